This is an optimization exercise on Yosys and OpenROAD, whose aim is small area, a short achievable clock period and few clock cycles per item, not a production implementation.
RTL that was checked went through simulation tests only; none was proved equivalent to the original.
Runs are listed by start time; runs that overlapped did not see each other's results, and the first one shown may already differ from the original design.
The series may have gaps, and a smaller design here may also do less where the tests do not look.
No functional check of the RTL was part of run 3.
Power figures rest on the tool's default switching activity, not on a simulated workload.

===== design/flow/config.mk =====
export PLATFORM = sky130hd
export DESIGN_NAME = Fibonacci
export DESIGN_NICKNAME = Fibonacci
export VERILOG_FILES = /design/flow/design.v
export SDC_FILE = /design/flow/constraint.sdc
export NUM_CORES = 4
export LEC_CHECK = 0
export CAP_MARGIN = 20
export CORE_MARGIN = 2
export CORE_UTILIZATION = 40
export SLEW_MARGIN = 20

===== design/flow/constraint.sdc =====
create_clock -name core_clock -period 4.0 [get_ports {CLK}]
set_input_delay 0.8000 -clock core_clock [delete_from_list [all_inputs] [get_ports {CLK}]]
set_output_delay 0.8000 -clock core_clock [all_outputs]
set_load 0.01 [all_outputs]

===== design/flow/design.v =====
module Adder#(BITS=32, CLKS=3'd0)(
    input CLK,
    input RST,
    input [BITS-1:0]A, B,
    input IEA, IEB,
    output reg [BITS-1:0]Y,
    output reg OE);
    reg [BITS-1:0]a, b;
    reg [2:0]cnt;		 
    localparam [2:0] StINIT=3'd0, StA=3'd1, StB=3'd2, StAB=3'd3, StOE=3'd4;
    reg [2:0]state;
    always @ (posedge CLK) begin
      if (RST) begin
        state<=StINIT;
        OE<=0;
        cnt<=0;
      end else
        case (state)
            StINIT: begin
                cnt<=CLKS;
                OE<=0;
                if (IEA && !IEB) begin
                    a<=A; state<=StA;
                end
                if (!IEA && IEB) begin
                    b<=B; state<=StB;
                end
                if (IEA && IEB) begin
                    a<=A; b<=B; state<=StAB;
                end
            end
            StA: begin
                if (IEB) begin
                    b<=B; state<=StAB;
                end
            end
            StB: begin
                if (IEA) begin
                    a<=A; state<=StAB;
                end
            end
            StAB: begin
                Y<=a+b;
                if (cnt)
                    cnt<=(cnt-3'b1);
                else
                    state<=StOE;
            end
            StOE: begin
                OE<=1;
                if (OE && !IEA && !IEB)
                    state<=StINIT;
            end
            default: state<=StINIT;
        endcase
    end
endmodule
module Counter#(BITS=32, CLKS=3'd1)(
    input CLK,
    input RST,
    input [BITS-1:0]INP,         
    input IE,
    output reg [BITS-1:0]OUT,    
    output reg OE,
    input DECR,		 
    input [BITS-1:0]STOP,	 
    input CE,		 
    output reg INIT, DONE);
   localparam one=BITS'(1);	 
   reg [2:0]cnt;		 
   localparam StTEST=1'b0, StWAIT=1'b1;
   reg state;
   always @ (posedge CLK) begin
      if (RST) begin
	 cnt<=0;
	 INIT<=0;
	 DONE<=1;
	 OE<=0;
	 state<=StTEST;
      end else if (IE) begin
	 cnt<=CLKS;
	 INIT<=1;
	 DONE<=0;
	 OUT<=INP;
	 OE<=0;
	 state<=StTEST;
      end else if (!DONE)
	case (state)
	  StTEST: begin
	     if (DECR ? (OUT<STOP || &OUT) : (OUT>STOP)) begin
		DONE<=1;
		OE<=0;
	     end else begin
		OE<=1;
		if (CE) begin
		   INIT<=0;
		   state<=StWAIT;
		end
	     end
	  end
	  StWAIT: begin
	     if (cnt && CE)
	       cnt<=(cnt-3'b1);
	     else
	       OE<=0;
	     if (!CE) begin
		OUT<=(DECR ? OUT-one : OUT+one);
		state<=StTEST;
	     end
	  end
	endcase
   end
endmodule
module Store#(BITS=32, FIRST=0)(
    input CLK,
    input RST,
    input [BITS-1:0]INP,
    output reg [BITS-1:0]OUT,
    input IE,
    output reg OE,
    input INIT);
   reg ie;
   always @ (posedge CLK) begin
      if (RST) begin
	 OE<=0;
	 ie<=0;
      end else begin
      if (IE && !ie) begin
	 OUT<=(INIT ? FIRST : INP);
	 OE<=1;
	 ie<=1;
      end
      if (!IE && ie) begin
	 OE<=0;
	 ie<=0;
      end
      end
   end
endmodule
module Fibonacci#(BITS=32)(
    input CLK,
    input RST,
    input      [BITS-1:0]INP, input      IE,
    output [BITS-1:0]OUT, output OE);
    wire [BITS-1:0]add_out, sto1_out;
    wire ctr_init, ctr_oe, sto1_oe, sto2_oe, add_oe;
    localparam false=1'b0;
    localparam true=1'b1;
    localparam zero=BITS'(0);
    localparam one=BITS'(1);
    Counter#(.BITS(BITS)) ctr(
        .CLK(CLK),
        .RST(RST),
        .INP(INP),
        .IE(IE),
        .OUT(),          
        .OE(ctr_oe),
        .DECR(true),     
        .STOP(zero),     
        .CE(add_oe),
        .INIT(ctr_init),
        .DONE(OE)
    );
    Adder#(.BITS(BITS)) add(
        .CLK(CLK),
        .RST(RST),
        .A(OUT),
        .IEA(sto2_oe),
        .B(sto1_out),
        .IEB(sto1_oe),
        .Y(add_out),
        .OE(add_oe)
    );
    Store#(.BITS(BITS), .FIRST(one)) sto1(
        .CLK(CLK),
        .RST(RST),
        .INP(add_out),
        .IE(ctr_oe),
        .OUT(sto1_out),
        .OE(sto1_oe),
        .INIT(ctr_init)
    );
    Store#(.BITS(BITS), .FIRST(zero)) sto2(
        .CLK(CLK),
        .RST(RST),
        .INP(sto1_out),
        .IE(ctr_oe),
        .OUT(OUT),
        .OE(sto2_oe),
        .INIT(ctr_init)
    );
endmodule

===== design/flow/run.sh =====
#!/bin/bash
# synth_recipe.tcl (not shown) runs the flow's synth.tcl, then flattens the netlist and writes it again
# the make line also repeats each setting of config.mk as NAME=value (left out here)
make -C /OpenROAD-flow-scripts/flow DESIGN_CONFIG=/design/flow/config.mk WORK_HOME=/design/flow/orfs CLKGATE_MAP_FILE= SYNTH_SCRIPT=/design/flow/synth_recipe.tcl finish

==> reports/metrics.csv, run 1 <==
metric,value,unit
status,timing/DRC/antenna clean,
cell area after layout,11500,sq um
"Distinct cells, synth",53,
PostCTS Resize Cnt,0,
Synth area leader,edfxtp_1,
critical path's slowest cell,fa_1,
WL/cell,15.6,um
Total Routing Usage GR,0.145,
Die Y-Extent,159,um
Fillers,2103,
R2R Setup Slk,1.04,ns
Root Driver,clkbuf_16,
port buffer count,67,
Worst Setup SP,add.b[0],
Post-route DRC,0,
Diodes inserted,0,
post-synthesis sequential area ratio,0.634,
DIE WIDTH,159,um
Final Cycle Share,0.740,
Clock Sinks,208,
CTS tree,yes,
Final Skew,0.00894,ns
ratio of cells with drive above 1 in the final layout,0.0800,
synth warn,4,
setup bufs post-CTS,0,
hpwl dp,12100,um
min cycle time layout,2.96,ns
worst endpoint data arrival time,3.21,ns
Avg Vias per Cell,5.03,
Max Freq,338,MHz
Synth top area share,0.600,
DR pass1 iterations,4,
Syn Nets,835,
setup_tns,0,ns
Mapped Area,9600,sq um
clk buf depth,3,
Relative slew margins,0.530,
cts hold-fix bufs,0,
worst-path cell chain,ha_1 > fa_1 > a21oi_1 > o221ai_1 > a31oi_1 > o21ai_0 > a21boi_0 > o21ai_0 > xor2_1,
total CTS buffers,24,
min-delay worst type,flop to flop,
Max VDD drop,0.268,mV
"top cells by area, synth","edfxtp_1 60%, ha_1 5.2%, nor2b_1 4.2%",
Post-synth ARST share,0,
"Clk Latency, worst-skew pair",0.50,ns
grt total ovfl,0,
first-pass GRT wire length,29900,um
Most common cell on crit path,o21ai_0,
Yosys reg bits,208,
area grow syn2layout,19.6,%
Max Fanout on Critical Path,3,
kind of critical path,flop to flop,
fin nets,908,
worst-margin pin slew,0.706,ns
top-level I/O count,68,
Leak,3.94,nW
starting density of the core,0.408,
post-synthesis cell count,759,
Detailed Route Iter0 Violations,344,
"Slew Viols, Final",0,
Post-DP Area,10600,sq um
routed vias,5881,
synth cell count leaders,"192 x edfxtp_1, 65 x nor2b_1, 64 x nand2_1",
nature of the critical path endpoint,flop,
largest net degree at the start of global routing,64,
RSZ-0062 raised after global routing,false,
r2r startpoint,add.b[0],
GP Congestion,0.807,
CP required,4.25,ns
die area,25300,sq um
Worst-path clk slew,0.06,ns
H-tree depth,1,
Detail Route Antenna Nets,0,
Total Wirelength,18300,um
Rows,56,
Final Util,0.488,
worst min-delay path startpoint,sto1.OUT[20],
core area,23500,sq um
initial antenna violation count,0,
most frequent cell after synthesis,edfxtp_1,
Synth Area per Inst,12.7,sq um
PwrDens,440,nW/um^2
Post-synth EDFFs,192,
startpoint types,flop,
final hold vios,0,
Main synth FF type,edfxtp_1,
"slowest stage delay, CP",0.47,ns
vias in the first global route,5824,
max capacitance violation total,0,
final setup fails,0,
metal layers:
metal  track usage  part of all wire
met5             0                 0
met1         0.209              0.49
met3        0.0234             0.032
met4        0.0335             0.020
met2         0.234              0.46
worst max-delay path: cells and delay by family (launching register included):
kind | cells | cell delay [ns]
fa+ha+maj | 2 | 0.71
compound gates | 6 | 1.49
xor+xnor | 1 | 0.16
flops | 1 | 0.36
sequential cells by signal (all words and copies together), names as in the netlist, 3 cells and up:
register	flops
add.Y	32
add.a	32
add.b	32
ctr.OUT	32
sto1.OUT	32
sto2.OUT	32
add.cnt	3
add.state	3
ctr.cnt	3
cells in the final DEF, fill, tap and decap left out, types with 23 or more instances in the layout:
cell,n
edfxtp_1,192
clkdlybuf4s50_1,66
nor2b_1,65
nand2_1,64
o21ai_0,49
xnor2_1,40
ha_1,40
a21oi_1,37
nor2_1,35
clkbuf_16,25
inv_1,23
xor2_1,23
final cells by class:
class / count / area, sq um / share of cell area
inverter: 23 / 86.3 / 0.00752
sequential: 208 / 6090 / 0.530
clock buffer: 29 / 641 / 0.0558
multi-input combinational: 498 / 3330 / 0.290
timing repair buffer: 77 / 741 / 0.0645
clock inverter: 15 / 201 / 0.0175
tap: 319 / 399 / 0.0347
cell families (layout without fill, tap and decap cells):
group | Yosys count | after routing | synth area share
DFF | 208 | 208 | 0.634
AOI/OAI and AO/OA | 146 | 146 | 0.0927
xor gates and xnor gates | 63 | 63 | 0.0575
buffers and inverters | 53 | 144 | 0.0246
muxes | 3 | 3 | 0.00326
adders and majority gates | 41 | 41 | 0.0542
and+or+nand+nor | 245 | 245 | 0.134
metrics by stage:
step	total power, W	hold slack, ns	cells	worst slack, ns
floorplan	0.00270	0.418	759	0.0617
global placement	0.00281	0.423	1125	1.12
detailed placement	0.00281	0.426	1125	1.05
CTS	0.00512	0.440	1169	1.04
global route	0.00525	0.452	1169	0.820
finish	0.00506	0.438	1169	1.04
path summary, 6_finish.rpt:
| kind | endpoint | cells past startpoint |
|---|---|---|
| worst max-delay path | add.Y[18] | 9 |
| worst min register to register | add.b[20] | 0 |
| worst max register to register | add.Y[18] | 9 |
| worst min-delay path | add.b[20] | 0 |
report_power, final:
| group | leakage (nW) | switching, W | internal, W |
|---|---|---|---|
| sequential | 1.89 | 0.0000384 | 0.00243 |
| combinational | 1.64 | 0.000166 | 0.000130 |
| clock | 0.410 | 0.000832 | 0.00146 |
Testbench counts, summed over its fixed seeds: cycles 1,044,579, items 384.
==> run 2: changes to the inputs <==
==> design/flow/design.v (replaced) <==
module FA(input a, input b, input c, output s, output co);
    assign s = a ^ b ^ c;
    assign co = (a & b) | (c & (a ^ b));
endmodule
module Fibonacci(
    input CLK,
    input RST,
    input [31:0] INP, input IE,
    output [31:0] OUT, output OE);
    reg [31:0] u, v;
    reg [27:0] cnt;    
    reg [0:0] act;    
    reg oe;           
    wire idle = ~act[0];
    assign OUT = v;
    assign OE = oe;
    wire go = IE & idle;
    wire [3:0] r = INP[3:0];
    wire [27:0] nit = INP[31:4];
    reg [31:0] pu, pv;
    always @* begin
        case (r)
        4'd0: begin pu = 32'hfffffc25; pv = 32'h00000000; end
        4'd1: begin pu = 32'h00000262; pv = 32'h00000001; end
        4'd2: begin pu = 32'hfffffe87; pv = 32'h00000001; end
        4'd3: begin pu = 32'h000000e9; pv = 32'h00000002; end
        4'd4: begin pu = 32'hffffff70; pv = 32'h00000003; end
        4'd5: begin pu = 32'h00000059; pv = 32'h00000005; end
        4'd6: begin pu = 32'hffffffc9; pv = 32'h00000008; end
        4'd7: begin pu = 32'h00000022; pv = 32'h0000000d; end
        4'd8: begin pu = 32'hffffffeb; pv = 32'h00000015; end
        4'd9: begin pu = 32'h0000000d; pv = 32'h00000022; end
        4'd10: begin pu = 32'hfffffff8; pv = 32'h00000037; end
        4'd11: begin pu = 32'h00000005; pv = 32'h00000059; end
        4'd12: begin pu = 32'hfffffffd; pv = 32'h00000090; end
        4'd13: begin pu = 32'h00000002; pv = 32'h000000e9; end
        4'd14: begin pu = 32'hffffffff; pv = 32'h00000179; end
        4'd15: begin pu = 32'h00000001; pv = 32'h00000262; end
        endcase
    end
    wire s1 = ~v[11] ^ v[6];
    wire c1 = ~v[11] & v[6];
    wire s2, c2;
    FA f2(.a(~v[12]), .b(v[7]), .c(v[5]), .s(s2), .co(c2));
    wire s3, c3;
    FA f3(.a(~v[13]), .b(v[8]), .c(v[6]), .s(s3), .co(c3));
    wire s4, c4;
    FA f4(.a(~v[14]), .b(v[9]), .c(v[7]), .s(s4), .co(c4));
    wire s5, c5;
    FA f5(.a(~v[15]), .b(v[10]), .c(v[8]), .s(s5), .co(c5));
    wire s6, c6;
    FA f6(.a(~v[16]), .b(v[11]), .c(v[9]), .s(s6), .co(c6));
    wire s7, c7;
    FA f7(.a(~v[17]), .b(v[12]), .c(v[10]), .s(s7), .co(c7));
    wire s8, c8;
    FA f8(.a(~v[18]), .b(v[13]), .c(v[11]), .s(s8), .co(c8));
    wire s9, c9;
    FA f9(.a(~v[19]), .b(v[14]), .c(v[12]), .s(s9), .co(c9));
    wire s10, c10;
    FA f10(.a(~v[20]), .b(v[15]), .c(v[13]), .s(s10), .co(c10));
    wire s11, c11;
    FA f11(.a(~v[21]), .b(v[16]), .c(v[14]), .s(s11), .co(c11));
    wire s12, c12;
    FA f12(.a(~v[22]), .b(v[17]), .c(v[15]), .s(s12), .co(c12));
    wire s13, c13;
    FA f13(.a(~v[23]), .b(v[18]), .c(v[16]), .s(s13), .co(c13));
    wire s14, c14;
    FA f14(.a(~v[24]), .b(v[19]), .c(v[17]), .s(s14), .co(c14));
    wire s15, c15;
    FA f15(.a(~v[25]), .b(v[20]), .c(v[18]), .s(s15), .co(c15));
    wire s16, c16;
    FA f16(.a(~v[26]), .b(v[21]), .c(v[19]), .s(s16), .co(c16));
    wire s17, c17;
    FA f17(.a(~v[27]), .b(v[22]), .c(v[20]), .s(s17), .co(c17));
    wire s18, c18;
    FA f18(.a(~v[28]), .b(v[23]), .c(v[21]), .s(s18), .co(c18));
    wire s19, c19;
    FA f19(.a(~v[29]), .b(v[24]), .c(v[22]), .s(s19), .co(c19));
    wire s20, c20;
    FA f20(.a(~v[30]), .b(v[25]), .c(v[23]), .s(s20), .co(c20));
    wire s21, c21;
    FA f21(.a(~v[31]), .b(v[26]), .c(v[24]), .s(s21), .co(c21));
    wire s22 = ~v[7] ^ v[2];
    wire c22 = ~v[7] & v[2];
    wire s23, c23;
    FA f23(.a(~v[8]), .b(v[3]), .c(v[1]), .s(s23), .co(c23));
    wire s24, c24;
    FA f24(.a(~v[9]), .b(v[4]), .c(v[2]), .s(s24), .co(c24));
    wire s25, c25;
    FA f25(.a(~v[10]), .b(v[5]), .c(v[3]), .s(s25), .co(c25));
    wire s26, c26;
    FA f26(.a(v[4]), .b(v[0]), .c(~u[11]), .s(s26), .co(c26));
    wire s27, c27;
    FA f27(.a(v[1]), .b(~u[12]), .c(c1), .s(s27), .co(c27));
    wire s28, c28;
    FA f28(.a(v[2]), .b(~u[13]), .c(c2), .s(s28), .co(c28));
    wire s29, c29;
    FA f29(.a(v[3]), .b(~u[14]), .c(c3), .s(s29), .co(c29));
    wire s30, c30;
    FA f30(.a(v[4]), .b(~u[15]), .c(c4), .s(s30), .co(c30));
    wire s31, c31;
    FA f31(.a(v[5]), .b(~u[16]), .c(c5), .s(s31), .co(c31));
    wire s32, c32;
    FA f32(.a(v[6]), .b(~u[17]), .c(c6), .s(s32), .co(c32));
    wire s33, c33;
    FA f33(.a(v[7]), .b(~u[18]), .c(c7), .s(s33), .co(c33));
    wire s34, c34;
    FA f34(.a(v[8]), .b(~u[19]), .c(c8), .s(s34), .co(c34));
    wire s35, c35;
    FA f35(.a(v[9]), .b(~u[20]), .c(c9), .s(s35), .co(c35));
    wire s36, c36;
    FA f36(.a(v[10]), .b(~u[21]), .c(c10), .s(s36), .co(c36));
    wire s37, c37;
    FA f37(.a(v[11]), .b(~u[22]), .c(c11), .s(s37), .co(c37));
    wire s38, c38;
    FA f38(.a(v[12]), .b(~u[23]), .c(c12), .s(s38), .co(c38));
    wire s39, c39;
    FA f39(.a(v[13]), .b(~u[24]), .c(c13), .s(s39), .co(c39));
    wire s40, c40;
    FA f40(.a(v[14]), .b(~u[25]), .c(c14), .s(s40), .co(c40));
    wire s41, c41;
    FA f41(.a(v[15]), .b(~u[26]), .c(c15), .s(s41), .co(c41));
    wire s42, c42;
    FA f42(.a(v[16]), .b(~u[27]), .c(c16), .s(s42), .co(c42));
    wire s43, c43;
    FA f43(.a(v[17]), .b(~u[28]), .c(c17), .s(s43), .co(c43));
    wire s44, c44;
    FA f44(.a(v[18]), .b(~u[29]), .c(c18), .s(s44), .co(c44));
    wire s45, c45;
    FA f45(.a(v[19]), .b(~u[30]), .c(c19), .s(s45), .co(c45));
    wire s46, c46;
    FA f46(.a(v[20]), .b(~u[31]), .c(c20), .s(s46), .co(c46));
    wire s47 = ~~v[1];
    wire c47 = ~v[1];
    wire s48 = ~v[2] ^ ~u[2];
    wire c48 = ~v[2] & ~u[2];
    wire s49 = ~v[3] ^ ~u[3];
    wire c49 = ~v[3] & ~u[3];
    wire s50 = ~v[4] ^ ~u[4];
    wire c50 = ~v[4] & ~u[4];
    wire s51, c51;
    FA f51(.a(~v[5]), .b(v[0]), .c(~u[5]), .s(s51), .co(c51));
    wire s52, c52;
    FA f52(.a(~v[6]), .b(v[1]), .c(~u[6]), .s(s52), .co(c52));
    wire s53, c53;
    FA f53(.a(v[0]), .b(~u[7]), .c(s22), .s(s53), .co(c53));
    wire s54, c54;
    FA f54(.a(~u[8]), .b(c22), .c(s23), .s(s54), .co(c54));
    wire s55, c55;
    FA f55(.a(~u[9]), .b(c23), .c(s24), .s(s55), .co(c55));
    wire s56, c56;
    FA f56(.a(~u[10]), .b(c24), .c(s25), .s(s56), .co(c56));
    wire s57, c57;
    FA f57(.a(s1), .b(c25), .c(s26), .s(s57), .co(c57));
    wire s58, c58;
    FA f58(.a(c26), .b(s2), .c(s27), .s(s58), .co(c58));
    wire s59, c59;
    FA f59(.a(s3), .b(c27), .c(s28), .s(s59), .co(c59));
    wire s60, c60;
    FA f60(.a(s4), .b(c28), .c(s29), .s(s60), .co(c60));
    wire s61, c61;
    FA f61(.a(s5), .b(c29), .c(s30), .s(s61), .co(c61));
    wire s62, c62;
    FA f62(.a(s6), .b(c30), .c(s31), .s(s62), .co(c62));
    wire s63, c63;
    FA f63(.a(s7), .b(c31), .c(s32), .s(s63), .co(c63));
    wire s64, c64;
    FA f64(.a(s8), .b(c32), .c(s33), .s(s64), .co(c64));
    wire s65, c65;
    FA f65(.a(s9), .b(c33), .c(s34), .s(s65), .co(c65));
    wire s66, c66;
    FA f66(.a(s10), .b(c34), .c(s35), .s(s66), .co(c66));
    wire s67, c67;
    FA f67(.a(s11), .b(c35), .c(s36), .s(s67), .co(c67));
    wire s68, c68;
    FA f68(.a(s12), .b(c36), .c(s37), .s(s68), .co(c68));
    wire s69, c69;
    FA f69(.a(s13), .b(c37), .c(s38), .s(s69), .co(c69));
    wire s70, c70;
    FA f70(.a(s14), .b(c38), .c(s39), .s(s70), .co(c70));
    wire s71, c71;
    FA f71(.a(s15), .b(c39), .c(s40), .s(s71), .co(c71));
    wire s72, c72;
    FA f72(.a(s16), .b(c40), .c(s41), .s(s72), .co(c72));
    wire s73, c73;
    FA f73(.a(s17), .b(c41), .c(s42), .s(s73), .co(c73));
    wire s74, c74;
    FA f74(.a(s18), .b(c42), .c(s43), .s(s74), .co(c74));
    wire s75, c75;
    FA f75(.a(s19), .b(c43), .c(s44), .s(s75), .co(c75));
    wire s76, c76;
    FA f76(.a(s20), .b(c44), .c(s45), .s(s76), .co(c76));
    wire s77, c77;
    FA f77(.a(s21), .b(c45), .c(s46), .s(s77), .co(c77));
    wire [31:0] ra_0 = {c76, c75, c74, c73, c72, c71, c70, c69, c68, c67, c66, c65, c64, c63, c62, c61, c60, c59, c58, c57, c56, c55, c54, c53, c52, c51, c50, c49, c48, c47, s47, ~v[0]};
    wire [31:0] rb_0 = {s77, s76, s75, s74, s73, s72, s71, s70, s69, s68, s67, s66, s65, s64, s63, s62, s61, s60, s59, s58, s57, s56, s55, s54, s53, s52, s51, s50, s49, s48, ~u[1], ~u[0]};
    wire [32:0] sum_0 = ra_0 + rb_0;
    always @(posedge CLK) begin
        if (go) v[31:0] <= pv[31:0];
        else if (act[0]) v[31:0] <= sum_0[31:0];
        u[31:0] <= idle ? pu[31:0] : v[31:0];
        cnt <= idle ? nit : cnt - 1'b1;
        if (RST) begin
            act <= 0;
            oe <= 1'b1;
        end else if (go) begin
            act <= |nit;
            oe <= ~|nit;
        end else begin
            act <= act[0] & (cnt != 28'd1);
            oe <= ~(act[0] & (cnt != 28'd1));
        end
    end
endmodule
==> design/flow/flow/run.sh (new file) <==
#!/bin/bash
# The standard layout (standard.sh: ORFS synthesis to finish), with
# the port buffers made of sky130_fd_sc_hd__buf_2 cells instead of the cell buffer_ports picks
# by default (a slow delay buffer). Make's output goes to flow.log here.
set -euo pipefail
bash standard.sh "BUFFER_PORTS_ARGS=-buffer_cell sky130_fd_sc_hd__buf_2" finish > flow.log 2>&1
==> design/flow/standard.sh (new file) <==
#!/bin/bash
# synth_recipe.tcl (not shown) runs the flow's synth.tcl, then flattens the netlist and writes it again
# the make line also repeats each setting of config.mk as NAME=value (left out here)
make -C /OpenROAD-flow-scripts/flow DESIGN_CONFIG=/design/flow/config.mk WORK_HOME=/design/flow/orfs CLKGATE_MAP_FILE= SYNTH_SCRIPT=/design/flow/synth_recipe.tcl "${@:-finish}"
--- a/design/flow/config.mk
+++ b/design/flow/config.mk
@@ -5,7 +5,11 @@
 export SDC_FILE = /design/flow/constraint.sdc
 export NUM_CORES = 4
 export LEC_CHECK = 0
+export ABC_CLOCK_PERIOD_IN_PS = 2000
 export CAP_MARGIN = 20
 export CORE_MARGIN = 2
 export CORE_UTILIZATION = 40
+export CTS_BUF_LIST = sky130_fd_sc_hd__clkbuf_8 sky130_fd_sc_hd__clkbuf_4
+export SETUP_SLACK_MARGIN = 0.6
 export SLEW_MARGIN = 20
+export SYNTH_HIERARCHICAL = 1
removed: design/flow/run.sh
==> run 2 against run 1 <==
Net effect:
- still clean on timing, DRC and antenna
- area after synthesis shrank 23%
- register-to-register slack lost 0.98 ns
- non-clock buffer count is 73 higher
- worst hold slack improved by 0.088 ns
- fmax is 25% lower
- wire length increased by 6.8%
- global-route usage up 5.9 points
- cell area is 19% lower
- largest cell class is now multi-input gates
==> reports/metrics.csv, run 2 <==
metric,value,unit
startpoint types,flop,
"Clk Latency, worst-skew pair",0.40,ns
RSZ-0062 raised after global routing,true,
area of the multi-input gates,5300,sq um
setup_tns,0,ns
Reg2Reg Depth,13,
synth warn,7,
min-delay worst type,flop to flop,
"most common cell after layout, fill and taps aside",a21oi_1,
Syn Nets,935,
"slowest stage delay, CP",0.53,ns
Yosys reg bits,94,
Synth Area per Inst,9.48,sq um
routed vias,6048,
Post-synth EDFFs,32,
Worst Setup SP,v[7],
Relative slew margins,0.410,
DR pass1 iterations,13,
Top Family by Delay on Critical Path,adder cells,
most frequent cell after synthesis,a21oi_1,
area grow syn2layout,25.4,%
Main synth FF type,dfxtp_1,
hpwl dp,14700,um
Total Routing Usage GR,0.205,
Synth area leader,fa_1,
synth cell count leaders,"103 x a21oi_1, 80 x nor2_1, 77 x inv_1",
Mapped Area,7400,sq um
clk buf depth,2,
min cycle time layout,3.94,ns
Post-route DRC,0,
ratio of cells with drive above 1 in the final layout,0.304,
Clock Sinks,94,
largest registers,"u (32), v (32), cnt (28)",
initial antenna violation count,0,
Max Freq,254,MHz
post-synthesis cell count,781,
critical path's slowest cell,fa_1,
first-pass GRT wire length,31400,um
cell area after layout,9290,sq um
CTS tree,yes,
Hold Slack,0.527,ns
H-tree depth,3,
most frequent cells in the layout,"87 x a21oi_1, 77 x nor2_1, 74 x buf_4",
Post-DP Area,8320,sq um
Fillers,1638,
Final Cycle Share,0.985,
worst endpoint data arrival time,4.21,ns
Final Util,0.513,
DIE WIDTH,140,um
Min-Delay Endpoint,cnt[6],
worst-path cell chain,buf_6 > fa_2 > fa_1 > fa_1 > ha_4 > nand2_4 > o32ai_1 > a211oi_2 > o211ai_2 > nand2_2 > or4b_4 > a21o_1 > a21oi_2,
core area,18100,sq um
Avg Vias per Cell,5.28,
Final Skew,0.0187,ns
"Slew Viols, Final",0,
Sequential cell area,2210,sq um
status,timing/DRC/antenna clean,
Diodes inserted,0,
CP bufs+invs,1,
nature of the critical path endpoint,flop,
grt total ovfl,0,
Total Wirelength,19500,um
Worst-path clk slew,0.12,ns
worst min-delay path startpoint,cnt[6],
"Distinct cells, synth",62,
Detailed Route Iter0 Violations,346,
Root Driver,clkbuf_8,
fin nets,1066,
R2R Setup Slk,0.06,ns
Detail Route Antenna Nets,0,
port buffer count,67,
"top cells by area, synth","fa_1 19%, dfxtp_1 17%, edfxtp_1 13%",
post-synthesis sequential area ratio,0.297,
WL/cell,17.0,um
Max Fanout on Critical Path,4,
vias in the first global route,6030,
top-level I/O count,68,
CP required,4.26,ns
Most common cell on crit path,fa_1,
worst-margin pin slew,0.885,ns
die area,19600,sq um
Rows,49,
Post-synth ARST share,0,
starting density of the core,0.409,
total CTS buffers,9,
WHS Path Cells,2,
largest net degree at the start of global routing,59,
final hold vios,0,
kind of critical path,flop to flop,
reg2reg end,v[29],
r2r startpoint,v[7],
GP Congestion,0.887,
final setup fails,0,
Die Y-Extent,140,um
Synth top area share,0.195,
max capacitance violation total,0,
run 2: area by class of cell:
cell class / count / share of cell area
multi-input cells: 580 / 0.571
well taps: 229 / 0.0309
inverters: 77 / 0.0314
flip-flops and latches: 94 / 0.238
clock inverters: 6 / 0.00795
clock buffers: 10 / 0.0148
repair buffers: 150 / 0.107
run 2: worst min-delay path, stage by stage (launching register included):
cell,delay [ns]
dfxtp_1,0.33
o21ai_0,0.08
a31oi_1,0.08
run 2: routing by layer:
| layer | wire [um] | track usage | part of all wire | vias to the layer above |
|---|---|---|---|---|
| li1 | - | - | - | 2939 |
| met2 | 9130 | 0.330 | 0.47 | 138 |
| met1 | 9280 | 0.289 | 0.48 | 2954 |
| met5 | 0 | 0 | 0 | - |
| met3 | 827 | 0.0335 | 0.042 | 17 |
| met4 | 285 | 0.0505 | 0.015 | 0 |
run 2: how the worst max path moves through the flow:
stage,to,cells past startpoint
finish,v[29],13
global route,v[26],12
CTS,v[29],11
detailed placement,v[26],12
global placement,v[26],12
floorplan,v[29],11
run 2: cells by family (layout without fill, tap and decap cells):
family / count (synthesis) / count (layout) / synth area share
compound gates: 191 / 191 / 0.153
flops: 94 / 94 / 0.297
simple gates: 207 / 207 / 0.144
fa+ha+maj: 119 / 119 / 0.274
xor+xnor: 51 / 51 / 0.0603
buf+inv: 107 / 243 / 0.0547
mux: 12 / 12 / 0.0169
run 2: repair_timing:
action | 4_1_cts | 5_1_grt
buffers inserted | 24 | 21
resized for setup | 43 | 42
hold buffers | 0 | 0
pin swaps | 18 | 19
setup endpoints to repair | 19 | 20
run 2: through the flow:
step,cells,setup WS (ns)
finish,1146,0.0584
detailed placement,1085,0.0189
floorplan,781,0.158
global placement,1085,0.104
global route,1146,-0.0104
CTS,1125,0.161
run 2: modules after synthesis (local to each module, per instance):
module / flops+latches / times used / cells inside
FA: 0 / 71 / 1
Fibonacci: 94 / 1 / 710
Testbench counts for the RTL of run 2, summed over its fixed seeds: cycles 6,114, items 384.
Power of run 2 is left out: the tool's default activity adds up to more than one toggle a clock period on the data nets, which glitch-free logic cannot reach.
==> run 3: changes to the inputs <==
--- a/design/flow/design.v
+++ b/design/flow/design.v
@@ -7,7 +7,7 @@
     input RST,
     input [31:0] INP, input IE,
     output [31:0] OUT, output OE);
-    reg [31:0] u, v;
+    reg [31:0] nu, v;    
     reg [27:0] cnt;    
     reg [0:0] act;    
     reg oe;           
@@ -89,67 +89,67 @@
     wire s25, c25;
     FA f25(.a(~v[10]), .b(v[5]), .c(v[3]), .s(s25), .co(c25));
     wire s26, c26;
-    FA f26(.a(v[4]), .b(v[0]), .c(~u[11]), .s(s26), .co(c26));
+    FA f26(.a(v[4]), .b(v[0]), .c(nu[11]), .s(s26), .co(c26));
     wire s27, c27;
-    FA f27(.a(v[1]), .b(~u[12]), .c(c1), .s(s27), .co(c27));
+    FA f27(.a(v[1]), .b(nu[12]), .c(c1), .s(s27), .co(c27));
     wire s28, c28;
-    FA f28(.a(v[2]), .b(~u[13]), .c(c2), .s(s28), .co(c28));
+    FA f28(.a(v[2]), .b(nu[13]), .c(c2), .s(s28), .co(c28));
     wire s29, c29;
-    FA f29(.a(v[3]), .b(~u[14]), .c(c3), .s(s29), .co(c29));
+    FA f29(.a(v[3]), .b(nu[14]), .c(c3), .s(s29), .co(c29));
     wire s30, c30;
-    FA f30(.a(v[4]), .b(~u[15]), .c(c4), .s(s30), .co(c30));
+    FA f30(.a(v[4]), .b(nu[15]), .c(c4), .s(s30), .co(c30));
     wire s31, c31;
-    FA f31(.a(v[5]), .b(~u[16]), .c(c5), .s(s31), .co(c31));
+    FA f31(.a(v[5]), .b(nu[16]), .c(c5), .s(s31), .co(c31));
     wire s32, c32;
-    FA f32(.a(v[6]), .b(~u[17]), .c(c6), .s(s32), .co(c32));
+    FA f32(.a(v[6]), .b(nu[17]), .c(c6), .s(s32), .co(c32));
     wire s33, c33;
-    FA f33(.a(v[7]), .b(~u[18]), .c(c7), .s(s33), .co(c33));
+    FA f33(.a(v[7]), .b(nu[18]), .c(c7), .s(s33), .co(c33));
     wire s34, c34;
-    FA f34(.a(v[8]), .b(~u[19]), .c(c8), .s(s34), .co(c34));
+    FA f34(.a(v[8]), .b(nu[19]), .c(c8), .s(s34), .co(c34));
     wire s35, c35;
-    FA f35(.a(v[9]), .b(~u[20]), .c(c9), .s(s35), .co(c35));
+    FA f35(.a(v[9]), .b(nu[20]), .c(c9), .s(s35), .co(c35));
     wire s36, c36;
-    FA f36(.a(v[10]), .b(~u[21]), .c(c10), .s(s36), .co(c36));
+    FA f36(.a(v[10]), .b(nu[21]), .c(c10), .s(s36), .co(c36));
     wire s37, c37;
-    FA f37(.a(v[11]), .b(~u[22]), .c(c11), .s(s37), .co(c37));
+    FA f37(.a(v[11]), .b(nu[22]), .c(c11), .s(s37), .co(c37));
     wire s38, c38;
-    FA f38(.a(v[12]), .b(~u[23]), .c(c12), .s(s38), .co(c38));
+    FA f38(.a(v[12]), .b(nu[23]), .c(c12), .s(s38), .co(c38));
     wire s39, c39;
-    FA f39(.a(v[13]), .b(~u[24]), .c(c13), .s(s39), .co(c39));
+    FA f39(.a(v[13]), .b(nu[24]), .c(c13), .s(s39), .co(c39));
     wire s40, c40;
-    FA f40(.a(v[14]), .b(~u[25]), .c(c14), .s(s40), .co(c40));
+    FA f40(.a(v[14]), .b(nu[25]), .c(c14), .s(s40), .co(c40));
     wire s41, c41;
-    FA f41(.a(v[15]), .b(~u[26]), .c(c15), .s(s41), .co(c41));
+    FA f41(.a(v[15]), .b(nu[26]), .c(c15), .s(s41), .co(c41));
     wire s42, c42;
-    FA f42(.a(v[16]), .b(~u[27]), .c(c16), .s(s42), .co(c42));
+    FA f42(.a(v[16]), .b(nu[27]), .c(c16), .s(s42), .co(c42));
     wire s43, c43;
-    FA f43(.a(v[17]), .b(~u[28]), .c(c17), .s(s43), .co(c43));
+    FA f43(.a(v[17]), .b(nu[28]), .c(c17), .s(s43), .co(c43));
     wire s44, c44;
-    FA f44(.a(v[18]), .b(~u[29]), .c(c18), .s(s44), .co(c44));
+    FA f44(.a(v[18]), .b(nu[29]), .c(c18), .s(s44), .co(c44));
     wire s45, c45;
-    FA f45(.a(v[19]), .b(~u[30]), .c(c19), .s(s45), .co(c45));
+    FA f45(.a(v[19]), .b(nu[30]), .c(c19), .s(s45), .co(c45));
     wire s46, c46;
-    FA f46(.a(v[20]), .b(~u[31]), .c(c20), .s(s46), .co(c46));
+    FA f46(.a(v[20]), .b(nu[31]), .c(c20), .s(s46), .co(c46));
     wire s47 = ~~v[1];
     wire c47 = ~v[1];
-    wire s48 = ~v[2] ^ ~u[2];
-    wire c48 = ~v[2] & ~u[2];
-    wire s49 = ~v[3] ^ ~u[3];
-    wire c49 = ~v[3] & ~u[3];
-    wire s50 = ~v[4] ^ ~u[4];
-    wire c50 = ~v[4] & ~u[4];
+    wire s48 = ~v[2] ^ nu[2];
+    wire c48 = ~v[2] & nu[2];
+    wire s49 = ~v[3] ^ nu[3];
+    wire c49 = ~v[3] & nu[3];
+    wire s50 = ~v[4] ^ nu[4];
+    wire c50 = ~v[4] & nu[4];
     wire s51, c51;
-    FA f51(.a(~v[5]), .b(v[0]), .c(~u[5]), .s(s51), .co(c51));
+    FA f51(.a(~v[5]), .b(v[0]), .c(nu[5]), .s(s51), .co(c51));
     wire s52, c52;
-    FA f52(.a(~v[6]), .b(v[1]), .c(~u[6]), .s(s52), .co(c52));
+    FA f52(.a(~v[6]), .b(v[1]), .c(nu[6]), .s(s52), .co(c52));
     wire s53, c53;
-    FA f53(.a(v[0]), .b(~u[7]), .c(s22), .s(s53), .co(c53));
+    FA f53(.a(v[0]), .b(nu[7]), .c(s22), .s(s53), .co(c53));
     wire s54, c54;
-    FA f54(.a(~u[8]), .b(c22), .c(s23), .s(s54), .co(c54));
+    FA f54(.a(nu[8]), .b(c22), .c(s23), .s(s54), .co(c54));
     wire s55, c55;
-    FA f55(.a(~u[9]), .b(c23), .c(s24), .s(s55), .co(c55));
+    FA f55(.a(nu[9]), .b(c23), .c(s24), .s(s55), .co(c55));
     wire s56, c56;
-    FA f56(.a(~u[10]), .b(c24), .c(s25), .s(s56), .co(c56));
+    FA f56(.a(nu[10]), .b(c24), .c(s25), .s(s56), .co(c56));
     wire s57, c57;
     FA f57(.a(s1), .b(c25), .c(s26), .s(s57), .co(c57));
     wire s58, c58;
@@ -193,12 +193,12 @@
     wire s77, c77;
     FA f77(.a(s21), .b(c45), .c(s46), .s(s77), .co(c77));
     wire [31:0] ra_0 = {c76, c75, c74, c73, c72, c71, c70, c69, c68, c67, c66, c65, c64, c63, c62, c61, c60, c59, c58, c57, c56, c55, c54, c53, c52, c51, c50, c49, c48, c47, s47, ~v[0]};
-    wire [31:0] rb_0 = {s77, s76, s75, s74, s73, s72, s71, s70, s69, s68, s67, s66, s65, s64, s63, s62, s61, s60, s59, s58, s57, s56, s55, s54, s53, s52, s51, s50, s49, s48, ~u[1], ~u[0]};
+    wire [31:0] rb_0 = {s77, s76, s75, s74, s73, s72, s71, s70, s69, s68, s67, s66, s65, s64, s63, s62, s61, s60, s59, s58, s57, s56, s55, s54, s53, s52, s51, s50, s49, s48, nu[1], nu[0]};
     wire [32:0] sum_0 = ra_0 + rb_0;
     always @(posedge CLK) begin
         if (go) v[31:0] <= pv[31:0];
         else if (act[0]) v[31:0] <= sum_0[31:0];
-        u[31:0] <= idle ? pu[31:0] : v[31:0];
+        nu[31:0] <= idle ? ~pu[31:0] : ~v[31:0];
         cnt <= idle ? nit : cnt - 1'b1;
         if (RST) begin
             act <= 0;
==> design/flow/config.mk (replaced) <==
export PLATFORM = sky130hd
export DESIGN_NAME = Fibonacci
export DESIGN_NICKNAME = Fibonacci
export VERILOG_FILES = /design/flow/design.v
export SDC_FILE = /design/flow/constraint.sdc
export NUM_CORES = 4
export LEC_CHECK = 0
export CAP_MARGIN = 20
export CORE_MARGIN = 2
export CORE_UTILIZATION = 40
export CTS_BUF_LIST = sky130_fd_sc_hd__clkbuf_8 sky130_fd_sc_hd__clkbuf_4
export SETUP_SLACK_MARGIN = 0.1
export SLEW_MARGIN = 20
export SYNTH_HIERARCHICAL = 1
==> run 3 against run 2 <==
Net effect:
- critical path depth is 3 lower
- register-to-register slack hardly changed
- core utilization is 3.0 points lower
- still clean
- worst hold slack worse by 0.043 ns
- fmax hardly changed
- cell area is 3.7% lower
- global-route usage is 0.38 points higher
==> reports/metrics.csv, run 3 <==
metric,value,unit
Max Freq,254,MHz
startpoint types,flop,
DIE WIDTH,141,um
die area,19800,sq um
most frequent cells in the layout,"72 x a21oi_1, 70 x nor2_1, 69 x buf_4",
Diodes inserted,0,
routed vias,6262,
clk buf depth,2,
Relative slew margins,0.330,
post-synthesis cell count,796,
H-tree depth,3,
Post-synth ARST share,0,
Min-Delay Endpoint,cnt[6],
Final Cycle Share,0.985,
largest registers,"nu (32), v (32), cnt (28)",
cts hold-fix bufs,0,
worst endpoint data arrival time,4.09,ns
kind of critical path,flop to flop,
"top cells by area, synth","fa_1 19%, dfxtp_1 17%, edfxtp_1 13%",
min-delay worst type,flop to flop,
nature of the critical path endpoint,flop,
R2R Setup Slk,0.06,ns
Hold Slack,0.484,ns
Rows,50,
synth cell count leaders,"78 x a21oi_1, 72 x fa_1, 71 x nor2_1",
total CTS buffers,9,
Layout Cells excl Fill,1140,
Total Routing Usage GR,0.208,
"Slew Viols, Final",0,
Mapped Area,7490,sq um
worst min-delay path startpoint,cnt[6],
Post-route DRC,0,
CP required,4.15,ns
first-pass GRT wire length,32500,um
GP Congestion,0.904,
DR pass1 iterations,5,
starting density of the core,0.405,
WHS Path Cells,2,
initial antenna violation count,1,
r2r startpoint,v[8],
Max Fanout on Critical Path,3,
Syn Nets,951,
Main synth FF type,dfxtp_1,
Synth Area per Inst,9.41,sq um
Yosys reg bits,94,
Fillers,1791,
worst-margin pin slew,1.00,ns
top-level I/O count,68,
Post-synth EDFFs,32,
WL/cell,17.9,um
Total Wirelength,20400,um
largest net degree at the start of global routing,56,
Reg2Reg Depth,10,
most frequent cell after synthesis,a21oi_1,
Die Y-Extent,141,um
core area,18500,sq um
ratio of cells with drive above 1 in the final layout,0.241,
"Clk Latency, worst-skew pair",0.39,ns
Clock Sinks,94,
post-synthesis sequential area ratio,0.294,
setup ws final,0.0591,ns
pre-CTS setup slack,0.0818,ns
Detailed Route Iter0 Violations,421,
Synth area leader,fa_1,
CTS tree,yes,
reg2reg end,v[28],
final setup fails,0,
fin nets,1056,
Worst-path clk slew,0.12,ns
Root Driver,clkbuf_8,
port buffer count,67,
grt total ovfl,0,
max capacitance violation total,0,
Final Skew,0.0109,ns
hpwl dp,15600,um
min cycle time layout,3.94,ns
area grow syn2layout,19.4,%
status,timing/DRC/antenna clean,
"Distinct cells, synth",60,
final hold vios,0,
vias in the first global route,6028,
Avg Vias per Cell,5.49,
"most common cell after layout, fill and taps aside",a21oi_1,
dpl cells,1104,
Detail Route Antenna Nets,0,
synth warn,7,
Synth top area share,0.192,
RSZ-0062 raised after global routing,true,
[run 3: cell types whose count changed in the layout (fill, tap and decap cells not counted), moves of 8 or more]
cell and delta:
inv_1 -20, xor2_1 -10, o21a_1 +8, buf_6 -9, a21oi_1 -15, nand2_1 +9, o21ai_0 +22, nor3_1 +14
[run 3: worst max path at each step]
stage	from	to	slack, ns	cells past startpoint
after floorplan	v[14]	v[28]	0.07	12
after global placement	v[18]	v[23]	0.09	12
after detailed placement	v[9]	v[28]	0.08	11
after CTS	v[17]	v[28]	0.08	11
after global routing	v[16]	v[28]	-0.02	12
final	v[8]	v[28]	0.06	10
[run 3: what timing repair did]
item | 4_1_cts | 5_1_grt
buffers inserted | 4 | 16
endpoints found under the setup margin | 6 | 15
gates resized for setup | 1 | 55
pin swaps | 0 | 25
[run 3: cells by family after synthesis]
logic type / share of synthesized area
mux: 0.0177
compound gates: 0.177
buf+inv: 0.0473
fa+ha+maj: 0.272
flops: 0.294
simple gates: 0.144
xor+xnor: 0.0479
[run 3: final cells by class]
type,count,area (sq um),area share
sequential,94,2200,0.246
clock buffer,9,124,0.0138
multi-input combinational,611,5230,0.584
inverter,49,184,0.0206
tap,234,293,0.0327
timing repair buffer,136,853,0.0954
clock inverter,7,61.3,0.00685
[run 3: Yosys stat by module (local to each module, per instance)]
module	flip-flops and latches	area, sq um	copies in the design	cells inside
Fibonacci	94	6070	1	725
FA	0	20.0	71	1
[run 3: per-stage QoR]
step	setup TNS, ns	utilization	area [sq um]
finish	0	0.483	8950
global placement	0	0.451	8350
CTS	0	0.463	8570
floorplan	0	-	7520
global route	-0.0245	0.483	8950
detailed placement	0	0.451	8350
[run 3: worst max-delay path: stages, from the launching register on]
cell and delay, ns:
edfxtp_1 0.54, fa_1 0.45, fa_1 0.53, fa_1 0.47, ha_4 0.31, and4_4 0.22, nand4_1 0.12, or3_4 0.44
a2111oi_4 0.39, o21a_1 0.17, nor3_1 0.05
[run 3: layer usage]
| metal | global-route usage | up-vias | part of all wire |
|---|---|---|---|
| met4 | 0.0495 | 2 | 0.018 |
| met1 | 0.291 | 3078 | 0.47 |
| met5 | 0 | - | 0.00064 |
| met2 | 0.337 | 141 | 0.47 |
| met3 | 0.0387 | 27 | 0.040 |
| li1 | - | 3014 | - |
Power of run 3 is left out for the same reason.
==> run 4: changes to the inputs <==
==> design/flow/design.v: back to that of run 2 <==
--- a/design/flow/config.mk
+++ b/design/flow/config.mk
@@ -5,10 +5,11 @@
 export SDC_FILE = /design/flow/constraint.sdc
 export NUM_CORES = 4
 export LEC_CHECK = 0
+export ABC_CLOCK_PERIOD_IN_PS = 3000
 export CAP_MARGIN = 20
 export CORE_MARGIN = 2
 export CORE_UTILIZATION = 40
 export CTS_BUF_LIST = sky130_fd_sc_hd__clkbuf_8 sky130_fd_sc_hd__clkbuf_4
-export SETUP_SLACK_MARGIN = 0.1
+export SETUP_SLACK_MARGIN = 0.3
 export SLEW_MARGIN = 20
 export SYNTH_HIERARCHICAL = 1
==> run 4 against run 3 <==
Net effect:
- still clean on timing, DRC and antenna
- global-route usage is 0.49 points lower
- via count is 6.5% lower
- first-iteration DRC count is 31% lower
- wire length is 5.3% lower
- core utilization is 1.5 points higher
- largest cell class unchanged
- highest routed layer is now met4
==> reports/metrics.csv, run 4 <==
metric,value,unit
max capacitance violation total,0,
Rows,49,
vias in the first global route,5928,
top-level I/O count,68,
critical path's slowest cell,fa_1,
"top cells by area, synth","fa_1 19%, dfxtp_1 17%, edfxtp_1 13%",
Avg Vias per Cell,5.21,
CTS tree,yes,
"Slew Viols, Final",0,
post-synthesis sequential area ratio,0.297,
Synth top area share,0.195,
Total Wirelength,19300,um
Die Y-Extent,140,um
fin nets,1045,
clk buf depth,2,
Detail Route Antenna Nets,0,
routed vias,5858,
first-pass GRT wire length,31300,um
Fillers,1651,
most frequent cell after synthesis,a21oi_1,
Root Driver,clkbuf_8,
"slowest stage delay, CP",0.57,ns
Hold Slack,0.524,ns
largest registers,"u (32), v (32), cnt (28)",
Simple-Gate Fraction of Synth Area,0.144,
starting density of the core,0.409,
grt total ovfl,0,
Mapped Area,7400,sq um
GP Congestion,0.882,
Most common cell on crit path,fa_1,
startpoint types,flop,
"Distinct cells, synth",62,
kind of critical path,flop to flop,
WL/cell,17.2,um
Synth area leader,fa_1,
synth cell count leaders,"103 x a21oi_1, 80 x nor2_1, 77 x inv_1",
Post-synth ARST share,0,
status,timing/DRC/antenna clean,
Post-DP Area,8310,sq um
core area,18100,sq um
die area,19600,sq um
post-synthesis cell count,781,
H-tree depth,3,
final hold vios,0,
worst-margin pin slew,0.867,ns
min-delay worst type,flop to flop,
worst endpoint data arrival time,4.07,ns
total CTS buffers,9,
Adder-Cell Fraction of Synth Area,0.274,
Post-route DRC,0,
synth warn,7,
"most common cell after layout, fill and taps aside",a21oi_1,
initial antenna violation count,0,
DIE WIDTH,140,um
final setup fails,0,
Main synth FF type,dfxtp_1,
Final Cycle Share,0.989,
nature of the critical path endpoint,flop,
Synth Area in Compound Gates,0.153,
Clock Sinks,94,
Diodes inserted,0,
area grow syn2layout,21.6,%
RSZ-0062 raised after global routing,true,
port buffer count,67,
Max Fanout on Critical Path,4,
Total Routing Usage GR,0.203,
DR pass1 iterations,23,
main combinational cell family by area after synthesis,adder cells,
CP required,4.11,ns
Synth Area per Inst,9.48,sq um
mux cell area share after synthesis,0.0169,
xor/xnor share of the synthesized area,0.0603,
most frequent cells in the layout,"87 x a21oi_1, 78 x nor2_1, 69 x inv_1",
cell area after layout,9000,sq um
worst-path cell chain,fa_2 > fa_1 > fa_1 > ha_4 > a21oi_2 > o21ai_2 > or4b_4 > o31ai_4 > a21oi_4 > a211oi_2 > xor2_1 > nor2_1,
Detailed Route Iter0 Violations,290,
Post-synth EDFFs,32,
Worst-path clk slew,0.11,ns
largest net degree at the start of global routing,53,
min cycle time layout,3.96,ns
Yosys reg bits,94,
Final Skew,0.0122,ns
"Clk Latency, worst-skew pair",0.39,ns
Max Freq,253,MHz
hpwl dp,14700,um
Syn Nets,935,
ratio of cells with drive above 1 in the final layout,0.278,
Relative slew margins,0.420,
[run 4: Yosys stat by module, one instance, submodules excluded]
| module | cell area, sq um | times used |
|---|---|---|
| Fibonacci | 5980 | 1 |
| FA | 20.0 | 71 |
[run 4: cells by family (layout without fill, tap and decap cells)]
group           count (synthesis)  after routing
compound gates                191            191
xor+xnor                       51             51
fa+ha+maj                     119            119
buf+inv                       107            222
flops                          94             94
mux                            12             12
simple gates                  207            207
[run 4: cell type report]
cell class                      instances  area (sq um)  share of cell area
Sequential cell                        94          2210               0.245
Clock inverter                          7          61.3             0.00681
Clock buffer                            9           124              0.0138
Tap cell                              229           287              0.0318
Inverter                               77           289              0.0321
Multi-Input combinational cell        580          5220               0.580
Timing Repair Buffer                  129           812              0.0902
[run 4: worst paths after layout]
| check | from | slack (ns) | to | cells after the start |
|---|---|---|---|---|
| worst max-delay path | v[7] | 0.04 | v[26] | 12 |
| worst min-delay path | cnt[6] | 0.52 | cnt[6] | 2 |
| worst max register to register | v[7] | 0.04 | v[26] | 12 |
| worst min register to register | cnt[6] | 0.52 | cnt[6] | 2 |
[run 4: what timing repair did]
item                       CTS  global route
hold buffers                 0             0
setup endpoints to repair   11            16
cloned                       0             0
resized for setup           30            41
hold endpoints to repair     0             0
setup buffers               16             8
pin swaps                   23            27
[run 4: per-stage QoR]
step	worst slack, ns	instances	setup TNS (ns)	utilization
finish	0.0440	1125	0	0.498
global route	-0.107	1125	-0.209	0.498
CTS	0.135	1117	0	0.484
detailed placement	0.0233	1085	0	0.460
global placement	0.0376	1085	0	0.460
floorplan	0.158	781	0	-
[run 4: critical path: cells and delay by family (launching register included)]
kind	cells	cell delay, ns
adder cells (fa/ha/maj)	4	1.65
AO/OA/AOI/OAI	5	0.72
AND/OR/NAND/NOR	2	0.63
flip-flops	1	0.51
XOR/XNOR	1	0.16
[run 4: metal layers]
layer  global-route usage  part of all wire
met1                0.286              0.48
met2                0.329              0.46
met3               0.0338             0.044
met4               0.0532             0.017
met5                    0                 0
Testbench counts for the RTL of run 4, summed over its fixed seeds: cycles 6,114, items 384.
Power of run 4 is left out for the same reason.
==> run 5: changes to the inputs <==
==> design/flow/design.v (replaced) <==
module FA(input a, input b, input c, output s, output co);
    assign s = a ^ b ^ c;
    assign co = (a & b) | (c & (a ^ b));
endmodule
module Fibonacci(
    input CLK,
    input RST,
    input [31:0] INP, input IE,
    output [31:0] OUT, output OE);
    reg [31:0] v;
    reg [15:0] nu;       
    reg [15:0] pre;      
    reg [0:0] cb;        
    reg [26:0] cnt;      
    reg [1:0] act;       
    reg oe;              
    wire idle = ~act[1];
    assign OUT = v;
    assign OE = oe;
    wire go = IE & idle;
    wire [4:0] r = INP[4:0];
    wire [26:0] nit = INP[31:5];
    reg [31:0] p_v;
    reg [15:0] p_nu;
    reg [0:0] p_cb;
    reg [15:0] p_pre;
    always @* begin
        case (r)
        5'd0: begin p_v = 32'hffde0000; p_nu = 16'h3d04; p_cb = 1'h0; p_pre = 16'hfe9f; end
        5'd1: begin p_v = 32'h00140001; p_nu = 16'h7522; p_cb = 1'h0; p_pre = 16'h8a55; end
        5'd2: begin p_v = 32'hfff30001; p_nu = 16'hb227; p_cb = 1'h0; p_pre = 16'h34f4; end
        5'd3: begin p_v = 32'h00070002; p_nu = 16'h274a; p_cb = 1'h0; p_pre = 16'hbe08; end
        5'd4: begin p_v = 32'hfffb0003; p_nu = 16'hd972; p_cb = 1'h0; p_pre = 16'h9efc; end
        5'd5: begin p_v = 32'h00020005; p_nu = 16'hbd; p_cb = 1'h0; p_pre = 16'h5bc3; end
        5'd6: begin p_v = 32'hfffe0008; p_nu = 16'hda30; p_cb = 1'h0; p_pre = 16'ha6bf; end
        5'd7: begin p_v = 32'h0001000d; p_nu = 16'hdaee; p_cb = 1'h0; p_pre = 16'hae82; end
        5'd8: begin p_v = 32'hffff0015; p_nu = 16'hb51f; p_cb = 1'h0; p_pre = 16'h5400; end
        5'd9: begin p_v = 32'h00000022; p_nu = 16'h900e; p_cb = 1'h0; p_pre = 16'h141; end
        5'd10: begin p_v = 32'hffff0037; p_nu = 16'h452e; p_cb = 1'h0; p_pre = 16'h5400; end
        5'd11: begin p_v = 32'h00000059; p_nu = 16'hd53d; p_cb = 1'h0; p_pre = 16'h141; end
        5'd12: begin p_v = 32'hffff0090; p_nu = 16'h1a6c; p_cb = 1'h0; p_pre = 16'h5400; end
        5'd13: begin p_v = 32'h000000e9; p_nu = 16'hefaa; p_cb = 1'h0; p_pre = 16'h141; end
        5'd14: begin p_v = 32'hffff0179; p_nu = 16'ha17; p_cb = 1'h0; p_pre = 16'h5400; end
        5'd15: begin p_v = 32'h00000262; p_nu = 16'hf9c2; p_cb = 1'h0; p_pre = 16'h141; end
        5'd16: begin p_v = 32'hffff03db; p_nu = 16'h3da; p_cb = 1'h0; p_pre = 16'h5400; end
        5'd17: begin p_v = 32'h0000063d; p_nu = 16'hfd9d; p_cb = 1'h0; p_pre = 16'h141; end
        5'd18: begin p_v = 32'hffff0a18; p_nu = 16'h178; p_cb = 1'h0; p_pre = 16'h5400; end
        5'd19: begin p_v = 32'h00001055; p_nu = 16'hff16; p_cb = 1'h0; p_pre = 16'h141; end
        5'd20: begin p_v = 32'hffff1a6d; p_nu = 16'h8f; p_cb = 1'h0; p_pre = 16'h5400; end
        5'd21: begin p_v = 32'h00002ac2; p_nu = 16'hffa6; p_cb = 1'h0; p_pre = 16'h141; end
        5'd22: begin p_v = 32'hffff452f; p_nu = 16'h36; p_cb = 1'h0; p_pre = 16'h5400; end
        5'd23: begin p_v = 32'h00006ff1; p_nu = 16'hffdd; p_cb = 1'h0; p_pre = 16'h141; end
        5'd24: begin p_v = 32'hffffb520; p_nu = 16'h14; p_cb = 1'h0; p_pre = 16'h5400; end
        5'd25: begin p_v = 32'h00002511; p_nu = 16'hfff2; p_cb = 1'h0; p_pre = 16'h142; end
        5'd26: begin p_v = 32'hffffda31; p_nu = 16'h7; p_cb = 1'h0; p_pre = 16'h5401; end
        5'd27: begin p_v = 32'h0000ff42; p_nu = 16'hfffa; p_cb = 1'h0; p_pre = 16'h143; end
        5'd28: begin p_v = 32'hffffd973; p_nu = 16'h2; p_cb = 1'h0; p_pre = 16'h5404; end
        5'd29: begin p_v = 32'h0000d8b5; p_nu = 16'hfffd; p_cb = 1'h0; p_pre = 16'h148; end
        5'd30: begin p_v = 32'hffffb228; p_nu = 16'h0; p_cb = 1'h0; p_pre = 16'h540c; end
        5'd31: begin p_v = 32'h00008add; p_nu = 16'hfffe; p_cb = 1'h0; p_pre = 16'h155; end
        endcase
    end
    wire sl1 = ~v[14] ^ ~v[8];
    wire cl1 = ~v[14] & ~v[8];
    wire sl2, cl2;
    FA fl2(.a(~v[15]), .b(~v[9]), .c(~v[7]), .s(sl2), .co(cl2));
    wire sl3 = ~~v[8];
    wire cl3 = ~v[8];
    wire sl4 = ~v[9] ^ ~v[3];
    wire cl4 = ~v[9] & ~v[3];
    wire sl5, cl5;
    FA fl5(.a(~v[10]), .b(~v[4]), .c(~v[2]), .s(sl5), .co(cl5));
    wire sl6, cl6;
    FA fl6(.a(~v[11]), .b(~v[5]), .c(~v[3]), .s(sl6), .co(cl6));
    wire sl7, cl7;
    FA fl7(.a(~v[12]), .b(~v[6]), .c(~v[4]), .s(sl7), .co(cl7));
    wire sl8 = v[2] ^ v[0];
    wire cl8 = v[2] & v[0];
    wire sl9, cl9;
    FA fl9(.a(~v[13]), .b(~v[7]), .c(~v[5]), .s(sl9), .co(cl9));
    wire sl10, cl10;
    FA fl10(.a(v[3]), .b(v[1]), .c(nu[13]), .s(sl10), .co(cl10));
    wire sl11, cl11;
    FA fl11(.a(~v[6]), .b(v[4]), .c(v[2]), .s(sl11), .co(cl11));
    wire sl12, cl12;
    FA fl12(.a(v[0]), .b(nu[14]), .c(sl1), .s(sl12), .co(cl12));
    wire sl13, cl13;
    FA fl13(.a(v[5]), .b(v[3]), .c(v[1]), .s(sl13), .co(cl13));
    wire sl14, cl14;
    FA fl14(.a(nu[15]), .b(cl1), .c(sl2), .s(sl14), .co(cl14));
    wire sl15 = ~~v[6];
    wire cl15 = ~v[6];
    wire sl16 = ~v[7] ^ ~v[1];
    wire cl16 = ~v[7] & ~v[1];
    wire sl17, cl17;
    FA fl17(.a(~v[2]), .b(~v[0]), .c(nu[8]), .s(sl17), .co(cl17));
    wire sl18, cl18;
    FA fl18(.a(~v[1]), .b(nu[9]), .c(cl3), .s(sl18), .co(cl18));
    wire sl19, cl19;
    FA fl19(.a(v[0]), .b(nu[10]), .c(cl4), .s(sl19), .co(cl19));
    wire sl20, cl20;
    FA fl20(.a(v[1]), .b(nu[11]), .c(cl5), .s(sl20), .co(cl20));
    wire sl21, cl21;
    FA fl21(.a(nu[12]), .b(sl8), .c(cl6), .s(sl21), .co(cl21));
    wire sl22, cl22;
    FA fl22(.a(cl8), .b(cl7), .c(sl9), .s(sl22), .co(cl22));
    wire sl23, cl23;
    FA fl23(.a(cl9), .b(cl10), .c(sl11), .s(sl23), .co(cl23));
    wire sl24, cl24;
    FA fl24(.a(cl11), .b(sl13), .c(cl12), .s(sl24), .co(cl24));
    wire sl25 = ~~v[1];
    wire cl25 = ~v[1];
    wire sl26 = ~v[2] ^ nu[2];
    wire cl26 = ~v[2] & nu[2];
    wire sl27 = ~v[3] ^ nu[3];
    wire cl27 = ~v[3] & nu[3];
    wire sl28 = ~v[4] ^ nu[4];
    wire cl28 = ~v[4] & nu[4];
    wire sl29 = ~v[5] ^ nu[5];
    wire cl29 = ~v[5] & nu[5];
    wire sl30, cl30;
    FA fl30(.a(~v[0]), .b(nu[6]), .c(sl15), .s(sl30), .co(cl30));
    wire sl31, cl31;
    FA fl31(.a(nu[7]), .b(cl15), .c(sl16), .s(sl31), .co(cl31));
    wire sl32, cl32;
    FA fl32(.a(cl16), .b(sl3), .c(sl17), .s(sl32), .co(cl32));
    wire sl33, cl33;
    FA fl33(.a(sl4), .b(cl17), .c(sl18), .s(sl33), .co(cl33));
    wire sl34, cl34;
    FA fl34(.a(sl5), .b(cl18), .c(sl19), .s(sl34), .co(cl34));
    wire sl35, cl35;
    FA fl35(.a(sl6), .b(cl19), .c(sl20), .s(sl35), .co(cl35));
    wire sl36, cl36;
    FA fl36(.a(sl7), .b(cl20), .c(sl21), .s(sl36), .co(cl36));
    wire sl37, cl37;
    FA fl37(.a(sl10), .b(cl21), .c(sl22), .s(sl37), .co(cl37));
    wire sl38, cl38;
    FA fl38(.a(sl12), .b(cl22), .c(sl23), .s(sl38), .co(cl38));
    wire sl39, cl39;
    FA fl39(.a(cl23), .b(sl14), .c(sl24), .s(sl39), .co(cl39));
    wire [15:0] ra_l = {cl38, cl37, cl36, cl35, cl34, cl33, cl32, cl31, cl30, cl29, cl28, cl27, cl26, cl25, sl25, ~v[0]};
    wire [15:0] rb_l = {sl39, sl38, sl37, sl36, sl35, sl34, sl33, sl32, sl31, sl30, sl29, sl28, sl27, sl26, nu[1], nu[0]};
    wire [16:0] sum_l = ra_l + rb_l;
    wire sh1 = ~v[30] ^ ~v[24];
    wire ch1 = ~v[30] & ~v[24];
    wire sh2, ch2;
    FA fh2(.a(~v[31]), .b(~v[25]), .c(~v[23]), .s(sh2), .co(ch2));
    wire sh3 = ~v[26] ^ ~v[20];
    wire ch3 = ~v[26] & ~v[20];
    wire sh4, ch4;
    FA fh4(.a(~v[27]), .b(~v[21]), .c(~v[19]), .s(sh4), .co(ch4));
    wire sh5, ch5;
    FA fh5(.a(~v[28]), .b(~v[22]), .c(~v[20]), .s(sh5), .co(ch5));
    wire sh6 = v[18] ^ v[16];
    wire ch6 = v[18] & v[16];
    wire sh7, ch7;
    FA fh7(.a(~v[29]), .b(~v[23]), .c(~v[21]), .s(sh7), .co(ch7));
    wire sh8, ch8;
    FA fh8(.a(v[19]), .b(v[17]), .c(pre[13]), .s(sh8), .co(ch8));
    wire sh9, ch9;
    FA fh9(.a(~v[22]), .b(v[20]), .c(v[18]), .s(sh9), .co(ch9));
    wire sh10, ch10;
    FA fh10(.a(v[16]), .b(pre[14]), .c(sh1), .s(sh10), .co(ch10));
    wire sh11, ch11;
    FA fh11(.a(v[21]), .b(v[19]), .c(v[17]), .s(sh11), .co(ch11));
    wire sh12, ch12;
    FA fh12(.a(pre[15]), .b(ch1), .c(sh2), .s(sh12), .co(ch12));
    wire sh13 = ~v[24] ^ ~v[18];
    wire ch13 = ~v[24] & ~v[18];
    wire sh14, ch14;
    FA fh14(.a(~v[25]), .b(~v[19]), .c(~v[17]), .s(sh14), .co(ch14));
    wire sh15, ch15;
    FA fh15(.a(~v[18]), .b(v[16]), .c(pre[10]), .s(sh15), .co(ch15));
    wire sh16, ch16;
    FA fh16(.a(v[17]), .b(pre[11]), .c(ch3), .s(sh16), .co(ch16));
    wire sh17, ch17;
    FA fh17(.a(pre[12]), .b(sh6), .c(ch4), .s(sh17), .co(ch17));
    wire sh18, ch18;
    FA fh18(.a(ch6), .b(ch5), .c(sh7), .s(sh18), .co(ch18));
    wire sh19, ch19;
    FA fh19(.a(ch7), .b(ch8), .c(sh9), .s(sh19), .co(ch19));
    wire sh20, ch20;
    FA fh20(.a(ch9), .b(sh11), .c(ch10), .s(sh20), .co(ch20));
    wire sh21 = ~v[16] ^ pre[0];
    wire ch21 = ~v[16] & pre[0];
    wire sh22 = ~v[17] ^ pre[1];
    wire ch22 = ~v[17] & pre[1];
    wire sh23 = ~v[18] ^ pre[2];
    wire ch23 = ~v[18] & pre[2];
    wire sh24 = ~v[19] ^ pre[3];
    wire ch24 = ~v[19] & pre[3];
    wire sh25 = ~v[20] ^ pre[4];
    wire ch25 = ~v[20] & pre[4];
    wire sh26 = ~v[21] ^ pre[5];
    wire ch26 = ~v[21] & pre[5];
    wire sh27, ch27;
    FA fh27(.a(~v[22]), .b(~v[16]), .c(pre[6]), .s(sh27), .co(ch27));
    wire sh28, ch28;
    FA fh28(.a(~v[23]), .b(~v[17]), .c(pre[7]), .s(sh28), .co(ch28));
    wire sh29, ch29;
    FA fh29(.a(~v[16]), .b(pre[8]), .c(sh13), .s(sh29), .co(ch29));
    wire sh30, ch30;
    FA fh30(.a(pre[9]), .b(ch13), .c(sh14), .s(sh30), .co(ch30));
    wire sh31, ch31;
    FA fh31(.a(sh3), .b(ch14), .c(sh15), .s(sh31), .co(ch31));
    wire sh32, ch32;
    FA fh32(.a(ch15), .b(sh4), .c(sh16), .s(sh32), .co(ch32));
    wire sh33, ch33;
    FA fh33(.a(sh5), .b(ch16), .c(sh17), .s(sh33), .co(ch33));
    wire sh34, ch34;
    FA fh34(.a(sh8), .b(ch17), .c(sh18), .s(sh34), .co(ch34));
    wire sh35, ch35;
    FA fh35(.a(sh10), .b(ch18), .c(sh19), .s(sh35), .co(ch35));
    wire sh36, ch36;
    FA fh36(.a(ch19), .b(sh12), .c(sh20), .s(sh36), .co(ch36));
    wire [15:0] ra_h = {ch35, ch34, ch33, ch32, ch31, ch30, ch29, ch28, ch27, ch26, ch25, ch24, ch23, ch22, ch21, sh21};
    wire [15:0] rb_h = {sh36, sh35, sh34, sh33, sh32, sh31, sh30, sh29, sh28, sh27, sh26, sh25, sh24, sh23, sh22, cb[0]};
    wire [15:0] sum_h = ra_h + rb_h;
    wire sp1, cp1;
    FA fp1(.a(~v[10]), .b(~v[8]), .c(v[6]), .s(sp1), .co(cp1));
    wire sp2, cp2;
    FA fp2(.a(v[4]), .b(v[2]), .c(~v[16]), .s(sp2), .co(cp2));
    wire sp3 = cl13 ^ cl2;
    wire cp3 = cl13 & cl2;
    wire sp4, cp4;
    FA fp4(.a(~v[11]), .b(~v[9]), .c(v[7]), .s(sp4), .co(cp4));
    wire sp5, cp5;
    FA fp5(.a(v[5]), .b(v[3]), .c(v[0]), .s(sp5), .co(cp5));
    wire sp6, cp6;
    FA fp6(.a(~v[12]), .b(~v[10]), .c(v[8]), .s(sp6), .co(cp6));
    wire sp7 = v[6] ^ v[4];
    wire cp7 = v[6] & v[4];
    wire sp8, cp8;
    FA fp8(.a(~v[13]), .b(~v[11]), .c(v[9]), .s(sp8), .co(cp8));
    wire sp9, cp9;
    FA fp9(.a(v[7]), .b(v[5]), .c(v[2]), .s(sp9), .co(cp9));
    wire sp10, cp10;
    FA fp10(.a(~v[14]), .b(~v[12]), .c(v[10]), .s(sp10), .co(cp10));
    wire sp11, cp11;
    FA fp11(.a(v[8]), .b(v[6]), .c(v[3]), .s(sp11), .co(cp11));
    wire sp12, cp12;
    FA fp12(.a(~v[15]), .b(~v[13]), .c(v[11]), .s(sp12), .co(cp12));
    wire sp13, cp13;
    FA fp13(.a(v[9]), .b(v[7]), .c(v[4]), .s(sp13), .co(cp13));
    wire sp14, cp14;
    FA fp14(.a(~v[14]), .b(v[12]), .c(v[10]), .s(sp14), .co(cp14));
    wire sp15, cp15;
    FA fp15(.a(v[8]), .b(v[5]), .c(v[3]), .s(sp15), .co(cp15));
    wire sp16, cp16;
    FA fp16(.a(~v[15]), .b(v[13]), .c(v[11]), .s(sp16), .co(cp16));
    wire sp17, cp17;
    FA fp17(.a(v[9]), .b(v[6]), .c(v[4]), .s(sp17), .co(cp17));
    wire sp18, cp18;
    FA fp18(.a(v[14]), .b(v[12]), .c(v[10]), .s(sp18), .co(cp18));
    wire sp19 = v[7] ^ v[5];
    wire cp19 = v[7] & v[5];
    wire sp20, cp20;
    FA fp20(.a(v[15]), .b(v[13]), .c(v[11]), .s(sp20), .co(cp20));
    wire sp21 = v[8] ^ v[6];
    wire cp21 = v[8] & v[6];
    wire sp22, cp22;
    FA fp22(.a(v[14]), .b(v[12]), .c(v[9]), .s(sp22), .co(cp22));
    wire sp23 = v[15] ^ v[13];
    wire cp23 = v[15] & v[13];
    wire sp24, cp24;
    FA fp24(.a(sp2), .b(sp1), .c(sp3), .s(sp24), .co(cp24));
    wire sp25, cp25;
    FA fp25(.a(~v[17]), .b(cp2), .c(cp1), .s(sp25), .co(cp25));
    wire sp26 = sp4 ^ sp5;
    wire cp26 = sp4 & sp5;
    wire sp27, cp27;
    FA fp27(.a(v[1]), .b(~v[18]), .c(sp7), .s(sp27), .co(cp27));
    wire sp28, cp28;
    FA fp28(.a(cp4), .b(cp5), .c(sp6), .s(sp28), .co(cp28));
    wire sp29, cp29;
    FA fp29(.a(v[0]), .b(~v[19]), .c(cp7), .s(sp29), .co(cp29));
    wire sp30, cp30;
    FA fp30(.a(cp6), .b(sp8), .c(sp9), .s(sp30), .co(cp30));
    wire sp31, cp31;
    FA fp31(.a(v[1]), .b(~v[20]), .c(cp8), .s(sp31), .co(cp31));
    wire sp32, cp32;
    FA fp32(.a(cp9), .b(sp10), .c(sp11), .s(sp32), .co(cp32));
    wire sp33, cp33;
    FA fp33(.a(v[2]), .b(~v[21]), .c(cp10), .s(sp33), .co(cp33));
    wire sp34, cp34;
    FA fp34(.a(cp11), .b(sp12), .c(sp13), .s(sp34), .co(cp34));
    wire sp35, cp35;
    FA fp35(.a(v[0]), .b(~v[22]), .c(cp12), .s(sp35), .co(cp35));
    wire sp36, cp36;
    FA fp36(.a(cp13), .b(sp14), .c(sp15), .s(sp36), .co(cp36));
    wire sp37, cp37;
    FA fp37(.a(v[1]), .b(~v[23]), .c(cp14), .s(sp37), .co(cp37));
    wire sp38, cp38;
    FA fp38(.a(cp15), .b(sp16), .c(sp17), .s(sp38), .co(cp38));
    wire sp39, cp39;
    FA fp39(.a(v[2]), .b(~v[24]), .c(sp19), .s(sp39), .co(cp39));
    wire sp40, cp40;
    FA fp40(.a(cp16), .b(cp17), .c(sp18), .s(sp40), .co(cp40));
    wire sp41, cp41;
    FA fp41(.a(v[3]), .b(~v[25]), .c(cp19), .s(sp41), .co(cp41));
    wire sp42, cp42;
    FA fp42(.a(sp21), .b(cp18), .c(sp20), .s(sp42), .co(cp42));
    wire sp43, cp43;
    FA fp43(.a(v[7]), .b(v[4]), .c(~v[26]), .s(sp43), .co(cp43));
    wire sp44, cp44;
    FA fp44(.a(cp21), .b(cp20), .c(sp22), .s(sp44), .co(cp44));
    wire sp45, cp45;
    FA fp45(.a(v[10]), .b(v[8]), .c(v[5]), .s(sp45), .co(cp45));
    wire sp46, cp46;
    FA fp46(.a(~v[27]), .b(sp23), .c(cp22), .s(sp46), .co(cp46));
    wire sp47, cp47;
    FA fp47(.a(v[14]), .b(v[11]), .c(v[9]), .s(sp47), .co(cp47));
    wire sp48, cp48;
    FA fp48(.a(v[6]), .b(~v[28]), .c(cp23), .s(sp48), .co(cp48));
    wire sp49, cp49;
    FA fp49(.a(v[15]), .b(v[12]), .c(v[10]), .s(sp49), .co(cp49));
    wire sp50 = v[7] ^ ~v[29];
    wire cp50 = v[7] & ~v[29];
    wire sp51, cp51;
    FA fp51(.a(v[13]), .b(v[11]), .c(v[8]), .s(sp51), .co(cp51));
    wire sp52 = v[14] ^ v[12];
    wire cp52 = v[14] & v[12];
    wire sp53 = cl14 ^ cl24;
    wire cp53 = cl14 & cl24;
    wire sp54, cp54;
    FA fp54(.a(cp3), .b(sp26), .c(sp25), .s(sp54), .co(cp54));
    wire sp55, cp55;
    FA fp55(.a(cp26), .b(sp27), .c(cp25), .s(sp55), .co(cp55));
    wire sp56, cp56;
    FA fp56(.a(cp27), .b(sp29), .c(cp28), .s(sp56), .co(cp56));
    wire sp57, cp57;
    FA fp57(.a(cp29), .b(cp30), .c(sp31), .s(sp57), .co(cp57));
    wire sp58, cp58;
    FA fp58(.a(cp31), .b(cp32), .c(sp33), .s(sp58), .co(cp58));
    wire sp59, cp59;
    FA fp59(.a(cp33), .b(cp34), .c(sp35), .s(sp59), .co(cp59));
    wire sp60, cp60;
    FA fp60(.a(cp35), .b(cp36), .c(sp37), .s(sp60), .co(cp60));
    wire sp61, cp61;
    FA fp61(.a(sp39), .b(cp37), .c(cp38), .s(sp61), .co(cp61));
    wire sp62, cp62;
    FA fp62(.a(cp39), .b(sp41), .c(cp40), .s(sp62), .co(cp62));
    wire sp63, cp63;
    FA fp63(.a(sp43), .b(cp41), .c(cp42), .s(sp63), .co(cp63));
    wire sp64, cp64;
    FA fp64(.a(cp43), .b(sp45), .c(cp44), .s(sp64), .co(cp64));
    wire sp65, cp65;
    FA fp65(.a(cp45), .b(sp47), .c(sp48), .s(sp65), .co(cp65));
    wire sp66, cp66;
    FA fp66(.a(sp50), .b(cp47), .c(sp49), .s(sp66), .co(cp66));
    wire sp67, cp67;
    FA fp67(.a(~v[30]), .b(cp50), .c(cp49), .s(sp67), .co(cp67));
    wire sp68, cp68;
    FA fp68(.a(v[9]), .b(~v[31]), .c(sp52), .s(sp68), .co(cp68));
    wire sp69 = sp24 ^ sp53;
    wire cp69 = sp24 & sp53;
    wire sp70, cp70;
    FA fp70(.a(cp24), .b(cp53), .c(sp54), .s(sp70), .co(cp70));
    wire sp71, cp71;
    FA fp71(.a(sp28), .b(cp54), .c(sp55), .s(sp71), .co(cp71));
    wire sp72, cp72;
    FA fp72(.a(sp30), .b(cp55), .c(sp56), .s(sp72), .co(cp72));
    wire sp73, cp73;
    FA fp73(.a(sp32), .b(cp56), .c(sp57), .s(sp73), .co(cp73));
    wire sp74, cp74;
    FA fp74(.a(sp34), .b(cp57), .c(sp58), .s(sp74), .co(cp74));
    wire sp75, cp75;
    FA fp75(.a(sp36), .b(cp58), .c(sp59), .s(sp75), .co(cp75));
    wire sp76, cp76;
    FA fp76(.a(sp38), .b(cp59), .c(sp60), .s(sp76), .co(cp76));
    wire sp77, cp77;
    FA fp77(.a(sp40), .b(cp60), .c(sp61), .s(sp77), .co(cp77));
    wire sp78, cp78;
    FA fp78(.a(sp42), .b(cp61), .c(sp62), .s(sp78), .co(cp78));
    wire sp79, cp79;
    FA fp79(.a(sp44), .b(cp62), .c(sp63), .s(sp79), .co(cp79));
    wire sp80, cp80;
    FA fp80(.a(sp46), .b(cp63), .c(sp64), .s(sp80), .co(cp80));
    wire sp81, cp81;
    FA fp81(.a(cp46), .b(sp65), .c(cp64), .s(sp81), .co(cp81));
    wire sp82, cp82;
    FA fp82(.a(cp48), .b(sp66), .c(cp65), .s(sp82), .co(cp82));
    wire sp83, cp83;
    FA fp83(.a(sp51), .b(cp66), .c(sp67), .s(sp83), .co(cp83));
    wire sp84, cp84;
    FA fp84(.a(cp51), .b(sp68), .c(cp67), .s(sp84), .co(cp84));
    wire [15:0] ra_p = {cp83, cp82, cp81, cp80, cp79, cp78, cp77, cp76, cp75, cp74, cp73, cp72, cp71, cp70, cp69, sp69};
    wire [15:0] rb_p = {sp84, sp83, sp82, sp81, sp80, sp79, sp78, sp77, sp76, sp75, sp74, sp73, sp72, sp71, sp70, cl39};
    wire [15:0] sum_p = ra_p + rb_p;
    always @(posedge CLK) begin
        if (go) v[15:0] <= p_v[15:0];
        else if (act[0]) v[15:0] <= sum_l[15:0];
        if (go) v[31:16] <= p_v[31:16];
        else if (act[1]) v[31:16] <= sum_h;
        nu <= idle ? p_nu : ~v[15:0];
        cb <= idle ? p_cb : sum_l[16];
        pre <= idle ? p_pre : sum_p;
        cnt <= idle ? nit : cnt - 1'b1;
        if (RST) begin
            act <= 0;
            oe <= 1'b1;
        end else if (go) begin
            act <= {1'b1, |nit};
            oe <= 1'b0;
        end else begin
            act <= {act[0], act[0] & (cnt != 27'd1)};
            oe <= ~act[0];
        end
    end
endmodule
==> run 5 against run 4 <==
Net effect:
- wire length rose by 61%
- worst hold slack got worse by 0.011 ns
- clock-buffer cell count rose by 2
- die area rose by 39%
- setup slack improved by 0.0085 ns
- critical endpoint is now pre[10]
- clock skew rose by 0.0037 ns
- global-route usage rose by 3.3 points
- core utilization fell by 0.54 points
- first-iteration DRC count rose by 120%
- area after synthesis rose by 40%
- final cell count rose by 38%
- flip-flop and latch count rose by 1
==> reports/metrics.csv, run 5 <==
metric,value,unit
max capacitance violation total,0,
fin nets,1482,
Syn Nets,1349,
most frequent cells in the layout,"105 x fa_1, 100 x a21oi_1, 87 x buf_4",
CTS tree,yes,
Worst Setup SP,v[8],
Max Fanout on Critical Path,3,
Root Driver,clkbuf_8,
min cycle time layout,3.95,ns
worst-margin pin slew,0.969,ns
max FFs per register,32,
Diodes inserted,0,
GP Congestion,0.979,
Synth area leader,fa_1,
Post-route DRC,0,
DR pass1 iterations,5,
Rows,58,
final setup fails,0,
cell area after layout,12500,sq um
Detail Route Antenna Nets,0,
most frequent cell after synthesis,fa_1,
Detailed Route Iter0 Violations,648,
RSZ-0062 raised after global routing,true,
cts hold-fix bufs,0,
r2r startpoint,v[8],
first-pass GRT wire length,48900,um
Total Routing Usage GR,0.237,
Synth Area per Inst,9.61,sq um
die area,27300,sq um
vias in the first global route,8434,
Synth top area share,0.252,
Fillers,2360,
most flop-heavy register,v,
synth warn,7,
Final Util,0.492,
ratio of cells with drive above 1 in the final layout,0.241,
Most common cell on crit path,fa_2,
clk buf depth,2,
top-level I/O count,68,
Worst-path clk slew,0.11,ns
Main synth FF type,dfxtp_1,
Post-synth EDFFs,32,
Final Cycle Share,0.987,
min-delay worst type,flop to flop,
Mapped Area,10400,sq um
largest net degree at the start of global routing,84,
"Slew Viols, Final",0,
Die Y-Extent,165,um
Yosys reg bits,95,
largest registers,"v (32), cnt (27)",
final hold vios,0,
synth cell count leaders,"131 x fa_1, 106 x a21oi_1, 102 x ha_1",
status,timing/DRC/antenna clean,
worst endpoint data arrival time,4.24,ns
total CTS buffers,9,
"most common cell after layout, fill and taps aside",fa_1,
Total Wirelength,31100,um
post-synthesis sequential area ratio,0.214,
CP bufs+invs,2,
WL/cell,20.1,um
worst-path cell chain,inv_2 > buf_12 > fa_2 > fa_1 > fa_1 > fa_2 > fa_2 > a211oi_4 > o21ai_2 > a21boi_2 > o31ai_2 > xor2_1 > a22o_1,
routed vias,8714,
core area,25300,sq um
CP required,4.29,ns
post-synthesis cell count,1081,
"top cells by area, synth","fa_1 25%, ha_1 12%, dfxtp_1 12%",
grt total ovfl,0,
startpoint types,flop,
"slowest stage delay, CP",0.51,ns
hpwl dp,24800,um
Post-synth ARST share,0,
DIE WIDTH,165,um
Clock Sinks,95,
nature of the critical path endpoint,flop,
Post-DP Area,11600,sq um
"Clk Latency, worst-skew pair",0.39,ns
initial antenna violation count,0,
Top Family by Delay on Critical Path,adder cells,
Hold Slack,0.514,ns
"Distinct cells, synth",69,
kind of critical path,flop to flop,
Relative slew margins,0.352,
area grow syn2layout,20.0,%
Avg Vias per Cell,5.63,
critical path's slowest cell,fa_1,
Final Skew,0.0159,ns
port buffer count,67,
H-tree depth,3,
Max Freq,253,MHz
worst min-delay path startpoint,cnt[6],
starting density of the core,0.410,
==> run 5: worst paths after layout <==
kind / slack, ns / endpoint / cells after the start
max: 0.05 / pre[10] / 13
min: 0.51 / cnt[6] / 2
max reg2reg: 0.05 / pre[10] / 13
min reg2reg: 0.51 / cnt[6] / 2
==> run 5: worst reg2reg max path: cells and delay by family, from the launching register on <==
kind	cells	cell delay (ns)
adder cells (fa/ha/maj)	5	2.20
AO/OA/AOI/OAI	5	0.87
XOR/XNOR	1	0.14
flip-flops	1	0.42
buffers and inverters	2	0.21
==> run 5: what timing repair did <==
action	4_1_cts	5_1_grt
resized for setup	44	45
setup buffers	21	15
endpoints found under the setup margin	14	19
pin swaps	32	39
endpoints found under the hold margin	0	0
==> run 5: area by class of cell <==
cell class | count | area, sq um | share of cell area
repair buffers | 169 | 1210 | 0.0970
inverters | 54 | 206 | 0.0166
clock inverters | 5 | 63.8 | 0.00512
multi-input cells | 885 | 8210 | 0.658
clock buffers | 11 | 145 | 0.0116
flip-flops and latches | 95 | 2230 | 0.179
well taps | 330 | 413 | 0.0331
==> run 5: Yosys stat by module (local to each module, per instance) <==
module / cells / flip-flops and latches / area (sq um) / copies in the design
FA: 1 / 0 / 20.0 / 128
Fibonacci: 953 / 95 / 7830 / 1
==> run 5: kinds of logic (layout without fill, tap and decap cells) <==
group | Yosys count | after routing | share of synthesized area
AND/OR/NAND/NOR | 274 | 274 | 0.128
XOR/XNOR | 59 | 59 | 0.0497
flip-flops | 95 | 95 | 0.214
adder cells (fa/ha/maj) | 233 | 233 | 0.375
buffers and inverters | 101 | 239 | 0.0383
multiplexers | 18 | 18 | 0.0176
AO/OA/AOI/OAI | 301 | 301 | 0.177
==> run 5: routing by layer <==
layer,vias to the layer above,routed length [um],part of all wire,global-route usage
li1,4102,-,-,-
met1,4280,14600,0.47,0.354
met2,307,14100,0.45,0.366
met3,25,2140,0.069,0.0380
met4,0,327,0.010,0.0387
met5,-,0,0,0
==> run 5: stage by stage <==
step / cells / worst slack, ns / TNS [ns]
floorplan: 1081 / 0.0476 / 0
global placement: 1497 / 0.0636 / 0
detailed placement: 1497 / 0.00812 / 0
CTS: 1534 / 0.0788 / 0
global route: 1549 / -0.0785 / -0.259
finish: 1549 / 0.0524 / 0
Testbench counts for the RTL of run 5, summed over its fixed seeds: cycles 3,534, items 384.
Power of run 5 is left out for the same reason.
==> run 6: changes to the inputs <==
==> design/flow/design.v (replaced) <==
module FA(input a, input b, input c, output s, output co);
    assign s = a ^ b ^ c;
    assign co = (a & b) | (c & (a ^ b));
endmodule
module Fibonacci(
    input CLK,
    input RST,
    input [31:0] INP, input IE,
    output [31:0] OUT, output OE);
    reg [31:0] v;
    reg [14:0] nu;       
    reg [16:0] pre;      
    reg [0:0] cb;        
    reg [1:0] pc;        
    reg [25:0] cnt;      
    reg [1:0] act;       
    reg oe;              
    wire idle = ~act[1];
    assign OUT = v;
    assign OE = oe;
    wire go = IE & idle;
    wire [5:0] r = INP[5:0];
    wire [25:0] nit = INP[31:6];
    reg [31:0] p_v;
    reg [14:0] p_nu;
    reg [0:0] p_cb;
    reg [16:0] p_pre;
    always @* begin
        case (r)
        6'd0: begin p_v = 32'h9e358000; p_nu = 15'h20ba; p_cb = 1'h0; p_pre = 17'h58ec; end
        6'd1: begin p_v = 32'hc7b00001; p_nu = 15'h1b1d; p_cb = 1'h0; p_pre = 17'h13f61; end
        6'd2: begin p_v = 32'h65e60001; p_nu = 15'h3bd8; p_cb = 1'h0; p_pre = 17'h18dcd; end
        6'd3: begin p_v = 32'h2d968002; p_nu = 15'h56f6; p_cb = 1'h0; p_pre = 17'hc2ae; end
        6'd4: begin p_v = 32'h937c8003; p_nu = 15'h12cf; p_cb = 1'h0; p_pre = 17'h1307a; end
        6'd5: begin p_v = 32'hc1138005; p_nu = 15'h69c6; p_cb = 1'h0; p_pre = 17'h1e8a8; end
        6'd6: begin p_v = 32'h54908008; p_nu = 15'h7c96; p_cb = 1'h0; p_pre = 17'h10ea2; end
        6'd7: begin p_v = 32'h15a4000d; p_nu = 15'h665d; p_cb = 1'h0; p_pre = 17'h1d749; end
        6'd8: begin p_v = 32'h6a348015; p_nu = 15'h62f4; p_cb = 1'h0; p_pre = 17'h1c5ea; end
        6'd9: begin p_v = 32'h7fd88022; p_nu = 15'h4952; p_cb = 1'h0; p_pre = 17'h7d32; end
        6'd10: begin p_v = 32'hea0d0037; p_nu = 15'h2c47; p_cb = 1'h0; p_pre = 17'h1231b; end
        6'd11: begin p_v = 32'h69e60059; p_nu = 15'h759a; p_cb = 1'h0; p_pre = 17'h195cd; end
        6'd12: begin p_v = 32'h53f30090; p_nu = 15'h21e2; p_cb = 1'h0; p_pre = 17'h198e7; end
        6'd13: begin p_v = 32'hbdd900e9; p_nu = 15'h177d; p_cb = 1'h0; p_pre = 17'heb3; end
        6'd14: begin p_v = 32'h11cc8179; p_nu = 15'h3960; p_cb = 1'h0; p_pre = 17'h19d1a; end
        6'd15: begin p_v = 32'hcfa60262; p_nu = 15'h50de; p_cb = 1'h0; p_pre = 17'h1a14d; end
        6'd16: begin p_v = 32'he17283db; p_nu = 15'ha3f; p_cb = 1'h0; p_pre = 17'h1e66; end
        6'd17: begin p_v = 32'hb119063d; p_nu = 15'h5b1e; p_cb = 1'h0; p_pre = 17'h1b533; end
        6'd18: begin p_v = 32'h928c0a18; p_nu = 15'h655e; p_cb = 1'h0; p_pre = 17'h1c919; end
        6'd19: begin p_v = 32'h43a51055; p_nu = 15'h407d; p_cb = 1'h0; p_pre = 17'h5e4b; end
        6'd20: begin p_v = 32'hd6311a6d; p_nu = 15'h25dc; p_cb = 1'h0; p_pre = 17'h10763; end
        6'd21: begin p_v = 32'h19d6aac2; p_nu = 15'h665a; p_cb = 1'h0; p_pre = 17'h15b2e; end
        6'd22: begin p_v = 32'hf007c52f; p_nu = 15'hc37; p_cb = 1'h0; p_pre = 17'h14290; end
        6'd23: begin p_v = 32'h09deeff1; p_nu = 15'h7292; p_cb = 1'h0; p_pre = 17'h933e; end
        6'd24: begin p_v = 32'hf9e6b520; p_nu = 15'h7eca; p_cb = 1'h0; p_pre = 17'h1cb4f; end
        6'd25: begin p_v = 32'h03c52511; p_nu = 15'h715d; p_cb = 1'h0; p_pre = 17'h13e8d; end
        6'd26: begin p_v = 32'hfdabda31; p_nu = 15'h7028; p_cb = 1'h0; p_pre = 17'h1e9db; end
        6'd27: begin p_v = 32'h0170ff42; p_nu = 15'h6186; p_cb = 1'h0; p_pre = 17'h867; end
        6'd28: begin p_v = 32'hff1c5973; p_nu = 15'h51af; p_cb = 1'h0; p_pre = 17'hd242; end
        6'd29: begin p_v = 32'h008cd8b5; p_nu = 15'h3336; p_cb = 1'h0; p_pre = 17'h1baa9; end
        6'd30: begin p_v = 32'hffa8b228; p_nu = 15'h4e6; p_cb = 1'h0; p_pre = 17'h16ceb; end
        6'd31: begin p_v = 32'h00358add; p_nu = 15'h381d; p_cb = 1'h0; p_pre = 17'h11d15; end
        6'd32: begin p_v = 32'hffdebd05; p_nu = 15'h3d04; p_cb = 1'h0; p_pre = 17'h7f80; end
        6'd33: begin p_v = 32'h0014c7e2; p_nu = 15'h7522; p_cb = 1'h0; p_pre = 17'h19215; end
        6'd34: begin p_v = 32'hfff304e7; p_nu = 15'h3227; p_cb = 1'h0; p_pre = 17'hf195; end
        6'd35: begin p_v = 32'h0007ccc9; p_nu = 15'h274a; p_cb = 1'h0; p_pre = 17'h163a9; end
        6'd36: begin p_v = 32'hfffb51b0; p_nu = 15'h5972; p_cb = 1'h0; p_pre = 17'h4abe; end
        6'd37: begin p_v = 32'h00029e79; p_nu = 15'hbd; p_cb = 1'h0; p_pre = 17'h8e67; end
        6'd38: begin p_v = 32'hfffe7029; p_nu = 15'h5a30; p_cb = 1'h0; p_pre = 17'hcea5; end
        6'd39: begin p_v = 32'h00010ea2; p_nu = 15'h5aee; p_cb = 1'h0; p_pre = 17'h1528d; end
        6'd40: begin p_v = 32'hffff7ecb; p_nu = 15'h351f; p_cb = 1'h0; p_pre = 17'h10131; end
        6'd41: begin p_v = 32'h00000d6d; p_nu = 15'h100e; p_cb = 1'h0; p_pre = 17'h133be; end
        6'd42: begin p_v = 32'hffff8c38; p_nu = 15'h452e; p_cb = 1'h0; p_pre = 17'h2a70; end
        6'd43: begin p_v = 32'h000019a5; p_nu = 15'h553d; p_cb = 1'h0; p_pre = 17'h153ae; end
        6'd44: begin p_v = 32'hffffa5dd; p_nu = 15'h1a6c; p_cb = 1'h0; p_pre = 17'h5e1d; end
        6'd45: begin p_v = 32'h00003f82; p_nu = 15'h6faa; p_cb = 1'h0; p_pre = 17'h1a74b; end
        6'd46: begin p_v = 32'hffffe55f; p_nu = 15'ha17; p_cb = 1'h0; p_pre = 17'he567; end
        6'd47: begin p_v = 32'h000024e1; p_nu = 15'h79c2; p_cb = 1'h0; p_pre = 17'h8233; end
        6'd48: begin p_v = 32'hffff8a40; p_nu = 15'h3da; p_cb = 1'h0; p_pre = 17'h479a; end
        6'd49: begin p_v = 32'h00002f21; p_nu = 15'h7d9d; p_cb = 1'h0; p_pre = 17'hbf4d; end
        6'd50: begin p_v = 32'hffffb961; p_nu = 15'h178; p_cb = 1'h0; p_pre = 17'h1e6e6; end
        6'd51: begin p_v = 32'h00006882; p_nu = 15'h7f16; p_cb = 1'h0; p_pre = 17'h9bb3; end
        6'd52: begin p_v = 32'hffffa1e3; p_nu = 15'h8f; p_cb = 1'h0; p_pre = 17'h16299; end
        6'd53: begin p_v = 32'h00000a65; p_nu = 15'h7fa6; p_cb = 1'h0; p_pre = 17'h1f3cd; end
        6'd54: begin p_v = 32'hffffac48; p_nu = 15'h36; p_cb = 1'h0; p_pre = 17'h3665; end
        6'd55: begin p_v = 32'h000036ad; p_nu = 15'h7fdd; p_cb = 1'h0; p_pre = 17'h1fb2; end
        6'd56: begin p_v = 32'hffffe2f5; p_nu = 15'h14; p_cb = 1'h0; p_pre = 17'h13616; end
        6'd57: begin p_v = 32'h000019a2; p_nu = 15'h7ff2; p_cb = 1'h0; p_pre = 17'h14b49; end
        6'd58: begin p_v = 32'hfffffc97; p_nu = 15'h7; p_cb = 1'h0; p_pre = 17'h1615e; end
        6'd59: begin p_v = 32'h00001639; p_nu = 15'h7ffa; p_cb = 1'h0; p_pre = 17'ha228; end
        6'd60: begin p_v = 32'hffff92d0; p_nu = 15'h2; p_cb = 1'h0; p_pre = 17'he386; end
        6'd61: begin p_v = 32'h00002909; p_nu = 15'h7ffd; p_cb = 1'h0; p_pre = 17'h17b2e; end
        6'd62: begin p_v = 32'hffffbbd9; p_nu = 15'h0; p_cb = 1'h0; p_pre = 17'h13eb3; end
        6'd63: begin p_v = 32'h000064e2; p_nu = 15'h7ffe; p_cb = 1'h0; p_pre = 17'haf61; end
        endcase
    end
    wire sl1 = ~(v[6]);
    wire cl1 = v[6];
    wire sl2 = v[7] ^ v[5];
    wire cl2 = v[7] & v[5];
    wire sl3 = v[4] ^ v[2];
    wire cl3 = v[4] & v[2];
    wire sl4, cl4;
    FA fl4(.a(v[5]), .b(v[3]), .c(v[1]), .s(sl4), .co(cl4));
    wire sl5, cl5;
    FA fl5(.a(v[4]), .b(v[2]), .c(nu[13]), .s(sl5), .co(cl5));
    wire sl6 = ~v[13] ^ ~v[0];
    wire cl6 = ~v[13] & ~v[0];
    wire sl7, cl7;
    FA fl7(.a(v[3]), .b(nu[14]), .c(~v[14]), .s(sl7), .co(cl7));
    wire sl8, cl8;
    FA fl8(.a(~v[1]), .b(cl1), .c(sl2), .s(sl8), .co(cl8));
    wire sl9 = v[2] ^ v[0];
    wire cl9 = v[2] & v[0];
    wire sl10, cl10;
    FA fl10(.a(v[3]), .b(v[1]), .c(nu[10]), .s(sl10), .co(cl10));
    wire sl11, cl11;
    FA fl11(.a(v[0]), .b(nu[11]), .c(~v[11]), .s(sl11), .co(cl11));
    wire sl12, cl12;
    FA fl12(.a(nu[12]), .b(~v[12]), .c(cl3), .s(sl12), .co(cl12));
    wire sl13, cl13;
    FA fl13(.a(sl6), .b(sl1), .c(cl4), .s(sl13), .co(cl13));
    wire sl14, cl14;
    FA fl14(.a(cl6), .b(cl5), .c(sl7), .s(sl14), .co(cl14));
    wire sl15 = ~(nu[1]);
    wire cl15 = nu[1];
    wire sl16 = nu[2] ^ ~v[2];
    wire cl16 = nu[2] & ~v[2];
    wire sl17 = nu[3] ^ ~v[3];
    wire cl17 = nu[3] & ~v[3];
    wire sl18 = nu[4] ^ ~v[4];
    wire cl18 = nu[4] & ~v[4];
    wire sl19 = nu[5] ^ ~v[5];
    wire cl19 = nu[5] & ~v[5];
    wire sl20 = nu[6] ^ ~v[6];
    wire cl20 = nu[6] & ~v[6];
    wire sl21, cl21;
    FA fl21(.a(v[0]), .b(nu[7]), .c(~v[7]), .s(sl21), .co(cl21));
    wire sl22, cl22;
    FA fl22(.a(v[1]), .b(nu[8]), .c(~v[8]), .s(sl22), .co(cl22));
    wire sl23, cl23;
    FA fl23(.a(nu[9]), .b(~v[9]), .c(sl9), .s(sl23), .co(cl23));
    wire sl24, cl24;
    FA fl24(.a(~v[10]), .b(cl9), .c(sl10), .s(sl24), .co(cl24));
    wire sl25, cl25;
    FA fl25(.a(sl3), .b(cl10), .c(sl11), .s(sl25), .co(cl25));
    wire sl26, cl26;
    FA fl26(.a(cl11), .b(sl4), .c(sl12), .s(sl26), .co(cl26));
    wire sl27, cl27;
    FA fl27(.a(sl5), .b(cl12), .c(sl13), .s(sl27), .co(cl27));
    wire sl28, cl28;
    FA fl28(.a(sl8), .b(cl13), .c(sl14), .s(sl28), .co(cl28));
    wire [14:0] ra_l = {cl27, cl26, cl25, cl24, cl23, cl22, cl21, cl20, cl19, cl18, cl17, cl16, cl15, sl15, nu[0]};
    wire [14:0] rb_l = {sl28, sl27, sl26, sl25, sl24, sl23, sl22, sl21, sl20, sl19, sl18, sl17, sl16, ~v[1], ~v[0]};
    wire [15:0] sum_l = ra_l + rb_l;
    wire sh1 = v[24] ^ v[22];
    wire ch1 = v[24] & v[22];
    wire sh2 = v[19] ^ v[17];
    wire ch2 = v[19] & v[17];
    wire sh3, ch3;
    FA fh3(.a(v[20]), .b(v[18]), .c(v[16]), .s(sh3), .co(ch3));
    wire sh4 = pre[12] ^ pc[1];
    wire ch4 = pre[12] & pc[1];
    wire sh5, ch5;
    FA fh5(.a(v[21]), .b(v[19]), .c(v[17]), .s(sh5), .co(ch5));
    wire sh6, ch6;
    FA fh6(.a(~pre[13]), .b(v[28]), .c(v[15]), .s(sh6), .co(ch6));
    wire sh7, ch7;
    FA fh7(.a(v[22]), .b(v[20]), .c(v[18]), .s(sh7), .co(ch7));
    wire sh8, ch8;
    FA fh8(.a(~pre[14]), .b(v[29]), .c(v[16]), .s(sh8), .co(ch8));
    wire sh9, ch9;
    FA fh9(.a(v[23]), .b(v[21]), .c(v[19]), .s(sh9), .co(ch9));
    wire sh10, ch10;
    FA fh10(.a(~pre[15]), .b(v[30]), .c(v[17]), .s(sh10), .co(ch10));
    wire sh11, ch11;
    FA fh11(.a(v[20]), .b(pre[16]), .c(~v[31]), .s(sh11), .co(ch11));
    wire sh12, ch12;
    FA fh12(.a(v[18]), .b(v[15]), .c(~sh1), .s(sh12), .co(ch12));
    wire sh13 = v[17] ^ v[15];
    wire ch13 = v[17] & v[15];
    wire sh14, ch14;
    FA fh14(.a(v[18]), .b(v[16]), .c(pre[10]), .s(sh14), .co(ch14));
    wire sh15, ch15;
    FA fh15(.a(v[15]), .b(pre[11]), .c(~v[26]), .s(sh15), .co(ch15));
    wire sh16, ch16;
    FA fh16(.a(~v[27]), .b(ch2), .c(sh4), .s(sh16), .co(ch16));
    wire sh17, ch17;
    FA fh17(.a(ch4), .b(ch3), .c(sh5), .s(sh17), .co(ch17));
    wire sh18, ch18;
    FA fh18(.a(ch5), .b(~ch6), .c(sh7), .s(sh18), .co(ch18));
    wire sh19, ch19;
    FA fh19(.a(ch7), .b(~ch8), .c(sh9), .s(sh19), .co(ch19));
    wire sh20, ch20;
    FA fh20(.a(ch9), .b(~ch10), .c(sh11), .s(sh20), .co(ch20));
    wire sh21 = pre[0] ^ cb[0];
    wire ch21 = pre[0] & cb[0];
    wire sh22 = pre[1] ^ ~v[16];
    wire ch22 = pre[1] & ~v[16];
    wire sh23 = pre[2] ^ ~v[17];
    wire ch23 = pre[2] & ~v[17];
    wire sh24 = pre[3] ^ ~v[18];
    wire ch24 = pre[3] & ~v[18];
    wire sh25 = pre[4] ^ ~v[19];
    wire ch25 = pre[4] & ~v[19];
    wire sh26 = pre[5] ^ ~v[20];
    wire ch26 = pre[5] & ~v[20];
    wire sh27, ch27;
    FA fh27(.a(pre[6]), .b(pc[0]), .c(~v[21]), .s(sh27), .co(ch27));
    wire sh28, ch28;
    FA fh28(.a(v[15]), .b(pre[7]), .c(~v[22]), .s(sh28), .co(ch28));
    wire sh29, ch29;
    FA fh29(.a(v[16]), .b(pre[8]), .c(~v[23]), .s(sh29), .co(ch29));
    wire sh30, ch30;
    FA fh30(.a(pre[9]), .b(~v[24]), .c(sh13), .s(sh30), .co(ch30));
    wire sh31, ch31;
    FA fh31(.a(~v[25]), .b(ch13), .c(sh14), .s(sh31), .co(ch31));
    wire sh32, ch32;
    FA fh32(.a(sh2), .b(ch14), .c(sh15), .s(sh32), .co(ch32));
    wire sh33, ch33;
    FA fh33(.a(ch15), .b(sh3), .c(sh16), .s(sh33), .co(ch33));
    wire sh34, ch34;
    FA fh34(.a(~sh6), .b(ch16), .c(sh17), .s(sh34), .co(ch34));
    wire sh35, ch35;
    FA fh35(.a(~sh8), .b(ch17), .c(sh18), .s(sh35), .co(ch35));
    wire sh36, ch36;
    FA fh36(.a(~sh10), .b(ch18), .c(sh19), .s(sh36), .co(ch36));
    wire sh37, ch37;
    FA fh37(.a(~sh12), .b(ch19), .c(sh20), .s(sh37), .co(ch37));
    wire [16:0] ra_h = {ch36, ch35, ch34, ch33, ch32, ch31, ch30, ch29, ch28, ch27, ch26, ch25, ch24, ch23, ch22, ch21, sh21};
    wire [16:0] rb_h = {sh37, sh36, sh35, sh34, sh33, sh32, sh31, sh30, sh29, sh28, sh27, sh26, sh25, sh24, sh23, sh22, ~v[15]};
    wire [16:0] sum_h = ra_h + rb_h;
    wire sp1 = v[8] ^ v[6];
    wire cp1 = v[8] & v[6];
    wire sp2, cp2;
    FA fp2(.a(~v[4]), .b(v[2]), .c(v[15]), .s(sp2), .co(cp2));
    wire sp3 = cl2 ^ sp1;
    wire cp3 = cl2 & sp1;
    wire sp4 = ~(v[9] ^ v[7]);
    wire cp4 = v[9] | v[7];
    wire sp5, cp5;
    FA fp5(.a(~v[5]), .b(v[3]), .c(v[0]), .s(sp5), .co(cp5));
    wire sp6, cp6;
    FA fp6(.a(v[10]), .b(v[8]), .c(v[6]), .s(sp6), .co(cp6));
    wire sp7 = ~(v[11] ^ v[9]);
    wire cp7 = v[11] | v[9];
    wire sp8 = v[7] ^ ~v[5];
    wire cp8 = v[7] & ~v[5];
    wire sp9, cp9;
    FA fp9(.a(v[12]), .b(v[10]), .c(v[8]), .s(sp9), .co(cp9));
    wire sp10 = ~v[6] ^ ~v[3];
    wire cp10 = ~v[6] & ~v[3];
    wire sp11 = ~(v[13] ^ v[11]);
    wire cp11 = v[13] | v[11];
    wire sp12, cp12;
    FA fp12(.a(~v[9]), .b(v[7]), .c(v[4]), .s(sp12), .co(cp12));
    wire sp13 = ~v[2] ^ ~v[0];
    wire cp13 = ~v[2] & ~v[0];
    wire sp14, cp14;
    FA fp14(.a(v[14]), .b(v[12]), .c(v[10]), .s(sp14), .co(cp14));
    wire sp15, cp15;
    FA fp15(.a(v[8]), .b(v[5]), .c(v[3]), .s(sp15), .co(cp15));
    wire sp16 = ~v[1] ^ ~v[21];
    wire cp16 = ~v[1] & ~v[21];
    wire sp17, cp17;
    FA fp17(.a(v[13]), .b(v[11]), .c(v[0]), .s(sp17), .co(cp17));
    wire sp18, cp18;
    FA fp18(.a(v[9]), .b(v[6]), .c(v[4]), .s(sp18), .co(cp18));
    wire sp19 = ~v[2] ^ ~v[22];
    wire cp19 = ~v[2] & ~v[22];
    wire sp20, cp20;
    FA fp20(.a(v[14]), .b(v[12]), .c(v[1]), .s(sp20), .co(cp20));
    wire sp21, cp21;
    FA fp21(.a(v[10]), .b(v[7]), .c(v[5]), .s(sp21), .co(cp21));
    wire sp22 = ~v[3] ^ ~v[23];
    wire cp22 = ~v[3] & ~v[23];
    wire sp23, cp23;
    FA fp23(.a(v[13]), .b(v[2]), .c(v[0]), .s(sp23), .co(cp23));
    wire sp24, cp24;
    FA fp24(.a(v[11]), .b(v[8]), .c(v[6]), .s(sp24), .co(cp24));
    wire sp25 = ~v[4] ^ ~v[24];
    wire cp25 = ~v[4] & ~v[24];
    wire sp26, cp26;
    FA fp26(.a(v[14]), .b(v[3]), .c(v[1]), .s(sp26), .co(cp26));
    wire sp27, cp27;
    FA fp27(.a(v[12]), .b(v[9]), .c(v[7]), .s(sp27), .co(cp27));
    wire sp28 = ~v[5] ^ ~v[25];
    wire cp28 = ~v[5] & ~v[25];
    wire sp29, cp29;
    FA fp29(.a(v[4]), .b(v[2]), .c(~v[13]), .s(sp29), .co(cp29));
    wire sp30, cp30;
    FA fp30(.a(v[10]), .b(v[8]), .c(v[6]), .s(sp30), .co(cp30));
    wire sp31, cp31;
    FA fp31(.a(v[5]), .b(v[3]), .c(~v[14]), .s(sp31), .co(cp31));
    wire sp32 = ~v[11] ^ ~v[9];
    wire cp32 = ~v[11] & ~v[9];
    wire sp33 = ~(v[6] ^ v[4]);
    wire cp33 = v[6] | v[4];
    wire sp34, cp34;
    FA fp34(.a(v[12]), .b(v[10]), .c(v[8]), .s(sp34), .co(cp34));
    wire sp35, cp35;
    FA fp35(.a(v[7]), .b(v[5]), .c(~v[13]), .s(sp35), .co(cp35));
    wire sp36 = ~v[11] ^ ~v[9];
    wire cp36 = ~v[11] & ~v[9];
    wire sp37, cp37;
    FA fp37(.a(v[8]), .b(v[6]), .c(~v[14]), .s(sp37), .co(cp37));
    wire sp38 = ~v[12] ^ ~v[10];
    wire cp38 = ~v[12] & ~v[10];
    wire sp39, cp39;
    FA fp39(.a(v[9]), .b(v[7]), .c(~v[13]), .s(sp39), .co(cp39));
    wire sp40, cp40;
    FA fp40(.a(cl7), .b(sp3), .c(~sp2), .s(sp40), .co(cp40));
    wire sp41, cp41;
    FA fp41(.a(~v[16]), .b(cp1), .c(sp4), .s(sp41), .co(cp41));
    wire sp42 = ~cp2 ^ cp3;
    wire cp42 = ~cp2 & cp3;
    wire sp43, cp43;
    FA fp43(.a(v[4]), .b(v[1]), .c(v[17]), .s(sp43), .co(cp43));
    wire sp44, cp44;
    FA fp44(.a(cp4), .b(~cp5), .c(sp6), .s(sp44), .co(cp44));
    wire sp45, cp45;
    FA fp45(.a(v[2]), .b(v[0]), .c(v[18]), .s(sp45), .co(cp45));
    wire sp46, cp46;
    FA fp46(.a(sp7), .b(sp8), .c(cp6), .s(sp46), .co(cp46));
    wire sp47, cp47;
    FA fp47(.a(v[1]), .b(v[19]), .c(~cp7), .s(sp47), .co(cp47));
    wire sp48, cp48;
    FA fp48(.a(cp8), .b(sp10), .c(sp9), .s(sp48), .co(cp48));
    wire sp49, cp49;
    FA fp49(.a(~v[20]), .b(cp10), .c(sp11), .s(sp49), .co(cp49));
    wire sp50, cp50;
    FA fp50(.a(sp13), .b(cp9), .c(~sp12), .s(sp50), .co(cp50));
    wire sp51, cp51;
    FA fp51(.a(cp11), .b(cp13), .c(sp16), .s(sp51), .co(cp51));
    wire sp52, cp52;
    FA fp52(.a(cp12), .b(~sp14), .c(sp15), .s(sp52), .co(cp52));
    wire sp53, cp53;
    FA fp53(.a(cp16), .b(sp19), .c(cp14), .s(sp53), .co(cp53));
    wire sp54, cp54;
    FA fp54(.a(cp15), .b(~sp17), .c(sp18), .s(sp54), .co(cp54));
    wire sp55, cp55;
    FA fp55(.a(cp19), .b(sp22), .c(cp17), .s(sp55), .co(cp55));
    wire sp56, cp56;
    FA fp56(.a(cp18), .b(~sp20), .c(sp21), .s(sp56), .co(cp56));
    wire sp57, cp57;
    FA fp57(.a(cp22), .b(sp25), .c(cp20), .s(sp57), .co(cp57));
    wire sp58, cp58;
    FA fp58(.a(cp21), .b(~sp23), .c(sp24), .s(sp58), .co(cp58));
    wire sp59, cp59;
    FA fp59(.a(cp25), .b(sp28), .c(cp23), .s(sp59), .co(cp59));
    wire sp60, cp60;
    FA fp60(.a(cp24), .b(~sp26), .c(sp27), .s(sp60), .co(cp60));
    wire sp61, cp61;
    FA fp61(.a(~v[26]), .b(cp28), .c(cp26), .s(sp61), .co(cp61));
    wire sp62, cp62;
    FA fp62(.a(cp27), .b(~sp29), .c(sp30), .s(sp62), .co(cp62));
    wire sp63, cp63;
    FA fp63(.a(v[7]), .b(v[27]), .c(~sp32), .s(sp63), .co(cp63));
    wire sp64, cp64;
    FA fp64(.a(cp29), .b(~cp30), .c(sp31), .s(sp64), .co(cp64));
    wire sp65, cp65;
    FA fp65(.a(v[0]), .b(v[28]), .c(~cp32), .s(sp65), .co(cp65));
    wire sp66, cp66;
    FA fp66(.a(sp33), .b(cp31), .c(~sp34), .s(sp66), .co(cp66));
    wire sp67, cp67;
    FA fp67(.a(v[1]), .b(v[29]), .c(~cp33), .s(sp67), .co(cp67));
    wire sp68, cp68;
    FA fp68(.a(sp36), .b(~cp34), .c(sp35), .s(sp68), .co(cp68));
    wire sp69, cp69;
    FA fp69(.a(v[2]), .b(v[30]), .c(~cp36), .s(sp69), .co(cp69));
    wire sp70, cp70;
    FA fp70(.a(sp38), .b(cp35), .c(sp37), .s(sp70), .co(cp70));
    wire sp71, cp71;
    FA fp71(.a(v[11]), .b(v[3]), .c(v[31]), .s(sp71), .co(cp71));
    wire sp72, cp72;
    FA fp72(.a(cp38), .b(cp37), .c(sp39), .s(sp72), .co(cp72));
    wire sp73 = cl8 ^ cl14;
    wire cp73 = cl8 & cl14;
    wire sp74, cp74;
    FA fp74(.a(~sp5), .b(sp42), .c(sp41), .s(sp74), .co(cp74));
    wire sp75, cp75;
    FA fp75(.a(~sp43), .b(cp41), .c(cp42), .s(sp75), .co(cp75));
    wire sp76, cp76;
    FA fp76(.a(cp43), .b(sp45), .c(~cp44), .s(sp76), .co(cp76));
    wire sp77, cp77;
    FA fp77(.a(cp45), .b(sp47), .c(~cp46), .s(sp77), .co(cp77));
    wire sp78, cp78;
    FA fp78(.a(~cp47), .b(sp49), .c(cp48), .s(sp78), .co(cp78));
    wire sp79, cp79;
    FA fp79(.a(cp49), .b(sp51), .c(cp50), .s(sp79), .co(cp79));
    wire sp80, cp80;
    FA fp80(.a(cp51), .b(sp53), .c(~cp52), .s(sp80), .co(cp80));
    wire sp81, cp81;
    FA fp81(.a(cp53), .b(sp55), .c(~cp54), .s(sp81), .co(cp81));
    wire sp82, cp82;
    FA fp82(.a(cp55), .b(sp57), .c(~cp56), .s(sp82), .co(cp82));
    wire sp83, cp83;
    FA fp83(.a(cp57), .b(sp59), .c(~cp58), .s(sp83), .co(cp83));
    wire sp84, cp84;
    FA fp84(.a(cp59), .b(sp61), .c(~cp60), .s(sp84), .co(cp84));
    wire sp85, cp85;
    FA fp85(.a(sp63), .b(~cp61), .c(cp62), .s(sp85), .co(cp85));
    wire sp86, cp86;
    FA fp86(.a(cp63), .b(sp65), .c(~cp64), .s(sp86), .co(cp86));
    wire sp87, cp87;
    FA fp87(.a(cp65), .b(sp67), .c(~cp66), .s(sp87), .co(cp87));
    wire sp88, cp88;
    FA fp88(.a(cp67), .b(sp69), .c(~cp68), .s(sp88), .co(cp88));
    wire sp89, cp89;
    FA fp89(.a(sp71), .b(cp69), .c(~cp70), .s(sp89), .co(cp89));
    wire sp90 = sp40 ^ sp73;
    wire cp90 = sp40 & sp73;
    wire sp91, cp91;
    FA fp91(.a(cp40), .b(cp73), .c(sp74), .s(sp91), .co(cp91));
    wire sp92, cp92;
    FA fp92(.a(sp44), .b(cp74), .c(sp75), .s(sp92), .co(cp92));
    wire sp93, cp93;
    FA fp93(.a(sp46), .b(cp75), .c(~sp76), .s(sp93), .co(cp93));
    wire sp94, cp94;
    FA fp94(.a(~sp48), .b(cp76), .c(sp77), .s(sp94), .co(cp94));
    wire sp95, cp95;
    FA fp95(.a(sp50), .b(~cp77), .c(sp78), .s(sp95), .co(cp95));
    wire sp96, cp96;
    FA fp96(.a(~sp52), .b(cp78), .c(sp79), .s(sp96), .co(cp96));
    wire sp97, cp97;
    FA fp97(.a(~sp54), .b(cp79), .c(sp80), .s(sp97), .co(cp97));
    wire sp98, cp98;
    FA fp98(.a(~sp56), .b(cp80), .c(sp81), .s(sp98), .co(cp98));
    wire sp99, cp99;
    FA fp99(.a(~sp58), .b(cp81), .c(sp82), .s(sp99), .co(cp99));
    wire sp100, cp100;
    FA fp100(.a(~sp60), .b(cp82), .c(sp83), .s(sp100), .co(cp100));
    wire sp101, cp101;
    FA fp101(.a(~sp62), .b(cp83), .c(sp84), .s(sp101), .co(cp101));
    wire sp102, cp102;
    FA fp102(.a(sp64), .b(cp84), .c(~sp85), .s(sp102), .co(cp102));
    wire sp103, cp103;
    FA fp103(.a(~sp66), .b(cp85), .c(sp86), .s(sp103), .co(cp103));
    wire sp104, cp104;
    FA fp104(.a(~sp68), .b(cp86), .c(sp87), .s(sp104), .co(cp104));
    wire sp105, cp105;
    FA fp105(.a(~sp70), .b(cp87), .c(sp88), .s(sp105), .co(cp105));
    wire sp106, cp106;
    FA fp106(.a(~sp72), .b(cp88), .c(sp89), .s(sp106), .co(cp106));
    wire [16:0] ra_p = {~cp105, ~cp104, ~cp103, cp102, cp101, cp100, cp99, cp98, cp97, cp96, cp95, ~cp94, cp93, cp92, cp91, cp90, sp90};
    wire [16:0] rb_p = {~sp106, ~sp105, ~sp104, ~sp103, sp102, sp101, sp100, sp99, sp98, sp97, sp96, sp95, ~sp94, sp93, sp92, sp91, cl28};
    wire [6:0] sp_0 = ra_p[5:0] + rb_p[5:0];
    wire [6:0] sp_1 = ra_p[11:6] + rb_p[11:6];
    wire [5:0] sp_2 = ra_p[16:12] + rb_p[16:12];
    wire [16:0] sum_p = {sp_2[4:0], sp_1[5:0], sp_0[5:0]};
    wire [1:0] pc_n = {sp_1[6], sp_0[6]};
    always @(posedge CLK) begin
        if (go) v[14:0] <= p_v[14:0];
        else if (act[0]) v[14:0] <= sum_l[14:0];
        if (go) v[31:15] <= p_v[31:15];
        else if (act[1]) v[31:15] <= sum_h;
        nu <= idle ? p_nu : ~v[14:0];
        cb <= idle ? p_cb : {sum_l[15]};
        pre <= idle ? p_pre : sum_p;
        pc <= idle ? 2'd0 : pc_n;
        cnt <= idle ? nit : cnt - 1'b1;
        if (RST) begin
            act <= 0;
            oe <= 1'b1;
        end else if (go) begin
            act <= {1'b1, |nit};
            oe <= 1'b0;
        end else begin
            act <= {act[0], act[0] & (cnt != 26'd1)};
            oe <= ~act[0];
        end
    end
endmodule
--- a/design/flow/config.mk
+++ b/design/flow/config.mk
@@ -10,6 +10,6 @@
 export CORE_MARGIN = 2
 export CORE_UTILIZATION = 40
 export CTS_BUF_LIST = sky130_fd_sc_hd__clkbuf_8 sky130_fd_sc_hd__clkbuf_4
-export SETUP_SLACK_MARGIN = 0.3
+export SETUP_SLACK_MARGIN = 0.2
 export SLEW_MARGIN = 20
 export SYNTH_HIERARCHICAL = 1
==> run 6 against run 5 <==
Net effect:
- still clean on timing, DRC and antenna
- die area increased by 32%
- setup slack better by 0.17 ns
- wire length rose by 87%
- via count up 61%
- global-route usage rose by 8.6 points
- area after synthesis up 32%
- clock skew down 0.00076 ns
- fmax increased by 4.6%
- largest cell class unchanged
==> reports/metrics.csv, run 6 <==
metric,value,unit
status,timing/DRC/antenna clean,
vias in the first global route,13500,
"Distinct cells, synth",76,
largest net degree at the start of global routing,74,
ratio of cells with drive above 1 in the final layout,0.163,
dpl cells,2166,
largest registers,"v (32), cnt (26), pre (17)",
Avg Vias per Cell,6.34,
final setup fails,0,
Synth area leader,fa_1,
Rows,67,
Diodes inserted,0,
"top cells by area, synth","fa_1 20%, ha_1 9.6%, dfxtp_1 9.3%",
WL/cell,26.3,um
core area,33700,sq um
setup_tns,0,ns
grt total ovfl,0,
Detailed Route Iter0 Violations,1837,
Yosys reg bits,96,
Total Wirelength,58200,um
Post-route DRC,0,
Relative slew margins,0.315,
total CTS buffers,9,
kind of critical path,flop to flop,
max capacitance violation total,0,
most flop-heavy register,v,
initial antenna violation count,1,
first-pass GRT wire length,86700,um
fin nets,2037,
Max Freq,265,MHz
Post-synth ARST share,0,
cts hold-fix bufs,0,
Root Driver,clkbuf_8,
max FFs per register,32,
Die Y-Extent,189,um
routed vias,14000,
CP required,4.32,ns
post-synthesis cell count,1674,
DIE WIDTH,189,um
most frequent cells in the layout,"149 x a21oi_1, 126 x buf_4, 125 x nand2_1",
min cycle time layout,3.77,ns
"Clk Latency, worst-skew pair",0.40,ns
area grow syn2layout,13.1,%
worst-margin pin slew,1.01,ns
Main synth FF type,dfxtp_1,
"Slew Viols, Final",0,
port buffer count,67,
top-level I/O count,68,
H-tree depth,3,
Syn Nets,1949,
final hold vios,0,
starting density of the core,0.408,
Detail Route Antenna Nets,0,
"most common cell after layout, fill and taps aside",a21oi_1,
RSZ-0062 raised after global routing,true,
hpwl dp,45200,um
Final Skew,0.0151,ns
DR pass1 iterations,7,
GP Congestion,1.04,
die area,35900,sq um
startpoint types,flop,
Clock Sinks,96,
synth warn,7,
Total Routing Usage GR,0.323,
synth cell count leaders,"154 x a21oi_1, 135 x fa_1, 125 x nand2_1",
Max Fanout on Critical Path,4,
worst endpoint data arrival time,4.09,ns
Synth top area share,0.197,
Final Cycle Share,0.944,
min-delay worst type,flop to flop,
Synth Area per Inst,8.21,sq um
Worst-path clk slew,0.11,ns
post-synthesis sequential area ratio,0.163,
Layout Cells excl Fill,2215,
nature of the critical path endpoint,flop,
CTS tree,yes,
Post-synth EDFFs,32,
Mapped Area,13800,sq um
most frequent cell after synthesis,a21oi_1,
clk buf depth,2,
-- run 6: layer usage --
metal / part of all wire / wire length, um / GRT usage
met1: 0.41 / 23600 / 0.435
met2: 0.45 / 26100 / 0.514
met3: 0.097 / 5650 / 0.0617
met4: 0.048 / 2820 / 0.121
met5: 0.00022 / 13 / 0
-- run 6: modules after synthesis, one instance, submodules excluded --
module | cells inside | flip-flops and latches | times used
FA | 1 | 0 | 130
Fibonacci | 1544 | 96 | 1
-- run 6: path summary, 6_finish.rpt --
| check | startpoint | to | slack (ns) | cells after the start |
|---|---|---|---|---|
| max reg2reg | v[8] | pre[16] | 0.23 | 13 |
| max | v[8] | pre[16] | 0.23 | 13 |
| min | cnt[7] | cnt[7] | 0.53 | 2 |
| min reg2reg | cnt[7] | cnt[7] | 0.53 | 2 |
-- run 6: layout make-up --
cell class              instances  area, sq um
well taps                     448          561
clock inverters                 7         71.3
fillers                      3436        18200
flip-flops and latches         96         2250
clock buffers                   9          124
inverters                     122          458
multi-input cells            1334        10700
repair buffers                199         1400
-- run 6: kinds of logic after synthesis --
group           Yosys count  share of synthesized area
fa+ha+maj               240                      0.292
mux                      20                     0.0187
xor+xnor                 57                     0.0363
simple gates            469                      0.165
buf+inv                 244                     0.0674
flops                    96                      0.163
compound gates          548                      0.258
-- run 6: through the flow --
stage	utilization	cell area [sq um]	hold WS, ns	worst slack [ns]
CTS	0.453	15300	0.523	0.201
global placement	0.445	15000	0.492	0.140
global route	0.461	15500	0.551	0.0989
detailed placement	0.445	15000	0.506	0.0680
floorplan	-	13800	0.471	0.204
finish	0.461	15500	0.529	0.226
-- run 6: timing repair --
action | 4_1_cts | 5_1_grt
resized for setup | 11 | 32
buffers inserted | 8 | 25
setup endpoints to repair | 6 | 11
gates cloned | 0 | 0
pin swaps | 0 | 15
-- run 6: critical path: stages, from the launching register on --
cell and delay, ns:
edfxtp_1 0.48, buf_4 0.18, fa_1 0.48, fa_2 0.38, fa_1 0.49, inv_1 0.05, fa_1 0.44, ha_2 0.22
fa_2 0.35, a21o_1 0.17, a21oi_2 0.15, xnor2_1 0.13, nand2_1 0.06, o21ai_1 0.11
Testbench counts for the RTL of run 6, summed over its fixed seeds: cycles 2,060, items 384.
Power of run 6 is left out for the same reason.
==> run 7: changes to the inputs <==
--- a/design/flow/config.mk
+++ b/design/flow/config.mk
@@ -6,10 +6,11 @@
 export NUM_CORES = 4
 export LEC_CHECK = 0
 export ABC_CLOCK_PERIOD_IN_PS = 3000
-export CAP_MARGIN = 20
+export CAP_MARGIN = 0
 export CORE_MARGIN = 2
 export CORE_UTILIZATION = 40
 export CTS_BUF_LIST = sky130_fd_sc_hd__clkbuf_8 sky130_fd_sc_hd__clkbuf_4
-export SETUP_SLACK_MARGIN = 0.2
-export SLEW_MARGIN = 20
+export GPL_TIMING_DRIVEN = 0
+export SETUP_SLACK_MARGIN = 0.0
+export SLEW_MARGIN = 0
 export SYNTH_HIERARCHICAL = 1
==> run 7 against run 6 <==
Net effect:
- clock-buffer cell count did not move
- synthesized cell count stayed put
- flip-flop and latch count unchanged
- largest cell class unchanged
- final cell count increased by 2.0%
- core utilization up 0.19 points
- die area did not move
- fmax fell by 9.8%
- critical path depth is 4 lower
- the layout now fails its checks (negative setup slack)
- cell area up 0.40%
- wire length is 34% higher
- worst hold slack improved by 0.0013 ns
- area after synthesis unchanged
==> reports/metrics.csv, run 7 <==
metric,value,unit
Failed Checks,negative setup slack,
Hold Slack,0.530,ns
worst-path cell chain,buf_2 > clkbuf_1 > buf_2 > buf_1 > a21oi_1 > a32oi_1 > o22ai_1 > o22ai_1 > nor3_1,
Worst-path clk slew,0.11,ns
Final Cycle Share,1.05,
DR pass1 iterations,7,
Syn Nets,1949,
Avg Vias per Cell,6.83,
starting density of the core,0.408,
Worst Setup SP,INP[3],
grt total ovfl,0,
DIE WIDTH,189,um
max FFs per register,32,
Post-route DRC,0,
area grow syn2layout,13.5,%
Relative slew margins,0.120,
Synth area leader,fa_1,
vias in the first global route,15100,
Die Y-Extent,189,um
area of the multi-input gates,10800,sq um
initial antenna violation count,2,
GP Congestion,1.12,
top-level I/O count,68,
worst endpoint data arrival time,4.33,ns
Synth top area share,0.197,
"Distinct cells, synth",76,
startpoint types,input port,
Main synth FF type,dfxtp_1,
Yosys reg bits,96,
CP required,4.15,ns
hpwl dp,59300,um
min cycle time layout,4.18,ns
Synth Area per Inst,8.21,sq um
setup_tns,-1.18,ns
min-delay worst type,flop to flop,
clk buf depth,2,
ratio of cells with drive above 1 in the final layout,0.133,
most frequent cell after synthesis,a21oi_1,
total CTS buffers,9,
core area,33700,sq um
Rows,67,
Mapped Area,13800,sq um
Detailed Route Iter0 Violations,2089,
routed vias,15400,
largest registers,"v (32), cnt (26), pre (17)",
Sequential cell area,2240,sq um
final setup fails,14,
critical path's slowest cell,buf_1,
synth warn,7,
CTS tree,yes,
RSZ-0062 raised after global routing,true,
Post-synth EDFFs,32,
worst-margin pin slew,1.32,ns
Final Util,0.463,
cts hold-fix bufs,0,
kind of critical path,input port to flop,
Total Routing Usage GR,0.434,
CP bufs+invs,4,
Fillers,3374,
synth cell count leaders,"154 x a21oi_1, 135 x fa_1, 125 x nand2_1",
Max Freq,239,MHz
Final Skew,0.0137,ns
final hold vios,0,
first-pass GRT wire length,110000,um
WL/cell,34.6,um
nature of the critical path endpoint,flop,
Post-synth ARST share,0,
Total Wirelength,78200,um
status,finished with violations,
post-synthesis sequential area ratio,0.163,
Max Fanout on Critical Path,10,
die area,35900,sq um
worst min-delay path startpoint,cnt[7],
"Clk Latency, worst-skew pair",0.41,ns
port buffer count,67,
"most common cell after layout, fill and taps aside",a21oi_1,
most flop-heavy register,v,
"Slew Viols, Final",0,
post-synthesis cell count,1674,
fin nets,2080,
Clock Sinks,96,
Top Family by Delay on Critical Path,buffers and inverters,
setup ws final,-0.183,ns
largest net degree at the start of global routing,19,
r2r startpoint,v[2],
Root Driver,clkbuf_8,
most frequent cells in the layout,"149 x a21oi_1, 126 x fa_1, 124 x nand2_1",
max capacitance violation total,0,
H-tree depth,3,
"slowest stage delay, CP",0.79,ns
Detail Route Antenna Nets,0,
"top cells by area, synth","fa_1 20%, ha_1 9.6%, dfxtp_1 9.3%",
[run 7: cell counts after synthesis]
Identical to the previous run, type by type.
[run 7: logic make-up after synthesis]
kind of cell / after synthesis / synth area share
compound gates: 548 / 0.258
simple gates: 469 / 0.165
buf+inv: 244 / 0.0674
fa+ha+maj: 240 / 0.292
flops: 96 / 0.163
xor+xnor: 57 / 0.0363
mux: 20 / 0.0187
[run 7: stage by stage]
stage                     setup WS [ns]  area [sq um]  instances
final                            -0.183         15600       2260
after floorplan                   0.150         13800       1674
after global placement            -2.07         14600       2189
after global routing             -0.155         15600       2258
after CTS                       -0.0153         15200       2234
after detailed placement          -1.89         14700       2189
[run 7: what timing repair did]
action | CTS | global route
setup buffers | 30 | 26
endpoints found under the hold margin | 0 | 0
setup endpoints to repair | 64 | 35
resized for setup | 35 | 62
pin swaps | 1 | 14
[run 7: final timing paths]
kind	to	slack (ns)	depth (start not counted)
setup / recovery	v[12]	-0.18	9
hold / removal	cnt[7]	0.53	2
setup reg to reg	pre[16]	0.06	14
hold reg to reg	cnt[7]	0.53	2
[run 7: worst min-delay path: cells and delay by family (launching register included)]
kind	cells	cell delay (ns)
DFF	1	0.34
AOI/OAI and AO/OA	2	0.15
[run 7: layout make-up]
type	instances	area share
inverters	122	0.0296
diodes	2	0.000321
multi-input cells	1334	0.691
flip-flops and latches	96	0.144
plain buffers	120	0.0322
repair buffers	122	0.0521
clock inverters	7	0.00713
well taps	448	0.0359
clock buffers	9	0.00793
[run 7: Yosys stat by module, one instance, submodules excluded]
module,cells inside,flops+latches
Fibonacci,1544,96
FA,1,0
[run 7: layer usage]
layer	GRT usage	part of all wire	vias to the layer above	wire length [um]
li1	-	-	6296	-
met1	0.534	0.37	7493	28900
met2	0.638	0.41	1262	31900
met3	0.131	0.12	391	9660
met4	0.327	0.098	0	7670
met5	0	0	-	0
Power of run 7 is left out for the same reason.
==> run 8: changes to the inputs <==
--- a/design/flow/config.mk
+++ b/design/flow/config.mk
@@ -10,7 +10,6 @@
 export CORE_MARGIN = 2
 export CORE_UTILIZATION = 40
 export CTS_BUF_LIST = sky130_fd_sc_hd__clkbuf_8 sky130_fd_sc_hd__clkbuf_4
-export GPL_TIMING_DRIVEN = 0
 export SETUP_SLACK_MARGIN = 0.0
 export SLEW_MARGIN = 0
 export SYNTH_HIERARCHICAL = 1
==> run 8 against run 7 <==
Net effect:
- clock skew is 0.0043 ns higher
- critical endpoint is now pre[16]
- non-clock buffer count is 60 lower
- sequential share of layout area is 0.28 points higher
- the run now finishes clean
- clock-buffer cell count is 1 higher
==> reports/metrics.csv, run 8 <==
metric,value,unit
Rows,67,
Reg2Reg Depth,13,
max capacitance violation total,0,
Synth Area per Inst,8.21,sq um
post-synthesis sequential area ratio,0.163,
Worst-path clk slew,0.11,ns
Detail Route Antenna Nets,0,
core area,33700,sq um
RSZ-0062 raised after global routing,false,
main combinational cell family by area after synthesis,adder cells,
area grow syn2layout,11.6,%
Avg Vias per Cell,6.37,
Relative slew margins,0.395,
"most common cell after layout, fill and taps aside",a21oi_1,
DIE WIDTH,189,um
grt total ovfl,0,
largest net degree at the start of global routing,71,
max FFs per register,32,
CP required,4.32,ns
ratio of cells with drive above 1 in the final layout,0.135,
die area,35900,sq um
Post-synth EDFFs,32,
top-level I/O count,68,
"Distinct cells, synth",76,
H-tree depth,3,
Adder-Cell Fraction of Synth Area,0.292,
clk buf depth,2,
routed vias,14000,
most frequent cells in the layout,"153 x a21oi_1, 134 x fa_1, 125 x nand2_1",
Yosys reg bits,96,
"Slew Viols, Final",0,
Post-synth ARST share,0,
final setup fails,0,
Root Driver,clkbuf_8,
mux cell area share after synthesis,0.0187,
hpwl dp,44400,um
most frequent cell after synthesis,a21oi_1,
Final Skew,0.0180,ns
worst endpoint data arrival time,4.18,ns
Synth top area share,0.197,
Detailed Route Iter0 Violations,1846,
Post-route DRC,0,
"Clk Latency, worst-skew pair",0.40,ns
startpoint types,flop,
synth warn,7,
nature of the critical path endpoint,flop,
Clock Sinks,96,
Final Cycle Share,0.964,
Synth area leader,fa_1,
total CTS buffers,9,
Simple-Gate Fraction of Synth Area,0.165,
"top cells by area, synth","fa_1 20%, ha_1 9.6%, dfxtp_1 9.3%",
port buffer count,67,
Synth Area in Compound Gates,0.258,
min cycle time layout,3.85,ns
xor/xnor share of the synthesized area,0.0363,
WL/cell,26.1,um
final hold vios,0,
setup_tns,0,ns
GP Congestion,1.05,
worst-margin pin slew,0.885,ns
initial antenna violation count,2,
CTS tree,yes,
Syn Nets,1949,
post-synthesis cell count,1674,
Diodes inserted,0,
Fillers,3382,
Mapped Area,13800,sq um
fin nets,2020,
vias in the first global route,13500,
Main synth FF type,dfxtp_1,
starting density of the core,0.408,
DR pass1 iterations,6,
Total Wirelength,57400,um
Total Routing Usage GR,0.320,
status,timing/DRC/antenna clean,
first-pass GRT wire length,86300,um
synth cell count leaders,"154 x a21oi_1, 135 x fa_1, 125 x nand2_1",
min-delay worst type,flop to flop,
largest registers,"v (32), cnt (26), pre (17)",
cts hold-fix bufs,0,
Die Y-Extent,189,um
Max Fanout on Critical Path,6,
Max Freq,259,MHz
most flop-heavy register,v,
WHS Path Cells,2,
kind of critical path,flop to flop,
## run 8: per-stage QoR
stage          utilization  hold WS (ns)  setup WS [ns]  cells  area [sq um]
2_1_floorplan            -         0.471          0.150   1674         13800
3_3_place_gp         0.447         0.498         0.0396   2173         15100
3_5_place_dp         0.447         0.512         0.0895   2173         15100
4_1_cts              0.453         0.528         0.0628   2189         15300
5_1_grt              0.455         0.546        0.00493   2198         15300
6_report             0.455         0.525          0.145   2198         15300
## run 8: metal layers
metal,wire (um),vias up,global-route usage
met5,27,-,0
met4,2710,4,0.128
met3,5560,159,0.0519
met2,25200,824,0.496
met1,23900,6850,0.443
li1,-,6163,-
## run 8: area by class of cell
cell class / count / area [sq um] / area share
Clock buffer: 10 / 131 / 0.00856
Clock inverter: 6 / 73.8 / 0.00481
Inverter: 122 / 458 / 0.0298
Multi-Input combinational cell: 1334 / 10600 / 0.690
Sequential cell: 96 / 2250 / 0.146
Tap cell: 448 / 561 / 0.0365
Timing Repair Buffer: 182 / 1280 / 0.0835
## run 8: timing repair
action,4_1_cts,5_1_grt
setup buffers,0,9
resized for setup,0,4
setup endpoints to repair,0,4
## run 8: critical path, cell delays in order (launching register included)
cell and delay [ns]:
edfxtp_1 0.52, fa_1 0.57, inv_1 0.05, fa_1 0.44, fa_1 0.50, inv_1 0.05
fa_1 0.44, ha_2 0.20, fa_2 0.36, a21o_1 0.18, a21oi_1 0.18, xnor2_1 0.13
nand2_1 0.06, o21ai_1 0.10
## run 8: logic make-up after synthesis
kind of cell    Yosys count
compound gates          548
xor+xnor                 57
fa+ha+maj               240
buf+inv                 244
flops                    96
mux                      20
simple gates            469
## run 8: Yosys stat by module, one instance, submodules excluded
| module | cells inside | area, sq um | flip-flops and latches | copies in the design |
|---|---|---|---|---|
| Fibonacci | 1544 | 11100 | 96 | 1 |
| FA | 1 | 20.0 | 0 | 130 |
## run 8: final timing paths
check         start      end  slack (ns)
min          cnt[7]   cnt[7]        0.52
max reg2reg    v[4]  pre[16]        0.15
max            v[4]  pre[16]        0.15
min reg2reg  cnt[7]   cnt[7]        0.52
Power of run 8 is left out for the same reason.
==> run 9: changes to the inputs <==
--- a/design/flow/design.v
+++ b/design/flow/design.v
@@ -25,74 +25,76 @@
     reg [14:0] p_nu;
     reg [0:0] p_cb;
     reg [16:0] p_pre;
+    reg [14:0] p_v1;     
     always @* begin
         case (r)
-        6'd0: begin p_v = 32'h9e358000; p_nu = 15'h20ba; p_cb = 1'h0; p_pre = 17'h58ec; end
-        6'd1: begin p_v = 32'hc7b00001; p_nu = 15'h1b1d; p_cb = 1'h0; p_pre = 17'h13f61; end
-        6'd2: begin p_v = 32'h65e60001; p_nu = 15'h3bd8; p_cb = 1'h0; p_pre = 17'h18dcd; end
-        6'd3: begin p_v = 32'h2d968002; p_nu = 15'h56f6; p_cb = 1'h0; p_pre = 17'hc2ae; end
-        6'd4: begin p_v = 32'h937c8003; p_nu = 15'h12cf; p_cb = 1'h0; p_pre = 17'h1307a; end
-        6'd5: begin p_v = 32'hc1138005; p_nu = 15'h69c6; p_cb = 1'h0; p_pre = 17'h1e8a8; end
-        6'd6: begin p_v = 32'h54908008; p_nu = 15'h7c96; p_cb = 1'h0; p_pre = 17'h10ea2; end
-        6'd7: begin p_v = 32'h15a4000d; p_nu = 15'h665d; p_cb = 1'h0; p_pre = 17'h1d749; end
-        6'd8: begin p_v = 32'h6a348015; p_nu = 15'h62f4; p_cb = 1'h0; p_pre = 17'h1c5ea; end
-        6'd9: begin p_v = 32'h7fd88022; p_nu = 15'h4952; p_cb = 1'h0; p_pre = 17'h7d32; end
-        6'd10: begin p_v = 32'hea0d0037; p_nu = 15'h2c47; p_cb = 1'h0; p_pre = 17'h1231b; end
-        6'd11: begin p_v = 32'h69e60059; p_nu = 15'h759a; p_cb = 1'h0; p_pre = 17'h195cd; end
-        6'd12: begin p_v = 32'h53f30090; p_nu = 15'h21e2; p_cb = 1'h0; p_pre = 17'h198e7; end
-        6'd13: begin p_v = 32'hbdd900e9; p_nu = 15'h177d; p_cb = 1'h0; p_pre = 17'heb3; end
-        6'd14: begin p_v = 32'h11cc8179; p_nu = 15'h3960; p_cb = 1'h0; p_pre = 17'h19d1a; end
-        6'd15: begin p_v = 32'hcfa60262; p_nu = 15'h50de; p_cb = 1'h0; p_pre = 17'h1a14d; end
-        6'd16: begin p_v = 32'he17283db; p_nu = 15'ha3f; p_cb = 1'h0; p_pre = 17'h1e66; end
-        6'd17: begin p_v = 32'hb119063d; p_nu = 15'h5b1e; p_cb = 1'h0; p_pre = 17'h1b533; end
-        6'd18: begin p_v = 32'h928c0a18; p_nu = 15'h655e; p_cb = 1'h0; p_pre = 17'h1c919; end
-        6'd19: begin p_v = 32'h43a51055; p_nu = 15'h407d; p_cb = 1'h0; p_pre = 17'h5e4b; end
-        6'd20: begin p_v = 32'hd6311a6d; p_nu = 15'h25dc; p_cb = 1'h0; p_pre = 17'h10763; end
-        6'd21: begin p_v = 32'h19d6aac2; p_nu = 15'h665a; p_cb = 1'h0; p_pre = 17'h15b2e; end
-        6'd22: begin p_v = 32'hf007c52f; p_nu = 15'hc37; p_cb = 1'h0; p_pre = 17'h14290; end
-        6'd23: begin p_v = 32'h09deeff1; p_nu = 15'h7292; p_cb = 1'h0; p_pre = 17'h933e; end
-        6'd24: begin p_v = 32'hf9e6b520; p_nu = 15'h7eca; p_cb = 1'h0; p_pre = 17'h1cb4f; end
-        6'd25: begin p_v = 32'h03c52511; p_nu = 15'h715d; p_cb = 1'h0; p_pre = 17'h13e8d; end
-        6'd26: begin p_v = 32'hfdabda31; p_nu = 15'h7028; p_cb = 1'h0; p_pre = 17'h1e9db; end
-        6'd27: begin p_v = 32'h0170ff42; p_nu = 15'h6186; p_cb = 1'h0; p_pre = 17'h867; end
-        6'd28: begin p_v = 32'hff1c5973; p_nu = 15'h51af; p_cb = 1'h0; p_pre = 17'hd242; end
-        6'd29: begin p_v = 32'h008cd8b5; p_nu = 15'h3336; p_cb = 1'h0; p_pre = 17'h1baa9; end
-        6'd30: begin p_v = 32'hffa8b228; p_nu = 15'h4e6; p_cb = 1'h0; p_pre = 17'h16ceb; end
-        6'd31: begin p_v = 32'h00358add; p_nu = 15'h381d; p_cb = 1'h0; p_pre = 17'h11d15; end
-        6'd32: begin p_v = 32'hffdebd05; p_nu = 15'h3d04; p_cb = 1'h0; p_pre = 17'h7f80; end
-        6'd33: begin p_v = 32'h0014c7e2; p_nu = 15'h7522; p_cb = 1'h0; p_pre = 17'h19215; end
-        6'd34: begin p_v = 32'hfff304e7; p_nu = 15'h3227; p_cb = 1'h0; p_pre = 17'hf195; end
-        6'd35: begin p_v = 32'h0007ccc9; p_nu = 15'h274a; p_cb = 1'h0; p_pre = 17'h163a9; end
-        6'd36: begin p_v = 32'hfffb51b0; p_nu = 15'h5972; p_cb = 1'h0; p_pre = 17'h4abe; end
-        6'd37: begin p_v = 32'h00029e79; p_nu = 15'hbd; p_cb = 1'h0; p_pre = 17'h8e67; end
-        6'd38: begin p_v = 32'hfffe7029; p_nu = 15'h5a30; p_cb = 1'h0; p_pre = 17'hcea5; end
-        6'd39: begin p_v = 32'h00010ea2; p_nu = 15'h5aee; p_cb = 1'h0; p_pre = 17'h1528d; end
-        6'd40: begin p_v = 32'hffff7ecb; p_nu = 15'h351f; p_cb = 1'h0; p_pre = 17'h10131; end
-        6'd41: begin p_v = 32'h00000d6d; p_nu = 15'h100e; p_cb = 1'h0; p_pre = 17'h133be; end
-        6'd42: begin p_v = 32'hffff8c38; p_nu = 15'h452e; p_cb = 1'h0; p_pre = 17'h2a70; end
-        6'd43: begin p_v = 32'h000019a5; p_nu = 15'h553d; p_cb = 1'h0; p_pre = 17'h153ae; end
-        6'd44: begin p_v = 32'hffffa5dd; p_nu = 15'h1a6c; p_cb = 1'h0; p_pre = 17'h5e1d; end
-        6'd45: begin p_v = 32'h00003f82; p_nu = 15'h6faa; p_cb = 1'h0; p_pre = 17'h1a74b; end
-        6'd46: begin p_v = 32'hffffe55f; p_nu = 15'ha17; p_cb = 1'h0; p_pre = 17'he567; end
-        6'd47: begin p_v = 32'h000024e1; p_nu = 15'h79c2; p_cb = 1'h0; p_pre = 17'h8233; end
-        6'd48: begin p_v = 32'hffff8a40; p_nu = 15'h3da; p_cb = 1'h0; p_pre = 17'h479a; end
-        6'd49: begin p_v = 32'h00002f21; p_nu = 15'h7d9d; p_cb = 1'h0; p_pre = 17'hbf4d; end
-        6'd50: begin p_v = 32'hffffb961; p_nu = 15'h178; p_cb = 1'h0; p_pre = 17'h1e6e6; end
-        6'd51: begin p_v = 32'h00006882; p_nu = 15'h7f16; p_cb = 1'h0; p_pre = 17'h9bb3; end
-        6'd52: begin p_v = 32'hffffa1e3; p_nu = 15'h8f; p_cb = 1'h0; p_pre = 17'h16299; end
-        6'd53: begin p_v = 32'h00000a65; p_nu = 15'h7fa6; p_cb = 1'h0; p_pre = 17'h1f3cd; end
-        6'd54: begin p_v = 32'hffffac48; p_nu = 15'h36; p_cb = 1'h0; p_pre = 17'h3665; end
-        6'd55: begin p_v = 32'h000036ad; p_nu = 15'h7fdd; p_cb = 1'h0; p_pre = 17'h1fb2; end
-        6'd56: begin p_v = 32'hffffe2f5; p_nu = 15'h14; p_cb = 1'h0; p_pre = 17'h13616; end
-        6'd57: begin p_v = 32'h000019a2; p_nu = 15'h7ff2; p_cb = 1'h0; p_pre = 17'h14b49; end
-        6'd58: begin p_v = 32'hfffffc97; p_nu = 15'h7; p_cb = 1'h0; p_pre = 17'h1615e; end
-        6'd59: begin p_v = 32'h00001639; p_nu = 15'h7ffa; p_cb = 1'h0; p_pre = 17'ha228; end
-        6'd60: begin p_v = 32'hffff92d0; p_nu = 15'h2; p_cb = 1'h0; p_pre = 17'he386; end
-        6'd61: begin p_v = 32'h00002909; p_nu = 15'h7ffd; p_cb = 1'h0; p_pre = 17'h17b2e; end
-        6'd62: begin p_v = 32'hffffbbd9; p_nu = 15'h0; p_cb = 1'h0; p_pre = 17'h13eb3; end
-        6'd63: begin p_v = 32'h000064e2; p_nu = 15'h7ffe; p_cb = 1'h0; p_pre = 17'haf61; end
+        6'd0: begin p_v = 32'h00000000; p_nu = 15'h7fff; p_cb = 1'h0; p_pre = 17'h1e395; p_v1 = 15'h20bb; end
+        6'd1: begin p_v = 32'h00000001; p_nu = 15'h7ffe; p_cb = 1'h0; p_pre = 17'h172f6; p_v1 = 15'h59d; end
+        6'd2: begin p_v = 32'h00000001; p_nu = 15'h7ffe; p_cb = 1'h0; p_pre = 17'h368a; p_v1 = 15'h2658; end
+        6'd3: begin p_v = 32'h00000002; p_nu = 15'h7ffd; p_cb = 1'h0; p_pre = 17'h897f; p_v1 = 15'h2bf5; end
+        6'd4: begin p_v = 32'h00000003; p_nu = 15'h7ffc; p_cb = 1'h0; p_pre = 17'h1a008; p_v1 = 15'h524d; end
+        6'd5: begin p_v = 32'h00000005; p_nu = 15'h7ffa; p_cb = 1'h0; p_pre = 17'h10986; p_v1 = 15'h7e42; end
+        6'd6: begin p_v = 32'h00000008; p_nu = 15'h7ff7; p_cb = 1'h0; p_pre = 17'h1898e; p_v1 = 15'h508f; end
+        6'd7: begin p_v = 32'h0000000d; p_nu = 15'h7ff2; p_cb = 1'h0; p_pre = 17'h17314; p_v1 = 15'h4ed1; end
+        6'd8: begin p_v = 32'h00000015; p_nu = 15'h7fea; p_cb = 1'h0; p_pre = 17'h1dca2; p_v1 = 15'h1f60; end
+        6'd9: begin p_v = 32'h00000022; p_nu = 15'h7fdd; p_cb = 1'h0; p_pre = 17'h2fb5; p_v1 = 15'h6e31; end
+        6'd10: begin p_v = 32'h00000037; p_nu = 15'h7fc8; p_cb = 1'h0; p_pre = 17'hec57; p_v1 = 15'hd91; end
+        6'd11: begin p_v = 32'h00000059; p_nu = 15'h7fa6; p_cb = 1'h0; p_pre = 17'h1fc0b; p_v1 = 15'h7bc2; end
+        6'd12: begin p_v = 32'h00000090; p_nu = 15'h7f6f; p_cb = 1'h0; p_pre = 17'h1c862; p_v1 = 15'h953; end
+        6'd13: begin p_v = 32'h000000e9; p_nu = 15'h7f16; p_cb = 1'h0; p_pre = 17'ha46d; p_v1 = 15'h515; end
+        6'd14: begin p_v = 32'h00000179; p_nu = 15'h7e86; p_cb = 1'h0; p_pre = 17'h14cce; p_v1 = 15'he68; end
+        6'd15: begin p_v = 32'h00000262; p_nu = 15'h7d9d; p_cb = 1'h0; p_pre = 17'hd13a; p_v1 = 15'h137d; end
+        6'd16: begin p_v = 32'h000003db; p_nu = 15'h7c24; p_cb = 1'h0; p_pre = 17'hfe07; p_v1 = 15'h21e5; end
+        6'd17: begin p_v = 32'h0000063d; p_nu = 15'h79c2; p_cb = 1'h0; p_pre = 17'haf40; p_v1 = 15'h3562; end
+        6'd18: begin p_v = 32'h00000a18; p_nu = 15'h75e7; p_cb = 1'h0; p_pre = 17'h8d46; p_v1 = 15'h5747; end
+        6'd19: begin p_v = 32'h00001055; p_nu = 15'h6faa; p_cb = 1'h0; p_pre = 17'h1c86; p_v1 = 15'hca9; end
+        6'd20: begin p_v = 32'h00001a6d; p_nu = 15'h6592; p_cb = 1'h0; p_pre = 17'h189cb; p_v1 = 15'h63f0; end
+        6'd21: begin p_v = 32'h00002ac2; p_nu = 15'h553d; p_cb = 1'h0; p_pre = 17'h8650; p_v1 = 15'h7099; end
+        6'd22: begin p_v = 32'h0000452f; p_nu = 15'h3ad0; p_cb = 1'h0; p_pre = 17'hf01b; p_v1 = 15'h5489; end
+        6'd23: begin p_v = 32'h00006ff1; p_nu = 15'h100e; p_cb = 1'h0; p_pre = 17'h566b; p_v1 = 15'h4522; end
+        6'd24: begin p_v = 32'h0000b520; p_nu = 15'h4adf; p_cb = 1'h0; p_pre = 17'h13c07; p_v1 = 15'h19ab; end
+        6'd25: begin p_v = 32'h00012511; p_nu = 15'h5aee; p_cb = 1'h0; p_pre = 17'h187f2; p_v1 = 15'h5ecd; end
+        6'd26: begin p_v = 32'h0001da31; p_nu = 15'h25ce; p_cb = 1'h0; p_pre = 17'h1a3f8; p_v1 = 15'h7878; end
+        6'd27: begin p_v = 32'h0002ff42; p_nu = 15'hbd; p_cb = 1'h0; p_pre = 17'hbea; p_v1 = 15'h5745; end
+        6'd28: begin p_v = 32'h0004d973; p_nu = 15'h268c; p_cb = 1'h0; p_pre = 17'h1a563; p_v1 = 15'h4fbd; end
+        6'd29: begin p_v = 32'h0007d8b5; p_nu = 15'h274a; p_cb = 1'h0; p_pre = 17'h1a6ce; p_v1 = 15'h2702; end
+        6'd30: begin p_v = 32'h000cb228; p_nu = 15'h4dd7; p_cb = 1'h0; p_pre = 17'h141b1; p_v1 = 15'h76bf; end
+        6'd31: begin p_v = 32'h00148add; p_nu = 15'h7522; p_cb = 1'h0; p_pre = 17'hde00; p_v1 = 15'h1dc1; end
+        6'd32: begin p_v = 32'h00213d05; p_nu = 15'h42fa; p_cb = 1'h0; p_pre = 17'hffb1; p_v1 = 15'h1480; end
+        6'd33: begin p_v = 32'h0035c7e2; p_nu = 15'h381d; p_cb = 1'h0; p_pre = 17'hbdb0; p_v1 = 15'h3241; end
+        6'd34: begin p_v = 32'h005704e7; p_nu = 15'h7b18; p_cb = 1'h0; p_pre = 17'h1b2e1; p_v1 = 15'h46c1; end
+        6'd35: begin p_v = 32'h008cccc9; p_nu = 15'h3336; p_cb = 1'h0; p_pre = 17'h15090; p_v1 = 15'h7902; end
+        6'd36: begin p_v = 32'h00e3d1b0; p_nu = 15'h2e4f; p_cb = 1'h0; p_pre = 17'h1e371; p_v1 = 15'h3fc3; end
+        6'd37: begin p_v = 32'h01709e79; p_nu = 15'h6186; p_cb = 1'h0; p_pre = 17'h12982; p_v1 = 15'h38c5; end
+        6'd38: begin p_v = 32'h02547029; p_nu = 15'hfd6; p_cb = 1'h0; p_pre = 17'h1ecf2; p_v1 = 15'h7888; end
+        6'd39: begin p_v = 32'h03c50ea2; p_nu = 15'h715d; p_cb = 1'h0; p_pre = 17'h10bf5; p_v1 = 15'h314d; end
+        6'd40: begin p_v = 32'h06197ecb; p_nu = 15'h134; p_cb = 1'h0; p_pre = 17'h1d8e7; p_v1 = 15'h29d5; end
+        6'd41: begin p_v = 32'h09de8d6d; p_nu = 15'h7292; p_cb = 1'h0; p_pre = 17'hda5c; p_v1 = 15'h5b22; end
+        6'd42: begin p_v = 32'h0ff80c38; p_nu = 15'h73c7; p_cb = 1'h0; p_pre = 17'ha8c4; p_v1 = 15'h4f7; end
+        6'd43: begin p_v = 32'h19d699a5; p_nu = 15'h665a; p_cb = 1'h0; p_pre = 17'h631f; p_v1 = 15'h6019; end
+        6'd44: begin p_v = 32'h29cea5dd; p_nu = 15'h5a22; p_cb = 1'h0; p_pre = 17'h1ebe2; p_v1 = 15'h6510; end
+        6'd45: begin p_v = 32'h43a53f82; p_nu = 15'h407d; p_cb = 1'h0; p_pre = 17'h12f01; p_v1 = 15'h4529; end
+        6'd46: begin p_v = 32'h6d73e55f; p_nu = 15'h1aa0; p_cb = 1'h0; p_pre = 17'h1fae3; p_v1 = 15'h2a39; end
+        6'd47: begin p_v = 32'hb11924e1; p_nu = 15'h5b1e; p_cb = 1'h0; p_pre = 17'h11f64; p_v1 = 15'h6f62; end
+        6'd48: begin p_v = 32'h1e8d0a40; p_nu = 15'h75bf; p_cb = 1'h0; p_pre = 17'h10fc8; p_v1 = 15'h199b; end
+        6'd49: begin p_v = 32'hcfa62f21; p_nu = 15'h50de; p_cb = 1'h0; p_pre = 17'h10f2c; p_v1 = 15'h8fd; end
+        6'd50: begin p_v = 32'hee333961; p_nu = 15'h469e; p_cb = 1'h0; p_pre = 17'hfef3; p_v1 = 15'h2298; end
+        6'd51: begin p_v = 32'hbdd96882; p_nu = 15'h177d; p_cb = 1'h0; p_pre = 17'hee1e; p_v1 = 15'h2b95; end
+        6'd52: begin p_v = 32'hac0ca1e3; p_nu = 15'h5e1c; p_cb = 1'h0; p_pre = 17'h1e291; p_v1 = 15'h4e2d; end
+        6'd53: begin p_v = 32'h69e60a65; p_nu = 15'h759a; p_cb = 1'h0; p_pre = 17'hc62f; p_v1 = 15'h79c2; end
+        6'd54: begin p_v = 32'h15f2ac48; p_nu = 15'h53b7; p_cb = 1'h0; p_pre = 17'h188c0; p_v1 = 15'h47ef; end
+        6'd55: begin p_v = 32'h7fd8b6ad; p_nu = 15'h4952; p_cb = 1'h0; p_pre = 17'h12eef; p_v1 = 15'h41b1; end
+        6'd56: begin p_v = 32'h95cb62f5; p_nu = 15'h1d0a; p_cb = 1'h0; p_pre = 17'h197af; p_v1 = 15'h9a0; end
+        6'd57: begin p_v = 32'h15a419a2; p_nu = 15'h665d; p_cb = 1'h0; p_pre = 17'hbc1e; p_v1 = 15'h4b51; end
+        6'd58: begin p_v = 32'hab6f7c97; p_nu = 15'h368; p_cb = 1'h0; p_pre = 17'h133cc; p_v1 = 15'h54f1; end
+        6'd59: begin p_v = 32'hc1139639; p_nu = 15'h69c6; p_cb = 1'h0; p_pre = 17'h1e56b; p_v1 = 15'h2042; end
+        6'd60: begin p_v = 32'h6c8312d0; p_nu = 15'h6d2f; p_cb = 1'h0; p_pre = 17'h10eb7; p_v1 = 15'h7533; end
+        6'd61: begin p_v = 32'h2d96a909; p_nu = 15'h56f6; p_cb = 1'h0; p_pre = 17'h1d422; p_v1 = 15'h1575; end
+        6'd62: begin p_v = 32'h9a19bbd9; p_nu = 15'h4426; p_cb = 1'h0; p_pre = 17'h1c2d9; p_v1 = 15'haa8; end
+        6'd63: begin p_v = 32'hc7b064e2; p_nu = 15'h1b1d; p_cb = 1'h0; p_pre = 17'h76fa; p_v1 = 15'h201d; end
         endcase
     end
+    wire more = |nit;    
     wire sl1 = ~(v[6]);
     wire cl1 = v[6];
     wire sl2 = v[7] ^ v[5];
@@ -449,7 +451,7 @@
     wire [16:0] sum_p = {sp_2[4:0], sp_1[5:0], sp_0[5:0]};
     wire [1:0] pc_n = {sp_1[6], sp_0[6]};
     always @(posedge CLK) begin
-        if (go) v[14:0] <= p_v[14:0];
+        if (go) v[14:0] <= more ? p_v1 : p_v[14:0];
         else if (act[0]) v[14:0] <= sum_l[14:0];
         if (go) v[31:15] <= p_v[31:15];
         else if (act[1]) v[31:15] <= sum_h;
@@ -462,10 +464,10 @@
             act <= 0;
             oe <= 1'b1;
         end else if (go) begin
-            act <= {1'b1, |nit};
-            oe <= 1'b0;
+            act <= {more, |nit[25:1]};
+            oe <= ~more;
         end else begin
-            act <= {act[0], act[0] & (cnt != 26'd1)};
+            act <= {act[0], act[0] & (cnt != 26'd2)};
             oe <= ~act[0];
         end
     end
--- a/design/flow/config.mk
+++ b/design/flow/config.mk
@@ -6,10 +6,10 @@
 export NUM_CORES = 4
 export LEC_CHECK = 0
 export ABC_CLOCK_PERIOD_IN_PS = 3000
-export CAP_MARGIN = 0
+export CAP_MARGIN = 20
 export CORE_MARGIN = 2
 export CORE_UTILIZATION = 40
 export CTS_BUF_LIST = sky130_fd_sc_hd__clkbuf_8 sky130_fd_sc_hd__clkbuf_4
-export SETUP_SLACK_MARGIN = 0.0
-export SLEW_MARGIN = 0
+export SETUP_SLACK_MARGIN = 0.2
+export SLEW_MARGIN = 20
 export SYNTH_HIERARCHICAL = 1
==> run 9 against run 8 <==
Net effect:
- the run now fails in synthesis (1_2_yosys)
==> reports/metrics.csv, run 9 <==
metric,value,unit
status,did not finish,
synth warn,1,
Halt Reason,ERROR: TCL interpreter returned an error: Source files actually used in the design:,
Halt Stage,synthesis (1_2_yosys),
Testbench counts for the RTL of run 9, summed over its fixed seeds: cycles 1,676, items 384.
==> run 10: changes to the inputs <==
==> design/flow/design.v (replaced) <==
module FA(input a, input b, input c, output s, output co);
    assign s = a ^ b ^ c;
    assign co = (a & b) | (c & (a ^ b));
endmodule
module Fibonacci(
    input CLK,
    input RST,
    input [31:0] INP, input IE,
    output [31:0] OUT, output OE);
    reg [31:0] v;
    reg [13:0] nu;       
    reg [17:0] pre;      
    reg [0:0] cb;        
    reg [1:0] pc;        
    reg [24:0] cnt;      
    reg [1:0] act;       
    reg oe;              
    wire idle = ~act[1];
    assign OUT = v;
    assign OE = oe;
    wire go = IE & idle;
    wire [6:0] r = INP[6:0];
    wire [24:0] nit = INP[31:7];
    reg [31:0] p_v;
    reg [13:0] p_nu;
    reg [0:0] p_cb;
    reg [17:0] p_pre;
    reg [13:0] p_v1;     
    always @* begin
        case (r)
        7'd0: begin p_v = 32'h00000000; p_nu = 14'h3fff; p_cb = 1'h0; p_pre = 18'h2d07d; p_v1 = 14'h2ac5; end
        7'd1: begin p_v = 32'h00000001; p_nu = 14'h3ffe; p_cb = 1'h0; p_pre = 18'h13fb0; p_v1 = 14'hae2; end
        7'd2: begin p_v = 32'h00000001; p_nu = 14'h3ffe; p_cb = 1'h0; p_pre = 18'h3fb2c; p_v1 = 14'h35a7; end
        7'd3: begin p_v = 32'h00000002; p_nu = 14'h3ffd; p_cb = 1'h0; p_pre = 18'h125dc; p_v1 = 14'h89; end
        7'd4: begin p_v = 32'h00000003; p_nu = 14'h3ffc; p_cb = 1'h0; p_pre = 18'h10c07; p_v1 = 14'h3630; end
        7'd5: begin p_v = 32'h00000005; p_nu = 14'h3ffa; p_cb = 1'h0; p_pre = 18'h21ce2; p_v1 = 14'h36b9; end
        7'd6: begin p_v = 32'h00000008; p_nu = 14'h3ff7; p_cb = 1'h0; p_pre = 18'h313e9; p_v1 = 14'h2ce9; end
        7'd7: begin p_v = 32'h0000000d; p_nu = 14'h3ff2; p_cb = 1'h0; p_pre = 18'h11bcb; p_v1 = 14'h23a2; end
        7'd8: begin p_v = 32'h00000015; p_nu = 14'h3fea; p_cb = 1'h0; p_pre = 18'h1ab4; p_v1 = 14'h108b; end
        7'd9: begin p_v = 32'h00000022; p_nu = 14'h3fdd; p_cb = 1'h0; p_pre = 18'h1217e; p_v1 = 14'h342d; end
        7'd10: begin p_v = 32'h00000037; p_nu = 14'h3fc8; p_cb = 1'h0; p_pre = 18'h12732; p_v1 = 14'h4b8; end
        7'd11: begin p_v = 32'h00000059; p_nu = 14'h3fa6; p_cb = 1'h0; p_pre = 18'h233af; p_v1 = 14'h38e5; end
        7'd12: begin p_v = 32'h00000090; p_nu = 14'h3f6f; p_cb = 1'h0; p_pre = 18'h345e0; p_v1 = 14'h3d9d; end
        7'd13: begin p_v = 32'h000000e9; p_nu = 14'h3f16; p_cb = 1'h0; p_pre = 18'h1648f; p_v1 = 14'h3682; end
        7'd14: begin p_v = 32'h00000179; p_nu = 14'h3e86; p_cb = 1'h0; p_pre = 18'h956f; p_v1 = 14'h341f; end
        7'd15: begin p_v = 32'h00000262; p_nu = 14'h3d9d; p_cb = 1'h0; p_pre = 18'h1e4fe; p_v1 = 14'h2aa1; end
        7'd16: begin p_v = 32'h000003db; p_nu = 14'h3c24; p_cb = 1'h0; p_pre = 18'h2656d; p_v1 = 14'h1ec0; end
        7'd17: begin p_v = 32'h0000063d; p_nu = 14'h39c2; p_cb = 1'h0; p_pre = 18'h356b; p_v1 = 14'h961; end
        7'd18: begin p_v = 32'h00000a18; p_nu = 14'h35e7; p_cb = 1'h0; p_pre = 18'h285d7; p_v1 = 14'h2821; end
        7'd19: begin p_v = 32'h00001055; p_nu = 14'h2faa; p_cb = 1'h0; p_pre = 18'h2a641; p_v1 = 14'h3182; end
        7'd20: begin p_v = 32'h00001a6d; p_nu = 14'h2592; p_cb = 1'h0; p_pre = 18'h11718; p_v1 = 14'h19a3; end
        7'd21: begin p_v = 32'h00002ac2; p_nu = 14'h153d; p_cb = 1'h0; p_pre = 18'h3a859; p_v1 = 14'hb25; end
        7'd22: begin p_v = 32'h0000452f; p_nu = 14'h3ad0; p_cb = 1'h0; p_pre = 18'h3f71; p_v1 = 14'h24c8; end
        7'd23: begin p_v = 32'h00006ff1; p_nu = 14'h100e; p_cb = 1'h0; p_pre = 18'h3d2c9; p_v1 = 14'h2fed; end
        7'd24: begin p_v = 32'h0000b520; p_nu = 14'hadf; p_cb = 1'h0; p_pre = 18'h3fd3a; p_v1 = 14'h14b5; end
        7'd25: begin p_v = 32'h00012511; p_nu = 14'h1aee; p_cb = 1'h0; p_pre = 18'h35004; p_v1 = 14'h4a2; end
        7'd26: begin p_v = 32'h0001da31; p_nu = 14'h25ce; p_cb = 1'h0; p_pre = 18'h2cd3e; p_v1 = 14'h1957; end
        7'd27: begin p_v = 32'h0002ff42; p_nu = 14'hbd; p_cb = 1'h0; p_pre = 18'h20841; p_v1 = 14'h1df9; end
        7'd28: begin p_v = 32'h0004d973; p_nu = 14'h268c; p_cb = 1'h0; p_pre = 18'h557f; p_v1 = 14'h3750; end
        7'd29: begin p_v = 32'h0007d8b5; p_nu = 14'h274a; p_cb = 1'h0; p_pre = 18'h1ddc1; p_v1 = 14'h1549; end
        7'd30: begin p_v = 32'h000cb228; p_nu = 14'hdd7; p_cb = 1'h0; p_pre = 18'h21e40; p_v1 = 14'hc99; end
        7'd31: begin p_v = 32'h00148add; p_nu = 14'h3522; p_cb = 1'h0; p_pre = 18'h37c01; p_v1 = 14'h21e2; end
        7'd32: begin p_v = 32'h00213d05; p_nu = 14'h2fa; p_cb = 1'h0; p_pre = 18'h18540; p_v1 = 14'h2e7b; end
        7'd33: begin p_v = 32'h0035c7e2; p_nu = 14'h381d; p_cb = 1'h0; p_pre = 18'h8142; p_v1 = 14'h105d; end
        7'd34: begin p_v = 32'h005704e7; p_nu = 14'h3b18; p_cb = 1'h0; p_pre = 18'h18682; p_v1 = 14'h3ed8; end
        7'd35: begin p_v = 32'h008cccc9; p_nu = 14'h3336; p_cb = 1'h0; p_pre = 18'h1f2c4; p_v1 = 14'hf35; end
        7'd36: begin p_v = 32'h00e3d1b0; p_nu = 14'h2e4f; p_cb = 1'h0; p_pre = 18'h36446; p_v1 = 14'he0d; end
        7'd37: begin p_v = 32'h01709e79; p_nu = 14'h2186; p_cb = 1'h0; p_pre = 18'h14209; p_v1 = 14'h1d42; end
        7'd38: begin p_v = 32'h02547029; p_nu = 14'hfd6; p_cb = 1'h0; p_pre = 18'h914e; p_v1 = 14'h2b4f; end
        7'd39: begin p_v = 32'h03c50ea2; p_nu = 14'h315d; p_cb = 1'h0; p_pre = 18'h15358; p_v1 = 14'h891; end
        7'd40: begin p_v = 32'h06197ecb; p_nu = 14'h134; p_cb = 1'h0; p_pre = 18'h1cfa5; p_v1 = 14'h33e0; end
        7'd41: begin p_v = 32'h09de8d6d; p_nu = 14'h3292; p_cb = 1'h0; p_pre = 18'h2a2fd; p_v1 = 14'h3c71; end
        7'd42: begin p_v = 32'h0ff80c38; p_nu = 14'h33c7; p_cb = 1'h0; p_pre = 18'h3f2a3; p_v1 = 14'h3051; end
        7'd43: begin p_v = 32'h19d699a5; p_nu = 14'h265a; p_cb = 1'h0; p_pre = 18'h280a0; p_v1 = 14'h2cc2; end
        7'd44: begin p_v = 32'h29cea5dd; p_nu = 14'h1a22; p_cb = 1'h0; p_pre = 18'h25e43; p_v1 = 14'h1d13; end
        7'd45: begin p_v = 32'h43a53f82; p_nu = 14'h7d; p_cb = 1'h0; p_pre = 18'hc9e3; p_v1 = 14'h9d5; end
        7'd46: begin p_v = 32'h6d73e55f; p_nu = 14'h1aa0; p_cb = 1'h0; p_pre = 18'h2a826; p_v1 = 14'h26e8; end
        7'd47: begin p_v = 32'hb11924e1; p_nu = 14'h1b1e; p_cb = 1'h0; p_pre = 18'h2f209; p_v1 = 14'h30bd; end
        7'd48: begin p_v = 32'h1e8d0a40; p_nu = 14'h35bf; p_cb = 1'h0; p_pre = 18'h11a30; p_v1 = 14'h17a5; end
        7'd49: begin p_v = 32'hcfa62f21; p_nu = 14'h10de; p_cb = 1'h0; p_pre = 18'h3f739; p_v1 = 14'h862; end
        7'd50: begin p_v = 32'hee333961; p_nu = 14'h69e; p_cb = 1'h0; p_pre = 18'hfc68; p_v1 = 14'h2007; end
        7'd51: begin p_v = 32'hbdd96882; p_nu = 14'h177d; p_cb = 1'h0; p_pre = 18'h73a1; p_v1 = 14'h2869; end
        7'd52: begin p_v = 32'hac0ca1e3; p_nu = 14'h1e1c; p_cb = 1'h0; p_pre = 18'hf00a; p_v1 = 14'h870; end
        7'd53: begin p_v = 32'h69e60a65; p_nu = 14'h359a; p_cb = 1'h0; p_pre = 18'he3ab; p_v1 = 14'h30d9; end
        7'd54: begin p_v = 32'h15f2ac48; p_nu = 14'h13b7; p_cb = 1'h0; p_pre = 18'h1beb4; p_v1 = 14'h3949; end
        7'd55: begin p_v = 32'h7fd8b6ad; p_nu = 14'h952; p_cb = 1'h0; p_pre = 18'h28d5f; p_v1 = 14'h2a22; end
        7'd56: begin p_v = 32'h95cb62f5; p_nu = 14'h1d0a; p_cb = 1'h0; p_pre = 18'h3cc14; p_v1 = 14'h236b; end
        7'd57: begin p_v = 32'h15a419a2; p_nu = 14'h265d; p_cb = 1'h0; p_pre = 18'h1d974; p_v1 = 14'hd8d; end
        7'd58: begin p_v = 32'hab6f7c97; p_nu = 14'h368; p_cb = 1'h0; p_pre = 18'h19087; p_v1 = 14'h30f8; end
        7'd59: begin p_v = 32'hc1139639; p_nu = 14'h29c6; p_cb = 1'h0; p_pre = 18'h2e9fb; p_v1 = 14'h3e85; end
        7'd60: begin p_v = 32'h6c8312d0; p_nu = 14'h2d2f; p_cb = 1'h0; p_pre = 18'h3fa83; p_v1 = 14'h2f7d; end
        7'd61: begin p_v = 32'h2d96a909; p_nu = 14'h16f6; p_cb = 1'h0; p_pre = 18'h2cf7e; p_v1 = 14'h2e02; end
        7'd62: begin p_v = 32'h9a19bbd9; p_nu = 14'h426; p_cb = 1'h0; p_pre = 18'h2b501; p_v1 = 14'h1d7f; end
        7'd63: begin p_v = 32'hc7b064e2; p_nu = 14'h1b1d; p_cb = 1'h0; p_pre = 18'h10480; p_v1 = 14'hb81; end
        7'd64: begin p_v = 32'h61ca20bb; p_nu = 14'h1f44; p_cb = 1'h0; p_pre = 18'h33981; p_v1 = 14'h2900; end
        7'd65: begin p_v = 32'h297a859d; p_nu = 14'h3a62; p_cb = 1'h0; p_pre = 18'h3be01; p_v1 = 14'h3481; end
        7'd66: begin p_v = 32'h8b44a658; p_nu = 14'h19a7; p_cb = 1'h0; p_pre = 18'h2e282; p_v1 = 14'h1d81; end
        7'd67: begin p_v = 32'hb4bf2bf5; p_nu = 14'h140a; p_cb = 1'h0; p_pre = 18'h28b83; p_v1 = 14'h1202; end
        7'd68: begin p_v = 32'h4003d24d; p_nu = 14'h2db2; p_cb = 1'h0; p_pre = 18'hee05; p_v1 = 14'h2f83; end
        7'd69: begin p_v = 32'hf4c2fe42; p_nu = 14'h1bd; p_cb = 1'h0; p_pre = 18'h36488; p_v1 = 14'h185; end
        7'd70: begin p_v = 32'h34c6d08f; p_nu = 14'h2f70; p_cb = 1'h0; p_pre = 18'h3d28d; p_v1 = 14'h3108; end
        7'd71: begin p_v = 32'h2989ced1; p_nu = 14'h312e; p_cb = 1'h0; p_pre = 18'h2b715; p_v1 = 14'h328d; end
        7'd72: begin p_v = 32'h5e509f60; p_nu = 14'h209f; p_cb = 1'h0; p_pre = 18'h274a2; p_v1 = 14'h2395; end
        7'd73: begin p_v = 32'h87da6e31; p_nu = 14'h11ce; p_cb = 1'h0; p_pre = 18'h116b7; p_v1 = 14'h1622; end
        7'd74: begin p_v = 32'he62b0d91; p_nu = 14'h326e; p_cb = 1'h0; p_pre = 18'h30b59; p_v1 = 14'h39b7; end
        7'd75: begin p_v = 32'h6e057bc2; p_nu = 14'h43d; p_cb = 1'h0; p_pre = 18'hd10; p_v1 = 14'hfd9; end
        7'd76: begin p_v = 32'h54308953; p_nu = 14'h36ac; p_cb = 1'h0; p_pre = 18'h2986a; p_v1 = 14'h990; end
        7'd77: begin p_v = 32'hc2360515; p_nu = 14'h3aea; p_cb = 1'h0; p_pre = 18'h2257a; p_v1 = 14'h1969; end
        7'd78: begin p_v = 32'h16668e68; p_nu = 14'h3197; p_cb = 1'h0; p_pre = 18'ha8e3; p_v1 = 14'h22f9; end
        7'd79: begin p_v = 32'hd89c937d; p_nu = 14'h2c82; p_cb = 1'h0; p_pre = 18'h2b95c; p_v1 = 14'h3c62; end
        7'd80: begin p_v = 32'hef0321e5; p_nu = 14'h1e1a; p_cb = 1'h0; p_pre = 18'h34d3f; p_v1 = 14'h1f5b; end
        7'd81: begin p_v = 32'hc79fb562; p_nu = 14'ha9d; p_cb = 1'h0; p_pre = 18'h1f19b; p_v1 = 14'h1bbd; end
        7'd82: begin p_v = 32'hb6a2d747; p_nu = 14'h28b8; p_cb = 1'h0; p_pre = 18'hbeda; p_v1 = 14'h3b18; end
        7'd83: begin p_v = 32'h7e428ca9; p_nu = 14'h3356; p_cb = 1'h0; p_pre = 18'h23076; p_v1 = 14'h16d5; end
        7'd84: begin p_v = 32'h34e563f0; p_nu = 14'h1c0f; p_cb = 1'h0; p_pre = 18'h2da50; p_v1 = 14'h11ed; end
        7'd85: begin p_v = 32'hb327f099; p_nu = 14'hf66; p_cb = 1'h0; p_pre = 18'hf5c5; p_v1 = 14'h28c2; end
        7'd86: begin p_v = 32'he80d5489; p_nu = 14'h2b76; p_cb = 1'h0; p_pre = 18'h35015; p_v1 = 14'h3aaf; end
        7'd87: begin p_v = 32'h9b354522; p_nu = 14'h3add; p_cb = 1'h0; p_pre = 18'h3c5db; p_v1 = 14'h2371; end
        7'd88: begin p_v = 32'h834299ab; p_nu = 14'h2654; p_cb = 1'h0; p_pre = 18'h300f0; p_v1 = 14'h1e20; end
        7'd89: begin p_v = 32'h1e77decd; p_nu = 14'h2132; p_cb = 1'h0; p_pre = 18'h2b1cb; p_v1 = 14'h191; end
        7'd90: begin p_v = 32'ha1ba7878; p_nu = 14'h787; p_cb = 1'h0; p_pre = 18'h19dba; p_v1 = 14'h1fb1; end
        7'd91: begin p_v = 32'hc0325745; p_nu = 14'h28ba; p_cb = 1'h0; p_pre = 18'h3cf85; p_v1 = 14'h2142; end
        7'd92: begin p_v = 32'h61eccfbd; p_nu = 14'h3042; p_cb = 1'h0; p_pre = 18'hed40; p_v1 = 14'hf3; end
        7'd93: begin p_v = 32'h221f2702; p_nu = 14'h18fd; p_cb = 1'h0; p_pre = 18'ha7c4; p_v1 = 14'h2235; end
        7'd94: begin p_v = 32'h840bf6bf; p_nu = 14'h940; p_cb = 1'h0; p_pre = 18'h18003; p_v1 = 14'h2328; end
        7'd95: begin p_v = 32'ha62b1dc1; p_nu = 14'h223e; p_cb = 1'h0; p_pre = 18'h1a7c8; p_v1 = 14'h55d; end
        7'd96: begin p_v = 32'h2a371480; p_nu = 14'h2b7f; p_cb = 1'h0; p_pre = 18'h2a7cb; p_v1 = 14'h2885; end
        7'd97: begin p_v = 32'hd0623241; p_nu = 14'hdbe; p_cb = 1'h0; p_pre = 18'h3a92; p_v1 = 14'h2de2; end
        7'd98: begin p_v = 32'hfa9946c1; p_nu = 14'h393e; p_cb = 1'h0; p_pre = 18'h2625e; p_v1 = 14'h1667; end
        7'd99: begin p_v = 32'hcafb7902; p_nu = 14'h6fd; p_cb = 1'h0; p_pre = 18'h287f0; p_v1 = 14'h449; end
        7'd100: begin p_v = 32'hc594bfc3; p_nu = 14'h3c; p_cb = 1'h0; p_pre = 18'hd54d; p_v1 = 14'h1ab0; end
        7'd101: begin p_v = 32'h909038c5; p_nu = 14'h73a; p_cb = 1'h0; p_pre = 18'h2dd3d; p_v1 = 14'h1ef9; end
        7'd102: begin p_v = 32'h5624f888; p_nu = 14'h777; p_cb = 1'h0; p_pre = 18'h3328a; p_v1 = 14'h39a9; end
        7'd103: begin p_v = 32'he6b5314d; p_nu = 14'heb2; p_cb = 1'h0; p_pre = 18'h18fc8; p_v1 = 14'h18a2; end
        7'd104: begin p_v = 32'h3cda29d5; p_nu = 14'h162a; p_cb = 1'h0; p_pre = 18'h4253; p_v1 = 14'h124b; end
        7'd105: begin p_v = 32'h238f5b22; p_nu = 14'h24dd; p_cb = 1'h0; p_pre = 18'h1521b; p_v1 = 14'h2aed; end
        7'd106: begin p_v = 32'h606984f7; p_nu = 14'h3b08; p_cb = 1'h0; p_pre = 18'h1146e; p_v1 = 14'h3d38; end
        7'd107: begin p_v = 32'h83f8e019; p_nu = 14'h1fe6; p_cb = 1'h0; p_pre = 18'h25189; p_v1 = 14'h2825; end
        7'd108: begin p_v = 32'he4626510; p_nu = 14'h1aef; p_cb = 1'h0; p_pre = 18'h350f7; p_v1 = 14'h255d; end
        7'd109: begin p_v = 32'h685b4529; p_nu = 14'h3ad6; p_cb = 1'h0; p_pre = 18'h12281; p_v1 = 14'hd82; end
        7'd110: begin p_v = 32'h4cbdaa39; p_nu = 14'h15c6; p_cb = 1'h0; p_pre = 18'h5e77; p_v1 = 14'h32df; end
        7'd111: begin p_v = 32'hb518ef62; p_nu = 14'h109d; p_cb = 1'h0; p_pre = 18'h16bf8; p_v1 = 14'h61; end
        7'd112: begin p_v = 32'h01d6999b; p_nu = 14'h2664; p_cb = 1'h0; p_pre = 18'h14a6f; p_v1 = 14'h3340; end
        7'd113: begin p_v = 32'hb6ef88fd; p_nu = 14'h3702; p_cb = 1'h0; p_pre = 18'h23667; p_v1 = 14'h33a1; end
        7'd114: begin p_v = 32'hb8c62298; p_nu = 14'h1d67; p_cb = 1'h0; p_pre = 18'h36bd6; p_v1 = 14'h26e1; end
        7'd115: begin p_v = 32'h6fb5ab95; p_nu = 14'h146a; p_cb = 1'h0; p_pre = 18'h18d3d; p_v1 = 14'h1a82; end
        7'd116: begin p_v = 32'h287bce2d; p_nu = 14'h31d2; p_cb = 1'h0; p_pre = 18'h7914; p_v1 = 14'h163; end
        7'd117: begin p_v = 32'h983179c2; p_nu = 14'h63d; p_cb = 1'h0; p_pre = 18'h1f150; p_v1 = 14'h1be5; end
        7'd118: begin p_v = 32'hc0ad47ef; p_nu = 14'h3810; p_cb = 1'h0; p_pre = 18'h1ea64; p_v1 = 14'h1d48; end
        7'd119: begin p_v = 32'h58dec1b1; p_nu = 14'h3e4e; p_cb = 1'h0; p_pre = 18'h35bb4; p_v1 = 14'h392d; end
        7'd120: begin p_v = 32'h198c09a0; p_nu = 14'h365f; p_cb = 1'h0; p_pre = 18'h13118; p_v1 = 14'h1675; end
        7'd121: begin p_v = 32'h726acb51; p_nu = 14'h34ae; p_cb = 1'h0; p_pre = 18'h77cc; p_v1 = 14'hfa2; end
        7'd122: begin p_v = 32'h8bf6d4f1; p_nu = 14'h2b0e; p_cb = 1'h0; p_pre = 18'h193e3; p_v1 = 14'h2617; end
        7'd123: begin p_v = 32'hfe61a042; p_nu = 14'h1fbd; p_cb = 1'h0; p_pre = 18'h1f6ae; p_v1 = 14'h35b9; end
        7'd124: begin p_v = 32'h8a587533; p_nu = 14'hacc; p_cb = 1'h0; p_pre = 18'h37591; p_v1 = 14'h1bd0; end
        7'd125: begin p_v = 32'h88ba1575; p_nu = 14'h2a8a; p_cb = 1'h0; p_pre = 18'hec40; p_v1 = 14'h1189; end
        7'd126: begin p_v = 32'h13128aa8; p_nu = 14'h3557; p_cb = 1'h0; p_pre = 18'h3e1d1; p_v1 = 14'h2d59; end
        7'd127: begin p_v = 32'h9bcca01d; p_nu = 14'h1fe2; p_cb = 1'h0; p_pre = 18'hb910; p_v1 = 14'h3ee2; end
        endcase
    end
    wire more = |nit;    
    wire sl1 = ~(nu[10]);
    wire cl1 = nu[10];
    wire sl2 = nu[11] ^ ~v[11];
    wire cl2 = nu[11] & ~v[11];
    wire sl3 = ~(nu[12] ^ ~v[12]);
    wire cl3 = nu[12] | ~v[12];
    wire sl4 = ~v[4] ^ ~v[2];
    wire cl4 = ~v[4] & ~v[2];
    wire sl5, cl5;
    FA fl5(.a(~nu[13]), .b(v[13]), .c(v[5]), .s(sl5), .co(cl5));
    wire sl6 = ~v[3] ^ ~v[1];
    wire cl6 = ~v[3] & ~v[1];
    wire sl7 = ~(nu[8]);
    wire cl7 = nu[8];
    wire sl8 = nu[9] ^ ~v[9];
    wire cl8 = nu[9] & ~v[9];
    wire sl9, cl9;
    FA fl9(.a(v[10]), .b(v[2]), .c(v[0]), .s(sl9), .co(cl9));
    wire sl10, cl10;
    FA fl10(.a(v[3]), .b(v[1]), .c(~cl1), .s(sl10), .co(cl10));
    wire sl11, cl11;
    FA fl11(.a(~v[0]), .b(cl2), .c(sl3), .s(sl11), .co(cl11));
    wire sl12, cl12;
    FA fl12(.a(cl3), .b(cl4), .c(sl6), .s(sl12), .co(cl12));
    wire sl13 = ~(nu[1]);
    wire cl13 = nu[1];
    wire sl14 = nu[2] ^ ~v[2];
    wire cl14 = nu[2] & ~v[2];
    wire sl15 = nu[3] ^ ~v[3];
    wire cl15 = nu[3] & ~v[3];
    wire sl16 = nu[4] ^ ~v[4];
    wire cl16 = nu[4] & ~v[4];
    wire sl17 = nu[5] ^ ~v[5];
    wire cl17 = nu[5] & ~v[5];
    wire sl18 = nu[6] ^ ~v[6];
    wire cl18 = nu[6] & ~v[6];
    wire sl19 = nu[7] ^ ~v[7];
    wire cl19 = nu[7] & ~v[7];
    wire sl20, cl20;
    FA fl20(.a(v[8]), .b(v[0]), .c(~sl7), .s(sl20), .co(cl20));
    wire sl21, cl21;
    FA fl21(.a(~v[1]), .b(cl7), .c(sl8), .s(sl21), .co(cl21));
    wire sl22, cl22;
    FA fl22(.a(cl8), .b(sl1), .c(~sl9), .s(sl22), .co(cl22));
    wire sl23, cl23;
    FA fl23(.a(~sl2), .b(cl9), .c(sl10), .s(sl23), .co(cl23));
    wire sl24, cl24;
    FA fl24(.a(sl4), .b(~cl10), .c(sl11), .s(sl24), .co(cl24));
    wire sl25, cl25;
    FA fl25(.a(~sl5), .b(cl11), .c(sl12), .s(sl25), .co(cl25));
    wire [13:0] ra_l = {cl24, ~cl23, cl22, cl21, ~cl20, cl19, cl18, cl17, cl16, cl15, cl14, cl13, sl13, nu[0]};
    wire [13:0] rb_l = {sl25, sl24, ~sl23, sl22, sl21, ~sl20, sl19, sl18, sl17, sl16, sl15, sl14, ~v[1], ~v[0]};
    wire [14:0] sum_l = ra_l + rb_l;
    wire sh1, ch1;
    FA fh1(.a(pre[12]), .b(pc[1]), .c(~v[26]), .s(sh1), .co(ch1));
    wire sh2, ch2;
    FA fh2(.a(~pre[13]), .b(v[27]), .c(v[19]), .s(sh2), .co(ch2));
    wire sh3, ch3;
    FA fh3(.a(~pre[14]), .b(v[28]), .c(v[20]), .s(sh3), .co(ch3));
    wire sh4, ch4;
    FA fh4(.a(v[14]), .b(pre[15]), .c(~v[29]), .s(sh4), .co(ch4));
    wire sh5 = ~v[21] ^ ~v[19];
    wire ch5 = ~v[21] & ~v[19];
    wire sh6, ch6;
    FA fh6(.a(v[15]), .b(pre[16]), .c(~v[30]), .s(sh6), .co(ch6));
    wire sh7, ch7;
    FA fh7(.a(v[22]), .b(v[20]), .c(v[18]), .s(sh7), .co(ch7));
    wire sh8, ch8;
    FA fh8(.a(v[16]), .b(pre[17]), .c(~v[31]), .s(sh8), .co(ch8));
    wire sh9, ch9;
    FA fh9(.a(v[23]), .b(v[21]), .c(v[19]), .s(sh9), .co(ch9));
    wire sh10 = pre[10] ^ ~v[24];
    wire ch10 = pre[10] & ~v[24];
    wire sh11, ch11;
    FA fh11(.a(~pre[11]), .b(v[25]), .c(v[17]), .s(sh11), .co(ch11));
    wire sh12, ch12;
    FA fh12(.a(v[18]), .b(v[16]), .c(v[14]), .s(sh12), .co(ch12));
    wire sh13, ch13;
    FA fh13(.a(v[17]), .b(v[15]), .c(~ch1), .s(sh13), .co(ch13));
    wire sh14, ch14;
    FA fh14(.a(v[18]), .b(v[16]), .c(ch2), .s(sh14), .co(ch14));
    wire sh15, ch15;
    FA fh15(.a(v[17]), .b(~sh5), .c(ch3), .s(sh15), .co(ch15));
    wire sh16, ch16;
    FA fh16(.a(ch5), .b(ch4), .c(sh6), .s(sh16), .co(ch16));
    wire sh17, ch17;
    FA fh17(.a(ch6), .b(~ch7), .c(sh8), .s(sh17), .co(ch17));
    wire sh18 = pre[0] ^ cb[0];
    wire ch18 = pre[0] & cb[0];
    wire sh19 = pre[1] ^ ~v[15];
    wire ch19 = pre[1] & ~v[15];
    wire sh20 = pre[2] ^ ~v[16];
    wire ch20 = pre[2] & ~v[16];
    wire sh21 = pre[3] ^ ~v[17];
    wire ch21 = pre[3] & ~v[17];
    wire sh22 = pre[4] ^ ~v[18];
    wire ch22 = pre[4] & ~v[18];
    wire sh23 = pre[5] ^ ~v[19];
    wire ch23 = pre[5] & ~v[19];
    wire sh24, ch24;
    FA fh24(.a(pre[6]), .b(pc[0]), .c(~v[20]), .s(sh24), .co(ch24));
    wire sh25 = pre[7] ^ ~v[21];
    wire ch25 = pre[7] & ~v[21];
    wire sh26, ch26;
    FA fh26(.a(~pre[8]), .b(v[22]), .c(v[14]), .s(sh26), .co(ch26));
    wire sh27, ch27;
    FA fh27(.a(~pre[9]), .b(v[23]), .c(v[15]), .s(sh27), .co(ch27));
    wire sh28, ch28;
    FA fh28(.a(v[16]), .b(v[14]), .c(~sh10), .s(sh28), .co(ch28));
    wire sh29, ch29;
    FA fh29(.a(v[15]), .b(~ch10), .c(sh11), .s(sh29), .co(ch29));
    wire sh30, ch30;
    FA fh30(.a(ch11), .b(~sh1), .c(sh12), .s(sh30), .co(ch30));
    wire sh31, ch31;
    FA fh31(.a(ch12), .b(sh2), .c(sh13), .s(sh31), .co(ch31));
    wire sh32, ch32;
    FA fh32(.a(sh3), .b(ch13), .c(sh14), .s(sh32), .co(ch32));
    wire sh33, ch33;
    FA fh33(.a(~sh4), .b(ch14), .c(sh15), .s(sh33), .co(ch33));
    wire sh34, ch34;
    FA fh34(.a(sh7), .b(ch15), .c(~sh16), .s(sh34), .co(ch34));
    wire sh35, ch35;
    FA fh35(.a(~sh9), .b(ch16), .c(sh17), .s(sh35), .co(ch35));
    wire [17:0] ra_h = {~ch34, ~ch33, ~ch32, ~ch31, ~ch30, ~ch29, ~ch28, ~ch27, ~ch26, ch25, ch24, ch23, ch22, ch21, ch20, ch19, ch18, sh18};
    wire [17:0] rb_h = {sh35, ~sh34, ~sh33, ~sh32, ~sh31, ~sh30, ~sh29, ~sh28, ~sh27, ~sh26, sh25, sh24, sh23, sh22, sh21, sh20, sh19, ~v[14]};
    wire [17:0] sum_h = ra_h + rb_h;
    wire sp1, cp1;
    FA fp1(.a(v[6]), .b(v[4]), .c(v[2]), .s(sp1), .co(cp1));
    wire sp2 = ~(v[4]);
    wire cp2 = v[4];
    wire sp3 = v[5] ^ ~v[12];
    wire cp3 = v[5] & ~v[12];
    wire sp4 = v[6] ^ ~v[13];
    wire cp4 = v[6] & ~v[13];
    wire sp5 = ~(v[10]);
    wire cp5 = v[10];
    wire sp6 = ~(v[6]);
    wire cp6 = v[6];
    wire sp7 = v[7] ^ v[3];
    wire cp7 = v[7] & v[3];
    wire sp8 = v[8] ^ v[4];
    wire cp8 = v[8] & v[4];
    wire sp9, cp9;
    FA fp9(.a(v[14]), .b(~cl6), .c(cl5), .s(sp9), .co(cp9));
    wire sp10, cp10;
    FA fp10(.a(~v[0]), .b(v[7]), .c(v[5]), .s(sp10), .co(cp10));
    wire sp11 = ~v[3] ^ ~v[15];
    wire cp11 = ~v[3] & ~v[15];
    wire sp12, cp12;
    FA fp12(.a(~v[1]), .b(v[8]), .c(v[6]), .s(sp12), .co(cp12));
    wire sp13 = ~v[4] ^ ~v[16];
    wire cp13 = ~v[4] & ~v[16];
    wire sp14, cp14;
    FA fp14(.a(~v[2]), .b(v[9]), .c(v[7]), .s(sp14), .co(cp14));
    wire sp15 = ~v[5] ^ ~v[17];
    wire cp15 = ~v[5] & ~v[17];
    wire sp16, cp16;
    FA fp16(.a(~v[3]), .b(v[10]), .c(v[8]), .s(sp16), .co(cp16));
    wire sp17 = ~v[6] ^ ~v[18];
    wire cp17 = ~v[6] & ~v[18];
    wire sp18, cp18;
    FA fp18(.a(v[11]), .b(v[9]), .c(v[7]), .s(sp18), .co(cp18));
    wire sp19, cp19;
    FA fp19(.a(v[0]), .b(v[19]), .c(~sp2), .s(sp19), .co(cp19));
    wire sp20, cp20;
    FA fp20(.a(v[10]), .b(v[8]), .c(v[1]), .s(sp20), .co(cp20));
    wire sp21, cp21;
    FA fp21(.a(~v[20]), .b(cp2), .c(sp3), .s(sp21), .co(cp21));
    wire sp22, cp22;
    FA fp22(.a(v[11]), .b(v[9]), .c(v[2]), .s(sp22), .co(cp22));
    wire sp23, cp23;
    FA fp23(.a(~v[21]), .b(cp3), .c(sp4), .s(sp23), .co(cp23));
    wire sp24, cp24;
    FA fp24(.a(~v[7]), .b(v[12]), .c(v[10]), .s(sp24), .co(cp24));
    wire sp25, cp25;
    FA fp25(.a(v[3]), .b(v[22]), .c(~cp4), .s(sp25), .co(cp25));
    wire sp26, cp26;
    FA fp26(.a(v[8]), .b(v[0]), .c(~v[13]), .s(sp26), .co(cp26));
    wire sp27, cp27;
    FA fp27(.a(v[11]), .b(v[4]), .c(v[23]), .s(sp27), .co(cp27));
    wire sp28, cp28;
    FA fp28(.a(v[9]), .b(v[1]), .c(~v[12]), .s(sp28), .co(cp28));
    wire sp29 = ~v[5] ^ ~v[24];
    wire cp29 = ~v[5] & ~v[24];
    wire sp30, cp30;
    FA fp30(.a(~v[2]), .b(v[13]), .c(v[6]), .s(sp30), .co(cp30));
    wire sp31, cp31;
    FA fp31(.a(v[0]), .b(v[25]), .c(~sp5), .s(sp31), .co(cp31));
    wire sp32, cp32;
    FA fp32(.a(v[11]), .b(v[3]), .c(~v[7]), .s(sp32), .co(cp32));
    wire sp33, cp33;
    FA fp33(.a(v[1]), .b(v[26]), .c(~cp5), .s(sp33), .co(cp33));
    wire sp34, cp34;
    FA fp34(.a(v[12]), .b(v[4]), .c(v[0]), .s(sp34), .co(cp34));
    wire sp35, cp35;
    FA fp35(.a(v[8]), .b(v[2]), .c(v[27]), .s(sp35), .co(cp35));
    wire sp36, cp36;
    FA fp36(.a(v[13]), .b(v[5]), .c(v[1]), .s(sp36), .co(cp36));
    wire sp37, cp37;
    FA fp37(.a(v[9]), .b(v[3]), .c(v[28]), .s(sp37), .co(cp37));
    wire sp38, cp38;
    FA fp38(.a(~v[2]), .b(v[10]), .c(v[4]), .s(sp38), .co(cp38));
    wire sp39, cp39;
    FA fp39(.a(v[0]), .b(v[29]), .c(~sp6), .s(sp39), .co(cp39));
    wire sp40, cp40;
    FA fp40(.a(v[11]), .b(v[5]), .c(v[1]), .s(sp40), .co(cp40));
    wire sp41, cp41;
    FA fp41(.a(~v[30]), .b(cp6), .c(sp7), .s(sp41), .co(cp41));
    wire sp42, cp42;
    FA fp42(.a(v[12]), .b(v[6]), .c(v[2]), .s(sp42), .co(cp42));
    wire sp43, cp43;
    FA fp43(.a(~v[31]), .b(cp7), .c(sp8), .s(sp43), .co(cp43));
    wire sp44 = ~sp1 ^ cl12;
    wire cp44 = ~sp1 & cl12;
    wire sp45, cp45;
    FA fp45(.a(~sp11), .b(cp1), .c(sp10), .s(sp45), .co(cp45));
    wire sp46, cp46;
    FA fp46(.a(cp11), .b(sp13), .c(~cp10), .s(sp46), .co(cp46));
    wire sp47, cp47;
    FA fp47(.a(cp13), .b(sp15), .c(~cp12), .s(sp47), .co(cp47));
    wire sp48, cp48;
    FA fp48(.a(cp15), .b(sp17), .c(~cp14), .s(sp48), .co(cp48));
    wire sp49, cp49;
    FA fp49(.a(~cp17), .b(cp16), .c(sp18), .s(sp49), .co(cp49));
    wire sp50, cp50;
    FA fp50(.a(cp18), .b(sp20), .c(cp19), .s(sp50), .co(cp50));
    wire sp51, cp51;
    FA fp51(.a(cp20), .b(sp22), .c(~cp21), .s(sp51), .co(cp51));
    wire sp52, cp52;
    FA fp52(.a(cp22), .b(sp24), .c(~cp23), .s(sp52), .co(cp52));
    wire sp53, cp53;
    FA fp53(.a(cp24), .b(~sp26), .c(sp27), .s(sp53), .co(cp53));
    wire sp54, cp54;
    FA fp54(.a(sp29), .b(cp26), .c(~cp27), .s(sp54), .co(cp54));
    wire sp55, cp55;
    FA fp55(.a(cp29), .b(cp28), .c(~sp30), .s(sp55), .co(cp55));
    wire sp56, cp56;
    FA fp56(.a(cp30), .b(~sp32), .c(cp31), .s(sp56), .co(cp56));
    wire sp57, cp57;
    FA fp57(.a(cp32), .b(sp34), .c(~sp35), .s(sp57), .co(cp57));
    wire sp58, cp58;
    FA fp58(.a(cp34), .b(~cp35), .c(sp36), .s(sp58), .co(cp58));
    wire sp59, cp59;
    FA fp59(.a(~cp36), .b(cp37), .c(sp38), .s(sp59), .co(cp59));
    wire sp60, cp60;
    FA fp60(.a(cp38), .b(sp40), .c(cp39), .s(sp60), .co(cp60));
    wire sp61, cp61;
    FA fp61(.a(cp40), .b(sp42), .c(~cp41), .s(sp61), .co(cp61));
    wire sp62 = sp44 ^ ~sp9;
    wire cp62 = sp44 & ~sp9;
    wire sp63, cp63;
    FA fp63(.a(cp9), .b(~cp44), .c(sp45), .s(sp63), .co(cp63));
    wire sp64, cp64;
    FA fp64(.a(sp12), .b(~sp46), .c(cp45), .s(sp64), .co(cp64));
    wire sp65, cp65;
    FA fp65(.a(~sp14), .b(cp46), .c(sp47), .s(sp65), .co(cp65));
    wire sp66, cp66;
    FA fp66(.a(~sp16), .b(cp47), .c(sp48), .s(sp66), .co(cp66));
    wire sp67, cp67;
    FA fp67(.a(sp19), .b(~cp48), .c(sp49), .s(sp67), .co(cp67));
    wire sp68, cp68;
    FA fp68(.a(~sp21), .b(cp49), .c(sp50), .s(sp68), .co(cp68));
    wire sp69, cp69;
    FA fp69(.a(~sp23), .b(cp50), .c(sp51), .s(sp69), .co(cp69));
    wire sp70, cp70;
    FA fp70(.a(sp25), .b(cp51), .c(sp52), .s(sp70), .co(cp70));
    wire sp71, cp71;
    FA fp71(.a(cp25), .b(sp53), .c(cp52), .s(sp71), .co(cp71));
    wire sp72, cp72;
    FA fp72(.a(sp28), .b(sp54), .c(~cp53), .s(sp72), .co(cp72));
    wire sp73, cp73;
    FA fp73(.a(~sp31), .b(cp54), .c(sp55), .s(sp73), .co(cp73));
    wire sp74, cp74;
    FA fp74(.a(sp33), .b(~cp55), .c(sp56), .s(sp74), .co(cp74));
    wire sp75, cp75;
    FA fp75(.a(cp33), .b(~sp57), .c(cp56), .s(sp75), .co(cp75));
    wire sp76, cp76;
    FA fp76(.a(~sp37), .b(cp57), .c(sp58), .s(sp76), .co(cp76));
    wire sp77, cp77;
    FA fp77(.a(sp39), .b(~cp58), .c(sp59), .s(sp77), .co(cp77));
    wire sp78, cp78;
    FA fp78(.a(~sp41), .b(cp59), .c(sp60), .s(sp78), .co(cp78));
    wire sp79, cp79;
    FA fp79(.a(~sp43), .b(cp60), .c(sp61), .s(sp79), .co(cp79));
    wire [17:0] ra_p = {~cp78, ~cp77, cp76, ~cp75, ~cp74, cp73, cp72, ~cp71, ~cp70, ~cp69, ~cp68, ~cp67, cp66, cp65, ~cp64, ~cp63, cp62, sp62};
    wire [17:0] rb_p = {~sp79, ~sp78, ~sp77, sp76, ~sp75, ~sp74, sp73, sp72, ~sp71, ~sp70, ~sp69, ~sp68, ~sp67, sp66, sp65, ~sp64, ~sp63, cl25};
    wire [6:0] sp_0 = ra_p[5:0] + rb_p[5:0];
    wire [6:0] sp_1 = ra_p[11:6] + rb_p[11:6];
    wire [6:0] sp_2 = ra_p[17:12] + rb_p[17:12];
    wire [17:0] sum_p = {sp_2[5:0], sp_1[5:0], sp_0[5:0]};
    wire [1:0] pc_n = {sp_1[6], sp_0[6]};
    always @(posedge CLK) begin
        if (go) v[13:0] <= more ? p_v1 : p_v[13:0];
        else if (act[0]) v[13:0] <= sum_l[13:0];
        if (go) v[31:14] <= p_v[31:14];
        else if (act[1]) v[31:14] <= sum_h;
        nu <= idle ? p_nu : ~v[13:0];
        cb <= idle ? p_cb : {sum_l[14]};
        pre <= idle ? p_pre : sum_p;
        pc <= idle ? 2'd0 : pc_n;
        cnt <= idle ? nit : cnt - 1'b1;
        if (RST) begin
            act <= 0;
            oe <= 1'b1;
        end else if (go) begin
            act <= {more, |nit[24:1]};
            oe <= ~more;
        end else begin
            act <= {act[0], act[0] & (cnt != 25'd2)};
            oe <= ~act[0];
        end
    end
endmodule
==> run 10 against run 9 <==
Net effect:
- the run again fails in synthesis (1_2_yosys)
==> reports/metrics.csv, run 10 <==
metric,value,unit
status,did not finish,
Halt Reason,ERROR: TCL interpreter returned an error: Source files actually used in the design:,
Halt Stage,synthesis (1_2_yosys),
synth warn,1,
Testbench counts for the RTL of run 10, summed over its fixed seeds: cycles 935, items 384.
==> run 11: changes to the inputs <==
==> design/flow/design.v: back to that of run 9 <==
--- a/design/flow/config.mk
+++ b/design/flow/config.mk
@@ -9,7 +9,8 @@
 export CAP_MARGIN = 20
 export CORE_MARGIN = 2
 export CORE_UTILIZATION = 40
-export CTS_BUF_LIST = sky130_fd_sc_hd__clkbuf_8 sky130_fd_sc_hd__clkbuf_4
+export CTS_BUF_LIST = sky130_fd_sc_hd__clkbuf_16 sky130_fd_sc_hd__clkbuf_8 sky130_fd_sc_hd__clkbuf_4
 export SETUP_SLACK_MARGIN = 0.2
 export SLEW_MARGIN = 20
 export SYNTH_HIERARCHICAL = 1
+export SYNTH_MEMORY_MAX_BITS = 65536
==> run 11 against run 10 <==
Net effect:
- now clean on timing, DRC and antenna
==> reports/metrics.csv, run 11 <==
metric,value,unit
most frequent cells in the layout,"175 x a21oi_1, 170 x buf_4, 132 x nor2_1",
Post-synth ARST share,0,
max FFs per register,32,
vias in the first global route,14700,
largest registers,"v (32), cnt (26), pre (17)",
mux cell area share after synthesis,0.0282,
"Distinct cells, synth",81,
Total Wirelength,67000,um
first-pass GRT wire length,98100,um
Adder-Cell Fraction of Synth Area,0.280,
Sequential cell area,2250,sq um
CP required,4.27,ns
r2r startpoint,v[7],
Fillers,3586,
core area,35600,sq um
CTS tree,yes,
Post-DP Area,16000,sq um
status,timing/DRC/antenna clean,
Die Y-Extent,194,um
Synth Area per Inst,8.14,sq um
Post-synth EDFFs,32,
starting density of the core,0.406,
clk buf depth,2,
largest net degree at the start of global routing,85,
Post-route DRC,0,
Synth Area in Compound Gates,0.261,
Max Fanout on Critical Path,5,
most frequent cell after synthesis,a21oi_1,
most flop-heavy register,v,
synth cell count leaders,"181 x a21oi_1, 135 x fa_1, 132 x nor2_1",
Final Skew,0.0219,ns
Synth area leader,fa_1,
startpoint types,flop,
Simple-Gate Fraction of Synth Area,0.170,
kind of critical path,flop to flop,
worst min-delay path startpoint,cnt[0],
post-synthesis sequential area ratio,0.155,
cts hold-fix bufs,0,
cell area after layout,16800,sq um
"most common cell after layout, fill and taps aside",a21oi_1,
worst endpoint data arrival time,4.10,ns
grt total ovfl,0,
Relative slew margins,0.272,
WL/cell,28.3,um
final setup fails,0,
total CTS buffers,9,
min cycle time layout,3.83,ns
Synth top area share,0.187,
Main synth FF type,dfxtp_1,
Worst Setup SP,v[7],
top-level I/O count,68,
die area,37600,sq um
Max Freq,261,MHz
GP Congestion,1.10,
Clock Sinks,96,
synth warn,7,
port buffer count,67,
worst-margin pin slew,1.06,ns
routed vias,15300,
"Slew Viols, Final",0,
fin nets,2177,
min-delay worst type,flop to flop,
Total Routing Usage GR,0.349,
Final Cycle Share,0.958,
area grow syn2layout,16.2,%
"top cells by area, synth","fa_1 19%, ha_1 9.3%, dfxtp_1 8.9%",
H-tree depth,3,
Avg Vias per Cell,6.47,
DIE WIDTH,194,um
Detail Route Antenna Nets,0,
main combinational cell family by area after synthesis,adder cells,
hpwl dp,53000,um
Syn Nets,2050,
Final Util,0.471,
"Clk Latency, worst-skew pair",0.37,ns
nature of the critical path endpoint,flop,
Mapped Area,14400,sq um
Rows,69,
Detailed Route Iter0 Violations,2025,
RSZ-0062 raised after global routing,true,
DR pass1 iterations,8,
Yosys reg bits,96,
final hold vios,0,
area of the multi-input gates,11300,sq um
Worst-path clk slew,0.09,ns
xor/xnor share of the synthesized area,0.0358,
Root Driver,clkbuf_16,
max capacitance violation total,0,
ratio of cells with drive above 1 in the final layout,0.182,
post-synthesis cell count,1773,
initial antenna violation count,2,
-- run 11: timing repair --
item / in CTS / in global routing
pin swaps: 1 / 11
endpoints found under the setup margin: 9 / 14
buffers inserted: 21 / 12
gates resized for setup: 6 / 45
-- run 11: final timing paths --
check,endpoint,slack [ns],cells past startpoint
max,pre[10],0.17,14
min,cnt[0],0.49,1
max reg2reg,pre[10],0.17,14
min reg2reg,cnt[0],0.49,1
-- run 11: cell type report --
type                    count  area share
flip-flops and latches     96       0.134
clock buffers               9      0.0134
multi-input cells        1424       0.676
clock inverters             7     0.00485
inverters                 118      0.0266
repair buffers            251       0.110
well taps                 461      0.0344
diodes                      1    0.000149
-- run 11: cells by family after synthesis --
family / count (synthesis)
compound gates: 587
flops: 96
fa+ha+maj: 242
xor+xnor: 59
buf+inv: 253
mux: 31
simple gates: 505
-- run 11: modules after synthesis (local to each module, per instance) --
module     flip-flops and latches  area [sq um]  cells inside  copies in the design
Fibonacci                      96         11800          1643                     1
FA                              0          20.0             1                   130
-- run 11: layer usage --
metal	share of wire	vias up	track usage
met3	0.11	217	0.0725
met1	0.41	7408	0.479
met2	0.43	1007	0.535
li1	-	6673	-
met5	0	-	0
met4	0.054	0	0.146
-- run 11: stage by stage --
stage	setup WS, ns	hold slack [ns]	TNS, ns	instances
after floorplan	0.203	0.447	0	1773
after global placement	0.0998	0.473	0	2317
after detailed placement	0.00260	0.483	0	2317
after CTS	0.171	0.496	0	2354
after global routing	-0.00304	0.510	-0.00304	2366
final	0.169	0.493	0	2367
-- run 11: critical path, cell delays in order (launching register included) --
cell and delay [ns]:
edfxtp_1 0.51, fa_1 0.55, inv_1 0.06, fa_1 0.37, fa_1 0.46, fa_1 0.53
ha_2 0.19, inv_1 0.05, fa_2 0.35, nor2b_1 0.12, o21ai_1 0.08, nand2b_1 0.12
xor2_1 0.16, nand2_1 0.08, o31ai_2 0.11
Testbench counts for the RTL of run 11, summed over its fixed seeds: cycles 1,676, items 384.
Power of run 11 is left out for the same reason.
==> run 12: changes to the inputs <==
==> design/flow/design.v: back to that of run 10 <==
--- a/design/flow/config.mk
+++ b/design/flow/config.mk
@@ -8,7 +8,7 @@
 export ABC_CLOCK_PERIOD_IN_PS = 3000
 export CAP_MARGIN = 20
 export CORE_MARGIN = 2
-export CORE_UTILIZATION = 40
+export CORE_UTILIZATION = 30
 export CTS_BUF_LIST = sky130_fd_sc_hd__clkbuf_16 sky130_fd_sc_hd__clkbuf_8 sky130_fd_sc_hd__clkbuf_4
 export SETUP_SLACK_MARGIN = 0.2
 export SLEW_MARGIN = 20
==> run 12 against run 11 <==
Net effect:
- synthesized cell count rose by 38%
- global-route usage rose by 11 points
- fmax rose by 4.0%
- via count rose by 62%
- worst hold slack improved by 0.0089 ns
- first-iteration DRC count rose by 110%
- area after synthesis rose by 27%
- clock-buffer cell count rose by 2
==> reports/metrics.csv, run 12 <==
metric,value,unit
worst-path cell chain,buf_2 > inv_1 > ha_1 > buf_12 > buf_4 > mux2i_4 > buf_4 > nor2_1 > nor3_1 > a2111oi_0 > buf_4 > a21oi_1 > nand3_1,
Max Freq,271,MHz
Top Family by Delay on Critical Path,buffers and inverters,
final hold vios,0,
"top cells by area, synth","fa_1 12%, ha_1 6.9%, dfxtp_1 6.9%",
largest registers,"v (32), cnt (25), pre (18)",
GP Congestion,1.15,
first-pass GRT wire length,198000,um
Post-DP Area,23100,sq um
most flop-heavy register,v,
Main synth FF type,dfxtp_1,
Rows,90,
Reg2Reg Depth,12,
core area,60200,sq um
Post-synth ARST share,0,
"most common cell after layout, fill and taps aside",buf_4,
CP required,4.24,ns
status,timing/DRC/antenna clean,
startpoint types,input port,
Final Skew,0.0141,ns
"slowest stage delay, CP",0.94,ns
min-delay worst type,flop to flop,
post-synthesis cell count,2441,
Total Routing Usage GR,0.457,
Post-synth EDFFs,32,
Worst-path clk slew,0.08,ns
port buffer count,67,
Yosys reg bits,95,
WHS Path Cells,1,
largest net degree at the start of global routing,65,
top-level I/O count,68,
final setup fails,0,
nature of the critical path endpoint,flop,
Root Driver,clkbuf_16,
Post-route DRC,0,
max capacitance violation total,0,
DR pass1 iterations,9,
starting density of the core,0.303,
Min-Delay Endpoint,cnt[0],
Avg Vias per Cell,6.83,
clk buf depth,2,
initial antenna violation count,15,
Total Wirelength,147000,um
Relative slew margins,0.259,
die area,62900,sq um
Sequential cell area,2230,sq um
r2r startpoint,v[2],
"Distinct cells, synth",106,
Max Fanout on Critical Path,18,
area grow syn2layout,29.4,%
ratio of cells with drive above 1 in the final layout,0.254,
hpwl dp,115000,um
H-tree depth,3,
most frequent cell after synthesis,a21oi_1,
Fillers,6309,
Worst Setup SP,INP[0],
critical path's slowest cell,a2111oi_0,
cell area after layout,23700,sq um
Syn Nets,2684,
WL/cell,40.5,um
Synth top area share,0.117,
RSZ-0062 raised after global routing,false,
reg2reg end,v[12],
most frequent cells in the layout,"516 x buf_4, 182 x a21oi_1, 174 x nor2_1",
kind of critical path,input port to flop,
synth warn,7,
worst min-delay path startpoint,cnt[0],
routed vias,24900,
min cycle time layout,3.68,ns
CP bufs+invs,6,
cts hold-fix bufs,0,
Die Y-Extent,251,um
area of the multi-input gates,14300,sq um
total CTS buffers,9,
R2R Setup Slk,0.35,ns
max FFs per register,32,
post-synthesis sequential area ratio,0.122,
CTS tree,yes,
Detailed Route Iter0 Violations,4230,
"Slew Viols, Final",0,
worst endpoint data arrival time,3.93,ns
DIE WIDTH,251,um
Most common cell on crit path,buf_4,
Clock Sinks,95,
"Clk Latency, worst-skew pair",0.37,ns
Mapped Area,18300,sq um
Final Cycle Share,0.921,
fin nets,3081,
Synth area leader,fa_1,
Detail Route Antenna Nets,0,
vias in the first global route,23700,
synth cell count leaders,"184 x a21oi_1, 175 x nor2_1, 163 x nand2_1",
worst-margin pin slew,1.08,ns
grt total ovfl,0,
Synth Area per Inst,7.49,sq um
Hold Slack,0.502,ns
==> run 12: cell types whose count changed in the layout (fill, tap and decap cells not counted), sizes merged, moves of 20 or more <==
cell,previous run,this run
a31oi,31,55
o31ai,15,37
nand2,122,166
inv,121,165
o21ai,122,177
nor3,41,94
fa,135,107
buf,251,631
nor2,133,177
nand3,51,73
a211oi,35,55
==> run 12: worst max path at each step <==
| stage | endpoint | slack, ns | cells after the start |
|---|---|---|---|
| finish | v[28] | 0.32 | 13 |
| detailed placement | v[8] | 0.08 | 11 |
| global placement | v[8] | -0.12 | 11 |
| CTS | pre[16] | 0.28 | 13 |
| global route | pre[16] | 0.20 | 14 |
| floorplan | pre[5] | 0.37 | 12 |
==> run 12: logic make-up after synthesis <==
kind of cell               share of synthesized area
AOI/OAI and AO/OA                              0.344
and+or+nand+nor                                0.200
buffers and inverters                         0.0995
adders and majority gates                      0.186
DFF                                            0.122
xor gates and xnor gates                      0.0281
muxes                                         0.0207
==> run 12: per-module statistics from Yosys, one instance, submodules excluded <==
| module | flops+latches | cells inside |
|---|---|---|
| Fibonacci | 95 | 2339 |
| FA | 0 | 1 |
==> run 12: routing by layer <==
| metal | vias to the layer above | track usage | part of all wire |
|---|---|---|---|
| li1 | 9880 | - | - |
| met5 | - | 0.00927 | 0.0011 |
| met4 | 14 | 0.361 | 0.097 |
| met3 | 738 | 0.190 | 0.14 |
| met1 | 12000 | 0.551 | 0.37 |
| met2 | 2264 | 0.636 | 0.39 |
==> run 12: layout make-up <==
class	count	area share
diodes	16	0.00169
clock buffers	11	0.0109
clock inverters	5	0.00185
inverters	162	0.0257
multi-input cells	1939	0.604
flip-flops and latches	95	0.0941
well taps	782	0.0414
repair buffers	631	0.221
==> run 12: what timing repair did <==
action / CTS / global route
setup endpoints to repair: 1 / 9
gates resized for setup: 0 / 9
setup buffers: 1 / 17
==> run 12: per-stage QoR <==
stage	util	setup WS [ns]	TNS [ns]	cells
global placement	0.384	-0.115	-0.115	3591
finish	0.393	0.315	0	3641
global route	0.392	0.195	0	3626
CTS	0.389	0.284	0	3608
detailed placement	0.384	0.0839	0	3591
floorplan	-	0.368	0	2441
Testbench counts for the RTL of run 12, summed over its fixed seeds: cycles 935, items 384.
Power of run 12 is not shown: the default activity estimate is doubtful for this run.

## static timing again, ports no longer ideal
No port has a modelled driver above. Below, the same layouts with a new extraction and two added sets of constraints. Step 1 assumes that a clkbuf_16 drives the clock port and a buf_2 every other input. Step 2 adds t to the input delays and takes it off the output delays; t is the mean of the earliest and latest rising clock arrival at the registers after step 1. Input paths then give back, and output paths get back, about the clock's delay inside the block. Three values: no drivers, after step 1, after step 2; two values: the first two.
| run | t (ns) | setup slack, ns | latest minus earliest clock arrival (ns) |
|---|---|---|---|
| run 1 | 0.543 | 1.038 / 1.038 / 1.038 | 0.012 / 0.012 |
| run 2 | 0.430 | 0.058 / 0.058 / 0.058 | 0.019 / 0.019 |
| run 3 | 0.427 | 0.059 / 0.059 / 0.059 | 0.011 / 0.010 |
| run 4 | 0.425 | 0.044 / 0.044 / 0.044 | 0.014 / 0.014 |
| run 5 | 0.426 | 0.052 / 0.052 / 0.052 | 0.016 / 0.016 |
| run 6 | 0.438 | 0.226 / 0.226 / 0.226 | 0.017 / 0.017 |
| run 7 | 0.444 | -0.183 / -0.159 / -0.602 | 0.015 / 0.015 |
| run 8 | 0.431 | 0.145 / 0.145 / -0.057 | 0.018 / 0.018 |
| run 11 | 0.414 | 0.169 / 0.169 / 0.169 | 0.022 / 0.022 |
| run 12 | 0.420 | 0.315 / 0.347 / -0.073 | 0.014 / 0.014 |
With both steps, setup timing fails in run 8 and run 12, where it was met with ideal ports. For run 7, which loses most, drivers alone change the setup slack by +0.024 ns; drivers and shift together by -0.419 ns.
